This is an optimization exercise on Yosys and OpenROAD, whose aim is small area, not a production implementation.
Where RTL was checked, it was by simulation tests only, not by an equivalence proof against the original.
Order is by start time. A run may have started before the one above it ended, and the first run may already hold edits.
Not every run is shown, and edits may drop behaviour that the tests do not exercise.
No functional check of the RTL was part of run 1.
Power is estimated from default activity; no workload was simulated.

==> flow/design.v <==
module ParityGenerator(
    input           clk,
    input           rst,
    input           p_ParityCalTrigger_i,    
    input           ParityMethod_i, 
    input [7:0]     Data_i, 
    output          ParityResult_o
    );
        reg         parity_result_r;
        wire        bit7_xor_bit6;       
        wire        bit5_xor_bit4;
        wire        bit3_xor_bit2;
        wire        bit1_xor_bit0;
        wire        bit76_xor_bit54;     
        wire        bit32_xor_bit10;
        wire        byte_xor;            
            parameter INTERVAL  = 5'b0_0001;
            parameter STARTBIT  = 5'b0_0010;
            parameter DATABITS  = 5'b0_0100;
            parameter PARITYBIT = 5'b0_1000;
            parameter STOPBIT   = 5'b1_0000;
            parameter BIT0      = 4'd0;
            parameter BIT1      = 4'd1;
            parameter BIT2      = 4'd2;
            parameter BIT3      = 4'd3;
            parameter BIT4      = 4'd4;
            parameter BIT5      = 4'd5;
            parameter BIT6      = 4'd6;
            parameter ENABLE    = 1'b1;
            parameter DISABLE   = 1'b0;
            parameter EVEN      = 1'b0;
            parameter ODD       = 1'b1;
            assign bit7_xor_bit6    = Data_i[7]         ^ Data_i[6];
            assign bit5_xor_bit4    = Data_i[5]         ^ Data_i[4] ;
            assign bit3_xor_bit2    = Data_i[3]         ^ Data_i[2] ;
            assign bit1_xor_bit0    = Data_i[1]         ^ Data_i[0] ;
            assign bit76_xor_bit54  = bit7_xor_bit6     ^ bit5_xor_bit4 ;
            assign bit32_xor_bit10  = bit3_xor_bit2     ^ bit1_xor_bit0 ;
            assign byte_xor         = bit76_xor_bit54   ^ bit32_xor_bit10 ;
            assign ParityResult_o   = parity_result_r;        
        always @(posedge clk or negedge rst) begin
            if (!rst) begin
                parity_result_r <= 1'b1;                
            end
            else if (p_ParityCalTrigger_i == 1'b1) begin
                if ( ParityMethod_i == EVEN) begin   
                    parity_result_r <= byte_xor;
                end
                else begin  
                    parity_result_r <= ~byte_xor ;
                end
            end
            else begin
                parity_result_r <= parity_result_r;
            end
        end 
endmodule
module  FIFO_ver2
#(
    parameter WIDTH = 16'd16,
    parameter DEPTH = 16'd4096
    )
(
    input           clk,
    input           rst,
    input [7:0]     data_i,
    input           n_we_i,
    input           n_re_i,
    input           n_clr_i,
    output [7:0]    data_o,
    output [15:0]   bytes_in_fifo_o,
    output          p_over_o,
    output          p_full_o,
    output          p_nearfull_o,        
    output          p_empty_o         
    );
        reg [7:0]   memory [DEPTH-1:0];      
            reg [15:0]  pointer_wr_r1 ;            
            reg [15:0]  pointer_rd_r1 ;            
            reg [15:0]  next_pointer_wr_r1 ;       
            reg [15:0]  pointer_wr_r2 ;            
            reg [15:0]  pointer_rd_r2 ;            
            reg [15:0]  next_pointer_wr_r2 ;       
            reg [15:0]  pointer_wr_r3 ;            
            reg [15:0]  pointer_rd_r3 ;            
            reg [15:0]  next_pointer_wr_r3 ;       
        reg [2:0]   p_empty_r ;
        reg [2:0]   p_full_r ;
        reg [2:0]   p_nearfull_r ;
        reg [2:0]   p_over_r ;
        reg [7:0]   output_data_r;
        reg [15:0]  bytes_in_fifo_r;         
        wire [15:0] pointer_wr_w;
        wire [15:0] pointer_rd_w;
        wire [15:0] next_pointer_wr_w;
        wire        p_full_w;
        wire        p_empty_w;
        wire        p_nearfull_w;
        wire        p_over_w;
        wire        p_full_condition_w;
        wire        p_empty_condition_w;
        wire        p_nearfull_condition_w;
        parameter   NEAR_FULL_LEVEL = (DEPTH>>2) * 3;
        assign pointer_wr_w             = (pointer_wr_r1 & pointer_wr_r2)|(pointer_wr_r2 & pointer_wr_r3)|(pointer_wr_r3 & pointer_wr_r1);
        assign pointer_rd_w             = (pointer_rd_r1 & pointer_rd_r2)|(pointer_rd_r2 & pointer_rd_r3)|(pointer_rd_r3 & pointer_rd_r1);
        assign next_pointer_wr_w        = (next_pointer_wr_r1 & next_pointer_wr_r2)|(next_pointer_wr_r2 & next_pointer_wr_r3)|(next_pointer_wr_r3 & next_pointer_wr_r1);        
        assign p_empty_condition_w      = (pointer_wr_w == pointer_rd_w);
        assign p_full_condition_w       = (next_pointer_wr_w == pointer_rd_w);
        assign p_nearfull_condition_w   = (bytes_in_fifo_r >= NEAR_FULL_LEVEL);
        assign p_empty_w                = (p_empty_r[0]&&p_empty_r[1])||(p_empty_r[1]&&p_empty_r[2])||(p_empty_r[2]&&p_empty_r[0]);
        assign p_full_w                 = (p_full_r[0] &&p_full_r[1]) ||(p_full_r[1]&& p_full_r[2]) ||(p_full_r[2]&& p_full_r[0]);
        assign p_nearfull_w             = (p_nearfull_r[0]&&p_nearfull_r[1])||(p_nearfull_r[1]&&p_nearfull_r[2])||(p_nearfull_r[2]&&p_nearfull_r[0]);
        assign p_over_w                 = (p_over_r[0]&&p_over_r[1])||(p_over_r[1]&&p_over_r[2])||(p_over_r[2]&&p_over_r[0]);
        assign p_empty_o                = p_empty_w;
        assign p_full_o                 = p_full_w;
        assign p_nearfull_o             = p_nearfull_w;
        assign p_over_o                 = p_over_w;
        assign data_o                   = output_data_r;
        assign bytes_in_fifo_o          = bytes_in_fifo_r;
        always @(posedge clk or negedge rst) begin
            if (!rst) begin
                pointer_wr_r1 <= 16'd0;
                pointer_wr_r2 <= 16'd0;
                pointer_wr_r3 <= 16'd0;              
            end
            else if (!n_clr_i) begin
                pointer_wr_r1 <= 16'd0;
                pointer_wr_r2 <= 16'd0;
                pointer_wr_r3 <= 16'd0;              
            end
            else if (n_we_i == 1'b0) begin
                pointer_wr_r1 <= next_pointer_wr_r1;
                pointer_wr_r2 <= next_pointer_wr_r2;
                pointer_wr_r3 <= next_pointer_wr_r3;
            end
            else begin
                pointer_wr_r1 <= pointer_wr_w;
                pointer_wr_r2 <= pointer_wr_w;
                pointer_wr_r3 <= pointer_wr_w;
            end
        end
        always @(posedge clk or negedge rst) begin
            if (!rst) begin
                next_pointer_wr_r1 <= 16'd1; 
                next_pointer_wr_r2 <= 16'd1;
                next_pointer_wr_r3 <= 16'd1;               
            end
            else if (!n_clr_i) begin
                next_pointer_wr_r1 <= 16'd1; 
                next_pointer_wr_r2 <= 16'd1;
                next_pointer_wr_r3 <= 16'd1;               
            end
            else if (n_we_i == 1'b0) begin
                if (next_pointer_wr_w >= DEPTH-1) begin
                    next_pointer_wr_r1 <= 16'd0;
                    next_pointer_wr_r2 <= 16'd0;
                    next_pointer_wr_r3 <= 16'd0;
                end
                else begin
                    next_pointer_wr_r1 <= next_pointer_wr_w + 1'b1;
                    next_pointer_wr_r2 <= next_pointer_wr_w + 1'b1;
                    next_pointer_wr_r3 <= next_pointer_wr_w + 1'b1;
                end
            end
            else begin
                next_pointer_wr_r1 <= next_pointer_wr_w;                
                next_pointer_wr_r2 <= next_pointer_wr_w;
                next_pointer_wr_r3 <= next_pointer_wr_w;                
            end
        end
        always @(posedge clk or negedge rst) begin
            if (!rst) begin
                pointer_rd_r1 <= 16'd0;
                pointer_rd_r2 <= 16'd0;
                pointer_rd_r3 <= 16'd0;                
            end
            else if (!n_clr_i) begin
                pointer_rd_r1 <= 16'd0;
                pointer_rd_r2 <= 16'd0;
                pointer_rd_r3 <= 16'd0;                
            end
            else if ((n_re_i == 1'b0) && (p_empty_w == 1'b0) || (n_we_i == 1'b0) && (p_full_w == 1'b1)) begin
                if (pointer_rd_w >= DEPTH-1) begin
                    pointer_rd_r1 <= 16'd0;
                    pointer_rd_r2 <= 16'd0;
                    pointer_rd_r3 <= 16'd0;
                end
                else begin
                    pointer_rd_r1 <= pointer_rd_w + 1'b1;
                    pointer_rd_r2 <= pointer_rd_w + 1'b1;
                    pointer_rd_r3 <= pointer_rd_w + 1'b1;
                end
            end
            else begin
                pointer_rd_r1 <= pointer_rd_w;
                pointer_rd_r2 <= pointer_rd_w;
                pointer_rd_r3 <= pointer_rd_w;
            end
        end
        always @(posedge clk or negedge rst) begin  
            if (!rst) begin
                p_empty_r   <= 3'b111;
                p_full_r    <= 3'b000;   
                p_nearfull_r<= 3'b000;  
            end
            else if (!n_clr_i) begin
                p_empty_r   <= 3'b111;
                p_full_r    <= 3'b000;   
                p_nearfull_r<= 3'b000;  
            end
            else begin
                p_empty_r   <= {p_empty_condition_w,p_empty_condition_w,p_empty_condition_w};
                p_full_r    <= {p_full_condition_w,p_full_condition_w,p_full_condition_w};
                p_nearfull_r<= {p_nearfull_condition_w,p_nearfull_condition_w,p_nearfull_condition_w};
            end
        end
        always @(posedge clk or negedge rst) begin
            if (!rst) begin
                p_over_r <= 3'b000;
            end
            else if (!n_clr_i) begin
                p_over_r <= 3'b000;
            end
            else if ((p_full_w == 1'b1)&&(n_we_i == 1'b0)&&(n_re_i == 1'b1)) begin
                p_over_r <= 3'b111;
            end
            else if (p_full_w == 1'b0) begin
                p_over_r <= 3'b000;
            end
            else begin
                p_over_r <= {p_over_w,p_over_w,p_over_w};
            end
        end
        always @(posedge clk or negedge rst) begin
            if (!rst) begin
                bytes_in_fifo_r <= 16'd0;              
            end
            else if (!n_clr_i) begin
                bytes_in_fifo_r <= 16'd0;              
            end
            else if (pointer_wr_w < pointer_rd_w) begin
                bytes_in_fifo_r <= pointer_wr_w - pointer_rd_w + DEPTH;           
            end
            else begin
                bytes_in_fifo_r <= pointer_wr_w - pointer_rd_w;
            end
        end
        always @(posedge clk) begin
            if (n_we_i == 1'b0) begin
                memory[pointer_wr_w] <= data_i;
            end
        end
        always @(posedge clk or negedge rst) begin
            if (!rst) begin
                output_data_r <= 8'd0;                
            end
            else if (!n_clr_i) begin
                output_data_r <= 8'd0;                
            end
            else if ((n_re_i == 1'b0) && (p_empty_w == 1'b0)) begin
                output_data_r <= memory[pointer_rd_w];
            end
            else begin
                output_data_r <= output_data_r;
            end
        end
endmodule
module FSM(
    input           clk,
    input           rst,
    input           p_Enable_i,
    input           p_BaudSig_i,
    input           p_FiFoEmpty_i,
    input           ParityEnable_i,
    output          p_ParityCalTrigger_o,
    output [4:0]    State_o,
    output [3:0]    BitCounter_o
    );
            reg [4:0]   state_A_r ;     
            reg [4:0]   state_B_r ;
            reg [4:0]   state_C_r ;
            reg [3:0]   bit_counter_A_r ;   
            reg [3:0]   bit_counter_B_r ;
            reg [3:0]   bit_counter_C_r ;
            wire [4:0]  state_w;    
            wire [3:0]  bit_counter_w;
            wire        p_ParityCalTrigger_w;
            parameter INTERVAL  = 5'b0_0001;
            parameter STARTBIT  = 5'b0_0010;
            parameter DATABITS  = 5'b0_0100;
            parameter PARITYBIT = 5'b0_1000;
            parameter STOPBIT   = 5'b1_0000;
            parameter EMPTY     = 1'b1;
            parameter NONEMPTY  = 1'b0;
            parameter ENABLE    = 1'b1;
            parameter DISABLE   = 1'b0;
            parameter BITNUMBER = 4'd7;
        assign state_w          = (state_A_r & state_B_r) 
                                | (state_B_r & state_C_r) 
                                | (state_C_r & state_A_r);
        assign bit_counter_w    = (bit_counter_A_r & bit_counter_B_r) 
                                | (bit_counter_B_r & bit_counter_C_r) 
                                | (bit_counter_C_r & bit_counter_A_r);
        assign BitCounter_o     = bit_counter_w;
        assign State_o          = state_w;
        assign p_ParityCalTrigger_o = p_ParityCalTrigger_w;
        assign p_ParityCalTrigger_w = (state_w == DATABITS) && (bit_counter_w == 4'd0) && (p_BaudSig_i == 1'b1);
        always @(posedge clk or negedge rst) begin
            if (!rst) begin
                bit_counter_A_r <= 4'd0;
                bit_counter_B_r <= 4'd0;
                bit_counter_C_r <= 4'd0;                
            end
            else if (state_w == DATABITS & p_BaudSig_i == 1'b1) begin
                bit_counter_A_r <= bit_counter_A_r + 1'b1;
                bit_counter_B_r <= bit_counter_B_r + 1'b1;
                bit_counter_C_r <= bit_counter_C_r + 1'b1;
            end
            else if (state_w == DATABITS & p_BaudSig_i == 1'b0) begin
                bit_counter_A_r <= bit_counter_A_r;
                bit_counter_B_r <= bit_counter_B_r;
                bit_counter_C_r <= bit_counter_C_r;
            end
            else begin
                bit_counter_A_r <= 4'd0;
                bit_counter_B_r <= 4'd0;
                bit_counter_C_r <= 4'd0;
            end
        end
        always @(posedge clk or negedge rst) begin
            if (!rst) begin
                state_A_r <= INTERVAL;
                state_B_r <= INTERVAL;
                state_C_r <= INTERVAL;                
            end
            else begin
                case(state_w)
                    INTERVAL:   begin
                        if (p_FiFoEmpty_i == NONEMPTY & p_BaudSig_i == 1'b1 & p_Enable_i == ENABLE) begin
                            state_A_r <= STARTBIT;
                            state_B_r <= STARTBIT;
                            state_C_r <= STARTBIT;
                        end
                        else begin
                            state_A_r <= INTERVAL;                            
                            state_B_r <= INTERVAL;
                            state_C_r <= INTERVAL;                            
                        end
                    end
                    STARTBIT:   begin
                        if (p_BaudSig_i == 1'b1) begin
                            state_A_r <= DATABITS;
                            state_B_r <= DATABITS;
                            state_C_r <= DATABITS;
                        end
                        else begin
                            state_A_r <= STARTBIT;                            
                            state_B_r <= STARTBIT;
                            state_C_r <= STARTBIT;                            
                        end
                    end
                    DATABITS:   begin
                        if ((bit_counter_w >= BITNUMBER) & (p_BaudSig_i == 1'b1) & (ParityEnable_i == ENABLE)) begin
                            state_A_r <= PARITYBIT;
                            state_B_r <= PARITYBIT;
                            state_C_r <= PARITYBIT;
                        end
                        else if ((bit_counter_w >= BITNUMBER) & (p_BaudSig_i == 1'b1) & (ParityEnable_i == DISABLE)) begin
                            state_A_r <= STOPBIT;
                            state_B_r <= STOPBIT;
                            state_C_r <= STOPBIT;
                        end
                        else begin
                            state_A_r <= DATABITS;                            
                            state_B_r <= DATABITS;
                            state_C_r <= DATABITS;   
                        end
                    end
                    PARITYBIT:  begin
                        if (p_BaudSig_i == 1'b1) begin
                            state_A_r <= STOPBIT;
                            state_B_r <= STOPBIT;
                            state_C_r <= STOPBIT;
                        end
                        else begin
                            state_A_r <= PARITYBIT;
                            state_B_r <= PARITYBIT;
                            state_C_r <= PARITYBIT;
                        end
                    end
                    STOPBIT:    begin
                        if (p_BaudSig_i == 1'b1) begin
                            state_A_r <= INTERVAL;
                            state_B_r <= INTERVAL;
                            state_C_r <= INTERVAL;
                        end
                        else begin
                            state_A_r <= STOPBIT;
                            state_B_r <= STOPBIT;
                            state_C_r <= STOPBIT;
                        end
                    end
                    default:    begin
                        state_A_r <= INTERVAL;                        
                        state_B_r <= INTERVAL;
                        state_C_r <= INTERVAL;                        
                    end
                endcase
            end
        end
endmodule
module ShiftRegister(
    input           clk,
    input           rst,
    input           p_BaudSig_i,
    input   [4:0]   State_i,
    input   [3:0]   BitCounter_i,
    output          n_FifoRe_o,
    input   [7:0]   FifoData_i,
    input           p_FiFoEmpty_i,
    input           p_BigEnd_i,
    input           ParityResult_i,
    output  [7:0]   ShiftData_o,
    output          SerialData_o
    );
            reg [1:0]   n_fifo_rd_r;
            reg [7:0]   shift_reg_r;
            reg         serial_data_r;
        wire    fifo_re_rising_w;  
            parameter INTERVAL  = 5'b0_0001;
            parameter STARTBIT  = 5'b0_0010;
            parameter DATABITS  = 5'b0_0100;
            parameter PARITYBIT = 5'b0_1000;
            parameter STOPBIT   = 5'b1_0000;
            parameter EMPTY     = 1'b1;
            parameter NONEMPTY  = 1'b0;
            parameter BIGEND    = 1'b1;
            parameter LITTLEEND = 1'b0;
            parameter BIT0      = 4'd0;
            parameter BIT1      = 4'd1;
            parameter BIT2      = 4'd2;
            parameter BIT3      = 4'd3;
            parameter BIT4      = 4'd4;
            parameter BIT5      = 4'd5;
            parameter BIT6      = 4'd6;
            parameter BIT7      = 4'd7;
            assign n_FifoRe_o   = n_fifo_rd_r[0];
            assign ShiftData_o  = shift_reg_r;
            assign SerialData_o = serial_data_r;
            assign fifo_re_rising_w     =   (State_i == INTERVAL)           
                                        &   (p_FiFoEmpty_i == NONEMPTY)
                                        &   (p_BaudSig_i == 1'b1);               
        always @(posedge clk or negedge rst) begin
            if (!rst) begin
                n_fifo_rd_r <= 2'b11;                
            end
            else if (fifo_re_rising_w == 1'b1) begin
                n_fifo_rd_r <= {n_fifo_rd_r[0],1'b0};
            end
            else begin
                n_fifo_rd_r <= {n_fifo_rd_r[0],1'b1};
            end
        end
        always @(posedge clk or negedge rst) begin
            if (!rst) begin
                shift_reg_r <= 7'd0;                
            end
            else if (n_fifo_rd_r[1] == 1'd0) begin
                shift_reg_r <= FifoData_i;
            end
            else begin
                shift_reg_r <= shift_reg_r;
            end
        end
        always @(posedge clk or negedge rst) begin
            if (!rst) begin
                serial_data_r <= 1'b1;                   
            end
            else if (State_i == STARTBIT) begin
                serial_data_r <= 1'b0;
            end
            else if (State_i == DATABITS) begin
                if (p_BigEnd_i == BIGEND) begin    
                    case(BitCounter_i)
                        BIT0:   serial_data_r <= shift_reg_r[7];
                        BIT1:   serial_data_r <= shift_reg_r[6];
                        BIT2:   serial_data_r <= shift_reg_r[5];
                        BIT3:   serial_data_r <= shift_reg_r[4];
                        BIT4:   serial_data_r <= shift_reg_r[3];
                        BIT5:   serial_data_r <= shift_reg_r[2];
                        BIT6:   serial_data_r <= shift_reg_r[1];
                        BIT7:   serial_data_r <= shift_reg_r[0];
                        default:serial_data_r <= 1'b0;
                    endcase
                end
                else begin                          
                    case(BitCounter_i)
                        BIT0:   serial_data_r <= shift_reg_r[0];
                        BIT1:   serial_data_r <= shift_reg_r[1];
                        BIT2:   serial_data_r <= shift_reg_r[2];
                        BIT3:   serial_data_r <= shift_reg_r[3];
                        BIT4:   serial_data_r <= shift_reg_r[4];
                        BIT5:   serial_data_r <= shift_reg_r[5];
                        BIT6:   serial_data_r <= shift_reg_r[6];
                        BIT7:   serial_data_r <= shift_reg_r[7];
                        default:serial_data_r <= 1'b0;
                    endcase
                end
            end
            else if (State_i == PARITYBIT) begin
                serial_data_r <= ParityResult_i;
            end
            else if (State_i == STOPBIT) begin
                serial_data_r <= 1'b1;
            end
            else begin
                serial_data_r <= 1'b1;
            end
        end
endmodule
module TxCore(
    input           clk,
    input           rst,
        input [7:0] Data_i,
        input       n_We_i,
        input       n_Clr_i,
        input       p_Enable_i,
        output      p_Full_o,
        output      p_Over_o,
        output      p_NearFull_o,
        output      p_Empty_o,
        output [15:0] bytes_in_fifo_o,
        input           p_BaudSig_i,
        input           p_ParityEnable_i,
        input           p_BigEnd_i,
        input           ParityMethod_i,
        output          Tx_o
    );
        wire    [4:0]   State_w;
        wire    [3:0]   BitCounter_w;
        wire            p_ParityCalTrigger_w;
        wire    [7:0]   ShiftData_w;
        wire    [7:0]   FifoData_w;
        wire            ParityResult_w;
        wire            p_FiFoEmpty_w;
        wire            n_FifoRe_w;
        wire            p_SendFinished_w;
        wire            n_enbaled_we_w;
            parameter INTERVAL  = 5'b0_0001;
            parameter STARTBIT  = 5'b0_0010;
            parameter DATABITS  = 5'b0_0100;
            parameter PARITYBIT = 5'b0_1000;
            parameter STOPBIT   = 5'b1_0000;
            parameter EMPTY     = 1'b1;
            parameter NONEMPTY  = 1'b0;
        assign p_SendFinished_w = (State_w == STOPBIT) && (p_FiFoEmpty_w == EMPTY) && (p_BaudSig_i == 1'b1);
        assign n_enbaled_we_w   = (~p_Enable_i) || (n_We_i);
            assign p_Empty_o    = p_FiFoEmpty_w;
    FSM StateMachine(
        .clk(clk),
        .rst(rst),
        .p_Enable_i(p_Enable_i),
        .p_BaudSig_i(p_BaudSig_i),
        .p_FiFoEmpty_i(p_FiFoEmpty_w),
        .ParityEnable_i(p_ParityEnable_i),
        .p_ParityCalTrigger_o(p_ParityCalTrigger_w),
        .State_o(State_w),
        .BitCounter_o(BitCounter_w)
        );
    ShiftRegister ShiftReg(
        .clk(clk),
        .rst(rst),
        .p_BaudSig_i(p_BaudSig_i),
        .State_i(State_w),
        .BitCounter_i(BitCounter_w),
        .n_FifoRe_o(n_FifoRe_w),
        .FifoData_i(FifoData_w),
        .p_FiFoEmpty_i(p_FiFoEmpty_w),
        .p_BigEnd_i(p_BigEnd_i),
        .ParityResult_i(ParityResult_w),
        .ShiftData_o(ShiftData_w),
        .SerialData_o(Tx_o)
        );
    ParityGenerator ParityGenerator(
        .clk(clk),
        .rst(rst),
        .p_ParityCalTrigger_i(p_ParityCalTrigger_w),
        .ParityMethod_i(ParityMethod_i),
        .Data_i(ShiftData_w),
        .ParityResult_o(ParityResult_w)
        );
    FIFO_ver2 #(
        .WIDTH(16'd128),
        .DEPTH(16'd128)        
        ) TxCoreFifo (
        .clk(clk),
        .rst(rst),
        .data_i(Data_i),
        .n_we_i(n_enbaled_we_w),
        .n_re_i(n_FifoRe_w),
        .n_clr_i(n_Clr_i),
        .data_o(FifoData_w),
        .bytes_in_fifo_o(bytes_in_fifo_o),
        .p_over_o(p_Over_o),
        .p_nearfull_o(p_NearFull_o),
        .p_empty_o(p_FiFoEmpty_w),
        .p_full_o(p_Full_o)
        );
endmodule
module FSM_Rx(
        input           clk,
        input           rst,
        input           p_Enable_i,
        input           Rx_Synch_i,          
        input           Bit_Synch_i,         
        input           AcqSig_i,
        input           p_ParityEnable_i,
        output [4:0]    State_o,             
        output [3:0]    BitCounter_o         
    );
            reg [4:0]   state_A_r ;     
            reg [4:0]   state_B_r ;
            reg [4:0]   state_C_r ;
            reg [3:0]   bit_counter_A_r ;   
            reg [3:0]   bit_counter_B_r ;
            reg [3:0]   bit_counter_C_r ;
        wire [4:0]      state_w;  
        wire [3:0]      bit_counter_w;
            parameter INTERVAL  = 5'b0_0001;
            parameter STARTBIT  = 5'b0_0010;
            parameter DATABITS  = 5'b0_0100;
            parameter PARITYBIT = 5'b0_1000;
            parameter STOPBIT   = 5'b1_0000;
            parameter ENABLE    = 1'b1;
            parameter DISABLE   = 1'b0;
        assign state_w          = (state_A_r & state_B_r)
                                & (state_B_r & state_C_r)
                                & (state_C_r & state_A_r);
        assign bit_counter_w    = (bit_counter_A_r & bit_counter_B_r)
                                & (bit_counter_B_r & bit_counter_C_r)
                                & (bit_counter_C_r & bit_counter_A_r);
        assign State_o          = state_w;
        assign BitCounter_o 	= bit_counter_w;
        always @(posedge clk or negedge rst) begin
            if (!rst) begin
                bit_counter_A_r <= 4'd0;
                bit_counter_B_r <= 4'd0;
                bit_counter_C_r <= 4'd0;                
            end
            else if ((state_w == DATABITS) && (Bit_Synch_i != 1'b1)) begin
                bit_counter_A_r <= bit_counter_w;
                bit_counter_B_r <= bit_counter_w;
                bit_counter_C_r <= bit_counter_w;
            end
            else if ((state_w == DATABITS) && (Bit_Synch_i == 1'b1)) begin
                bit_counter_A_r <= bit_counter_A_r + 1'b1;
                bit_counter_B_r <= bit_counter_B_r + 1'b1;
                bit_counter_C_r <= bit_counter_C_r + 1'b1;
            end
            else begin
                bit_counter_A_r <= 4'd0;
                bit_counter_B_r <= 4'd0;
                bit_counter_C_r <= 4'd0;
            end
         end 
        always @(posedge clk or negedge rst) begin
            if (!rst) begin
                state_A_r <= INTERVAL;                  
                state_B_r <= INTERVAL;
                state_C_r <= INTERVAL;              
            end
            else begin
                case(state_w)
                    INTERVAL: begin
                        if ((Rx_Synch_i == 1'b1)&&(p_Enable_i == ENABLE)) begin
                            state_A_r <= STARTBIT;                              
                            state_B_r <= STARTBIT;
                            state_C_r <= STARTBIT;
                        end
                        else begin
                            state_A_r <= INTERVAL;                              
                            state_B_r <= INTERVAL;
                            state_C_r <= INTERVAL;
                        end
                    end
                    STARTBIT: begin
                        if (Bit_Synch_i == 1'b1) begin
                            state_A_r <= DATABITS;
                            state_B_r <= DATABITS;
                            state_C_r <= DATABITS;
                        end
                        else begin
                            state_A_r <= STARTBIT;
                            state_B_r <= STARTBIT;
                            state_C_r <= STARTBIT;
                        end
                    end
                    DATABITS: begin
                        if ((Bit_Synch_i == 1'b1) && (bit_counter_w == 4'd7) && (p_ParityEnable_i == ENABLE)) begin
                            state_A_r <= PARITYBIT;
                            state_B_r <= PARITYBIT;
                            state_C_r <= PARITYBIT; 
                        end
                        else if ((Bit_Synch_i == 1'b1) && (bit_counter_w == 4'd7) && (p_ParityEnable_i == DISABLE)) begin
                            state_A_r <= STOPBIT;
                            state_B_r <= STOPBIT;
                            state_C_r <= STOPBIT; 
                        end
                        else begin
                            state_A_r <= DATABITS;
                            state_B_r <= DATABITS;
                            state_C_r <= DATABITS;
                        end
                    end
                    PARITYBIT: begin
                        if (Bit_Synch_i == 1'b1) begin
                            state_A_r <= STOPBIT;
                            state_B_r <= STOPBIT;
                            state_C_r <= STOPBIT;
                        end
                        else begin
                            state_A_r <= PARITYBIT;
                            state_B_r <= PARITYBIT;
                            state_C_r <= PARITYBIT;
                        end
                    end
                    STOPBIT: begin
                        if (Bit_Synch_i == 1'b1) begin
                            state_A_r <= INTERVAL;
                            state_B_r <= INTERVAL;
                            state_C_r <= INTERVAL;
                        end
                        else begin
                            state_A_r <= STOPBIT;
                            state_B_r <= STOPBIT;
                            state_C_r <= STOPBIT;
                        end
                    end
                endcase
            end
        end
endmodule
module ShiftRegister_Rx(
        input           clk,
        input           rst,
        input           AcqSig_i,
        input           Rx_i,
        input   [3:0]   AcqNumPerBit_i,
        input   [4:0]   State_i,
        output  [3:0]   BitWidthCnt_o,    
        output  [11:0]  Byte_o,          
        output          Bit_Synch_o,     
        output          Rx_Synch_o,      
        output          Byte_Synch_o     
    );
        reg [3:0]   shift_syn_rx_r;      
        reg [2:0]   shift_acq_r;         
        reg [2:0]   shift_reg_r;         
        reg [3:0]   bit_width_cnt_r;    
        reg [11:0]  byte_r;              
        reg         parity_error_r;      
        wire        filter_rx_w;         
        wire        falling_edge_rx_w;   
        wire        acqsig_dly_1clk_w;   
        wire        acqsig_dly_2clk_w;   
        wire        acqsig_dly_3clk_w;   
        wire [3:0]  acquisition_point_w; 
        wire        acquisite_time_w;    
            parameter   IDLE        = 5'b0_0001;   
            parameter   STARTBIT    = 5'b0_0010;
            parameter   DATABITS    = 5'b0_0100;
            parameter   PARITYBIT   = 5'b0_1000;
            parameter   STOPBIT     = 5'b1_0000;
            parameter   WRONG       = 1'b1;
            parameter   RIGHT       = 1'b0;  
        assign filter_rx_w          = (shift_syn_rx_r[3]&&shift_syn_rx_r[2])||(shift_syn_rx_r[2]&&shift_syn_rx_r[1])||(shift_syn_rx_r[1]&&shift_syn_rx_r[3]);
        assign falling_edge_rx_w    = shift_reg_r[2] & !shift_reg_r[1];  
        assign acqsig_dly_1clk_w    = shift_acq_r[0];
        assign acqsig_dly_2clk_w    = shift_acq_r[1];
        assign acqsig_dly_3clk_w    = shift_acq_r[2];
        assign acquisition_point_w  = {1'b0, AcqNumPerBit_i[3:1]};       
        assign acquisite_time_w     = bit_width_cnt_r == acquisition_point_w;
        assign Rx_Synch_o           = falling_edge_rx_w & (State_i == IDLE);
        assign Bit_Synch_o          = (bit_width_cnt_r >= AcqNumPerBit_i) & (State_i != IDLE) & (AcqSig_i == 1'b1);
        assign Byte_Synch_o         = (State_i == STOPBIT) & (acquisite_time_w == 1'b1) & (AcqSig_i == 1'b1);
        assign Byte_o               = byte_r;
        assign BitWidthCnt_o        = bit_width_cnt_r;
        always @(posedge clk or negedge rst) begin
            if (!rst) begin
                shift_syn_rx_r <= 4'b1111;               
            end
            else begin
                shift_syn_rx_r <= {shift_syn_rx_r[2:0], Rx_i};
            end
        end
        always @(posedge clk or negedge rst) begin
            if (!rst) begin
                shift_acq_r <= 3'b000;
            end
            else begin
                shift_acq_r <= {shift_acq_r[1:0],AcqSig_i};
            end
        end
        always @(posedge clk or negedge rst) begin
            if (!rst) begin
                shift_reg_r <= 3'b000;            
            end
            else if (AcqSig_i == 1'b1) begin
                shift_reg_r <= {shift_reg_r[1:0],filter_rx_w};
            end
            else begin
                shift_reg_r <= shift_reg_r;
            end
        end
        always @(posedge clk or negedge rst) begin   
            if (!rst) begin
                bit_width_cnt_r <= 4'd0;                
            end
            else if ((State_i == IDLE) && (falling_edge_rx_w == 1'd0) && (AcqSig_i == 1'b1)) begin
                bit_width_cnt_r <= 4'd0;
            end
            else if (Rx_Synch_o == 1'b1 && (AcqSig_i == 1'b1)) begin  
                bit_width_cnt_r <= 4'd1;
            end
            else if (Bit_Synch_o == 1'b1) begin
                bit_width_cnt_r <= 4'd0;    
            end
            else if ((State_i != IDLE) && (AcqSig_i == 1'b1) && (bit_width_cnt_r < AcqNumPerBit_i)) begin
                bit_width_cnt_r <= bit_width_cnt_r + 1'b1;
            end
            else begin
                bit_width_cnt_r <= bit_width_cnt_r;
            end
        end
        always @(posedge clk or negedge rst) begin
            if (!rst) begin
                byte_r <= 12'b0000_0000_0000;                
            end
            else if ((State_i == IDLE)) begin
                byte_r <= byte_r;
            end
            else if ((State_i == STARTBIT) && (acquisite_time_w == 1'b1) && (acqsig_dly_1clk_w == 1'b1)) begin    
                byte_r <= {shift_reg_r[2] , 11'd0};
            end
            else if ((State_i == DATABITS) && (acquisite_time_w == 1'b1) && (acqsig_dly_1clk_w == 1'b1)) begin    
                byte_r <= {byte_r[11] , byte_r[9:3] , shift_reg_r[2] , 1'b1 , byte_r[1:0]};
            end
            else if ((State_i == PARITYBIT) && (acquisite_time_w == 1'b1) && (acqsig_dly_1clk_w == 1'b1)) begin   
                byte_r <= {byte_r[11:3] , shift_reg_r[2] , byte_r[1:0]}; 
            end
            else if ((State_i == STOPBIT) && (acquisite_time_w == 1'b1) && (acqsig_dly_1clk_w == 1'b1)) begin     
                byte_r <= {byte_r[11:2],shift_reg_r[2],1'b1};
            end
            else begin
                byte_r <= byte_r;
            end
        end
endmodule
module ByteAnalyseV3(
    input   clk,
    input   rst,
        output          n_we_o,
        output  [7:0]   data_o,
        input           BaudSig_i,
        input   [11:0]  byte_i,
        input           Byte_Synch_i,
        input           p_ParityEnable_i,
        input           p_BigEnd_i,
        output  [7:0]   ParityCalData_o,
        output          p_ParityCalTrigger_o,
        input           ParityResult_i,
        output          p_ParityErr_o,     
        output          p_FrameErr_o,      
        output  [7:0]   ParityErrorNum_o
    );
            reg [4:0]       state_r;         
            reg [11:0]      byte_r;    
            reg             parity_trig_r;
            reg [2:0]       parity_result_r ;
            reg [2:0]       frame_error_r ;
            reg [7:0]       fifo_data_r;         
            reg             n_we_r;              
            reg [7:0]       parity_error_num_r;  
            wire [7:0]  big_end_data_w; 
            wire [7:0]  little_end_data_w;  
            wire        start_bit_w;
            wire        parity_bit_w;
            wire        stop_bit_w;
            wire        falling_edge_rd_fifo_w;
            wire        parity_result_w;
            wire        frame_error_w;
            wire [11:0] frame0_stamp_ms_w;
            wire [3:0]  frame0_stamp_us_w;
            wire [11:0] frame0_byte_num_w;
            wire [11:0] frame3_stamp_ms_w;
            wire [3:0]  frame3_stamp_us_w;
            wire [11:0] frame3_byte_num_w;
            parameter IDLE      = 5'b0_0001;     
            parameter BUFF      = 5'b0_0010;     
            parameter PARR      = 5'b0_0100;     
            parameter CHCK      = 5'b0_1000;     
            parameter FIFO      = 5'b1_0000;     
            parameter MAX_CNT_NUM           = 8'hff;
            parameter BYTE_CNT_NUM          = 8'd11;
            parameter FRAME_BYTE_INTERVAL   = BYTE_CNT_NUM + 8'd17;   
            parameter FRAME_INTERVAL        = BYTE_CNT_NUM + 8'd55;   
            parameter NEW_FRAME = 1'b1;
            parameter NOT_FINISH= 1'b0;
            parameter ENABLE    = 1'b1;
            parameter DISABLE   = 1'b0;
            parameter BIGEND    = 1'b1;
            parameter LITTLEEND = 1'b0;
            parameter PAR_TRUE  = 1'b1;
            parameter PAR_FALSE = 1'b0;
            parameter FRM_TRUE  = 1'b0;
            parameter FRM_FALSE = 1'b1; 
            assign ParityCalData_o      = byte_r[10:3];
            assign data_o               = fifo_data_r;
            assign p_ParityCalTrigger_o = parity_trig_r;
            assign n_we_o               = n_we_r;
            assign ParityErrorNum_o     = parity_error_num_r;
            assign p_ParityErr_o        = ~parity_result_w;
            assign p_FrameErr_o         = frame_error_w;
            assign start_bit_w              = byte_r[11];
            assign little_end_data_w        = {
                                                byte_r[3],byte_r[4],byte_r[5],byte_r[6],
                                                byte_r[7],byte_r[8],byte_r[9],byte_r[10]
                                                };
            assign big_end_data_w           = {
                                                byte_r[10],byte_r[9],byte_r[8],byte_r[7],
                                                byte_r[6],byte_r[5],byte_r[4],byte_r[3]
                                                };
            assign parity_bit_w             = byte_r[2];
            assign stop_bit_w               = byte_r[1];
            assign parity_result_w          = (
                                                    (parity_result_r[0]&parity_result_r[1])
                                                ||  (parity_result_r[1]&parity_result_r[2])
                                                ||  (parity_result_r[2]&parity_result_r[0])
                                            );
            assign frame_error_w            = (
                                                    (frame_error_r[0]&frame_error_r[1])
                                                ||  (frame_error_r[1]&frame_error_r[2])
                                                ||  (frame_error_r[2]&frame_error_r[0])
                                            ) ;
            always @(posedge clk or negedge rst) begin
                if (!rst) begin
                    state_r <= IDLE;                
                end
                else begin
                    case(state_r)
                        IDLE:   begin
                            if (Byte_Synch_i == 1'b1) begin
                                state_r <= BUFF;
                            end
                            else begin
                                state_r <= IDLE;
                            end
                        end
                        BUFF:   begin
                            state_r <= PARR;
                        end
                        PARR:   begin
                            state_r <= CHCK;
                        end
                        CHCK:   begin
                            state_r <= FIFO;
                        end
                        FIFO:   begin
                            state_r <= IDLE;
                        end
                        default: begin
                            state_r <= IDLE;
                        end
                    endcase
                end
            end
            always @(posedge clk or negedge rst) begin
                if (!rst) begin
                    byte_r <= 12'h000;
                end
                else if (Byte_Synch_i == 1'b1) begin
                    byte_r <= byte_i;
                end
                else begin
                    byte_r <= byte_r;
                end
            end
            always @(posedge clk or negedge rst) begin
                if (!rst) begin
                    parity_trig_r <= 1'b0;              
                end
                else if ((state_r == BUFF) && (p_ParityEnable_i == ENABLE)) begin
                    parity_trig_r <= 1'b1;
                end 
                else begin
                    parity_trig_r <= 1'b0;
                end
            end
            always @(posedge clk or negedge rst) begin
                if (!rst) begin
                    fifo_data_r <= 8'd0;                
                end
                else if (state_r == PARR) begin
                    if (p_BigEnd_i == BIGEND) begin
                        fifo_data_r <= big_end_data_w;
                    end
                    else begin
                        fifo_data_r <= little_end_data_w;
                    end
                end
                else begin
                    fifo_data_r <= fifo_data_r;
                end
            end
            always @(posedge clk or negedge rst) begin
                if (!rst) begin
                    parity_result_r <= {PAR_TRUE,PAR_TRUE,PAR_TRUE};                
                end
                else if ((state_r == CHCK) && (p_ParityEnable_i == ENABLE)) begin
                    parity_result_r <= {
                        ParityResult_i ^ ~parity_bit_w,
                        ParityResult_i ^ ~parity_bit_w,
                        ParityResult_i ^ ~parity_bit_w
                    };
                end
                else if (p_ParityEnable_i == DISABLE) begin
                    parity_result_r <= {PAR_TRUE,PAR_TRUE,PAR_TRUE};
                end
                else begin
                    parity_result_r <= parity_result_r;
                end
            end
            always @(posedge clk or negedge rst) begin
                if (!rst) begin
                    frame_error_r <= {FRM_TRUE, FRM_TRUE, FRM_TRUE};                  
                end
                else if (state_r == CHCK) begin
                    frame_error_r <= {~stop_bit_w,~stop_bit_w,~stop_bit_w};    
                end 
                else begin
                    frame_error_r <= {frame_error_w,frame_error_w,frame_error_w};
                end
            end
            always @(posedge clk or negedge rst) begin
                if (!rst) begin
                    n_we_r <= 1'b1;             
                end
                else if ((state_r == FIFO) && (parity_result_w == PAR_TRUE) && (frame_error_w == FRM_TRUE)) begin
                    n_we_r <= 1'b0;
                end
                else begin
                    n_we_r <= 1'b1;
                end
            end
endmodule
module AnsDelayTimeMeasure_ver2(
	input 	clk,
	input 	rst,
		input [15:0] 	TimeOutSet_i,
		input 			p_TimeCntHoldSig_i,
		input 			p_TimeCntStartSig_i,
		input 			p_TimeCntResetSig_i,
		output [15:0]	TimeCnt_o,
		output 			p_TimeOut_o,
		input 			AcqSig_i
	);
		reg [15:0]	RxTimeCounter_r;
		reg [2:0] 	WorkState_r ;
		reg [2:0]	TimeOut_r ;
		wire 		WorkState_w;
		wire 		p_over_limit_w;
		wire 		p_over_max_w;
			parameter COUNT = 1'b1;
			parameter HOLD 	= 1'b0;
			parameter MAX 	= 16'hFFFF;
		assign WorkState_w 		= (WorkState_r[0]&&WorkState_r[1])||(WorkState_r[1]&&WorkState_r[2])||(WorkState_r[2]&&WorkState_r[0]);
		assign p_over_limit_w 	= (RxTimeCounter_r >= TimeOutSet_i);
		assign p_over_max_w 	= (RxTimeCounter_r >= MAX);
		assign TimeCnt_o 		= RxTimeCounter_r;
		assign p_TimeOut_o   	= (TimeOut_r[0]&&TimeOut_r[1])||(TimeOut_r[1]&&TimeOut_r[2])||(TimeOut_r[2]&&TimeOut_r[0]);
		always @(posedge clk or negedge rst) begin
			if (!rst) begin
				WorkState_r <= {HOLD,HOLD,HOLD};				
			end
			else if (p_TimeCntStartSig_i == 1'b1) begin
				WorkState_r <= {COUNT,COUNT,COUNT};
			end
			else if ((p_over_limit_w == 1'b1) || (p_over_max_w == 1'b1) || (p_TimeCntHoldSig_i == 1'b1) ) begin
				WorkState_r <= {HOLD,HOLD,HOLD};
			end
			else begin
				WorkState_r <= {WorkState_w,WorkState_w,WorkState_w};
			end
		end
		always @(posedge clk or negedge rst) begin
			if (!rst) begin
				RxTimeCounter_r	<= 16'd0;			
			end
			else if ((WorkState_w == COUNT) && (AcqSig_i == 1'b1)) begin
				RxTimeCounter_r <= RxTimeCounter_r + 1'b1;
			end
			else if ((p_TimeCntStartSig_i == 1'b1) || (p_TimeCntResetSig_i == 1'b1)) begin
				RxTimeCounter_r	<= 16'd0;
			end
			else begin
				RxTimeCounter_r <= RxTimeCounter_r;   
			end
		end
	 	always @(posedge clk or negedge rst) begin
	 		if (!rst) begin
	 			TimeOut_r <= 3'b111;	 			
	 		end
	 		else begin
	 			TimeOut_r <= {p_over_limit_w,p_over_limit_w,p_over_limit_w};
	 		end
	 	end
endmodule
module RxCore(
    input   clk,
    input   rst,
        output [7:0]    Data_o,
        input           n_Rd_i,          
        input           n_Clr_i,	     
        input           p_Enable_i,      
        input           n_RxFrameInfo_Rd_i,  
        output          p_Empty_o,   
        output          p_NearFull_o,
        output          p_Full_o,
        output          p_Over_o,
        output [15:0]   RxFifoLevel_o,
        output          p_RxParityErr_o,
        output          p_RxFrameErr_o,
        input           p_ParityEnable_i,
        input           p_BigEnd_i,
        input           ParityMethod_i,
        input [15:0]    RxTimeOutSet_i,
        output          p_RxTimeOut_o,
        output[15:0]    RxDlyTime_o,
        input           p_TimeCntStartSig_i,
        input           p_TimeCntResetSig_i,
        input           AcqSig_i,    
        input 			BaudSig_i,
        input [3:0]     AcqNumPerBit_i,  
        output [7:0]    ParityErrorNum_o,
        input           Rx_i
    );
        wire        Rx_Synch_w;
        wire        Bit_Synch_w;
        wire 		Byte_Synch_w;
        wire        p_ParityCalTrigger_w;
        wire [4:0]  State_w;
        wire [3:0]  BitCounter_w;
        wire [3:0]  BitWidthCnt_w;
        wire        ParityResult_w;
        wire [11:0] Byte_w;
        wire [7:0]  Data_w;
        wire [7:0]	ParityData_w;
        wire        n_we_w;
        wire        p_full_w;
        wire 		p_DataReceived_w;
        	parameter INTERVAL  = 5'b0_0001;
            parameter STARTBIT  = 5'b0_0010;
            parameter DATABITS  = 5'b0_0100;
            parameter PARITYBIT = 5'b0_1000;
            parameter STOPBIT   = 5'b1_0000;
    	assign p_DataReceived_w = Byte_Synch_w;
    	assign p_DataReceived_o = p_DataReceived_w;
        assign RxFrameInfo = 28'h1234567;
    FSM_Rx StateMachine(
        .clk(clk),
        .rst(rst),
        .p_Enable_i(p_Enable_i),
        .Rx_Synch_i(Rx_Synch_w),
        .Bit_Synch_i(Bit_Synch_w),
        .AcqSig_i(AcqSig_i),
        .p_ParityEnable_i(p_ParityEnable_i),
        .State_o(State_w),
        .BitCounter_o(BitCounter_w)
        );
    ShiftRegister_Rx ShiftReg(
        .clk(clk),
        .rst(rst),
        .AcqSig_i(AcqSig_i),
        .AcqNumPerBit_i(AcqNumPerBit_i),
        .Rx_i(Rx_i),
        .State_i(State_w),
        .BitWidthCnt_o(BitWidthCnt_w),
        .Byte_o(Byte_w),
        .Bit_Synch_o(Bit_Synch_w),
        .Byte_Synch_o(Byte_Synch_w),
        .Rx_Synch_o(Rx_Synch_w)
        );
    ParityGenerator ParityGenerator(
        .clk(clk),
        .rst(rst),
        .p_ParityCalTrigger_i(p_ParityCalTrigger_w),
        .ParityMethod_i(ParityMethod_i),
        .Data_i(ParityData_w),           
        .ParityResult_o(ParityResult_w)
        );
    ByteAnalyseV3 ByteAnalyse(
      	.clk(clk),
		.rst(rst),
		.n_we_o(n_we_w),
		.data_o(Data_w),
		.BaudSig_i(BaudSig_i),
		.byte_i(Byte_w),
		.Byte_Synch_i(Byte_Synch_w),
		.p_ParityEnable_i(p_ParityEnable_i),
		.p_BigEnd_i(p_BigEnd_i),
		.ParityCalData_o(ParityData_w),
		.p_ParityCalTrigger_o(p_ParityCalTrigger_w),
		.ParityResult_i(ParityResult_w),
        .p_ParityErr_o(p_RxParityErr_o),
        .p_FrameErr_o(p_RxFrameErr_o),
		.ParityErrorNum_o(ParityErrorNum_o)
        );
    AnsDelayTimeMeasure_ver2 DlyTimeMea(
        .clk(clk),
        .rst(rst),
        .TimeOutSet_i(RxTimeOutSet_i),
        .p_TimeCntHoldSig_i(Byte_Synch_w),
        .p_TimeCntStartSig_i(p_TimeCntStartSig_i),
        .p_TimeCntResetSig_i(p_TimeCntResetSig_i),
        .TimeCnt_o(RxDlyTime_o),
        .p_TimeOut_o(p_RxTimeOut_o),
        .AcqSig_i(AcqSig_i)
        );
    FIFO_ver2 #(
        .DEPTH(16'd128),
        .WIDTH(16'd128)
        ) 
    RxCoreFifo (
        .clk(clk),
        .rst(rst),
        .data_i(Data_w),
        .n_we_i(n_we_w),
        .n_re_i(n_Rd_i),
        .n_clr_i(n_Clr_i),
        .data_o(Data_o),
        .bytes_in_fifo_o(RxFifoLevel_o),
        .p_over_o(p_Over_o),
        .p_full_o(p_Full_o),
        .p_empty_o(p_Empty_o),
        .p_nearfull_o(p_NearFull_o)
        );
endmodule
module BaudrateModule_ver2(
        input               clk,             
        input               rst,             
        input   [15:0]  AcqPeriod_i,         
        input   [7:0]   BitCompensation_i,   
        output          AcqSig_o,     
        output          BaudSig_o     
    );
            reg     [15:0]  acq_period_down_r;               
            reg     [15:0]  acq_period_up_r;                 
            reg     [3:0]   acq_up_time_limit_r;             
            reg     [3:0]   acq_down_time_limit_r;           
            reg     [15:0]  acq_period_limit_r;              
            reg     [15:0]  acq_period_counter_r;            
            reg     [3:0]   acq_down_time_cnt_r;             
            reg     [3:0]   acq_up_time_cnt_r;               
            reg             acqsig_r;                        
            reg             baudsig_r;                       
            wire        Time2Reload_w;                   
            wire        AcqUpNumberReachLimit_w;             
            wire        AcqDownNumberReachLimit_w;           
            wire        AcqUpNumberLeftMore_w;               
            wire        AcqUpNumberInitMore_w;               
            wire        AcqRising_w;                         
            wire        BaudRising_w;                        
            wire        AcqTimeUpSelected_w;                 
            wire        AcqNumberReload_w;                   
            wire [4:0]  Divivder_Cnt_w;
            parameter       DEFAULT_PERIOD      = 16'd20;
            parameter       DEFAULT_UP_TIME     = 4'd10;
            parameter       DEFAULT_DOWN_TIME   = 4'd5;
            parameter       BYTEWIDTH   = 4'd10;        
            parameter       POSITIVE    = 1'b1;         
            parameter       NEGATIVE    = 1'b0;         
            parameter       UP_PERIOD   = 1'b1;
            parameter       DOWN_PERIOD = 1'b0;
            parameter       INVALID     = 1'b0;
            parameter       ACTIVE      = 1'b1;
            assign Time2Reload_w    =   (acq_period_counter_r == 16'd0);
            assign AcqUpNumberReachLimit_w    = (acq_up_time_cnt_r == 4'd0);       
            assign AcqDownNumberReachLimit_w  = (acq_down_time_cnt_r == 4'd0);     
            assign AcqUpNumberLeftMore_w      = (acq_up_time_cnt_r > acq_down_time_cnt_r);
            assign AcqUpNumberInitMore_w      = (acq_up_time_limit_r > acq_down_time_limit_r);
            assign AcqRising_w          = (acq_period_counter_r == 16'd0);
            assign BaudRising_w         = AcqRising_w & (acq_up_time_cnt_r == 4'd0) & (acq_down_time_cnt_r == 4'd0);
            assign AcqTimeUpSelected_w  = (AcqUpNumberReachLimit_w & AcqDownNumberReachLimit_w & AcqUpNumberInitMore_w) 
                                        | (~AcqUpNumberReachLimit_w& AcqDownNumberReachLimit_w ) 
                                        | (~AcqUpNumberReachLimit_w&~AcqDownNumberReachLimit_w & AcqUpNumberLeftMore_w);
            assign AcqNumberReload_w    = AcqUpNumberReachLimit_w & AcqDownNumberReachLimit_w;
            assign AcqSig_o     = acqsig_r;
            assign BaudSig_o    = baudsig_r;
            assign Divivder_Cnt_w = acq_up_time_cnt_r + acq_down_time_cnt_r;
        always @(posedge clk or negedge rst) begin
            if (!rst) begin
                acq_period_down_r           <= DEFAULT_PERIOD;
                acq_period_up_r             <= DEFAULT_PERIOD + 1'b1;
                acq_up_time_limit_r         <= DEFAULT_UP_TIME;
                acq_down_time_limit_r       <= DEFAULT_DOWN_TIME;
            end
            else if (BaudRising_w == 1'b1) begin   
                acq_period_down_r           <= AcqPeriod_i;
                acq_period_up_r             <= AcqPeriod_i + 1'b1;
                acq_up_time_limit_r         <= BitCompensation_i[7:4];
                acq_down_time_limit_r       <= BitCompensation_i[3:0];
            end
            else begin
                acq_period_down_r           <= acq_period_down_r;                    
                acq_period_up_r             <= acq_period_up_r;      
                acq_up_time_limit_r         <= acq_up_time_limit_r;  
                acq_down_time_limit_r       <= acq_down_time_limit_r;                
            end
        end
        always @(posedge clk or negedge rst) begin
            if (!rst) begin
                acq_period_counter_r <= DEFAULT_PERIOD;
            end
            else if ((Time2Reload_w == 1'b1)) begin
                if (AcqTimeUpSelected_w == UP_PERIOD) begin
                    acq_period_counter_r <= acq_period_up_r;
                end
                else begin
                    acq_period_counter_r <= acq_period_down_r;
                end
            end
            else begin
                acq_period_counter_r <= acq_period_counter_r - 1'b1;
            end
        end 
        always @(posedge clk or negedge rst) begin
            if (!rst) begin
                acq_up_time_cnt_r   <= DEFAULT_UP_TIME;
                acq_down_time_cnt_r <= DEFAULT_DOWN_TIME;
            end
            else if (Time2Reload_w == 1'b1) begin
                if (AcqNumberReload_w == 1'b1) begin
                    acq_up_time_cnt_r   <= acq_up_time_limit_r;
                    acq_down_time_cnt_r <= acq_down_time_limit_r;
                end 
                else if (AcqTimeUpSelected_w == UP_PERIOD) begin
                    acq_up_time_cnt_r   <= acq_up_time_cnt_r - 1'b1;
                    acq_down_time_cnt_r <= acq_down_time_cnt_r;
                end
                else begin
                    acq_up_time_cnt_r   <= acq_up_time_cnt_r;
                    acq_down_time_cnt_r <= acq_down_time_cnt_r - 1'b1;
                end
            end
            else begin
                acq_up_time_cnt_r   <= acq_up_time_cnt_r;                   
                acq_down_time_cnt_r <= acq_down_time_cnt_r;                 
            end
        end
        always @(posedge clk or negedge rst) begin
            if (!rst) begin
                acqsig_r <= INVALID;              
            end
            else if (AcqRising_w == 1'b1) begin
                acqsig_r <= ACTIVE;
            end
            else begin
                acqsig_r <= INVALID;
            end
        end
        always @(posedge clk or negedge rst) begin
            if (!rst) begin
                baudsig_r <= INVALID;                
            end
            else if (BaudRising_w == 1'b1) begin
                baudsig_r <= ACTIVE;
            end
            else begin
                baudsig_r <= INVALID;
            end
        end
endmodule
module CtrlCore(
    input   clk,
    input   rst,
        input  [3:0]    AddrBus_i,                   
        input           n_ChipSelect_i,              
        input           n_rd_i,                      
        input           n_we_i,                      
        input  [7:0]    DataBus_i,                   
        output [7:0]    DataBus_o,                   
        output          p_IrqSig_o,                  
        output [15:0]   BaudRateGen_o,               
        output [3:0]    RoundUpNum_o,                
        output [3:0]    RoundDownNum_o,              
        output [3:0]    BaudDivider_o,               
        output          p_TxCoreEn_o,                
            output [7:0]    TxData_o,                
            input           p_TxFIFO_Over_i,         
            input           p_TxFIFO_Full_i,         
            input           p_TxFIFO_NearFull_i,     
            input           p_TxFIFO_Empty_i,        
            output          n_TxFIFO_We_o,           
            output          n_TxFIFO_Clr_o,          
            input [15:0]    TxFIFO_Level_i,          
        output          p_RxCoreEn_o,                
            input           p_RxParityErr_i,         
            input           p_RxFrameErr_i,          
            input [7:0]     RxData_i,                
            input           p_RxFIFO_Empty_i,        
            input           p_RxFIFO_Over_i,         
            input           p_RxFIFO_Full_i,         
            input           p_RxFIFO_NearFull_i,     
            output          n_RxFIFO_Rd_o,           
            output          n_RxFIFO_Clr_o,          
            output [15:0]   RxTimeOutSet_o,          
            input           p_RxTimeOut_i,           
            input [15:0]    RxFIFO_Level_i,          
            input [15:0]    AnsDelayTime_i,          
        output          p_ParityEnable_o,
        output          p_BigEnd_o,
        output          ParityMethod_o
    );
        reg [2:0]   shift_rd_r1                  ;   
        reg [7:0]   UartControl_r1               ;   
        reg         p_RxRst_r1                   ; 
        reg         p_TxRst_r1                   ; 
        reg [7:0]   UartMode_r1                  ;   
        reg [15:0]  BaudGenerator_r1             ;   
        reg [7:0]   BitCompensateMethod_r1       ;   
        reg [15:0]  InterruptMask_r1             ;   
        reg [15:0]  RxTrigLevel_r1               ;   
        reg [15:0]  TxTrigLevel_r1               ;   
        reg [15:0]  InterruptState_r1            ;   
        reg [15:0]  UartState_r1                 ;   
        reg [3:0]   BaudDivider_r1               ;   
        reg [2:0]   TxFIFO_We_r1                 ;   
        reg [7:0]   DataBus_r1                   ;   
        reg [15:0]  BytesNumberInRxFifo_r1       ;   
        reg [15:0]  BytesNumberInTxFifo_r1       ;   
        reg [15:0]  ReceiveTimeOutLvl_r1         ;   
        reg         p_IrqSig_r1                  ;   
        reg [2:0]   shift_TOVR_r1                ;   
        reg [2:0]   shift_TNFUL_r1               ;   
        reg [2:0]   shift_TTRIG_r1               ;   
        reg [2:0]   shift_TIMEOUT_r1             ;   
        reg [2:0]   shift_TFUL_r1                ;   
        reg [2:0]   shift_ParityErr_r1           ;   
        reg [2:0]   shift_FrameErr_r1            ;   
        reg [2:0]   shift_ROVR_r1                ;   
        reg [2:0]   shift_TEMPTY_r1              ;   
        reg [2:0]   shift_RFULL_r1               ;   
        reg [2:0]   shift_REMPTY_r1              ;   
        reg [2:0]   shift_RTRIG_r1               ;   
            wire        ConfigEn_w;
            wire        IrqConfigEn_w;
            wire        IrqLvlEn_w;
            wire        ClkSel_w;
            wire        RxEn_w;
            wire        TxEn_w;
            wire [3:0]  ModeSel_w;
            wire        EndSel_w;
            wire        ParEn_w;
            wire        ParSel_w;
            wire        p_Irq_TOVR_w;
            wire        p_Irq_TNFUL_w;
            wire        p_Irq_TTRIG_w;
            wire        p_Irq_TIMEOUT_w;
            wire        p_Irq_PARE_w;
            wire        p_Irq_FRAME_w;
            wire        p_Irq_ROVR_w;
            wire        p_Irq_TFUL_w;
            wire        p_Irq_TEMPTY_w;
            wire        p_Irq_RFULL_w;
            wire        p_Irq_REMPTY_w;
            wire        p_Irq_RTRIG_w;
            wire        FallingEdge_rd_w;        
            wire        ChipWriteAccess_w;       
            wire        ChipReadAccess_w;        
            wire        UartControl_Write_Access_w;
            wire        TxDataPort_Write_Access_w;
            wire        UartMode_Write_Access_w;
            wire        BaudGeneratorHigh_Write_Access_w;
            wire        BaudGeneratorLow_Write_Access_w;
            wire        BitCompensateMethod_Write_Access_w;
            wire        InterrputEnable1_Write_Access_w;
            wire        InterrputEnable2_Write_Access_w;
            wire        RxTrigLevelHigh_Write_Access_w;
            wire        RxTrigLevelLow_Write_Access_w;
            wire        TxTrigLevelHigh_Write_Access_w;
            wire        TxTrigLevelLow_Write_Access_w;
            wire        ReceiveTimeOutLvlHigh_Write_Access_w;
            wire        ReceiveTimeOutLvlLow_Write_Access_w;
            wire        InterruptStatus1_Write_Access_w;
            wire        InterruptStatus2_Write_Access_w;
            wire        UartControl_Read_Access_w;
            wire        UartStatus1_Read_Access_w;
            wire        UartStatus2_Read_Access_w;
            wire        RxDataPort_Read_Access_w;
            wire        UartMode_Read_Access_w;
            wire        BaudGeneratorHigh_Read_Access_w;
            wire        BaudGeneratorLow_Read_Access_w;
            wire        BitCompensateMethod_Read_Access_w;
            wire        InterruptMask1_Read_Access_w;
            wire        InterruptMask2_Read_Access_w;
            wire        RxTrigLevelHigh_Read_Access_w;
            wire        RxTrigLevelLow_Read_Access_w;
            wire        TxTrigLevelHigh_Read_Access_w;
            wire        TxTrigLevelLow_Read_Access_w;
            wire        ReceiveTimeOutLvlHigh_Read_Access_w;
            wire        ReceiveTimeOutLvlLow_Read_Access_w;
            wire        InterruptStatus1_Read_Access_w;
            wire        InterruptStatus2_Read_Access_w;
            wire        BytesNumberReceived1_Read_Access_w;
            wire        BytesNumberReceived2_Read_Access_w;
            wire        FrameFifoStatus_Read_Access_w;
            wire        FrameBytesNumberHigh_Read_Access_w;
            wire        FrameBytesNumberLow_Read_Access_w;
            wire        FrameTimeStampInfo1_Read_Access_w;
            wire        FrameTimeStampInfo2_Read_Access_w;
            wire        FrameAnsTimeInfo1_Read_Access_w;
            wire        FrameAnsTimeInfo2_Read_Access_w;
            wire        ReservedAddr3_Read_Access_w;
            wire        RisingEdge_TOVR_w;
            wire        RisingEdge_TNFUL_w;
            wire        RisingEdge_TTRIG_w;
            wire        RisingEdge_TIMEOUT_w;
            wire        RisingEdge_PARE_w;
            wire        RisingEdge_FRAME_w;
            wire        RisingEdge_ROVR_w;
            wire        RisingEdge_TFUL_w;
            wire        RisingEdge_TEMPTY_w;
            wire        RisingEdge_RFULL_w;
            wire        RisingEdge_REMPTY_w;
            wire        RisingEdge_RTRIG_w;
            parameter   ADDR_UartControl                = 4'b0000;
            parameter   ADDR_UartStatus1                = 4'b0001;
            parameter   ADDR_UartStatus2                = 4'b0010;
            parameter   ADDR_RxDataPort                 = 4'b0011;
            parameter   ADDR_TxDataPort                 = 4'b0011;
            parameter   ADDR_UartMode                   = 4'b0100;
            parameter   ADDR_BaudGeneratorHigh          = 4'b0101;
            parameter   ADDR_BaudGeneratorLow           = 4'b0110;
            parameter   ADDR_BitCompensateMethod        = 4'b0111;
            parameter   ADDR_InterrputEnable1           = 4'b1000;
            parameter   ADDR_InterrputEnable2           = 4'b1001;
            parameter   ADDR_InterruptMask1             = 4'b1000;
            parameter   ADDR_InterruptMask2             = 4'b1001;
            parameter   ADDR_RxTrigLevelHigh            = 4'b1010;
            parameter   ADDR_RxTrigLevelLow             = 4'b1011;
            parameter   ADDR_TxTrigLevelHigh            = 4'b1100;
            parameter   ADDR_TxTrigLevelLow             = 4'b1101;
            parameter   ADDR_ReceiveTimeOutHigh         = 4'b1110;
            parameter   ADDR_ReceiveTimeOutLow          = 4'b1111;
            parameter   ADDR_InterruptStatus1           = 4'b0100;
            parameter   ADDR_InterruptStatus2           = 4'b0101;
            parameter   ADDR_BytesNumberReceived1       = 4'b0110;
            parameter   ADDR_BytesNumberReceived2       = 4'b0111;
            parameter   ADDR_FrameFifoStatus            = 4'b1000;
            parameter   ADDR_FrameBytesNumberHigh       = 4'b1001;
            parameter   ADDR_FrameBytesNumberLow        = 4'b1010;
            parameter   ADDR_FrameTimeStampInfo1        = 4'b1011;
            parameter   ADDR_FrameTimeStampInfo2        = 4'b1100;
            parameter   ADDR_FrameAnsTimeInfo1          = 4'b1101;
            parameter   ADDR_FrameAnsTimeInfo2          = 4'b1110;
            parameter   ADDR_ReservedAddr3              = 4'b1111;
            parameter   ON      = 1'b1;
            parameter   OFF     = 1'b0;
            parameter   N_ON    = 1'b0;
            parameter   N_OFF   = 1'b1;
                    parameter   UartControl_ConfigEn_ON     = 1'b1;    
                    parameter   UartControl_ConfigEn_OFF    = 1'b0;    
                    parameter   UartControl_ClkSel_Time1    = 1'b0;
                    parameter   UartControl_ClkSel_Time8    = 1'b1;
                    parameter   UartControl_TxEn_ON         = 1'b1;
                    parameter   UartControl_TxEn_OFF        = 1'b0;
                    parameter   UartControl_RxEn_On         = 1'b1;
                    parameter   UartControl_RxEn_OFF        = 1'b0;
                    parameter   UartMode_NORMAL             = 4'b0001;     
                    parameter   UartMode_AUTO_ECHO          = 4'b0010;     
                    parameter   UartMode_LOCAL_LOOPBACK     = 4'b0100;     
                    parameter   UartMode_REMOTE_LOOPBACK    = 4'b1000;     
                    parameter   UartMode_BIGEND             = 1'b1;
                    parameter   UartMode_LITTLEEND          = 1'b0;    
                    parameter   UartMode_Parity_ENABLE      = 1'b1;
                    parameter   UartMode_Parity_DISABLE     = 1'b0;
                    parameter   UartMode_ParSel_EVEN        = 1'b0;
                    parameter   UartMode_ParSel_ODD         = 1'b1;
                    parameter   IRQ_TOVR_ON                 = 1'b1;
                    parameter   IRQ_TOVR_OFF                = 1'b0;
                    parameter   IRQ_TNFUL_ON                = 1'b1;
                    parameter   IRQ_TNFUL_OFF               = 1'b0;
                    parameter   IRQ_TTRIG_ON                = 1'b1;
                    parameter   IRQ_TTRIG_OFF               = 1'b0;
                    parameter   IRQ_TIMEOUT_ON              = 1'b1;
                    parameter   IRQ_TIMEOUT_OFF             = 1'b0;
                    parameter   IRQ_PARE_ON                 = 1'b1;
                    parameter   IRQ_PARE_OFF                = 1'b0;
                    parameter   IRQ_FRAME_ON                = 1'b1;
                    parameter   IRQ_FRAME_OFF               = 1'b0;
                    parameter   IRQ_ROVR_ON                 = 1'b1;
                    parameter   IRQ_ROVR_OFF                = 1'b0;
                    parameter   IRQ_TFUL_ON                 = 1'b1;
                    parameter   IRQ_TFUL_OFF                = 1'b0;
                    parameter   IRQ_TEMPTY_ON               = 1'b1;
                    parameter   IRQ_TEMPTY_OFF              = 1'b0;
                    parameter   IRQ_RFULL_ON                = 1'b1;
                    parameter   IRQ_RFULL_OFF               = 1'b0;
                    parameter   IRQ_REMPTY_ON               = 1'b1;
                    parameter   IRQ_REMPTY_OFF              = 1'b0;
                    parameter   IRQ_RTRIG_ON                = 1'b1;
                    parameter   IRQ_RTRIG_OFF               = 1'b0;
            parameter       DEFAULT_PERIOD      = 16'd68;     
            parameter       DEFAULT_UP_TIME     = 4'd2;
            parameter       DEFAULT_DOWN_TIME   = 4'd3;
            assign ConfigEn_w       = UartControl_r1[7];
            assign ClkSel_w         = UartControl_r1[4];
            assign RxEn_w           = UartControl_r1[3];
            assign TxEn_w           = UartControl_r1[2];
            assign ModeSel_w        = UartMode_r1[7:4];
            assign EndSel_w         = UartMode_r1[3];
            assign ParEn_w          = UartMode_r1[2];
            assign ParSel_w         = UartMode_r1[1];
            assign p_Irq_TOVR_w     = InterruptState_r1[12];
            assign p_Irq_TNFUL_w    = InterruptState_r1[11];
            assign p_Irq_TTRIG_w    = InterruptState_r1[10];
            assign p_Irq_TIMEOUT_w  = InterruptState_r1[8];
            assign p_Irq_PARE_w     = InterruptState_r1[7];
            assign p_Irq_FRAME_w    = InterruptState_r1[6];
            assign p_Irq_ROVR_w     = InterruptState_r1[5];
            assign p_Irq_TFUL_w     = InterruptState_r1[4];
            assign p_Irq_TEMPTY_w   = InterruptState_r1[3];
            assign p_Irq_RFULL_w    = InterruptState_r1[2];
            assign p_Irq_REMPTY_w   = InterruptState_r1[1];
            assign p_Irq_RTRIG_w    = InterruptState_r1[0];
            assign FallingEdge_rd_w                     = (n_ChipSelect_i == N_ON) && (shift_rd_r1[2] == N_OFF)&& (shift_rd_r1[1] == N_ON);      
            assign ChipWriteAccess_w                    = (n_ChipSelect_i == N_ON) && (n_we_i == N_ON);
            assign ChipReadAccess_w                     = (n_ChipSelect_i == N_ON) && (shift_rd_r1[2] == N_ON);  
            assign UartControl_Write_Access_w           = ChipWriteAccess_w && (AddrBus_i == ADDR_UartControl           );
            assign TxDataPort_Write_Access_w            = ChipWriteAccess_w && (AddrBus_i == ADDR_TxDataPort            );
            assign UartMode_Write_Access_w              = ChipWriteAccess_w && (AddrBus_i == ADDR_UartMode              ) && (ConfigEn_w == ON  );
            assign BaudGeneratorHigh_Write_Access_w     = ChipWriteAccess_w && (AddrBus_i == ADDR_BaudGeneratorHigh     ) && (ConfigEn_w == ON  );
            assign BaudGeneratorLow_Write_Access_w      = ChipWriteAccess_w && (AddrBus_i == ADDR_BaudGeneratorLow      ) && (ConfigEn_w == ON  );
            assign BitCompensateMethod_Write_Access_w   = ChipWriteAccess_w && (AddrBus_i == ADDR_BitCompensateMethod   ) && (ConfigEn_w == ON  );
            assign InterrputEnable1_Write_Access_w      = ChipWriteAccess_w && (AddrBus_i == ADDR_InterrputEnable1      ) && (ConfigEn_w == ON  );
            assign InterrputEnable2_Write_Access_w      = ChipWriteAccess_w && (AddrBus_i == ADDR_InterrputEnable2      ) && (ConfigEn_w == ON  );
            assign RxTrigLevelHigh_Write_Access_w       = ChipWriteAccess_w && (AddrBus_i == ADDR_RxTrigLevelHigh       ) && (ConfigEn_w == ON  );
            assign RxTrigLevelLow_Write_Access_w        = ChipWriteAccess_w && (AddrBus_i == ADDR_RxTrigLevelLow        ) && (ConfigEn_w == ON  );
            assign TxTrigLevelHigh_Write_Access_w       = ChipWriteAccess_w && (AddrBus_i == ADDR_TxTrigLevelHigh       ) && (ConfigEn_w == ON  );
            assign TxTrigLevelLow_Write_Access_w        = ChipWriteAccess_w && (AddrBus_i == ADDR_TxTrigLevelLow        ) && (ConfigEn_w == ON  );
            assign ReceiveTimeOutLvlHigh_Write_Access_w = ChipWriteAccess_w && (AddrBus_i == ADDR_ReceiveTimeOutHigh    ) && (ConfigEn_w == ON  );
            assign ReceiveTimeOutLvlLow_Write_Access_w  = ChipWriteAccess_w && (AddrBus_i == ADDR_ReceiveTimeOutLow     ) && (ConfigEn_w == ON  );
            assign InterruptStatus1_Write_Access_w      = ChipWriteAccess_w && (AddrBus_i == ADDR_InterruptStatus1      ) && (ConfigEn_w == OFF );
            assign InterruptStatus2_Write_Access_w      = ChipWriteAccess_w && (AddrBus_i == ADDR_InterruptStatus2      ) && (ConfigEn_w == OFF );           
            assign UartControl_Read_Access_w            = ChipReadAccess_w  && (AddrBus_i == ADDR_UartControl           );
            assign UartStatus1_Read_Access_w            = ChipReadAccess_w  && (AddrBus_i == ADDR_UartStatus1           );
            assign UartStatus2_Read_Access_w            = ChipReadAccess_w  && (AddrBus_i == ADDR_UartStatus2           );
            assign RxDataPort_Read_Access_w             = ChipReadAccess_w  && (AddrBus_i == ADDR_RxDataPort            );
            assign UartMode_Read_Access_w               = ChipReadAccess_w  && (AddrBus_i == ADDR_UartMode              ) && (ConfigEn_w == ON  );
            assign BaudGeneratorHigh_Read_Access_w      = ChipReadAccess_w  && (AddrBus_i == ADDR_BaudGeneratorHigh     ) && (ConfigEn_w == ON  );
            assign BaudGeneratorLow_Read_Access_w       = ChipReadAccess_w  && (AddrBus_i == ADDR_BaudGeneratorLow      ) && (ConfigEn_w == ON  );
            assign BitCompensateMethod_Read_Access_w    = ChipReadAccess_w  && (AddrBus_i == ADDR_BitCompensateMethod   ) && (ConfigEn_w == ON  );
            assign InterruptMask1_Read_Access_w         = ChipReadAccess_w  && (AddrBus_i == ADDR_InterruptMask1        ) && (ConfigEn_w == ON  );
            assign InterruptMask2_Read_Access_w         = ChipReadAccess_w  && (AddrBus_i == ADDR_InterruptMask2        ) && (ConfigEn_w == ON  );
            assign RxTrigLevelHigh_Read_Access_w        = ChipReadAccess_w  && (AddrBus_i == ADDR_RxTrigLevelHigh       ) && (ConfigEn_w == ON  );
            assign RxTrigLevelLow_Read_Access_w         = ChipReadAccess_w  && (AddrBus_i == ADDR_RxTrigLevelLow        ) && (ConfigEn_w == ON  );
            assign TxTrigLevelHigh_Read_Access_w        = ChipReadAccess_w  && (AddrBus_i == ADDR_TxTrigLevelHigh       ) && (ConfigEn_w == ON  );
            assign TxTrigLevelLow_Read_Access_w         = ChipReadAccess_w  && (AddrBus_i == ADDR_TxTrigLevelLow        ) && (ConfigEn_w == ON  );
            assign ReceiveTimeOutLvlHigh_Read_Access_w  = ChipReadAccess_w  && (AddrBus_i == ADDR_ReceiveTimeOutHigh    ) && (ConfigEn_w == ON  );
            assign ReceiveTimeOutLvlLow_Read_Access_w   = ChipReadAccess_w  && (AddrBus_i == ADDR_ReceiveTimeOutLow     ) && (ConfigEn_w == ON  );
            assign InterruptStatus1_Read_Access_w       = ChipReadAccess_w  && (AddrBus_i == ADDR_InterruptStatus1      ) && (ConfigEn_w == OFF );
            assign InterruptStatus2_Read_Access_w       = ChipReadAccess_w  && (AddrBus_i == ADDR_InterruptStatus2      ) && (ConfigEn_w == OFF );
            assign BytesNumberReceived1_Read_Access_w   = ChipReadAccess_w  && (AddrBus_i == ADDR_BytesNumberReceived1  ) && (ConfigEn_w == OFF );
            assign BytesNumberReceived2_Read_Access_w   = ChipReadAccess_w  && (AddrBus_i == ADDR_BytesNumberReceived2  ) && (ConfigEn_w == OFF );
            assign FrameFifoStatus_Read_Access_w        = ChipReadAccess_w  && (AddrBus_i == ADDR_FrameFifoStatus       ) && (ConfigEn_w == OFF );
            assign FrameBytesNumberHigh_Read_Access_w   = ChipReadAccess_w  && (AddrBus_i == ADDR_FrameBytesNumberHigh  ) && (ConfigEn_w == OFF );
            assign FrameBytesNumberLow_Read_Access_w    = ChipReadAccess_w  && (AddrBus_i == ADDR_FrameBytesNumberLow   ) && (ConfigEn_w == OFF );
            assign FrameTimeStampInfo1_Read_Access_w    = ChipReadAccess_w  && (AddrBus_i == ADDR_FrameTimeStampInfo1   ) && (ConfigEn_w == OFF );
            assign FrameTimeStampInfo2_Read_Access_w    = ChipReadAccess_w  && (AddrBus_i == ADDR_FrameTimeStampInfo2   ) && (ConfigEn_w == OFF );
            assign FrameAnsTimeInfo1_Read_Access_w      = ChipReadAccess_w  && (AddrBus_i == ADDR_FrameAnsTimeInfo1     ) && (ConfigEn_w == OFF );
            assign FrameAnsTimeInfo2_Read_Access_w      = ChipReadAccess_w  && (AddrBus_i == ADDR_FrameAnsTimeInfo2     ) && (ConfigEn_w == OFF );
            assign ReservedAddr3_Read_Access_w          = ChipReadAccess_w  && (AddrBus_i == ADDR_ReservedAddr3         ) && (ConfigEn_w == OFF );            
            assign DataBus_o            = DataBus_r1;
            assign p_TxCoreEn_o         = TxEn_w;
            assign TxData_o             = DataBus_i;
            assign n_TxFIFO_We_o        = ~((TxFIFO_We_r1[2] == N_OFF) && (TxFIFO_We_r1[1] == N_ON));      
            assign n_TxFIFO_Clr_o       = ~p_TxRst_r1; 
            assign p_RxCoreEn_o         = RxEn_w;
            assign n_RxFIFO_Rd_o        = ~(FallingEdge_rd_w && (AddrBus_i == ADDR_RxDataPort));     
            assign n_RxFIFO_Clr_o       = ~p_RxRst_r1;
            assign BaudRateGen_o        = BaudGenerator_r1;
            assign RoundUpNum_o         = BitCompensateMethod_r1[7:4];
            assign RoundDownNum_o       = BitCompensateMethod_r1[3:0];
            assign BaudDivider_o        = BaudDivider_r1;
            assign RxTimeOutSet_o       = ReceiveTimeOutLvl_r1;
            assign p_IrqSig_o           =       InterruptState_r1[12]        
                                            |   InterruptState_r1[11]        
                                            |   InterruptState_r1[10]        
                                            |   InterruptState_r1[08]        
                                            |   InterruptState_r1[07]        
                                            |   InterruptState_r1[06]        
                                            |   InterruptState_r1[05]        
                                            |   InterruptState_r1[04]        
                                            |   InterruptState_r1[03]        
                                            |   InterruptState_r1[02]        
                                            |   InterruptState_r1[01]        
                                            |   InterruptState_r1[00];       
            assign p_ParityEnable_o     = ParEn_w;
            assign p_BigEnd_o           = EndSel_w;
            assign ParityMethod_o       = ParSel_w;
            assign RisingEdge_TOVR_w    = (shift_TOVR_r1[2]     == OFF) && (shift_TOVR_r1[1]     == ON);
            assign RisingEdge_TNFUL_w   = (shift_TNFUL_r1[2]    == OFF) && (shift_TNFUL_r1[1]    == ON);
            assign RisingEdge_TTRIG_w   = (shift_TTRIG_r1[2]    == OFF) && (shift_TTRIG_r1[1]    == ON);
            assign RisingEdge_TIMEOUT_w = (shift_TIMEOUT_r1[2]  == OFF) && (shift_TIMEOUT_r1[1]  == ON);
            assign RisingEdge_TFUL_w    = (shift_TFUL_r1[2]     == OFF) && (shift_TFUL_r1[1]     == ON);
            assign RisingEdge_PARE_w    = (shift_ParityErr_r1[2]== OFF) && (shift_ParityErr_r1[1]== ON);
            assign RisingEdge_ROVR_w    = (shift_ROVR_r1[2]     == OFF) && (shift_ROVR_r1[1]     == ON);
            assign RisingEdge_FRAME_w   = (shift_FrameErr_r1[2] == OFF) && (shift_FrameErr_r1[1] == ON);
            assign RisingEdge_TEMPTY_w  = (shift_TEMPTY_r1[2]   == OFF) && (shift_TEMPTY_r1[1]   == ON);
            assign RisingEdge_RFULL_w   = (shift_RFULL_r1[2]    == OFF) && (shift_RFULL_r1[1]    == ON);
            assign RisingEdge_REMPTY_w  = (shift_REMPTY_r1[2]   == OFF) && (shift_REMPTY_r1[1]   == ON);
            assign RisingEdge_RTRIG_w   = (shift_RTRIG_r1[2]    == OFF) && (shift_RTRIG_r1[1]    == ON);
        always @(posedge clk or negedge rst) begin
            if (!rst) begin
                shift_rd_r1 <= 3'b111;
            end
            else begin
                shift_rd_r1 <= {shift_rd_r1[1:0],n_rd_i};
            end
        end
        always @(posedge clk or negedge rst) begin
            if (!rst) begin     
                UartControl_r1  <= {    UartControl_ConfigEn_ON,    OFF,                    OFF,    UartControl_ClkSel_Time1,
                                        UartControl_RxEn_OFF,       UartControl_TxEn_OFF,   OFF,    OFF
                                    };
                p_RxRst_r1      <= OFF;
                p_TxRst_r1      <= OFF;                              
            end
            else if (UartControl_Write_Access_w == ON ) begin
                UartControl_r1  <= {DataBus_i[7:2],2'b00};
                p_RxRst_r1      <= DataBus_i[1];
                p_TxRst_r1      <= DataBus_i[0];  
            end
            else begin
                UartControl_r1  <= UartControl_r1;
                p_RxRst_r1      <= OFF;
                p_TxRst_r1      <= OFF; 
            end
        end
        always @(posedge clk or negedge rst) begin
            if (!rst) begin    
                UartMode_r1     <= {UartMode_LOCAL_LOOPBACK,    UartMode_BIGEND,
                                    UartMode_Parity_DISABLE,    UartMode_ParSel_EVEN,
                                    1'b0};                
            end
            else if (UartMode_Write_Access_w == ON ) begin
                UartMode_r1     <= DataBus_i;
            end
            else begin
                UartMode_r1     <= UartMode_r1;
            end
        end
        always @(posedge clk or negedge rst) begin
            if (!rst) begin
                BaudGenerator_r1[15:8] <= DEFAULT_PERIOD[15:8];
            end
            else if (BaudGeneratorHigh_Write_Access_w == ON ) begin
                BaudGenerator_r1[15:8] <= DataBus_i;
            end
            else begin
                BaudGenerator_r1[15:8] <= BaudGenerator_r1[15:8];
            end
        end
        always @(posedge clk or negedge rst) begin
            if (!rst) begin
                BaudGenerator_r1[7:0]  <= DEFAULT_PERIOD[7:0];
            end
            else if (BaudGeneratorLow_Write_Access_w == ON ) begin
                BaudGenerator_r1[7:0]  <= DataBus_i;
            end
            else begin
                BaudGenerator_r1[7:0]  <= BaudGenerator_r1[7:0];
            end
        end
        always @(posedge clk or negedge rst) begin
            if (!rst) begin
                BitCompensateMethod_r1 <= {DEFAULT_UP_TIME, DEFAULT_DOWN_TIME};
                BaudDivider_r1         <= DEFAULT_UP_TIME + DEFAULT_DOWN_TIME;
            end
            else if (BitCompensateMethod_Write_Access_w == ON ) begin
                BitCompensateMethod_r1 <= DataBus_i;
                BaudDivider_r1         <= DataBus_i[7:4] + DataBus_i[3:0];
            end
            else begin
                BitCompensateMethod_r1 <= BitCompensateMethod_r1;
                BaudDivider_r1         <= BaudDivider_r1;
            end
        end
        always @(posedge clk or negedge rst) begin
            if (!rst) begin
                InterruptMask_r1[15:8] <= {
                    1'b0,           1'b0,           1'b0,   IRQ_TOVR_OFF,
                    IRQ_TNFUL_OFF,  IRQ_TTRIG_OFF,  1'b0,   IRQ_TIMEOUT_OFF
                };    
            end
            else if (InterrputEnable1_Write_Access_w == ON ) begin
                InterruptMask_r1[15:8] <= DataBus_i;
            end
            else begin
                InterruptMask_r1[15:8] <= InterruptMask_r1[15:8];
            end
        end
        always @(posedge clk or negedge rst) begin
            if (!rst) begin
                InterruptMask_r1[7:0] <= {
                    IRQ_PARE_OFF,   IRQ_FRAME_OFF,  IRQ_ROVR_OFF,   IRQ_TFUL_OFF,
                    IRQ_TEMPTY_OFF, IRQ_RFULL_OFF,  IRQ_REMPTY_OFF, IRQ_RTRIG_OFF
                };    
            end
            else if (InterrputEnable2_Write_Access_w == ON ) begin
                InterruptMask_r1[7:0] <= DataBus_i;
            end
            else begin
                InterruptMask_r1[7:0] <= InterruptMask_r1[7:0];
            end
        end
        always @(posedge clk or negedge rst) begin
            if (!rst) begin
                RxTrigLevel_r1[15:8] <= 8'h00;
            end
            else if (RxTrigLevelHigh_Write_Access_w == ON ) begin
                RxTrigLevel_r1[15:8] <= DataBus_i;
            end
            else begin
                RxTrigLevel_r1[15:8] <=  RxTrigLevel_r1[15:8];
            end
        end
        always @(posedge clk or negedge rst) begin
            if (!rst) begin
                RxTrigLevel_r1[7:0] <= 8'h00;
            end
            else if (RxTrigLevelLow_Write_Access_w == ON ) begin
                RxTrigLevel_r1[7:0] <= DataBus_i;
            end
            else begin
                RxTrigLevel_r1[7:0] <= RxTrigLevel_r1[7:0];
            end
        end
        always @(posedge clk or negedge rst) begin
            if (!rst) begin
                TxTrigLevel_r1[15:8] <= 8'h00;
            end
            else if (TxTrigLevelHigh_Write_Access_w == ON ) begin
                TxTrigLevel_r1[15:8] <= DataBus_i;
            end
            else begin
                TxTrigLevel_r1[15:8] <= TxTrigLevel_r1[15:8];
            end
        end
        always @(posedge clk or negedge rst) begin
            if (!rst) begin
                TxTrigLevel_r1[7:0] <= 8'h00;                
            end
            else if (TxTrigLevelLow_Write_Access_w == ON ) begin
                TxTrigLevel_r1[7:0] <= DataBus_i;
            end
            else begin
                TxTrigLevel_r1[7:0] <= TxTrigLevel_r1[7:0];
            end
        end
        always @(posedge clk or negedge rst) begin
            if (!rst) begin
                TxFIFO_We_r1   <= {N_OFF, N_OFF, N_OFF};
            end
            else if (TxDataPort_Write_Access_w == ON) begin
                TxFIFO_We_r1   <= {TxFIFO_We_r1[1:0], N_ON};
            end
            else begin
                TxFIFO_We_r1   <= {TxFIFO_We_r1[1:0], N_OFF};
            end
        end
        always @(posedge clk or negedge rst) begin
            if (!rst) begin
                BytesNumberInRxFifo_r1 <= 16'd0;              
            end
            else if (RxEn_w == ON ) begin
                BytesNumberInRxFifo_r1 <= RxFIFO_Level_i;
            end
            else begin
                BytesNumberInRxFifo_r1 <= 16'd0;
            end
        end
        always @(posedge clk or negedge rst) begin
            if (!rst) begin
                BytesNumberInTxFifo_r1 <= 16'd0; 
            end
            else if (TxEn_w == ON ) begin
                BytesNumberInTxFifo_r1 <= TxFIFO_Level_i;
            end
            else begin
                BytesNumberInTxFifo_r1 <= 16'd0;
            end
        end
        always @(posedge clk or negedge rst) begin
            if (!rst) begin
                ReceiveTimeOutLvl_r1[15:8] <= 8'd0;
            end
            else if (ReceiveTimeOutLvlHigh_Write_Access_w == ON ) begin
                ReceiveTimeOutLvl_r1[15:8] <= DataBus_i;
            end
            else begin
                ReceiveTimeOutLvl_r1[15:8] <= ReceiveTimeOutLvl_r1[15:8];
            end
        end
        always @(posedge clk or negedge rst) begin
            if (!rst) begin
                ReceiveTimeOutLvl_r1[7:0] <= 8'd0;
            end
            else if (ReceiveTimeOutLvlLow_Write_Access_w == ON ) begin
                ReceiveTimeOutLvl_r1[7:0] <= DataBus_i;
            end
            else begin
                ReceiveTimeOutLvl_r1[7:0] <= ReceiveTimeOutLvl_r1[7:0];
            end
        end
        always @(posedge clk or negedge rst) begin
            if (!rst) begin
                DataBus_r1 <= 8'hff;              
            end
            else if (UartControl_Read_Access_w == ON) begin
                DataBus_r1 <= UartControl_r1;
            end
            else if (UartStatus1_Read_Access_w == ON ) begin
                DataBus_r1 <= UartState_r1[15:8];
            end
            else if (UartStatus2_Read_Access_w == ON ) begin
                DataBus_r1 <= UartState_r1[7:0];
            end
            else if (RxDataPort_Read_Access_w == ON) begin
                DataBus_r1 <= RxData_i;
            end
            else if (UartMode_Read_Access_w == ON ) begin
                DataBus_r1 <= UartMode_r1;
            end
            else if (BaudGeneratorHigh_Read_Access_w == ON ) begin
                DataBus_r1 <= BaudGenerator_r1[15:8];
            end
            else if (BaudGeneratorLow_Read_Access_w == ON ) begin
                DataBus_r1 <= BaudGenerator_r1[7:0];
            end
            else if (BitCompensateMethod_Read_Access_w == ON ) begin
                DataBus_r1 <= BitCompensateMethod_r1;
            end
            else if (InterruptMask1_Read_Access_w == ON ) begin
                DataBus_r1 <= InterruptMask_r1[15:8];
            end
            else if (InterruptMask2_Read_Access_w == ON ) begin
                DataBus_r1 <= InterruptMask_r1[7:0];
            end
            else if (RxTrigLevelHigh_Read_Access_w == ON ) begin
                DataBus_r1 <= RxTrigLevel_r1[15:8];
            end
            else if (RxTrigLevelLow_Read_Access_w == ON ) begin
                DataBus_r1 <= RxTrigLevel_r1[7:0];
            end
            else if (TxTrigLevelHigh_Read_Access_w == ON ) begin
                DataBus_r1 <= TxTrigLevel_r1[15:8];
            end
            else if (TxTrigLevelLow_Read_Access_w == ON ) begin
                DataBus_r1 <= TxTrigLevel_r1[7:0];
            end
            else if (ReceiveTimeOutLvlHigh_Read_Access_w == ON ) begin
                DataBus_r1 <= ReceiveTimeOutLvl_r1[15:8];
            end
            else if (ReceiveTimeOutLvlLow_Read_Access_w == ON ) begin
                DataBus_r1 <= ReceiveTimeOutLvl_r1[7:0];
            end
            else if (InterruptStatus1_Read_Access_w == ON ) begin
                DataBus_r1 <= InterruptState_r1[15:8];
            end
            else if (InterruptStatus2_Read_Access_w == ON ) begin
                DataBus_r1 <= InterruptState_r1[7:0];
            end
            else if (BytesNumberReceived1_Read_Access_w == ON ) begin
                DataBus_r1 <= BytesNumberInRxFifo_r1[15:8];
            end
            else if (BytesNumberReceived2_Read_Access_w == ON ) begin
                DataBus_r1 <= BytesNumberInRxFifo_r1[7:0];
            end
            else if (FrameFifoStatus_Read_Access_w == ON ) begin
            end
            else if (FrameBytesNumberHigh_Read_Access_w == ON ) begin
            end
            else if (FrameBytesNumberLow_Read_Access_w == ON ) begin
            end
            else if (FrameTimeStampInfo1_Read_Access_w == ON ) begin
            end
            else if (FrameTimeStampInfo2_Read_Access_w == ON ) begin
            end
            else if (FrameAnsTimeInfo1_Read_Access_w == ON ) begin
                DataBus_r1 <= AnsDelayTime_i[15:8];
            end
            else if (FrameAnsTimeInfo2_Read_Access_w == ON ) begin
                DataBus_r1 <= AnsDelayTime_i[7:0];
            end
            else if (ReservedAddr3_Read_Access_w == ON ) begin
            end
         end 
            always @(posedge clk or negedge rst) begin
                if (!rst) begin
                    shift_TOVR_r1       <= 3'b0;
                    shift_TNFUL_r1      <= 3'b0;
                    shift_TTRIG_r1      <= 3'b0;
                    shift_TIMEOUT_r1    <= 3'b0;
                    shift_ParityErr_r1  <= 3'b0;
                    shift_FrameErr_r1   <= 3'b0;
                    shift_TFUL_r1       <= 3'b0;
                    shift_TEMPTY_r1     <= 3'b0;
                    shift_RFULL_r1      <= 3'b0;
                    shift_REMPTY_r1     <= 3'b0;
                    shift_ROVR_r1       <= 3'b0;
                    shift_RTRIG_r1      <= 3'b0;
                end
                else begin
                    shift_TOVR_r1       <= {shift_TOVR_r1[1:0],         p_TxFIFO_Over_i};
                    shift_TNFUL_r1      <= {shift_TNFUL_r1[1:0],        p_TxFIFO_NearFull_i};
                    shift_TTRIG_r1      <= {shift_TTRIG_r1[1:0],        ((BytesNumberInTxFifo_r1 >= TxTrigLevel_r1)&(TxTrigLevel_r1!=16'd0))};  
                    shift_TIMEOUT_r1    <= {shift_TIMEOUT_r1[1:0],      p_RxTimeOut_i};
                    shift_ParityErr_r1  <= {shift_ParityErr_r1[1:0],    p_RxParityErr_i};
                    shift_FrameErr_r1   <= {shift_FrameErr_r1[1:0],     p_RxFrameErr_i};
                    shift_TFUL_r1       <= {shift_TFUL_r1[1:0],         p_TxFIFO_Full_i};
                    shift_TEMPTY_r1     <= {shift_TEMPTY_r1[1:0],       p_TxFIFO_Empty_i};
                    shift_RFULL_r1      <= {shift_RFULL_r1[1:0],         p_RxFIFO_Full_i};
                    shift_REMPTY_r1     <= {shift_REMPTY_r1[1:0],       p_RxFIFO_Empty_i};
                    shift_ROVR_r1       <= {shift_ROVR_r1[1:0],         p_RxFIFO_Over_i};
                    shift_RTRIG_r1      <= {shift_RTRIG_r1[1:0],        ((BytesNumberInRxFifo_r1 >= RxTrigLevel_r1)&(RxTrigLevel_r1!=16'd0))};
                end
            end
            always @(posedge clk or negedge rst) begin
                if (!rst) begin
                    InterruptState_r1[12] <= IRQ_TOVR_OFF;    
                end
                else if (RisingEdge_TOVR_w == ON) begin  
                    InterruptState_r1[12] <= IRQ_TOVR_ON && InterruptMask_r1[12];    
                end
                else if (InterruptStatus1_Write_Access_w == ON) begin   
                    InterruptState_r1[12] <= DataBus_i[4]?IRQ_TOVR_OFF:InterruptState_r1[12];
                end
                else begin
                    InterruptState_r1[12] <= InterruptState_r1[12];
                end
            end
            always @(posedge clk or negedge rst) begin
                if (!rst) begin
                    InterruptState_r1[11] <= IRQ_TNFUL_OFF;  
                end
                else if (RisingEdge_TNFUL_w == ON) begin    
                    InterruptState_r1[11] <= IRQ_TNFUL_ON && InterruptMask_r1[11];
                end
                else if (InterruptStatus1_Write_Access_w == ON) begin  
                    InterruptState_r1[11] <= DataBus_i[3]?IRQ_TNFUL_OFF:InterruptState_r1[11];
                end
                else begin
                    InterruptState_r1[11] <= InterruptState_r1[11];
                end
            end
            always @(posedge clk or negedge rst) begin
                if (!rst) begin
                    InterruptState_r1[10] <= IRQ_TTRIG_OFF;
                end
                else if (RisingEdge_TTRIG_w == ON) begin  
                    InterruptState_r1[10] <= IRQ_TTRIG_ON && InterruptMask_r1[10];
                end
                else if (InterruptStatus1_Write_Access_w == ON ) begin   
                    InterruptState_r1[10] <= DataBus_i[2]?IRQ_TTRIG_OFF:InterruptState_r1[10];
                end
                else begin
                    InterruptState_r1[10] <= InterruptState_r1[10];
                end
            end
            always @(posedge clk or negedge rst) begin
                if (!rst) begin
                    InterruptState_r1[8] <= IRQ_TIMEOUT_OFF;                   
                end
                else if (RisingEdge_TIMEOUT_w ==  ON ) begin  
                    InterruptState_r1[8] <= IRQ_TIMEOUT_ON && InterruptMask_r1[8];
                end
                else if (InterruptStatus1_Write_Access_w == ON ) begin  
                    InterruptState_r1[8] <= DataBus_i[0]?IRQ_TIMEOUT_OFF:InterruptState_r1[8];
                end
                else begin
                    InterruptState_r1[8] <= InterruptState_r1[8];
                end
            end
            always @(posedge clk or negedge rst) begin
                if (!rst) begin
                    InterruptState_r1[7] <= IRQ_PARE_OFF;
                end
                else if (RisingEdge_PARE_w == ON ) begin   
                    InterruptState_r1[7] <= IRQ_PARE_ON && InterruptMask_r1[7];
                end
                else if (InterruptStatus2_Write_Access_w == ON ) begin  
                    InterruptState_r1[7] <= DataBus_i[7]?IRQ_PARE_OFF:InterruptState_r1[7];
                end
                else begin
                    InterruptState_r1[7] <= InterruptState_r1[7];
                end
            end
            always @(posedge clk or negedge rst) begin
                if (!rst) begin
                    InterruptState_r1[6] <= IRQ_FRAME_OFF;
                end
                else if (RisingEdge_FRAME_w == ON) begin  
                    InterruptState_r1[6] <= IRQ_FRAME_ON && InterruptMask_r1[6];
                end
                else if (InterruptStatus2_Write_Access_w == ON ) begin  
                    InterruptState_r1[6] <= DataBus_i[6]?IRQ_FRAME_OFF:InterruptState_r1[6];
                end
                else begin
                    InterruptState_r1[6] <= InterruptState_r1[6];
                end
            end
            always @(posedge clk or negedge rst) begin
                if (!rst) begin
                    InterruptState_r1[5] <= IRQ_ROVR_OFF;                  
                end
                else if (RisingEdge_ROVR_w == ON ) begin  
                    InterruptState_r1[5] <= IRQ_ROVR_ON && InterruptMask_r1[5];
                end
                else if (InterruptStatus2_Write_Access_w == ON ) begin  
                    InterruptState_r1[5] <= DataBus_i[5]?IRQ_ROVR_OFF:InterruptState_r1[5];
                end
                else begin
                    InterruptState_r1[5] <= InterruptState_r1[5];
                end
            end
            always @(posedge clk or negedge rst) begin
                if (!rst) begin
                    InterruptState_r1[4] <= IRQ_TFUL_OFF;
                end
                else if (RisingEdge_TFUL_w == ON ) begin  
                    InterruptState_r1[4] <= IRQ_TFUL_ON && InterruptMask_r1[4];
                end
                else if (InterruptStatus2_Write_Access_w == ON ) begin  
                    InterruptState_r1[4] <= DataBus_i[4]?IRQ_TFUL_OFF:InterruptState_r1[4];
                end
                else begin
                    InterruptState_r1[4] <= InterruptState_r1[4];
                end
            end
            always @(posedge clk or negedge rst) begin
                if (!rst) begin
                    InterruptState_r1[3] <= IRQ_TEMPTY_OFF;                    
                end
                else if (RisingEdge_TEMPTY_w == ON ) begin
                    InterruptState_r1[3] <= IRQ_TEMPTY_ON && InterruptMask_r1[3];
                end
                else if (InterruptStatus2_Write_Access_w == ON ) begin
                    InterruptState_r1[3] <= DataBus_i[3]?IRQ_TEMPTY_OFF:InterruptState_r1[3];
                end
                else begin
                    InterruptState_r1[3] <= InterruptState_r1[3];
                end
            end
            always @(posedge clk or negedge rst) begin
                if (!rst) begin
                    InterruptState_r1[2] <= IRQ_RFULL_OFF;
                end
                else if (RisingEdge_RFULL_w == ON ) begin
                    InterruptState_r1[2] <= IRQ_RFULL_ON && InterruptMask_r1[2];
                end
                else if (InterruptStatus2_Write_Access_w == ON ) begin
                    InterruptState_r1[2] <= DataBus_i[2]?IRQ_RFULL_OFF:InterruptState_r1[2];
                end
                else begin
                    InterruptState_r1[2] <= InterruptState_r1[2];
                end
            end
            always @(posedge clk or negedge rst) begin
                if (!rst) begin
                    InterruptState_r1[1] <= IRQ_REMPTY_OFF;
                end
                else if (RisingEdge_REMPTY_w == ON ) begin
                    InterruptState_r1[1] <= IRQ_REMPTY_ON && InterruptMask_r1[1];
                end
                else if (InterruptStatus2_Write_Access_w == ON ) begin
                    InterruptState_r1[1] <= DataBus_i[1]?IRQ_REMPTY_OFF:InterruptState_r1[1];
                end
                else begin
                    InterruptState_r1[1] <= InterruptState_r1[1];
                end
            end
            always @(posedge clk or negedge rst) begin
                if (!rst) begin
                    InterruptState_r1[0] <= IRQ_RTRIG_OFF;                    
                end
                else if (RisingEdge_RTRIG_w == ON ) begin
                    InterruptState_r1[0] <= IRQ_RTRIG_ON && InterruptMask_r1[0];
                end
                else if (InterruptStatus2_Write_Access_w == ON ) begin
                    InterruptState_r1[0] <= DataBus_i[0]?IRQ_RTRIG_OFF:InterruptState_r1[0];
                end
                else begin
                    InterruptState_r1[0] <= InterruptState_r1[0];
                end
            end
            always @(posedge clk or negedge rst) begin
                if (!rst) begin
                    UartState_r1 <= 16'd0;
                end
                else begin
                    UartState_r1 <= {
                        1'b0,   p_TxFIFO_NearFull_i,    ((BytesNumberInTxFifo_r1 >= TxTrigLevel_r1)&(TxTrigLevel_r1!=16'd0)),   1'b0,
                        ~p_TxFIFO_Empty_i,  ~p_RxFIFO_Empty_i,  2'b00,
                        3'b000, p_TxFIFO_Full_i,
                        p_TxFIFO_Empty_i,   p_RxFIFO_Full_i,    p_RxFIFO_Empty_i,   ((BytesNumberInRxFifo_r1 >= RxTrigLevel_r1)&(RxTrigLevel_r1!=16'd0))
                    };
                end
            end
            always @(posedge clk or negedge rst) begin
                if (!rst) begin
                    InterruptState_r1[15:13] <= 3'b000;
                    InterruptState_r1[9]     <= 1'b0;
                end
                else begin
                    InterruptState_r1[15:13] <= 3'b000;
                    InterruptState_r1[9]     <= 1'b0;
                end
            end
endmodule
module UartCore(
    input   clk,
    input   rst,
        input  [3:0]    AddrBus_i,     
        input           n_ChipSelect_i,
        input           n_rd_i,        
        input           n_we_i,        
        input  [7:0]    DataBus_i,     
        output [7:0]    DataBus_o,     
        output          p_IrqSig_o, 
        input           Rx_i,
        output          Tx_o
    );
    wire [15:0] AcqPeriod_w;
    wire [7:0]  BitCompensation_w;
    wire [3:0]  RoundUpNum_w;
    wire [3:0]  RoundDownNum_w;
    wire [3:0]  AcqNumPerBit_w;
    wire [15:0] RxFIFO_Level_w;
    wire [15:0] RxTimeOutSet_w;
    wire [15:0] RxTimeCnt_w;
    wire [7:0]  TxData_w;
    wire [7:0]  RxData_w;
    wire [15:0] TxFIFO_Level_w;
    wire [7:0]  ParityErrorNum_w;     
    wire        p_ParityEnable_w;
    wire        p_BigEnd_w;
    wire        ParityMethod_w; 
    wire        AcqSig_w;
    wire        BaudSig_w;
    wire        p_SendFinished_w;
    wire        p_DataReceived_w;
    wire        p_RxTimeOut_w;
        assign BitCompensation_w = {RoundUpNum_w, RoundDownNum_w};
    CtrlCore ControlCore(
        .clk(clk),
        .rst(rst),
            .AddrBus_i(AddrBus_i),
            .n_ChipSelect_i(n_ChipSelect_i),
            .n_rd_i(n_rd_i),
            .n_we_i(n_we_i),
            .DataBus_i(DataBus_i),
            .DataBus_o(DataBus_o),
            .p_IrqSig_o(p_IrqSig_o),
            .BaudRateGen_o(AcqPeriod_w),
            .RoundUpNum_o(RoundUpNum_w),
            .RoundDownNum_o(RoundDownNum_w),
            .BaudDivider_o(AcqNumPerBit_w), 
            .p_TxCoreEn_o(p_TxCoreEn_w),
            .TxData_o(TxData_w),
            .p_TxFIFO_Over_i(p_TxFIFO_Over_w),
            .p_TxFIFO_Full_i(p_TxFIFO_Full_w),
            .p_TxFIFO_NearFull_i(p_TxFIFO_NearFull_w),
            .p_TxFIFO_Empty_i(p_TxFIFO_Empty_w),
            .n_TxFIFO_We_o(n_TxFIFO_We_w),
            .n_TxFIFO_Clr_o(n_TxFIFO_Clr_w),
            .TxFIFO_Level_i(TxFIFO_Level_w),            
            .p_RxCoreEn_o(p_RxCoreEn_w),
            .p_RxParityErr_i(p_RxParityErr_w),
            .p_RxFrameErr_i(p_RxFrameErr_w),
            .RxData_i(RxData_w),
            .p_RxFIFO_Empty_i(p_RxFIFO_Empty_w),
            .p_RxFIFO_Over_i(p_RxFIFO_Over_w),
            .p_RxFIFO_Full_i(p_RxFIFO_Full_w),
            .p_RxFIFO_NearFull_i(p_RxFIFO_NearFull_w),
            .n_RxFIFO_Rd_o(n_RxFIFO_Rd_w),
            .n_RxFIFO_Clr_o(n_RxFIFO_Clr_w),
            .RxTimeOutSet_o(RxTimeOutSet_w),
            .p_RxTimeOut_i(p_RxTimeOut_w),
            .RxFIFO_Level_i(RxFIFO_Level_w),
            .AnsDelayTime_i(RxTimeCnt_w),
            .p_ParityEnable_o(p_ParityEnable_w),
            .p_BigEnd_o(p_BigEnd_w),
            .ParityMethod_o(ParityMethod_w)
    );
    BaudrateModule_ver2 BaudGen(
        .clk(clk),
        .rst(rst),
        .AcqPeriod_i(AcqPeriod_w),
        .BitCompensation_i(BitCompensation_w),
        .AcqSig_o(AcqSig_w),
        .BaudSig_o(BaudSig_w)
    );
    RxCore RxCore(
        .clk(clk),
        .rst(rst),
            .Data_o(RxData_w),
            .n_Rd_i(n_RxFIFO_Rd_w),
            .n_Clr_i(n_RxFIFO_Clr_w),
            .p_Enable_i(p_RxCoreEn_w),
            .n_RxFrameInfo_Rd_i(1'b1),
            .p_Empty_o(p_RxFIFO_Empty_w),
            .p_NearFull_o(p_RxFIFO_NearFull_w),
            .p_Full_o(p_RxFIFO_Full_w),
            .p_Over_o(p_RxFIFO_Over_w),
            .RxFifoLevel_o(RxFIFO_Level_w),
            .p_RxParityErr_o(p_RxParityErr_w),
            .p_RxFrameErr_o(p_RxFrameErr_w),
            .p_ParityEnable_i(p_ParityEnable_w),
            .p_BigEnd_i(p_BigEnd_w),
            .ParityMethod_i(ParityMethod_w),
            .RxTimeOutSet_i(RxTimeOutSet_w),
            .p_RxTimeOut_o(p_RxTimeOut_w),
            .RxDlyTime_o(RxTimeCnt_w),
            .p_TimeCntStartSig_i(p_TxFIFO_Empty_w),
            .p_TimeCntResetSig_i(1'b0),    
            .AcqSig_i(AcqSig_w),
            .BaudSig_i(BaudSig_w),
            .AcqNumPerBit_i(AcqNumPerBit_w),
            .ParityErrorNum_o(ParityErrorNum_w),
        .Rx_i(Rx_i)
    );
    TxCore TxCore(
        .clk(clk),
        .rst(rst),
            .Data_i(TxData_w),
            .n_We_i(n_TxFIFO_We_w),
            .n_Clr_i(n_TxFIFO_Clr_w),
            .p_Enable_i(p_TxCoreEn_w),
            .p_Full_o(p_TxFIFO_Full_w),
            .p_Over_o(p_TxFIFO_Over_w),
            .p_NearFull_o(p_TxFIFO_NearFull_w),
            .p_Empty_o(p_TxFIFO_Empty_w),
            .bytes_in_fifo_o(TxFIFO_Level_w),
            .p_BaudSig_i(BaudSig_w),
            .p_ParityEnable_i(p_ParityEnable_w),
            .p_BigEnd_i(p_BigEnd_w),
            .ParityMethod_i(ParityMethod_w),
        .Tx_o(Tx_o) 
    );
endmodule
==> flow/run.sh <==
#!/bin/bash
# synth_recipe.tcl (not shown) runs the flow's synth.tcl, then flattens the netlist and writes it again
# the make line also repeats each setting of config.mk as NAME=value (left out here)
make -C /OpenROAD-flow-scripts/flow DESIGN_CONFIG=/design/flow/config.mk WORK_HOME=/design/flow/orfs CLKGATE_MAP_FILE= SYNTH_SCRIPT=/design/flow/synth_recipe.tcl finish
==> flow/config.mk <==
export PLATFORM = sky130hd
export DESIGN_NAME = UartCore
export DESIGN_NICKNAME = UartCore
export VERILOG_FILES = /design/flow/design.v
export SDC_FILE = /design/flow/constraint.sdc
export NUM_CORES = 4
export LEC_CHECK = 0
export CAP_MARGIN = 20
export CORE_MARGIN = 2
export CORE_UTILIZATION = 40
export SLEW_MARGIN = 20
==> flow/constraint.sdc <==
create_clock -name core_clock -period 10.0 [get_ports {clk}]
set_input_delay 2.0000 -clock core_clock [delete_from_list [all_inputs] [get_ports {clk}]]
set_output_delay 2.0000 -clock core_clock [all_outputs]
set_load 0.01 [all_outputs]
==> notes.md, run 1 <==
Post-Syn Area=0.107 mm2; simple-gate share of the synthesized area=6.25%; Final HPWL DP=approximately 160000 um; max-slew violation count=0; Peak VDD IR=around 0.14 mV; Routed Antenna Nets=0; Adder-Cell Fraction of Synth Area=under 10%; Worst-Margin Slew=about 1100 ps; Avg Cell Area, Syn=around 16 um2; Initial Util=between 40% and 50%; Yosys top cell area share=57.7%; postcts setup bufs=0; drt via density=5.66; path type of the worst setup path=primary input to flip-flop; Worst Hold Path EP=ControlCore.shift_FrameErr_r1[1]$_DFF_PN0_; Synth Instances=6542; Num CTS Buffers=276; critical path fanouts, max=37; most frequent cells in the layout=edfxtp_1 (2048), nor2_1 (551), mux4_2 (466); most used flip-flop cell after synthesis=edfxtp_1; DR iter-0 viols=5692; utilization after layout=45.0%; layout cells sized above 1=16.8%; drt wl/cell=roughly 25 um; crit path DAT=5500 ps; CTS Buffer Depth=4; mux contribution to synthesized area=13.7%; GR Util All Layers=between 10% and 20%; largest net degree at the start of global routing=170; htree depth=5; hold buffer count at cts=0; R2R Path Start=RxCore.RxCoreFifo.pointer_rd_r3[1]$_DFFE_PN0P_; final worst setup slack=around 5300 ps; placed cell areas=0.111 mm2; first-pass GRT wire length=392000 um; YS warnings=28; status=no timing/DRC/antenna violations; CTS tree=yes; CTS resizes=0; Slowest-stage cell, CP=and2_1; period utilization=between 40% and 50%; type of origin of the critical path=primary input; flop2flop setup slack=between 5000 and 6000 ps; Final nets=6738; I/O pin total=28; Remaining Overflow, GRT=0; GP Congestion=0.891; drt pass-1 iters=19; P per Cell Area=207 mW/mm2; Die ar.=0.270 mm2; Clock transition at path regs=60 ps; post-synthesis compound-gate area fraction=5.44%; CTS root buf=clkbuf_16; RSZ-0062 raised after global routing=false; CP Cell Sequence=buf_2 -> buf_4 -> and2_1 -> nand4_1 -> nand2b_1 -> a221oi_1 -> and2_1 -> nor2_1 -> a21oi_1; Reg2Reg Depth=7; register area share after synthesis=70.4%; CP required=10770 ps; XOR/XNOR Fraction of Synth Area=about 1.0%; main combinational cell family by area after synthesis=multiplexers; fin area=0.119 mm2; Clk Latency, worst-skew pair=860 ps; Die Y=520 um; dominant cells by area after synthesis=edfxtp_1 (58%), dfrtp_1 (11%), mux4_2 (9.9%); Hold WS=348 ps; Worst setup EP type=flip-flop; CP peak stage delay=640 ps; synth-to-layout area growth=12.1%; Layout Skew=around 60 ps; Leakage=39.0 nW; Die Wd=520 um; async set-reset flop share out of synthesis=20.7%; max_cap viols=0; total negative slack=0 ps; initial antenna violation count=7; Post-Route WL=approximately 260000 um; number of I/O port buffers=27; hold path cells=0; CP most frequent cell=and2_1; # setup viols final=0; minimum clock period=4730 ps; fmax=211 MHz; flop and latch count out of synthesis=2583; dominant cell type by area after synthesis=edfxtp_1; Max-Slew Margin vs Limit=between 20% and 30%; dpl ws=4560 ps; Hold Crit Class=flip-flop to flip-flop; row cnt=189; Reg-to-Reg End=RxCore.RxCoreFifo.output_data_r[0]$_DFFE_PN0P_; vias=~59k; most common cell after layout, fill and taps aside=edfxtp_1; vias in the first global route=58.3k; # DRC=0; startpoint of the worst hold path=ControlCore.shift_FrameErr_r1[0]$_DFF_PN0_; number of synthesized flops with an enable pin=~2k; Yosys cell types=83; Num Clock Sinks=2583; core footprint=roughly 0.27 mm2; Hold Violations, Final=0
-- critical path: cells and delay by family --
kind                   cells  cell delay, ps
and+or+nand+nor            5            1770
buffers and inverters      2             930
AOI/OAI and AO/OA          2             750
-- flip-flops by register name (all words and copies together) (netlist names), 12 cells and up --
register	cells
BaudGen.acq_period_counter_r	16
BaudGen.acq_period_down_r	16
BaudGen.acq_period_up_r	16
ControlCore.BaudGenerator_r1	16
ControlCore.BytesNumberInRxFifo_r1	16
ControlCore.BytesNumberInTxFifo_r1	16
ControlCore.InterruptMask_r1	16
ControlCore.InterruptState_r1	12
ControlCore.ReceiveTimeOutLvl_r1	16
ControlCore.RxTrigLevel_r1	16
ControlCore.TxTrigLevel_r1	16
RxCore.DlyTimeMea.RxTimeCounter_r	16
RxCore.RxCoreFifo.bytes_in_fifo_r	16
RxCore.RxCoreFifo.memory	1024
RxCore.RxCoreFifo.next_pointer_wr_r3	16
RxCore.RxCoreFifo.pointer_rd_r3	16
RxCore.RxCoreFifo.pointer_wr_r1	16
TxCore.TxCoreFifo.bytes_in_fifo_r	16
TxCore.TxCoreFifo.memory	1024
TxCore.TxCoreFifo.next_pointer_wr_r1	16
TxCore.TxCoreFifo.pointer_rd_r3	16
TxCore.TxCoreFifo.pointer_wr_r1	16
-- Yosys cell counts, types with 15 or more instances --
cell	number
nor3_1	48
xor2_1	81
a211oi_1	15
a22o_1	21
nor2b_1	34
nand2b_1	35
and3_1	36
mux2i_1	317
nand4_1	62
and2_1	53
dfrtp_1	477
xnor2_1	46
o211ai_1	17
nor4_1	42
a21o_1	34
buf_1	42
edfxtp_1	2048
nor2_1	553
clkbuf_1	229
mux2_2	80
a31oi_1	28
nand2_1	438
o221ai_1	133
a21oi_1	209
ha_1	116
dfstp_2	58
o21ai_0	230
o31ai_1	17
o22ai_1	78
buf_2	49
mux4_2	466
inv_1	141
nand3_1	114
-- metrics by stage --
| stage | power (mW) | std cells |
|---|---|---|
| floorplan | 14.1 | 6542 |
| global placement | 15.0 | 9853 |
| detailed placement | 15.0 | 9855 |
| CTS | 24.9 | 10300 |
| global route | 25.5 | 10300 |
| finish | 24.7 | 10300 |
-- how the worst max path moves through the flow --
stage | from | endpoint | slack, ps | cells after the start
floorplan | n_ChipSelect_i | ControlCore.DataBus_r1[7]$_DFFE_PN1P_ | 6030 | 11
global placement | n_ChipSelect_i | ControlCore.DataBus_r1[2]$_DFFE_PN1P_ | 4570 | 9
detailed placement | n_ChipSelect_i | ControlCore.DataBus_r1[2]$_DFFE_PN1P_ | 4560 | 9
CTS | RxCore.RxCoreFifo.pointer_rd_r3[1]$_DFFE_PN0P_ | RxCore.RxCoreFifo.output_data_r[0]$_DFFE_PN0P_ | 5290 | 7
global route | RxCore.RxCoreFifo.pointer_rd_r3[1]$_DFFE_PN0P_ | RxCore.RxCoreFifo.output_data_r[0]$_DFFE_PN0P_ | 5210 | 7
finish | AddrBus_i[1] | RxCore.RxCoreFifo.pointer_rd_r3[5]$_DFFE_PN0P_ | 5270 | 9
-- routing by layer --
metal / GRT usage, % / routed length [um] / vias to the layer above
met5: 0 / 13 / -
met4: 4.83 / 6150 / 2
met3: 3.02 / 15700 / 383
met2: 31.0 / 126000 / 1741
met1: 27.3 / 115000 / 30700
li1: - / - / 25700
-- power breakdown --
part	switching (mW)	internal [mW]	total, mW	leakage (nW)
clock	4.17	5.73	9.89	4.27
combinational	1.46	1.11	2.57	11.7
sequential	0.376	11.8	12.2	23.1
-- kinds of logic after synthesis --
logic type,after synthesis
flops,2583
buf+inv,475
compound gates,893
simple gates,1478
xor+xnor,127
fa+ha+maj,123
mux,863
-- cell type report --
cell class                      instances  area (um2)
Multi-Input combinational cell       3484       29700
Tap cell                             3533        4420
Clock buffer                          346        7430
Fill cell                           22800      146000
Clock inverter                        141        1260
Antenna cell                            2        5.00
Sequential cell                      2583       75000
Timing Repair Buffer                  111        1020
Inverter                              145         547
==> inputs of run 2 (changes only) <==
==> flow/design.v (replaced) <==
module ParityGenerator(
    input           clk,
    input           rst,
    input           p_ParityCalTrigger_i,
    input           ParityMethod_i,
    input [7:0]     Data_i,
    output          ParityResult_o
    );
    reg parity_result_r;
    assign ParityResult_o = parity_result_r;
    always @(posedge clk or negedge rst) begin
        if (!rst)
            parity_result_r <= 1'b1;
        else if (p_ParityCalTrigger_i)
            parity_result_r <= (^Data_i) ^ ParityMethod_i;
    end
endmodule
module  FIFO_ver2
#(
    parameter WIDTH = 16'd16,
    parameter DEPTH = 16'd128
    )
(
    input           clk,
    input           rst,
    input [7:0]     data_i,
    input           n_we_i,
    input           n_re_i,
    input           n_clr_i,
    output [7:0]    data_o,
    output [15:0]   bytes_in_fifo_o,
    output          p_over_o,
    output          p_full_o,
    output          p_nearfull_o,
    output          p_empty_o
    );
    localparam SLOTS = DEPTH - 1;                
    localparam NEAR_FULL_LEVEL = (DEPTH>>2) * 3;
    reg [8*SLOTS-1:0]   slot_r;                  
    reg [6:0]           cnt_r;                   
    reg [6:0]           bytes_r;                 
    reg                 nearfull_r;
    reg                 over_r;
    reg [7:0]           output_data_r;
    wire write_w = ~n_we_i;
    wire empty_w = (bytes_r == 7'd0);
    wire full_w  = (bytes_r == SLOTS);
    wire read_w  = ~n_re_i & ~empty_w;
    wire drop_w  = read_w | (write_w & full_w);
    assign p_empty_o        = empty_w;
    assign p_full_o         = full_w;
    assign p_nearfull_o     = nearfull_r;
    assign p_over_o         = over_r;
    assign data_o           = output_data_r;
    assign bytes_in_fifo_o  = {9'd0, bytes_r};
    reg [7:0] rd_data_w;
    integer k;
    always @(*) begin
        rd_data_w = 8'd0;
        for (k = 1; k <= SLOTS; k = k + 1)
            rd_data_w = rd_data_w | ({8{cnt_r == k}} & slot_r[8*k-1 -: 8]);
    end
    always @(posedge clk) begin
        if (write_w)
            slot_r <= {slot_r[8*SLOTS-9:0], data_i};
    end
    always @(posedge clk or negedge rst) begin
        if (!rst) begin
            cnt_r           <= 7'd0;
            bytes_r         <= 7'd0;
            nearfull_r      <= 1'b0;
            over_r          <= 1'b0;
            output_data_r   <= 8'd0;
        end
        else if (!n_clr_i) begin
            cnt_r           <= 7'd0;
            bytes_r         <= 7'd0;
            nearfull_r      <= 1'b0;
            over_r          <= 1'b0;
            output_data_r   <= 8'd0;
        end
        else begin
            cnt_r           <= cnt_r + {6'd0, write_w} - {6'd0, drop_w};
            bytes_r         <= cnt_r;
            nearfull_r      <= (bytes_r >= NEAR_FULL_LEVEL);
            if (full_w & write_w & n_re_i)
                over_r      <= 1'b1;
            else if (!full_w)
                over_r      <= 1'b0;
            if (read_w)
                output_data_r <= rd_data_w;
        end
    end
endmodule
module FSM(
    input           clk,
    input           rst,
    input           p_Enable_i,
    input           p_BaudSig_i,
    input           p_FiFoEmpty_i,
    input           ParityEnable_i,
    output          p_ParityCalTrigger_o,
    output [4:0]    State_o,
    output [2:0]    BitCounter_o
    );
    reg [4:0]   state_r;         
    reg [2:0]   bit_counter_r;
    wire s_int_w  = state_r[0];
    wire s_start_w= state_r[1];
    wire s_data_w = state_r[2];
    wire s_par_w  = state_r[3];
    wire s_stop_w = state_r[4];
    assign State_o              = state_r;
    assign BitCounter_o         = bit_counter_r;
    assign p_ParityCalTrigger_o = s_data_w & (bit_counter_r == 3'd0) & p_BaudSig_i;
    wire last_bit_w = s_data_w & (bit_counter_r == 3'd7) & p_BaudSig_i;
    always @(posedge clk or negedge rst) begin
        if (!rst)
            bit_counter_r <= 3'd0;
        else if (s_data_w)
            bit_counter_r <= bit_counter_r + {2'd0, p_BaudSig_i};
        else
            bit_counter_r <= 3'd0;
    end
    always @(posedge clk or negedge rst) begin
        if (!rst)
            state_r <= 5'b00001;
        else if (p_BaudSig_i) begin
            state_r[0] <= (s_int_w & ~(~p_FiFoEmpty_i & p_Enable_i)) | s_stop_w;
            state_r[1] <= s_int_w & ~p_FiFoEmpty_i & p_Enable_i;
            state_r[2] <= s_start_w | (s_data_w & ~last_bit_w);
            state_r[3] <= last_bit_w & ParityEnable_i;
            state_r[4] <= (last_bit_w & ~ParityEnable_i) | s_par_w;
        end
    end
endmodule
module ShiftRegister(
    input           clk,
    input           rst,
    input           p_BaudSig_i,
    input   [4:0]   State_i,
    input   [2:0]   BitCounter_i,
    output          n_FifoRe_o,
    input   [7:0]   FifoData_i,
    input           p_FiFoEmpty_i,
    input           p_BigEnd_i,
    input           ParityResult_i,
    output  [7:0]   ShiftData_o,
    output          SerialData_o
    );
    reg [1:0]   n_fifo_rd_r;
    reg [7:0]   shift_reg_r;
    reg         serial_data_r;
    assign n_FifoRe_o   = n_fifo_rd_r[0];
    assign ShiftData_o  = shift_reg_r;
    assign SerialData_o = serial_data_r;
    wire fifo_re_rising_w = State_i[0] & ~p_FiFoEmpty_i & p_BaudSig_i;
    wire [2:0] bit_index_w = p_BigEnd_i ? ~BitCounter_i : BitCounter_i;
    always @(posedge clk or negedge rst) begin
        if (!rst)
            n_fifo_rd_r <= 2'b11;
        else
            n_fifo_rd_r <= {n_fifo_rd_r[0], ~fifo_re_rising_w};
    end
    always @(posedge clk or negedge rst) begin
        if (!rst)
            shift_reg_r <= 8'd0;
        else if (!n_fifo_rd_r[1])
            shift_reg_r <= FifoData_i;
    end
    always @(posedge clk or negedge rst) begin
        if (!rst)
            serial_data_r <= 1'b1;
        else if (State_i[1])
            serial_data_r <= 1'b0;
        else if (State_i[2])
            serial_data_r <= shift_reg_r[bit_index_w];
        else if (State_i[3])
            serial_data_r <= ParityResult_i;
        else
            serial_data_r <= 1'b1;
    end
endmodule
module TxCore(
    input           clk,
    input           rst,
        input [7:0]     Data_i,
        input           n_We_i,
        input           n_Clr_i,
        input           p_Enable_i,
        output          p_Full_o,
        output          p_Over_o,
        output          p_NearFull_o,
        output          p_Empty_o,
        output [6:0]    bytes_in_fifo_o,
        input           p_BaudSig_i,
        input           p_ParityEnable_i,
        input           p_BigEnd_i,
        input           ParityMethod_i,
    output          Tx_o
    );
    wire    [4:0]   State_w;
    wire    [2:0]   BitCounter_w;
    wire            p_ParityCalTrigger_w;
    wire    [7:0]   ShiftData_w;
    wire    [7:0]   FifoData_w;
    wire            ParityResult_w;
    wire            p_FiFoEmpty_w;
    wire            n_FifoRe_w;
    wire    [15:0]  bytes_w;
    assign p_Empty_o        = p_FiFoEmpty_w;
    assign bytes_in_fifo_o  = bytes_w[6:0];
    FSM StateMachine(
        .clk(clk),
        .rst(rst),
        .p_Enable_i(p_Enable_i),
        .p_BaudSig_i(p_BaudSig_i),
        .p_FiFoEmpty_i(p_FiFoEmpty_w),
        .ParityEnable_i(p_ParityEnable_i),
        .p_ParityCalTrigger_o(p_ParityCalTrigger_w),
        .State_o(State_w),
        .BitCounter_o(BitCounter_w)
    );
    ShiftRegister ShiftReg(
        .clk(clk),
        .rst(rst),
        .p_BaudSig_i(p_BaudSig_i),
        .State_i(State_w),
        .BitCounter_i(BitCounter_w),
        .n_FifoRe_o(n_FifoRe_w),
        .FifoData_i(FifoData_w),
        .p_FiFoEmpty_i(p_FiFoEmpty_w),
        .p_BigEnd_i(p_BigEnd_i),
        .ParityResult_i(ParityResult_w),
        .ShiftData_o(ShiftData_w),
        .SerialData_o(Tx_o)
    );
    ParityGenerator ParityGenerator(
        .clk(clk),
        .rst(rst),
        .p_ParityCalTrigger_i(p_ParityCalTrigger_w),
        .ParityMethod_i(ParityMethod_i),
        .Data_i(ShiftData_w),
        .ParityResult_o(ParityResult_w)
    );
    FIFO_ver2 #(
        .WIDTH(16'd128),
        .DEPTH(16'd128)
    ) TxCoreFifo (
        .clk(clk),
        .rst(rst),
        .data_i(Data_i),
        .n_we_i(~p_Enable_i | n_We_i),
        .n_re_i(n_FifoRe_w),
        .n_clr_i(n_Clr_i),
        .data_o(FifoData_w),
        .bytes_in_fifo_o(bytes_w),
        .p_over_o(p_Over_o),
        .p_nearfull_o(p_NearFull_o),
        .p_empty_o(p_FiFoEmpty_w),
        .p_full_o(p_Full_o)
    );
endmodule
module FSM_Rx(
    input           clk,
    input           rst,
    input           p_Enable_i,
    input           Rx_Synch_i,
    input           Bit_Synch_i,
    input           AcqSig_i,
    input           p_ParityEnable_i,
    output [4:0]    State_o,
    output [2:0]    BitCounter_o
    );
    reg [4:0]   state_r;         
    reg [2:0]   bit_counter_r;
    wire s_int_w  = state_r[0];
    wire s_start_w= state_r[1];
    wire s_data_w = state_r[2];
    wire s_par_w  = state_r[3];
    wire s_stop_w = state_r[4];
    assign State_o      = state_r;
    assign BitCounter_o = bit_counter_r;
    wire go_w       = s_int_w & Rx_Synch_i & p_Enable_i;
    wire last_bit_w = s_data_w & Bit_Synch_i & (bit_counter_r == 3'd7);
    always @(posedge clk or negedge rst) begin
        if (!rst)
            bit_counter_r <= 3'd0;
        else if (s_data_w)
            bit_counter_r <= bit_counter_r + {2'd0, Bit_Synch_i};
        else
            bit_counter_r <= 3'd0;
    end
    always @(posedge clk or negedge rst) begin
        if (!rst)
            state_r <= 5'b00001;
        else if (go_w | (Bit_Synch_i & ~s_int_w)) begin
            state_r[0] <= s_stop_w;
            state_r[1] <= s_int_w;
            state_r[2] <= s_start_w | (s_data_w & ~last_bit_w);
            state_r[3] <= last_bit_w & p_ParityEnable_i;
            state_r[4] <= (last_bit_w & ~p_ParityEnable_i) | s_par_w;
        end
    end
endmodule
module ShiftRegister_Rx(
    input           clk,
    input           rst,
    input           AcqSig_i,
    input           Rx_i,
    input   [3:0]   AcqNumPerBit_i,
    input   [4:0]   State_i,
    output  [3:0]   BitWidthCnt_o,
    output  [10:1]  Byte_o,
    output          Bit_Synch_o,
    output          Rx_Synch_o,
    output          Byte_Synch_o
    );
    reg [3:0]   shift_syn_rx_r;
    reg         acq_dly_r;
    reg [2:0]   shift_reg_r;
    reg [3:0]   bit_width_cnt_r;
    reg [10:1]  byte_r;
    wire idle_w             = State_i[0];
    wire filter_rx_w        = (shift_syn_rx_r[3] & shift_syn_rx_r[2]) | (shift_syn_rx_r[2] & shift_syn_rx_r[1]) | (shift_syn_rx_r[1] & shift_syn_rx_r[3]);
    wire falling_edge_rx_w  = shift_reg_r[2] & ~shift_reg_r[1];
    wire acquisite_time_w   = (bit_width_cnt_r == {1'b0, AcqNumPerBit_i[3:1]});
    wire sample_w           = acquisite_time_w & acq_dly_r;
    assign Rx_Synch_o   = falling_edge_rx_w & idle_w;
    assign Bit_Synch_o  = (bit_width_cnt_r >= AcqNumPerBit_i) & ~idle_w & AcqSig_i;
    assign Byte_Synch_o = State_i[4] & acquisite_time_w & AcqSig_i;
    assign Byte_o       = byte_r;
    assign BitWidthCnt_o= bit_width_cnt_r;
    always @(posedge clk or negedge rst) begin
        if (!rst)
            shift_syn_rx_r <= 4'b1111;
        else
            shift_syn_rx_r <= {shift_syn_rx_r[2:0], Rx_i};
    end
    always @(posedge clk or negedge rst) begin
        if (!rst)
            acq_dly_r <= 1'b0;
        else
            acq_dly_r <= AcqSig_i;
    end
    always @(posedge clk or negedge rst) begin
        if (!rst)
            shift_reg_r <= 3'b000;
        else if (AcqSig_i)
            shift_reg_r <= {shift_reg_r[1:0], filter_rx_w};
    end
    always @(posedge clk or negedge rst) begin
        if (!rst)
            bit_width_cnt_r <= 4'd0;
        else if (idle_w && !falling_edge_rx_w && AcqSig_i)
            bit_width_cnt_r <= 4'd0;
        else if (Rx_Synch_o && AcqSig_i)
            bit_width_cnt_r <= 4'd1;
        else if (Bit_Synch_o)
            bit_width_cnt_r <= 4'd0;
        else if (!idle_w && AcqSig_i && (bit_width_cnt_r < AcqNumPerBit_i))
            bit_width_cnt_r <= bit_width_cnt_r + 1'b1;
    end
    always @(posedge clk or negedge rst) begin
        if (!rst)
            byte_r <= 10'd0;
        else if (sample_w) begin
            if (State_i[1])
                byte_r <= 10'd0;
            else if (State_i[2])
                byte_r <= {byte_r[9:3], shift_reg_r[2], 1'b1, byte_r[1]};
            else if (State_i[3])
                byte_r[2] <= shift_reg_r[2];
            else if (State_i[4])
                byte_r[1] <= shift_reg_r[2];
        end
    end
endmodule
module ByteAnalyseV3(
    input   clk,
    input   rst,
    output          n_we_o,
    output  [7:0]   data_o,
    input           BaudSig_i,
    input   [10:1]  byte_i,
    input           Byte_Synch_i,
    input           p_ParityEnable_i,
    input           p_BigEnd_i,
    output  [7:0]   ParityCalData_o,
    output          p_ParityCalTrigger_o,
    input           ParityResult_i,
    output          p_ParityErr_o,
    output          p_FrameErr_o,
    output  [7:0]   ParityErrorNum_o
    );
    reg [3:0]       state_r;         
    reg [10:1]      byte_r;
    reg             parity_trig_r;
    reg             parity_result_r;
    reg             frame_error_r;
    reg [7:0]       fifo_data_r;
    reg             n_we_r;
    wire idle_w = ~|state_r;
    assign ParityCalData_o      = byte_r[10:3];
    assign data_o               = fifo_data_r;
    assign p_ParityCalTrigger_o = parity_trig_r;
    assign n_we_o               = n_we_r;
    assign ParityErrorNum_o     = 8'd0;
    assign p_ParityErr_o        = ~parity_result_r;
    assign p_FrameErr_o         = frame_error_r;
    always @(posedge clk or negedge rst) begin
        if (!rst)
            state_r <= 4'd0;
        else
            state_r <= {state_r[2:0], idle_w & Byte_Synch_i};
    end
    always @(posedge clk or negedge rst) begin
        if (!rst)
            byte_r <= 10'd0;
        else if (Byte_Synch_i)
            byte_r <= byte_i;
    end
    always @(posedge clk or negedge rst) begin
        if (!rst)
            parity_trig_r <= 1'b0;
        else
            parity_trig_r <= state_r[0] & p_ParityEnable_i;
    end
    always @(posedge clk or negedge rst) begin
        if (!rst)
            fifo_data_r <= 8'd0;
        else if (state_r[1])
            fifo_data_r <= p_BigEnd_i ? byte_r[10:3]
                         : {byte_r[3], byte_r[4], byte_r[5], byte_r[6],
                            byte_r[7], byte_r[8], byte_r[9], byte_r[10]};
    end
    always @(posedge clk or negedge rst) begin
        if (!rst)
            parity_result_r <= 1'b1;
        else if (state_r[2] && p_ParityEnable_i)
            parity_result_r <= ParityResult_i ^ ~byte_r[2];
        else if (!p_ParityEnable_i)
            parity_result_r <= 1'b1;
    end
    always @(posedge clk or negedge rst) begin
        if (!rst)
            frame_error_r <= 1'b0;
        else if (state_r[2])
            frame_error_r <= ~byte_r[1];
    end
    always @(posedge clk or negedge rst) begin
        if (!rst)
            n_we_r <= 1'b1;
        else
            n_we_r <= ~(state_r[3] & parity_result_r & ~frame_error_r);
    end
endmodule
module AnsDelayTimeMeasure_ver2(
    input   clk,
    input   rst,
        input [15:0]    TimeOutSet_i,
        input           p_TimeCntHoldSig_i,
        input           p_TimeCntStartSig_i,
        input           p_TimeCntResetSig_i,
        output [15:0]   TimeCnt_o,
        output          p_TimeOut_o,
        input           AcqSig_i
    );
    reg [15:0]  RxTimeCounter_r;
    reg         WorkState_r;
    reg         TimeOut_r;
    wire p_over_limit_w = (RxTimeCounter_r >= TimeOutSet_i);
    wire p_over_max_w   = &RxTimeCounter_r;
    assign TimeCnt_o    = RxTimeCounter_r;
    assign p_TimeOut_o  = TimeOut_r;
    always @(posedge clk or negedge rst) begin
        if (!rst)
            WorkState_r <= 1'b0;
        else if (p_TimeCntStartSig_i)
            WorkState_r <= 1'b1;
        else if (p_over_limit_w || p_over_max_w || p_TimeCntHoldSig_i)
            WorkState_r <= 1'b0;
    end
    always @(posedge clk or negedge rst) begin
        if (!rst)
            RxTimeCounter_r <= 16'd0;
        else if (WorkState_r && AcqSig_i)
            RxTimeCounter_r <= RxTimeCounter_r + 1'b1;
        else if (p_TimeCntStartSig_i || p_TimeCntResetSig_i)
            RxTimeCounter_r <= 16'd0;
    end
    always @(posedge clk or negedge rst) begin
        if (!rst)
            TimeOut_r <= 1'b1;
        else
            TimeOut_r <= p_over_limit_w;
    end
endmodule
module RxCore(
    input   clk,
    input   rst,
        output [7:0]    Data_o,
        input           n_Rd_i,
        input           n_Clr_i,
        input           p_Enable_i,
        output          p_Empty_o,
        output          p_NearFull_o,
        output          p_Full_o,
        output          p_Over_o,
        output [6:0]    RxFifoLevel_o,
        output          p_RxParityErr_o,
        output          p_RxFrameErr_o,
        input           p_ParityEnable_i,
        input           p_BigEnd_i,
        input           ParityMethod_i,
        input [15:0]    RxTimeOutSet_i,
        output          p_RxTimeOut_o,
        output [15:0]   RxDlyTime_o,
        input           p_TimeCntStartSig_i,
        input           p_TimeCntResetSig_i,
        input           AcqSig_i,
        input           BaudSig_i,
        input [3:0]     AcqNumPerBit_i,
    input           Rx_i
    );
    wire        Rx_Synch_w;
    wire        Bit_Synch_w;
    wire        Byte_Synch_w;
    wire        p_ParityCalTrigger_w;
    wire [4:0]  State_w;
    wire [2:0]  BitCounter_w;
    wire [3:0]  BitWidthCnt_w;
    wire        ParityResult_w;
    wire [10:1] Byte_w;
    wire [7:0]  Data_w;
    wire [7:0]  ParityData_w;
    wire        n_we_w;
    wire [7:0]  ParityErrorNum_w;
    wire [15:0] bytes_w;
    assign RxFifoLevel_o = bytes_w[6:0];
    FSM_Rx StateMachine(
        .clk(clk),
        .rst(rst),
        .p_Enable_i(p_Enable_i),
        .Rx_Synch_i(Rx_Synch_w),
        .Bit_Synch_i(Bit_Synch_w),
        .AcqSig_i(AcqSig_i),
        .p_ParityEnable_i(p_ParityEnable_i),
        .State_o(State_w),
        .BitCounter_o(BitCounter_w)
    );
    ShiftRegister_Rx ShiftReg(
        .clk(clk),
        .rst(rst),
        .AcqSig_i(AcqSig_i),
        .AcqNumPerBit_i(AcqNumPerBit_i),
        .Rx_i(Rx_i),
        .State_i(State_w),
        .BitWidthCnt_o(BitWidthCnt_w),
        .Byte_o(Byte_w),
        .Bit_Synch_o(Bit_Synch_w),
        .Byte_Synch_o(Byte_Synch_w),
        .Rx_Synch_o(Rx_Synch_w)
    );
    ParityGenerator ParityGenerator(
        .clk(clk),
        .rst(rst),
        .p_ParityCalTrigger_i(p_ParityCalTrigger_w),
        .ParityMethod_i(ParityMethod_i),
        .Data_i(ParityData_w),
        .ParityResult_o(ParityResult_w)
    );
    ByteAnalyseV3 ByteAnalyse(
        .clk(clk),
        .rst(rst),
        .n_we_o(n_we_w),
        .data_o(Data_w),
        .BaudSig_i(BaudSig_i),
        .byte_i(Byte_w),
        .Byte_Synch_i(Byte_Synch_w),
        .p_ParityEnable_i(p_ParityEnable_i),
        .p_BigEnd_i(p_BigEnd_i),
        .ParityCalData_o(ParityData_w),
        .p_ParityCalTrigger_o(p_ParityCalTrigger_w),
        .ParityResult_i(ParityResult_w),
        .p_ParityErr_o(p_RxParityErr_o),
        .p_FrameErr_o(p_RxFrameErr_o),
        .ParityErrorNum_o(ParityErrorNum_w)
    );
    AnsDelayTimeMeasure_ver2 DlyTimeMea(
        .clk(clk),
        .rst(rst),
        .TimeOutSet_i(RxTimeOutSet_i),
        .p_TimeCntHoldSig_i(Byte_Synch_w),
        .p_TimeCntStartSig_i(p_TimeCntStartSig_i),
        .p_TimeCntResetSig_i(p_TimeCntResetSig_i),
        .TimeCnt_o(RxDlyTime_o),
        .p_TimeOut_o(p_RxTimeOut_o),
        .AcqSig_i(AcqSig_i)
    );
    FIFO_ver2 #(
        .DEPTH(16'd128),
        .WIDTH(16'd128)
    ) RxCoreFifo (
        .clk(clk),
        .rst(rst),
        .data_i(Data_w),
        .n_we_i(n_we_w),
        .n_re_i(n_Rd_i),
        .n_clr_i(n_Clr_i),
        .data_o(Data_o),
        .bytes_in_fifo_o(bytes_w),
        .p_over_o(p_Over_o),
        .p_full_o(p_Full_o),
        .p_empty_o(p_Empty_o),
        .p_nearfull_o(p_NearFull_o)
    );
endmodule
module BaudrateModule_ver2(
    input           clk,
    input           rst,
    input   [15:0]  AcqPeriod_i,
    input   [7:0]   BitCompensation_i,
    output          AcqSig_o,
    output          BaudSig_o
    );
    reg     [15:0]  acq_period_down_r;
    reg     [3:0]   acq_up_time_limit_r;
    reg     [3:0]   acq_down_time_limit_r;
    reg     [15:0]  acq_period_counter_r;
    reg     [3:0]   acq_down_time_cnt_r;
    reg     [3:0]   acq_up_time_cnt_r;
    reg             acqsig_r;
    reg             baudsig_r;
    wire Time2Reload_w              = (acq_period_counter_r == 16'd0);
    wire AcqUpNumberReachLimit_w    = (acq_up_time_cnt_r == 4'd0);
    wire AcqDownNumberReachLimit_w  = (acq_down_time_cnt_r == 4'd0);
    wire AcqUpNumberLeftMore_w      = (acq_up_time_cnt_r > acq_down_time_cnt_r);
    wire AcqUpNumberInitMore_w      = (acq_up_time_limit_r > acq_down_time_limit_r);
    wire AcqNumberReload_w          = AcqUpNumberReachLimit_w & AcqDownNumberReachLimit_w;
    wire BaudRising_w               = Time2Reload_w & AcqNumberReload_w;
    wire AcqTimeUpSelected_w        = (AcqNumberReload_w & AcqUpNumberInitMore_w)
                                    | (~AcqUpNumberReachLimit_w & AcqDownNumberReachLimit_w)
                                    | (~AcqUpNumberReachLimit_w & ~AcqDownNumberReachLimit_w & AcqUpNumberLeftMore_w);
    assign AcqSig_o  = acqsig_r;
    assign BaudSig_o = baudsig_r;
    always @(posedge clk or negedge rst) begin
        if (!rst) begin
            acq_period_down_r       <= 16'd20;
            acq_up_time_limit_r     <= 4'd10;
            acq_down_time_limit_r   <= 4'd5;
        end
        else if (BaudRising_w) begin
            acq_period_down_r       <= AcqPeriod_i;
            acq_up_time_limit_r     <= BitCompensation_i[7:4];
            acq_down_time_limit_r   <= BitCompensation_i[3:0];
        end
    end
    always @(posedge clk or negedge rst) begin
        if (!rst)
            acq_period_counter_r <= 16'd20;
        else if (Time2Reload_w)
            acq_period_counter_r <= acq_period_down_r + {15'd0, AcqTimeUpSelected_w};
        else
            acq_period_counter_r <= acq_period_counter_r - 1'b1;
    end
    always @(posedge clk or negedge rst) begin
        if (!rst) begin
            acq_up_time_cnt_r   <= 4'd10;
            acq_down_time_cnt_r <= 4'd5;
        end
        else if (Time2Reload_w) begin
            if (AcqNumberReload_w) begin
                acq_up_time_cnt_r   <= acq_up_time_limit_r;
                acq_down_time_cnt_r <= acq_down_time_limit_r;
            end
            else if (AcqTimeUpSelected_w)
                acq_up_time_cnt_r   <= acq_up_time_cnt_r - 1'b1;
            else
                acq_down_time_cnt_r <= acq_down_time_cnt_r - 1'b1;
        end
    end
    always @(posedge clk or negedge rst) begin
        if (!rst) begin
            acqsig_r  <= 1'b0;
            baudsig_r <= 1'b0;
        end
        else begin
            acqsig_r  <= Time2Reload_w;
            baudsig_r <= BaudRising_w;
        end
    end
endmodule
module CtrlCore(
    input   clk,
    input   rst,
        input  [3:0]    AddrBus_i,
        input           n_ChipSelect_i,
        input           n_rd_i,
        input           n_we_i,
        input  [7:0]    DataBus_i,
        output [7:0]    DataBus_o,
        output          p_IrqSig_o,
        output [15:0]   BaudRateGen_o,
        output [3:0]    RoundUpNum_o,
        output [3:0]    RoundDownNum_o,
        output [3:0]    BaudDivider_o,
        output          p_TxCoreEn_o,
            output [7:0]    TxData_o,
            input           p_TxFIFO_Over_i,
            input           p_TxFIFO_Full_i,
            input           p_TxFIFO_NearFull_i,
            input           p_TxFIFO_Empty_i,
            output          n_TxFIFO_We_o,
            output          n_TxFIFO_Clr_o,
            input [6:0]     TxFIFO_Level_i,
        output          p_RxCoreEn_o,
            input           p_RxParityErr_i,
            input           p_RxFrameErr_i,
            input [7:0]     RxData_i,
            input           p_RxFIFO_Empty_i,
            input           p_RxFIFO_Over_i,
            input           p_RxFIFO_Full_i,
            input           p_RxFIFO_NearFull_i,
            output          n_RxFIFO_Rd_o,
            output          n_RxFIFO_Clr_o,
            output [15:0]   RxTimeOutSet_o,
            input           p_RxTimeOut_i,
            input [6:0]     RxFIFO_Level_i,
            input [15:0]    AnsDelayTime_i,
        output          p_ParityEnable_o,
        output          p_BigEnd_o,
        output          ParityMethod_o
    );
    reg [2:0]   shift_rd_r1;
    reg [7:2]   UartControl_r1;              
    reg         p_RxRst_r1;
    reg         p_TxRst_r1;
    reg [7:0]   UartMode_r1;
    reg [15:0]  BaudGenerator_r1;
    reg [7:0]   BitCompensateMethod_r1;
    reg [15:0]  InterruptMask_r1;
    reg [15:0]  RxTrigLevel_r1;
    reg [15:0]  TxTrigLevel_r1;
    reg [12:0]  InterruptState_r1;           
    reg [2:0]   TxFIFO_We_r1;
    reg [7:0]   DataBus_r1;
    reg [6:0]   BytesNumberInRxFifo_r1;
    reg [6:0]   BytesNumberInTxFifo_r1;
    reg [15:0]  ReceiveTimeOutLvl_r1;
    reg [2:0]   shift_TOVR_r1;
    reg [2:0]   shift_TNFUL_r1;
    reg [2:0]   shift_TTRIG_r1;
    reg [2:0]   shift_TIMEOUT_r1;
    reg [2:0]   shift_TFUL_r1;
    reg [2:0]   shift_ParityErr_r1;
    reg [2:0]   shift_FrameErr_r1;
    reg [2:0]   shift_ROVR_r1;
    reg [2:0]   shift_TEMPTY_r1;
    reg [2:0]   shift_RFULL_r1;
    reg [2:0]   shift_REMPTY_r1;
    reg [2:0]   shift_RTRIG_r1;
    reg [8:0]   UartState_r1;
    wire ConfigEn_w = UartControl_r1[7];
    wire RxEn_w     = UartControl_r1[3];
    wire TxEn_w     = UartControl_r1[2];
    wire ChipWriteAccess_w  = ~n_ChipSelect_i & ~n_we_i;
    wire ChipReadAccess_w   = ~n_ChipSelect_i & ~shift_rd_r1[2];
    wire FallingEdge_rd_w   = ~n_ChipSelect_i & shift_rd_r1[2] & ~shift_rd_r1[1];
    wire wr_ctrl_w  = ChipWriteAccess_w && (AddrBus_i == 4'd0);
    wire wr_tx_w    = ChipWriteAccess_w && (AddrBus_i == 4'd3);
    wire wr_cfg_w   = ChipWriteAccess_w &&  ConfigEn_w;
    wire wr_irq_w   = ChipWriteAccess_w && !ConfigEn_w;
    wire wr_mode_w  = wr_cfg_w && (AddrBus_i == 4'd4);
    wire wr_bgh_w   = wr_cfg_w && (AddrBus_i == 4'd5);
    wire wr_bgl_w   = wr_cfg_w && (AddrBus_i == 4'd6);
    wire wr_bcm_w   = wr_cfg_w && (AddrBus_i == 4'd7);
    wire wr_ie1_w   = wr_cfg_w && (AddrBus_i == 4'd8);
    wire wr_ie2_w   = wr_cfg_w && (AddrBus_i == 4'd9);
    wire wr_rth_w   = wr_cfg_w && (AddrBus_i == 4'd10);
    wire wr_rtl_w   = wr_cfg_w && (AddrBus_i == 4'd11);
    wire wr_tth_w   = wr_cfg_w && (AddrBus_i == 4'd12);
    wire wr_ttl_w   = wr_cfg_w && (AddrBus_i == 4'd13);
    wire wr_toh_w   = wr_cfg_w && (AddrBus_i == 4'd14);
    wire wr_tol_w   = wr_cfg_w && (AddrBus_i == 4'd15);
    wire wr_is1_w   = wr_irq_w && (AddrBus_i == 4'd4);
    wire wr_is2_w   = wr_irq_w && (AddrBus_i == 4'd5);
    wire TxTrig_w = (BytesNumberInTxFifo_r1 >= TxTrigLevel_r1) & (TxTrigLevel_r1 != 16'd0);
    wire RxTrig_w = (BytesNumberInRxFifo_r1 >= RxTrigLevel_r1) & (RxTrigLevel_r1 != 16'd0);
    assign DataBus_o        = DataBus_r1;
    assign p_TxCoreEn_o     = TxEn_w;
    assign TxData_o         = DataBus_i;
    assign n_TxFIFO_We_o    = ~(TxFIFO_We_r1[2] & ~TxFIFO_We_r1[1]);
    assign n_TxFIFO_Clr_o   = ~p_TxRst_r1;
    assign p_RxCoreEn_o     = RxEn_w;
    assign n_RxFIFO_Rd_o    = ~(FallingEdge_rd_w && (AddrBus_i == 4'd3));
    assign n_RxFIFO_Clr_o   = ~p_RxRst_r1;
    assign BaudRateGen_o    = BaudGenerator_r1;
    assign RoundUpNum_o     = BitCompensateMethod_r1[7:4];
    assign RoundDownNum_o   = BitCompensateMethod_r1[3:0];
    assign BaudDivider_o    = BitCompensateMethod_r1[7:4] + BitCompensateMethod_r1[3:0];
    assign RxTimeOutSet_o   = ReceiveTimeOutLvl_r1;
    assign p_IrqSig_o       = |{InterruptState_r1[12:10], InterruptState_r1[8:0]};
    assign p_ParityEnable_o = UartMode_r1[2];
    assign p_BigEnd_o       = UartMode_r1[3];
    assign ParityMethod_o   = UartMode_r1[1];
    always @(posedge clk or negedge rst) begin
        if (!rst)
            shift_rd_r1 <= 3'b111;
        else
            shift_rd_r1 <= {shift_rd_r1[1:0], n_rd_i};
    end
    always @(posedge clk or negedge rst) begin
        if (!rst) begin
            UartControl_r1  <= 6'b100000;
            p_RxRst_r1      <= 1'b0;
            p_TxRst_r1      <= 1'b0;
        end
        else if (wr_ctrl_w) begin
            UartControl_r1  <= DataBus_i[7:2];
            p_RxRst_r1      <= DataBus_i[1];
            p_TxRst_r1      <= DataBus_i[0];
        end
        else begin
            p_RxRst_r1      <= 1'b0;
            p_TxRst_r1      <= 1'b0;
        end
    end
    always @(posedge clk or negedge rst) begin
        if (!rst) begin
            UartMode_r1             <= 8'h48;
            BaudGenerator_r1        <= 16'd68;
            BitCompensateMethod_r1  <= 8'h23;
            InterruptMask_r1        <= 16'd0;
            RxTrigLevel_r1          <= 16'd0;
            TxTrigLevel_r1          <= 16'd0;
            ReceiveTimeOutLvl_r1    <= 16'd0;
        end
        else begin
            if (wr_mode_w) UartMode_r1                  <= DataBus_i;
            if (wr_bgh_w)  BaudGenerator_r1[15:8]       <= DataBus_i;
            if (wr_bgl_w)  BaudGenerator_r1[7:0]        <= DataBus_i;
            if (wr_bcm_w)  BitCompensateMethod_r1       <= DataBus_i;
            if (wr_ie1_w)  InterruptMask_r1[15:8]       <= DataBus_i;
            if (wr_ie2_w)  InterruptMask_r1[7:0]        <= DataBus_i;
            if (wr_rth_w)  RxTrigLevel_r1[15:8]         <= DataBus_i;
            if (wr_rtl_w)  RxTrigLevel_r1[7:0]          <= DataBus_i;
            if (wr_tth_w)  TxTrigLevel_r1[15:8]         <= DataBus_i;
            if (wr_ttl_w)  TxTrigLevel_r1[7:0]          <= DataBus_i;
            if (wr_toh_w)  ReceiveTimeOutLvl_r1[15:8]   <= DataBus_i;
            if (wr_tol_w)  ReceiveTimeOutLvl_r1[7:0]    <= DataBus_i;
        end
    end
    always @(posedge clk or negedge rst) begin
        if (!rst)
            TxFIFO_We_r1 <= 3'b111;
        else
            TxFIFO_We_r1 <= {TxFIFO_We_r1[1:0], ~wr_tx_w};
    end
    always @(posedge clk or negedge rst) begin
        if (!rst) begin
            BytesNumberInRxFifo_r1 <= 7'd0;
            BytesNumberInTxFifo_r1 <= 7'd0;
        end
        else begin
            BytesNumberInRxFifo_r1 <= RxEn_w ? RxFIFO_Level_i : 7'd0;
            BytesNumberInTxFifo_r1 <= TxEn_w ? TxFIFO_Level_i : 7'd0;
        end
    end
    always @(posedge clk or negedge rst) begin
        if (!rst)
            DataBus_r1 <= 8'hff;
        else if (ChipReadAccess_w) begin
            case ({ConfigEn_w, AddrBus_i})
                5'h00, 5'h10: DataBus_r1 <= {UartControl_r1, 2'b00};
                5'h01, 5'h11: DataBus_r1 <= {1'b0, UartState_r1[8:7], 1'b0, UartState_r1[6:5], 2'b00};
                5'h02, 5'h12: DataBus_r1 <= {3'b000, UartState_r1[4:0]};
                5'h03, 5'h13: DataBus_r1 <= RxData_i;
                5'h14: DataBus_r1 <= UartMode_r1;
                5'h15: DataBus_r1 <= BaudGenerator_r1[15:8];
                5'h16: DataBus_r1 <= BaudGenerator_r1[7:0];
                5'h17: DataBus_r1 <= BitCompensateMethod_r1;
                5'h18: DataBus_r1 <= InterruptMask_r1[15:8];
                5'h19: DataBus_r1 <= InterruptMask_r1[7:0];
                5'h1a: DataBus_r1 <= RxTrigLevel_r1[15:8];
                5'h1b: DataBus_r1 <= RxTrigLevel_r1[7:0];
                5'h1c: DataBus_r1 <= TxTrigLevel_r1[15:8];
                5'h1d: DataBus_r1 <= TxTrigLevel_r1[7:0];
                5'h1e: DataBus_r1 <= ReceiveTimeOutLvl_r1[15:8];
                5'h1f: DataBus_r1 <= ReceiveTimeOutLvl_r1[7:0];
                5'h04: DataBus_r1 <= {3'b000, InterruptState_r1[12:10], 1'b0, InterruptState_r1[8]};
                5'h05: DataBus_r1 <= InterruptState_r1[7:0];
                5'h06: DataBus_r1 <= 8'd0;
                5'h07: DataBus_r1 <= {1'b0, BytesNumberInRxFifo_r1};
                5'h0d: DataBus_r1 <= AnsDelayTime_i[15:8];
                5'h0e: DataBus_r1 <= AnsDelayTime_i[7:0];
                default: ;
            endcase
        end
    end
    always @(posedge clk or negedge rst) begin
        if (!rst) begin
            shift_TOVR_r1       <= 3'b0;
            shift_TNFUL_r1      <= 3'b0;
            shift_TTRIG_r1      <= 3'b0;
            shift_TIMEOUT_r1    <= 3'b0;
            shift_ParityErr_r1  <= 3'b0;
            shift_FrameErr_r1   <= 3'b0;
            shift_TFUL_r1       <= 3'b0;
            shift_TEMPTY_r1     <= 3'b0;
            shift_RFULL_r1      <= 3'b0;
            shift_REMPTY_r1     <= 3'b0;
            shift_ROVR_r1       <= 3'b0;
            shift_RTRIG_r1      <= 3'b0;
        end
        else begin
            shift_TOVR_r1       <= {shift_TOVR_r1[1:0],         p_TxFIFO_Over_i};
            shift_TNFUL_r1      <= {shift_TNFUL_r1[1:0],        p_TxFIFO_NearFull_i};
            shift_TTRIG_r1      <= {shift_TTRIG_r1[1:0],        TxTrig_w};
            shift_TIMEOUT_r1    <= {shift_TIMEOUT_r1[1:0],      p_RxTimeOut_i};
            shift_ParityErr_r1  <= {shift_ParityErr_r1[1:0],    p_RxParityErr_i};
            shift_FrameErr_r1   <= {shift_FrameErr_r1[1:0],     p_RxFrameErr_i};
            shift_TFUL_r1       <= {shift_TFUL_r1[1:0],         p_TxFIFO_Full_i};
            shift_TEMPTY_r1     <= {shift_TEMPTY_r1[1:0],       p_TxFIFO_Empty_i};
            shift_RFULL_r1      <= {shift_RFULL_r1[1:0],        p_RxFIFO_Full_i};
            shift_REMPTY_r1     <= {shift_REMPTY_r1[1:0],       p_RxFIFO_Empty_i};
            shift_ROVR_r1       <= {shift_ROVR_r1[1:0],         p_RxFIFO_Over_i};
            shift_RTRIG_r1      <= {shift_RTRIG_r1[1:0],        RxTrig_w};
        end
    end
    wire [12:0] rise_w = {
        ~shift_TOVR_r1[2]      & shift_TOVR_r1[1],
        ~shift_TNFUL_r1[2]     & shift_TNFUL_r1[1],
        ~shift_TTRIG_r1[2]     & shift_TTRIG_r1[1],
        1'b0,
        ~shift_TIMEOUT_r1[2]   & shift_TIMEOUT_r1[1],
        ~shift_ParityErr_r1[2] & shift_ParityErr_r1[1],
        ~shift_FrameErr_r1[2]  & shift_FrameErr_r1[1],
        ~shift_ROVR_r1[2]      & shift_ROVR_r1[1],
        ~shift_TFUL_r1[2]      & shift_TFUL_r1[1],
        ~shift_TEMPTY_r1[2]    & shift_TEMPTY_r1[1],
        ~shift_RFULL_r1[2]     & shift_RFULL_r1[1],
        ~shift_REMPTY_r1[2]    & shift_REMPTY_r1[1],
        ~shift_RTRIG_r1[2]     & shift_RTRIG_r1[1]
    };
    wire [12:0] clr_w = {{5{wr_is1_w}} & DataBus_i[4:0], {8{wr_is2_w}} & DataBus_i[7:0]};
    integer i;
    always @(posedge clk or negedge rst) begin
        if (!rst)
            InterruptState_r1 <= 13'd0;
        else begin
            for (i = 0; i <= 12; i = i + 1) begin
                if (i != 9) begin
                    if (rise_w[i])
                        InterruptState_r1[i] <= InterruptMask_r1[i];
                    else if (clr_w[i])
                        InterruptState_r1[i] <= 1'b0;
                end
                else
                    InterruptState_r1[i] <= 1'b0;
            end
        end
    end
    always @(posedge clk or negedge rst) begin
        if (!rst)
            UartState_r1 <= 9'd0;
        else
            UartState_r1 <= {
                p_TxFIFO_NearFull_i, TxTrig_w, ~p_TxFIFO_Empty_i, ~p_RxFIFO_Empty_i,
                p_TxFIFO_Full_i, p_TxFIFO_Empty_i, p_RxFIFO_Full_i, p_RxFIFO_Empty_i, RxTrig_w
            };
    end
endmodule
module UartCore(
    input   clk,
    input   rst,
        input  [3:0]    AddrBus_i,     
        input           n_ChipSelect_i,
        input           n_rd_i,        
        input           n_we_i,        
        input  [7:0]    DataBus_i,     
        output [7:0]    DataBus_o,     
        output          p_IrqSig_o, 
        input           Rx_i,
        output          Tx_o
    );
    wire [15:0] AcqPeriod_w;
    wire [7:0]  BitCompensation_w;
    wire [3:0]  RoundUpNum_w;
    wire [3:0]  RoundDownNum_w;
    wire [3:0]  AcqNumPerBit_w;
    wire [6:0]  RxFIFO_Level_w;
    wire [15:0] RxTimeOutSet_w;
    wire [15:0] RxTimeCnt_w;
    wire [7:0]  TxData_w;
    wire [7:0]  RxData_w;
    wire [6:0]  TxFIFO_Level_w;
    wire [7:0]  ParityErrorNum_w;     
    wire        p_ParityEnable_w;
    wire        p_BigEnd_w;
    wire        ParityMethod_w; 
    wire        AcqSig_w;
    wire        BaudSig_w;
    wire        p_SendFinished_w;
    wire        p_DataReceived_w;
    wire        p_RxTimeOut_w;
        assign BitCompensation_w = {RoundUpNum_w, RoundDownNum_w};
    CtrlCore ControlCore(
        .clk(clk),
        .rst(rst),
            .AddrBus_i(AddrBus_i),
            .n_ChipSelect_i(n_ChipSelect_i),
            .n_rd_i(n_rd_i),
            .n_we_i(n_we_i),
            .DataBus_i(DataBus_i),
            .DataBus_o(DataBus_o),
            .p_IrqSig_o(p_IrqSig_o),
            .BaudRateGen_o(AcqPeriod_w),
            .RoundUpNum_o(RoundUpNum_w),
            .RoundDownNum_o(RoundDownNum_w),
            .BaudDivider_o(AcqNumPerBit_w), 
            .p_TxCoreEn_o(p_TxCoreEn_w),
            .TxData_o(TxData_w),
            .p_TxFIFO_Over_i(p_TxFIFO_Over_w),
            .p_TxFIFO_Full_i(p_TxFIFO_Full_w),
            .p_TxFIFO_NearFull_i(p_TxFIFO_NearFull_w),
            .p_TxFIFO_Empty_i(p_TxFIFO_Empty_w),
            .n_TxFIFO_We_o(n_TxFIFO_We_w),
            .n_TxFIFO_Clr_o(n_TxFIFO_Clr_w),
            .TxFIFO_Level_i(TxFIFO_Level_w),            
            .p_RxCoreEn_o(p_RxCoreEn_w),
            .p_RxParityErr_i(p_RxParityErr_w),
            .p_RxFrameErr_i(p_RxFrameErr_w),
            .RxData_i(RxData_w),
            .p_RxFIFO_Empty_i(p_RxFIFO_Empty_w),
            .p_RxFIFO_Over_i(p_RxFIFO_Over_w),
            .p_RxFIFO_Full_i(p_RxFIFO_Full_w),
            .p_RxFIFO_NearFull_i(p_RxFIFO_NearFull_w),
            .n_RxFIFO_Rd_o(n_RxFIFO_Rd_w),
            .n_RxFIFO_Clr_o(n_RxFIFO_Clr_w),
            .RxTimeOutSet_o(RxTimeOutSet_w),
            .p_RxTimeOut_i(p_RxTimeOut_w),
            .RxFIFO_Level_i(RxFIFO_Level_w),
            .AnsDelayTime_i(RxTimeCnt_w),
            .p_ParityEnable_o(p_ParityEnable_w),
            .p_BigEnd_o(p_BigEnd_w),
            .ParityMethod_o(ParityMethod_w)
    );
    BaudrateModule_ver2 BaudGen(
        .clk(clk),
        .rst(rst),
        .AcqPeriod_i(AcqPeriod_w),
        .BitCompensation_i(BitCompensation_w),
        .AcqSig_o(AcqSig_w),
        .BaudSig_o(BaudSig_w)
    );
    RxCore RxCore(
        .clk(clk),
        .rst(rst),
            .Data_o(RxData_w),
            .n_Rd_i(n_RxFIFO_Rd_w),
            .n_Clr_i(n_RxFIFO_Clr_w),
            .p_Enable_i(p_RxCoreEn_w),
            .p_Empty_o(p_RxFIFO_Empty_w),
            .p_NearFull_o(p_RxFIFO_NearFull_w),
            .p_Full_o(p_RxFIFO_Full_w),
            .p_Over_o(p_RxFIFO_Over_w),
            .RxFifoLevel_o(RxFIFO_Level_w),
            .p_RxParityErr_o(p_RxParityErr_w),
            .p_RxFrameErr_o(p_RxFrameErr_w),
            .p_ParityEnable_i(p_ParityEnable_w),
            .p_BigEnd_i(p_BigEnd_w),
            .ParityMethod_i(ParityMethod_w),
            .RxTimeOutSet_i(RxTimeOutSet_w),
            .p_RxTimeOut_o(p_RxTimeOut_w),
            .RxDlyTime_o(RxTimeCnt_w),
            .p_TimeCntStartSig_i(p_TxFIFO_Empty_w),
            .p_TimeCntResetSig_i(1'b0),    
            .AcqSig_i(AcqSig_w),
            .BaudSig_i(BaudSig_w),
            .AcqNumPerBit_i(AcqNumPerBit_w),
        .Rx_i(Rx_i)
    );
    TxCore TxCore(
        .clk(clk),
        .rst(rst),
            .Data_i(TxData_w),
            .n_We_i(n_TxFIFO_We_w),
            .n_Clr_i(n_TxFIFO_Clr_w),
            .p_Enable_i(p_TxCoreEn_w),
            .p_Full_o(p_TxFIFO_Full_w),
            .p_Over_o(p_TxFIFO_Over_w),
            .p_NearFull_o(p_TxFIFO_NearFull_w),
            .p_Empty_o(p_TxFIFO_Empty_w),
            .bytes_in_fifo_o(TxFIFO_Level_w),
            .p_BaudSig_i(BaudSig_w),
            .p_ParityEnable_i(p_ParityEnable_w),
            .p_BigEnd_i(p_BigEnd_w),
            .ParityMethod_i(ParityMethod_w),
        .Tx_o(Tx_o) 
    );
endmodule
==> run 2 against run 1 <==
  * Still clean
  * Worst hold slack worse by 8.1 ps
  * Global-route usage up 13 points
  * Non-clock buffer count is 184 higher
  * Sequential share of layout area increased by 3.7 points
  * Sequential power decreased by 8%
  * Design area down 11%
  * Critical path type unchanged
==> notes.md, run 2 <==
status=no timing/DRC/antenna violations (unchanged); CTS tree=yes (unchanged); Peak VDD IR=0.189 mV (was 0.140 mV); drt via density=6.78 (was 5.66); htree depth=4 (was 5); Final HPWL DP=256000 um (was 162000 um); hold path cells=0 (unchanged); Die ar.=0.232 mm2 (was 0.270 mm2); vias=62.7k (was 58.5k); RSZ-0062 raised after global routing=false (unchanged); most common cell after layout, fill and taps aside=edfxtp_1 (unchanged); filler instances=19.4k (was 22.8k); drt wl/cell=40.7 um (was 25.4 um); # setup viols final=0 (unchanged); P per Cell Area=230 mW/mm2 (was 207 mW/mm2); register area share after synthesis=77.2% (was 70.4%); Clk Latency, worst-skew pair=920 ps (was 860 ps); Worst setup EP type=flip-flop (unchanged); async set-reset flop share out of synthesis=15.5% (was 20.7%); max_cap viols=0 (unchanged); type of origin of the critical path=primary input (unchanged); CP required=10750 ps (was 10770 ps); Die Y=481 um (was 520 um); fmax=188 MHz (was 211 MHz); Max-Slew Margin vs Limit=5.43% (was 23.2%); layout cells sized above 1=16.5% (was 16.8%); dominant cell type by area after synthesis=edfxtp_1 (unchanged); Reg2Reg Depth=10 (was 7); P_sw=6.78 mW (was 6.01 mW); Clock transition at path regs=60 ps (about the same); Avg Cell Area, Syn=16.4 um2 (was 16.3 um2); synth cell count leaders=edfxtp_1 (2032), a22oi_1 (784), nor2_1 (380), dfrtp_1 (326), nand2_1 (276) (was edfxtp_1 (2048), nor2_1 (553), dfrtp_1 (477), mux4_2 (466), nand2_1 (438)); Reg power frac=46.2% (was 49.4%); clock power share=39.9% (was 40.1%); Die Wd=481 um (was 520 um); most used flip-flop cell after synthesis=edfxtp_1 (unchanged); hold buffer count at cts=0 (unchanged); YS warnings=26 (was 28); flop and latch count out of synthesis=2406 (was 2583); Post-Route WL=377000 um (was 263000 um); total negative slack=0 ps (unchanged); CTS resizes=0 (unchanged); Largest regs=RxCore.RxCoreFifo.slot_r (1016), TxCore.TxCoreFifo.slot_r (1016) (was RxCore.RxCoreFifo.memory (1024), TxCore.TxCoreFifo.memory (1024)); largest net degree at the start of global routing=221 (was 170); minimum clock period=5310 ps (was 4730 ps); DR iter-0 viols=14.1k (was 5692); initial antenna violation count=42 (was 7); Yosys cell types=87 (was 83); row cnt=175 (was 189); period utilization=53.1% (was 47.3%); count leader, synth=edfxtp_1 (unchanged); max-slew violation count=0 (unchanged); core footprint=0.227 mm2 (was 0.265 mm2); synth-to-layout area growth=16.1% (was 12.1%); GR Util All Layers=31.7% (was 19.2%); critical path fanouts, max=16 (was 37); Num CTS Buffers=241 (was 276); P_int=17.5 mW (was 18.7 mW); Routed Antenna Nets=0 (unchanged); Switching Share=27.9% (was 24.4%); Remaining Overflow, GRT=0 (unchanged); first-pass GRT wire length=497000 um (was 392000 um); Final nets=6074 (was 6738); Yosys top cell area share=66.9% (was 57.7%); crit path DAT=6060 ps (was 5500 ps); Post-Syn Area=0.0912 mm2 (was 0.107 mm2); # DRC=0 (unchanged); Layout Skew=101 ps (was 61.8 ps); most frequent cells in the layout=edfxtp_1 (2032), a22oi_1 (784), dfrtp_1 (326) (was edfxtp_1 (2048), nor2_1 (551), mux4_2 (466)); combinational fraction of design power=13.9% (was 10.4%); Hold Violations, Final=0 (unchanged); Hold Crit Class=flip-flop to flip-flop (unchanged); vias in the first global route=57.4k (was 58.3k); dominant cells by area after synthesis=edfxtp_1 (67%), dfrtp_1 (8.9%), a22oi_1 (6.5%) (was edfxtp_1 (58%), dfrtp_1 (11%), mux4_2 (9.9%)); Initial Util=40.2% (about the same); CTS root buf=clkbuf_16 (unchanged); path type of the worst setup path=primary input to flip-flop (unchanged); Synth Instances=5568 (was 6542); placed cell areas=0.0972 mm2 (was 0.111 mm2); postcts setup bufs=0 (unchanged); CTS Buffer Depth=3 (was 4); Worst-Margin Slew=1420 ps (was 1150 ps); number of synthesized flops with an enable pin=2032 (was 2048); drt pass-1 iters=10 (was 19); Leakage=30.3 nW (was 39.0 nW); number of I/O port buffers=27 (unchanged); startpoint of the worst hold path=ControlCore.shift_FrameErr_r1[0]$_DFF_PN0_ (unchanged); I/O pin total=28 (unchanged); fin area=0.106 mm2 (was 0.119 mm2); GP Congestion=1.05 (was 0.891); Num Clock Sinks=2406 (was 2583); crit path from=AddrBus_i[1] (unchanged); R2R Path Start=RxCore.RxCoreFifo.cnt_r[5]$_DFF_PN0_ (was RxCore.RxCoreFifo.pointer_rd_r3[1]$_DFFE_PN0P_)
[run 2: cell count changes after synthesis, moves of 113 or more]
cell and change:
a22oi_1 +772, a21oi_1 -124, nand2_1 -162, clkbuf_1 -159
o221ai_1 -127, dfrtp_1 -151, mux2i_1 -298, nor2_1 -173
o21ai_0 -113, mux4_2 -461
[run 2: final timing paths]
path                                                              endpoint  slack (ps)
max                                   RxCore.RxCoreFifo.cnt_r[6]$_DFF_PN0_        4690
min                             ControlCore.shift_FrameErr_r1[1]$_DFF_PN0_         340
max reg2reg                 RxCore.RxCoreFifo.output_data_r[2]$_DFFE_PN0P_        5570
min reg2reg                     ControlCore.shift_FrameErr_r1[1]$_DFF_PN0_         340
max in group asynchronous  ControlCore.ReceiveTimeOutLvl_r1[1]$_DFFE_PN0P_        6790
min in group asynchronous   TxCore.TxCoreFifo.output_data_r[3]$_DFFE_PN0P_        1100
[run 2: cell type report]
class	count	area [um2]	area share (%)
Clock buffer	310	6480	6.12
Antenna cell	54	135	0.128
Clock inverter	147	1920	1.81
Inverter	105	398	0.376
Tap cell	3009	3760	3.56
Timing Repair Buffer	295	2470	2.33
Multi-Input combinational cell	2921	20300	19.1
Sequential cell	2406	70400	66.5
[run 2: kinds of logic after synthesis]
group	Yosys count	synth area share [%]
compound gates	1355	11.1
xor+xnor	62	0.612
fa+ha+maj	87	1.22
flops	2406	77.2
buf+inv	241	1.16
simple gates	1281	7.00
mux	136	1.72
[run 2: per-layer routing]
| metal | vias up | track usage (%) | part of all wire (%) |
|---|---|---|---|
| met2 | 6141 | 43.1 | 40 |
| met5 | - | 1.49 | 0.17 |
| li1 | 23500 | - | - |
| met1 | 31300 | 40.7 | 35 |
| met3 | 1625 | 15.2 | 16 |
| met4 | 40 | 18.9 | 7.9 |
[run 2: worst max-delay path, cell delays in order]
cell and delay [ps]:
clkdlybuf4s50_1 930, nand2_1 390, nor3_1 230, buf_4 180, nand3_1 100, nor2_1 100, buf_4 300, nand2_1 160
o21ai_0 120, ha_1 220, inv_1 70, fa_1 440, inv_1 90, a21oi_1 70, nor2_1 120, o21ai_0 120
a21oi_1 220, or3_1 130, a21oi_1 60
[run 2: power by group through the flow]
stage	registers (mW)	clock network [mW]	logic [mW]
4_1_cts	11.2	9.70	3.14
2_1_floorplan	11.3	0	1.73
6_report	11.2	9.69	3.38
5_1_grt	11.3	10.1	3.39
3_3_place_gp	11.4	0	3.11
3_5_place_dp	11.4	0	3.12
[run 2: per-stage QoR]
step	worst slack (ps)	cells	power, mW	hold WS (ps)	util [%]
final	4690	9247	24.3	340	46.6
after global routing	4510	9199	24.8	342	46.6
after CTS	4820	9190	24.1	320	46.5
after detailed placement	3890	8733	14.6	335	42.8
after global placement	3700	8730	14.6	331	42.8
after floorplan	-18010	5568	13.0	331	-
==> inputs of run 3 (changes only) <==
==> flow/design.v (replaced) <==
module UartCore(
    input   clk,
    input   rst,
        input  [3:0]    AddrBus_i,
        input           n_ChipSelect_i,
        input           n_rd_i,
        input           n_we_i,
        input  [7:0]    DataBus_i,
        output [7:0]    DataBus_o,
        output          p_IrqSig_o,
        input           Rx_i,
        output          Tx_o
    );
    reg [2:0]   shift_rd_r1;
    reg [7:2]   UartControl_r1;              
    reg         p_RxRst_r1;
    reg         p_TxRst_r1;
    reg [7:0]   UartMode_r1;
    reg [15:0]  BaudGenerator_r1;
    reg [7:0]   BitCompensateMethod_r1;
    reg [15:0]  InterruptMask_r1;
    reg [15:0]  RxTrigLevel_r1;
    reg [15:0]  TxTrigLevel_r1;
    reg [15:0]  ReceiveTimeOutLvl_r1;
    reg [12:0]  InterruptState_r1;           
    reg [2:0]   TxFIFO_We_r1;
    reg [7:0]   DataBus_r1;
    reg [6:0]   BytesNumberInRxFifo_r1;
    reg [6:0]   BytesNumberInTxFifo_r1;
    reg [2:0]   shift_TOVR_r1;
    reg [2:0]   shift_TNFUL_r1;
    reg [2:0]   shift_TTRIG_r1;
    reg [2:0]   shift_TIMEOUT_r1;
    reg [2:0]   shift_TFUL_r1;
    reg [2:0]   shift_ParityErr_r1;
    reg [2:0]   shift_FrameErr_r1;
    reg [2:0]   shift_ROVR_r1;
    reg [2:0]   shift_TEMPTY_r1;
    reg [2:0]   shift_RFULL_r1;
    reg [2:0]   shift_REMPTY_r1;
    reg [2:0]   shift_RTRIG_r1;
    wire [1:0]  fifo_empty_w;
    wire [1:0]  fifo_full_w;
    wire [1:0]  fifo_nearfull_w;
    wire [1:0]  fifo_over_w;
    wire [6:0]  fifo_bytes_w [0:1];
    wire [7:0]  fifo_data_w  [0:1];
    wire [1:0]  fifo_n_we_w;
    wire [1:0]  fifo_n_re_w;
    wire [1:0]  fifo_n_clr_w;
    wire [7:0]  fifo_din_w   [0:1];
    wire        rx_parity_err_w;
    wire        rx_frame_err_w;
    wire        rx_timeout_w;
    wire [15:0] rx_time_cnt_w;
    wire ConfigEn_w = UartControl_r1[7];
    wire RxEn_w     = UartControl_r1[3];
    wire TxEn_w     = UartControl_r1[2];
    wire BigEnd_w   = UartMode_r1[3];
    wire ParEn_w    = UartMode_r1[2];
    wire ParOdd_w   = UartMode_r1[1];
    wire [3:0] AcqNumPerBit_w = BitCompensateMethod_r1[7:4] + BitCompensateMethod_r1[3:0];
    wire ChipWriteAccess_w  = ~n_ChipSelect_i & ~n_we_i;
    wire ChipReadAccess_w   = ~n_ChipSelect_i & ~shift_rd_r1[2];
    wire FallingEdge_rd_w   = ~n_ChipSelect_i & shift_rd_r1[2] & ~shift_rd_r1[1];
    wire wr_ctrl_w  = ChipWriteAccess_w && (AddrBus_i == 4'd0);
    wire wr_tx_w    = ChipWriteAccess_w && (AddrBus_i == 4'd3);
    wire wr_cfg_w   = ChipWriteAccess_w &&  ConfigEn_w;
    wire wr_irq_w   = ChipWriteAccess_w && !ConfigEn_w;
    wire wr_is1_w   = wr_irq_w && (AddrBus_i == 4'd4);
    wire wr_is2_w   = wr_irq_w && (AddrBus_i == 4'd5);
    wire TxTrig_w = (BytesNumberInTxFifo_r1 >= TxTrigLevel_r1) & (TxTrigLevel_r1 != 16'd0);
    wire RxTrig_w = (BytesNumberInRxFifo_r1 >= RxTrigLevel_r1) & (RxTrigLevel_r1 != 16'd0);
    assign DataBus_o    = DataBus_r1;
    assign p_IrqSig_o   = |{InterruptState_r1[12:10], InterruptState_r1[8:0]};
    assign fifo_n_we_w[0]  = ~TxEn_w | ~(TxFIFO_We_r1[2] & ~TxFIFO_We_r1[1]);
    assign fifo_n_clr_w[0] = ~p_TxRst_r1;
    assign fifo_din_w[0]   = DataBus_i;
    assign fifo_n_re_w[1]  = ~(FallingEdge_rd_w && (AddrBus_i == 4'd3));
    assign fifo_n_clr_w[1] = ~p_RxRst_r1;
    always @(posedge clk or negedge rst) begin
        if (!rst)
            shift_rd_r1 <= 3'b111;
        else
            shift_rd_r1 <= {shift_rd_r1[1:0], n_rd_i};
    end
    always @(posedge clk or negedge rst) begin
        if (!rst) begin
            UartControl_r1  <= 6'b100000;
            p_RxRst_r1      <= 1'b0;
            p_TxRst_r1      <= 1'b0;
        end
        else if (wr_ctrl_w) begin
            UartControl_r1  <= DataBus_i[7:2];
            p_RxRst_r1      <= DataBus_i[1];
            p_TxRst_r1      <= DataBus_i[0];
        end
        else begin
            p_RxRst_r1      <= 1'b0;
            p_TxRst_r1      <= 1'b0;
        end
    end
    always @(posedge clk or negedge rst) begin
        if (!rst) begin
            UartMode_r1             <= 8'h48;
            BaudGenerator_r1        <= 16'd68;
            BitCompensateMethod_r1  <= 8'h23;
            InterruptMask_r1        <= 16'd0;
            RxTrigLevel_r1          <= 16'd0;
            TxTrigLevel_r1          <= 16'd0;
            ReceiveTimeOutLvl_r1    <= 16'd0;
        end
        else if (wr_cfg_w) begin
            case (AddrBus_i)
                4'd4:  UartMode_r1                  <= DataBus_i;
                4'd5:  BaudGenerator_r1[15:8]       <= DataBus_i;
                4'd6:  BaudGenerator_r1[7:0]        <= DataBus_i;
                4'd7:  BitCompensateMethod_r1       <= DataBus_i;
                4'd8:  InterruptMask_r1[15:8]       <= DataBus_i;
                4'd9:  InterruptMask_r1[7:0]        <= DataBus_i;
                4'd10: RxTrigLevel_r1[15:8]         <= DataBus_i;
                4'd11: RxTrigLevel_r1[7:0]          <= DataBus_i;
                4'd12: TxTrigLevel_r1[15:8]         <= DataBus_i;
                4'd13: TxTrigLevel_r1[7:0]          <= DataBus_i;
                4'd14: ReceiveTimeOutLvl_r1[15:8]   <= DataBus_i;
                4'd15: ReceiveTimeOutLvl_r1[7:0]    <= DataBus_i;
                default: ;
            endcase
        end
    end
    always @(posedge clk or negedge rst) begin
        if (!rst)
            TxFIFO_We_r1 <= 3'b111;
        else
            TxFIFO_We_r1 <= {TxFIFO_We_r1[1:0], ~wr_tx_w};
    end
    always @(posedge clk or negedge rst) begin
        if (!rst) begin
            BytesNumberInRxFifo_r1 <= 7'd0;
            BytesNumberInTxFifo_r1 <= 7'd0;
        end
        else begin
            BytesNumberInRxFifo_r1 <= RxEn_w ? fifo_bytes_w[1] : 7'd0;
            BytesNumberInTxFifo_r1 <= TxEn_w ? fifo_bytes_w[0] : 7'd0;
        end
    end
    wire [7:0] status1_w = {1'b0, shift_TNFUL_r1[0], shift_TTRIG_r1[0], 1'b0,
                            ~shift_TEMPTY_r1[0], ~shift_REMPTY_r1[0], 2'b00};
    wire [7:0] status2_w = {3'b000, shift_TFUL_r1[0], shift_TEMPTY_r1[0],
                            shift_RFULL_r1[0], shift_REMPTY_r1[0], shift_RTRIG_r1[0]};
    always @(posedge clk or negedge rst) begin
        if (!rst)
            DataBus_r1 <= 8'hff;
        else if (ChipReadAccess_w) begin
            case ({ConfigEn_w, AddrBus_i})
                5'h00, 5'h10: DataBus_r1 <= {UartControl_r1, 2'b00};
                5'h01, 5'h11: DataBus_r1 <= status1_w;
                5'h02, 5'h12: DataBus_r1 <= status2_w;
                5'h03, 5'h13: DataBus_r1 <= fifo_data_w[1];
                5'h14: DataBus_r1 <= UartMode_r1;
                5'h15: DataBus_r1 <= BaudGenerator_r1[15:8];
                5'h16: DataBus_r1 <= BaudGenerator_r1[7:0];
                5'h17: DataBus_r1 <= BitCompensateMethod_r1;
                5'h18: DataBus_r1 <= InterruptMask_r1[15:8];
                5'h19: DataBus_r1 <= InterruptMask_r1[7:0];
                5'h1a: DataBus_r1 <= RxTrigLevel_r1[15:8];
                5'h1b: DataBus_r1 <= RxTrigLevel_r1[7:0];
                5'h1c: DataBus_r1 <= TxTrigLevel_r1[15:8];
                5'h1d: DataBus_r1 <= TxTrigLevel_r1[7:0];
                5'h1e: DataBus_r1 <= ReceiveTimeOutLvl_r1[15:8];
                5'h1f: DataBus_r1 <= ReceiveTimeOutLvl_r1[7:0];
                5'h04: DataBus_r1 <= {3'b000, InterruptState_r1[12:10], 1'b0, InterruptState_r1[8]};
                5'h05: DataBus_r1 <= InterruptState_r1[7:0];
                5'h06: DataBus_r1 <= 8'd0;
                5'h07: DataBus_r1 <= {1'b0, BytesNumberInRxFifo_r1};
                5'h0d: DataBus_r1 <= rx_time_cnt_w[15:8];
                5'h0e: DataBus_r1 <= rx_time_cnt_w[7:0];
                default: ;       
            endcase
        end
    end
    always @(posedge clk or negedge rst) begin
        if (!rst) begin
            shift_TOVR_r1       <= 3'b0;
            shift_TNFUL_r1      <= 3'b0;
            shift_TTRIG_r1      <= 3'b0;
            shift_TIMEOUT_r1    <= 3'b0;
            shift_ParityErr_r1  <= 3'b0;
            shift_FrameErr_r1   <= 3'b0;
            shift_TFUL_r1       <= 3'b0;
            shift_TEMPTY_r1     <= 3'b0;
            shift_RFULL_r1      <= 3'b0;
            shift_REMPTY_r1     <= 3'b0;
            shift_ROVR_r1       <= 3'b0;
            shift_RTRIG_r1      <= 3'b0;
        end
        else begin
            shift_TOVR_r1       <= {shift_TOVR_r1[1:0],         fifo_over_w[0]};
            shift_TNFUL_r1      <= {shift_TNFUL_r1[1:0],        fifo_nearfull_w[0]};
            shift_TTRIG_r1      <= {shift_TTRIG_r1[1:0],        TxTrig_w};
            shift_TIMEOUT_r1    <= {shift_TIMEOUT_r1[1:0],      rx_timeout_w};
            shift_ParityErr_r1  <= {shift_ParityErr_r1[1:0],    rx_parity_err_w};
            shift_FrameErr_r1   <= {shift_FrameErr_r1[1:0],     rx_frame_err_w};
            shift_TFUL_r1       <= {shift_TFUL_r1[1:0],         fifo_full_w[0]};
            shift_TEMPTY_r1     <= {shift_TEMPTY_r1[1:0],       fifo_empty_w[0]};
            shift_RFULL_r1      <= {shift_RFULL_r1[1:0],        fifo_full_w[1]};
            shift_REMPTY_r1     <= {shift_REMPTY_r1[1:0],       fifo_empty_w[1]};
            shift_ROVR_r1       <= {shift_ROVR_r1[1:0],         fifo_over_w[1]};
            shift_RTRIG_r1      <= {shift_RTRIG_r1[1:0],        RxTrig_w};
        end
    end
    wire [12:0] rise_w = {
        ~shift_TOVR_r1[2]      & shift_TOVR_r1[1],
        ~shift_TNFUL_r1[2]     & shift_TNFUL_r1[1],
        ~shift_TTRIG_r1[2]     & shift_TTRIG_r1[1],
        1'b0,
        ~shift_TIMEOUT_r1[2]   & shift_TIMEOUT_r1[1],
        ~shift_ParityErr_r1[2] & shift_ParityErr_r1[1],
        ~shift_FrameErr_r1[2]  & shift_FrameErr_r1[1],
        ~shift_ROVR_r1[2]      & shift_ROVR_r1[1],
        ~shift_TFUL_r1[2]      & shift_TFUL_r1[1],
        ~shift_TEMPTY_r1[2]    & shift_TEMPTY_r1[1],
        ~shift_RFULL_r1[2]     & shift_RFULL_r1[1],
        ~shift_REMPTY_r1[2]    & shift_REMPTY_r1[1],
        ~shift_RTRIG_r1[2]     & shift_RTRIG_r1[1]
    };
    wire [12:0] clr_w = {{5{wr_is1_w}} & DataBus_i[4:0], {8{wr_is2_w}} & DataBus_i[7:0]};
    integer i;
    always @(posedge clk or negedge rst) begin
        if (!rst)
            InterruptState_r1 <= 13'd0;
        else begin
            for (i = 0; i <= 12; i = i + 1) begin
                if (i == 9)
                    InterruptState_r1[i] <= 1'b0;
                else if (rise_w[i])
                    InterruptState_r1[i] <= InterruptMask_r1[i];
                else if (clr_w[i])
                    InterruptState_r1[i] <= 1'b0;
            end
        end
    end
    reg     [15:0]  acq_period_down_r;
    reg     [3:0]   acq_up_time_limit_r;
    reg     [3:0]   acq_down_time_limit_r;
    reg     [15:0]  acq_period_counter_r;
    reg     [3:0]   acq_down_time_cnt_r;
    reg     [3:0]   acq_up_time_cnt_r;
    reg             acqsig_r;
    reg             baudsig_r;
    wire Time2Reload_w              = (acq_period_counter_r == 16'd0);
    wire AcqUpNumberReachLimit_w    = (acq_up_time_cnt_r == 4'd0);
    wire AcqDownNumberReachLimit_w  = (acq_down_time_cnt_r == 4'd0);
    wire AcqUpNumberLeftMore_w      = (acq_up_time_cnt_r > acq_down_time_cnt_r);
    wire AcqUpNumberInitMore_w      = (acq_up_time_limit_r > acq_down_time_limit_r);
    wire AcqNumberReload_w          = AcqUpNumberReachLimit_w & AcqDownNumberReachLimit_w;
    wire BaudRising_w               = Time2Reload_w & AcqNumberReload_w;
    wire AcqTimeUpSelected_w        = (AcqNumberReload_w & AcqUpNumberInitMore_w)
                                    | (~AcqUpNumberReachLimit_w & AcqDownNumberReachLimit_w)
                                    | (~AcqUpNumberReachLimit_w & ~AcqDownNumberReachLimit_w & AcqUpNumberLeftMore_w);
    wire AcqSig_w  = acqsig_r;
    wire BaudSig_w = baudsig_r;
    always @(posedge clk or negedge rst) begin
        if (!rst) begin
            acq_period_down_r       <= 16'd20;
            acq_up_time_limit_r     <= 4'd10;
            acq_down_time_limit_r   <= 4'd5;
        end
        else if (BaudRising_w) begin
            acq_period_down_r       <= BaudGenerator_r1;
            acq_up_time_limit_r     <= BitCompensateMethod_r1[7:4];
            acq_down_time_limit_r   <= BitCompensateMethod_r1[3:0];
        end
    end
    always @(posedge clk or negedge rst) begin
        if (!rst)
            acq_period_counter_r <= 16'd20;
        else if (Time2Reload_w)
            acq_period_counter_r <= acq_period_down_r + {15'd0, AcqTimeUpSelected_w};
        else
            acq_period_counter_r <= acq_period_counter_r - 1'b1;
    end
    always @(posedge clk or negedge rst) begin
        if (!rst) begin
            acq_up_time_cnt_r   <= 4'd10;
            acq_down_time_cnt_r <= 4'd5;
        end
        else if (Time2Reload_w) begin
            if (AcqNumberReload_w) begin
                acq_up_time_cnt_r   <= acq_up_time_limit_r;
                acq_down_time_cnt_r <= acq_down_time_limit_r;
            end
            else if (AcqTimeUpSelected_w)
                acq_up_time_cnt_r   <= acq_up_time_cnt_r - 1'b1;
            else
                acq_down_time_cnt_r <= acq_down_time_cnt_r - 1'b1;
        end
    end
    always @(posedge clk or negedge rst) begin
        if (!rst) begin
            acqsig_r  <= 1'b0;
            baudsig_r <= 1'b0;
        end
        else begin
            acqsig_r  <= Time2Reload_w;
            baudsig_r <= BaudRising_w;
        end
    end
    reg [4:0]   tx_state_r;
    reg [2:0]   tx_bit_cnt_r;
    reg [1:0]   tx_n_fifo_rd_r;
    reg [7:0]   tx_shift_reg_r;
    reg         tx_serial_r;
    reg         tx_parity_r;
    wire tx_int_w   = tx_state_r[0];
    wire tx_start_w = tx_state_r[1];
    wire tx_data_w  = tx_state_r[2];
    wire tx_par_w   = tx_state_r[3];
    wire tx_stop_w  = tx_state_r[4];
    wire tx_go_w    = tx_int_w & ~fifo_empty_w[0] & TxEn_w;
    wire tx_last_w  = tx_data_w & (tx_bit_cnt_r == 3'd7) & BaudSig_w;
    wire [2:0] tx_bit_index_w = BigEnd_w ? ~tx_bit_cnt_r : tx_bit_cnt_r;
    assign Tx_o             = tx_serial_r;
    assign fifo_n_re_w[0]   = tx_n_fifo_rd_r[0];
    always @(posedge clk or negedge rst) begin
        if (!rst)
            tx_bit_cnt_r <= 3'd0;
        else if (tx_data_w)
            tx_bit_cnt_r <= tx_bit_cnt_r + {2'd0, BaudSig_w};
        else
            tx_bit_cnt_r <= 3'd0;
    end
    always @(posedge clk or negedge rst) begin
        if (!rst)
            tx_state_r <= 5'b00001;
        else if (BaudSig_w) begin
            tx_state_r[0] <= (tx_int_w & ~tx_go_w) | tx_stop_w;
            tx_state_r[1] <= tx_go_w;
            tx_state_r[2] <= tx_start_w | (tx_data_w & ~tx_last_w);
            tx_state_r[3] <= tx_last_w & ParEn_w;
            tx_state_r[4] <= (tx_last_w & ~ParEn_w) | tx_par_w;
        end
    end
    always @(posedge clk or negedge rst) begin
        if (!rst)
            tx_n_fifo_rd_r <= 2'b11;
        else
            tx_n_fifo_rd_r <= {tx_n_fifo_rd_r[0], ~(tx_int_w & ~fifo_empty_w[0] & BaudSig_w)};
    end
    always @(posedge clk or negedge rst) begin
        if (!rst)
            tx_shift_reg_r <= 8'd0;
        else if (!tx_n_fifo_rd_r[1])
            tx_shift_reg_r <= fifo_data_w[0];
    end
    always @(posedge clk or negedge rst) begin
        if (!rst)
            tx_parity_r <= 1'b1;
        else if (tx_data_w & (tx_bit_cnt_r == 3'd0) & BaudSig_w)
            tx_parity_r <= (^tx_shift_reg_r) ^ ParOdd_w;
    end
    always @(posedge clk or negedge rst) begin
        if (!rst)
            tx_serial_r <= 1'b1;
        else if (tx_start_w)
            tx_serial_r <= 1'b0;
        else if (tx_data_w)
            tx_serial_r <= tx_shift_reg_r[tx_bit_index_w];
        else if (tx_par_w)
            tx_serial_r <= tx_parity_r;
        else
            tx_serial_r <= 1'b1;
    end
    reg [4:0]   rx_state_r;
    reg [2:0]   rx_bit_cnt_r;
    reg [3:0]   rx_syn_r;
    reg         rx_acq_dly_r;
    reg [2:0]   rx_shift_r;
    reg [3:0]   rx_width_cnt_r;
    reg [10:1]  rx_byte_r;
    wire rx_int_w   = rx_state_r[0];
    wire rx_start_w = rx_state_r[1];
    wire rx_data_w  = rx_state_r[2];
    wire rx_par_w   = rx_state_r[3];
    wire rx_stop_w  = rx_state_r[4];
    wire rx_filter_w    = (rx_syn_r[3] & rx_syn_r[2]) | (rx_syn_r[2] & rx_syn_r[1]) | (rx_syn_r[1] & rx_syn_r[3]);
    wire rx_fall_w      = rx_shift_r[2] & ~rx_shift_r[1];
    wire rx_acq_time_w  = (rx_width_cnt_r == {1'b0, AcqNumPerBit_w[3:1]});
    wire rx_sample_w    = rx_acq_time_w & rx_acq_dly_r;
    wire rx_synch_w     = rx_fall_w & rx_int_w;
    wire bit_synch_w    = (rx_width_cnt_r >= AcqNumPerBit_w) & ~rx_int_w & AcqSig_w;
    wire byte_synch_w   = rx_stop_w & rx_acq_time_w & AcqSig_w;
    wire rx_go_w        = rx_int_w & rx_synch_w & RxEn_w;
    wire rx_last_w      = rx_data_w & bit_synch_w & (rx_bit_cnt_r == 3'd7);
    always @(posedge clk or negedge rst) begin
        if (!rst)
            rx_bit_cnt_r <= 3'd0;
        else if (rx_data_w)
            rx_bit_cnt_r <= rx_bit_cnt_r + {2'd0, bit_synch_w};
        else
            rx_bit_cnt_r <= 3'd0;
    end
    always @(posedge clk or negedge rst) begin
        if (!rst)
            rx_state_r <= 5'b00001;
        else if (rx_go_w | (bit_synch_w & ~rx_int_w)) begin
            rx_state_r[0] <= rx_stop_w;
            rx_state_r[1] <= rx_int_w;
            rx_state_r[2] <= rx_start_w | (rx_data_w & ~rx_last_w);
            rx_state_r[3] <= rx_last_w & ParEn_w;
            rx_state_r[4] <= (rx_last_w & ~ParEn_w) | rx_par_w;
        end
    end
    always @(posedge clk or negedge rst) begin
        if (!rst) begin
            rx_syn_r     <= 4'b1111;
            rx_acq_dly_r <= 1'b0;
        end
        else begin
            rx_syn_r     <= {rx_syn_r[2:0], Rx_i};
            rx_acq_dly_r <= AcqSig_w;
        end
    end
    always @(posedge clk or negedge rst) begin
        if (!rst)
            rx_shift_r <= 3'b000;
        else if (AcqSig_w)
            rx_shift_r <= {rx_shift_r[1:0], rx_filter_w};
    end
    always @(posedge clk or negedge rst) begin
        if (!rst)
            rx_width_cnt_r <= 4'd0;
        else if (rx_int_w && !rx_fall_w && AcqSig_w)
            rx_width_cnt_r <= 4'd0;
        else if (rx_synch_w && AcqSig_w)
            rx_width_cnt_r <= 4'd1;
        else if (bit_synch_w)
            rx_width_cnt_r <= 4'd0;
        else if (!rx_int_w && AcqSig_w && (rx_width_cnt_r < AcqNumPerBit_w))
            rx_width_cnt_r <= rx_width_cnt_r + 1'b1;
    end
    always @(posedge clk or negedge rst) begin
        if (!rst)
            rx_byte_r <= 10'd0;
        else if (rx_sample_w) begin
            if (rx_start_w)
                rx_byte_r <= 10'd0;
            else if (rx_data_w)
                rx_byte_r <= {rx_byte_r[9:3], rx_shift_r[2], 1'b1, rx_byte_r[1]};
            else if (rx_par_w)
                rx_byte_r[2] <= rx_shift_r[2];
            else if (rx_stop_w)
                rx_byte_r[1] <= rx_shift_r[2];
        end
    end
    reg [3:0]   ba_state_r;
    reg [10:1]  ba_byte_r;
    reg         ba_parity_trig_r;
    reg         ba_parity_calc_r;
    reg         ba_parity_ok_r;
    reg         ba_frame_err_r;
    reg [7:0]   ba_fifo_data_r;
    reg         ba_n_we_r;
    assign rx_parity_err_w  = ~ba_parity_ok_r;
    assign rx_frame_err_w   = ba_frame_err_r;
    assign fifo_n_we_w[1]   = ba_n_we_r;
    assign fifo_din_w[1]    = ba_fifo_data_r;
    always @(posedge clk or negedge rst) begin
        if (!rst)
            ba_state_r <= 4'd0;
        else
            ba_state_r <= {ba_state_r[2:0], ~|ba_state_r & byte_synch_w};
    end
    always @(posedge clk or negedge rst) begin
        if (!rst)
            ba_byte_r <= 10'd0;
        else if (byte_synch_w)
            ba_byte_r <= rx_byte_r;
    end
    always @(posedge clk or negedge rst) begin
        if (!rst) begin
            ba_parity_trig_r <= 1'b0;
            ba_parity_calc_r <= 1'b1;
        end
        else begin
            ba_parity_trig_r <= ba_state_r[0] & ParEn_w;
            if (ba_parity_trig_r)
                ba_parity_calc_r <= (^ba_byte_r[10:3]) ^ ParOdd_w;
        end
    end
    always @(posedge clk or negedge rst) begin
        if (!rst)
            ba_fifo_data_r <= 8'd0;
        else if (ba_state_r[1])
            ba_fifo_data_r <= BigEnd_w ? ba_byte_r[10:3]
                            : {ba_byte_r[3], ba_byte_r[4], ba_byte_r[5], ba_byte_r[6],
                               ba_byte_r[7], ba_byte_r[8], ba_byte_r[9], ba_byte_r[10]};
    end
    always @(posedge clk or negedge rst) begin
        if (!rst) begin
            ba_parity_ok_r  <= 1'b1;
            ba_frame_err_r  <= 1'b0;
            ba_n_we_r       <= 1'b1;
        end
        else begin
            if (ba_state_r[2] && ParEn_w)
                ba_parity_ok_r <= ba_parity_calc_r ^ ~ba_byte_r[2];
            else if (!ParEn_w)
                ba_parity_ok_r <= 1'b1;
            if (ba_state_r[2])
                ba_frame_err_r <= ~ba_byte_r[1];
            ba_n_we_r <= ~(ba_state_r[3] & ba_parity_ok_r & ~ba_frame_err_r);
        end
    end
    reg [15:0]  to_cnt_r;
    reg         to_run_r;
    reg         to_flag_r;
    wire to_over_w = (to_cnt_r >= ReceiveTimeOutLvl_r1);
    assign rx_time_cnt_w = to_cnt_r;
    assign rx_timeout_w  = to_flag_r;
    always @(posedge clk or negedge rst) begin
        if (!rst) begin
            to_run_r  <= 1'b0;
            to_cnt_r  <= 16'd0;
            to_flag_r <= 1'b1;
        end
        else begin
            if (fifo_empty_w[0])
                to_run_r <= 1'b1;
            else if (to_over_w || (&to_cnt_r) || byte_synch_w)
                to_run_r <= 1'b0;
            if (to_run_r && AcqSig_w)
                to_cnt_r <= to_cnt_r + 1'b1;
            else if (fifo_empty_w[0])
                to_cnt_r <= 16'd0;
            to_flag_r <= to_over_w;
        end
    end
    genvar f, g, b;
    generate
        for (f = 0; f < 2; f = f + 1) begin : fifo
            reg [8*127-1:0] slot_r;          
            reg [6:0]       cnt_r;           
            reg [6:0]       bytes_r;         
            reg             nearfull_r;
            reg             over_r;
            reg [7:0]       out_r;
            wire write_w = ~fifo_n_we_w[f];
            wire empty_w = (bytes_r == 7'd0);
            wire full_w  = (bytes_r == 7'd127);
            wire read_w  = ~fifo_n_re_w[f] & ~empty_w;
            wire drop_w  = read_w | (write_w & full_w);
            assign fifo_empty_w[f]      = empty_w;
            assign fifo_full_w[f]       = full_w;
            assign fifo_nearfull_w[f]   = nearfull_r;
            assign fifo_over_w[f]       = over_r;
            assign fifo_bytes_w[f]      = bytes_r;
            assign fifo_data_w[f]       = out_r;
            wire [128:0]     sel_w;
            wire [8*129-1:0] vec_w = {8'd0, slot_r, 8'd0};
            for (g = 0; g < 129; g = g + 1) begin : dec
                if (g >= 1 && g <= 127)
                    assign sel_w[g] = (cnt_r == g);
                else
                    assign sel_w[g] = 1'b0;
            end
            wire [7:0] rd_data_w;
            for (b = 0; b < 8; b = b + 1) begin : bits
                wire [42:0] grp_n;
                for (g = 0; g < 43; g = g + 1) begin : grp
                    Aoi222 u (
                        .a1(sel_w[3*g]),   .a2(vec_w[8*(3*g)+b]),
                        .b1(sel_w[3*g+1]), .b2(vec_w[8*(3*g+1)+b]),
                        .c1(sel_w[3*g+2]), .c2(vec_w[8*(3*g+2)+b]),
                        .y(grp_n[g]));
                end
                assign rd_data_w[b] = ~&grp_n;
            end
            always @(posedge clk) begin
                if (write_w)
                    slot_r <= {slot_r[8*126-1:0], fifo_din_w[f]};
            end
            always @(posedge clk or negedge rst) begin
                if (!rst) begin
                    cnt_r       <= 7'd0;
                    bytes_r     <= 7'd0;
                    nearfull_r  <= 1'b0;
                    over_r      <= 1'b0;
                    out_r       <= 8'd0;
                end
                else if (!fifo_n_clr_w[f]) begin
                    cnt_r       <= 7'd0;
                    bytes_r     <= 7'd0;
                    nearfull_r  <= 1'b0;
                    over_r      <= 1'b0;
                    out_r       <= 8'd0;
                end
                else begin
                    cnt_r       <= cnt_r + {6'd0, write_w} - {6'd0, drop_w};
                    bytes_r     <= cnt_r;
                    nearfull_r  <= (bytes_r >= 7'd96);
                    if (full_w & write_w & fifo_n_re_w[f])
                        over_r  <= 1'b1;
                    else if (!full_w)
                        over_r  <= 1'b0;
                    if (read_w)
                        out_r   <= rd_data_w;
                end
            end
        end
    endgenerate
endmodule
module Aoi222(
    input   a1, input a2,
    input   b1, input b2,
    input   c1, input c2,
    output  y
    );
    assign y = ~((a1 & a2) | (b1 & b2) | (c1 & c2));
endmodule
--- a/flow/config.mk
+++ b/flow/config.mk
@@ -9,3 +9,6 @@
 export CORE_MARGIN = 2
 export CORE_UTILIZATION = 40
+export CTS_CLUSTER_DIAMETER = 80
+export CTS_CLUSTER_SIZE = 24
 export SLEW_MARGIN = 20
+export SYNTH_HIERARCHICAL = 1
==> run 3 against run 2 <==
  * Global-route usage shrank 13 points
  * Critical path type unchanged
  * Largest power group unchanged
  * Design area decreased by 8.6%
  * Worst hold slack improved by 9.5 ps
  * Wire length down 41%
  * First-iteration DRC count shrank 32%
==> notes.md, run 3 <==
Post-Syn Area=0.0887 mm2 (was 0.0912 mm2); CTS Buffer Depth=3 (unchanged); fmax=185 MHz (was 188 MHz); drt pass-1 iters=10 (unchanged); count leader, synth=edfxtp_1 (unchanged); Final HPWL DP=149000 um (was 256000 um); GR Util All Layers=19.1% (was 31.7%); fin area=0.0967 mm2 (was 0.106 mm2); flop and latch count out of synthesis=2404 (was 2406); CP Cell Sequence=clkdlybuf4s50_1 -> buf_4 -> and2_1 -> nand2_1 -> nor4_4 -> nand2_1 -> o21ai_0 -> ha_1 -> inv_1 -> fa_1 -> nand2b_1 -> a21oi_1 -> o21ai_0 -> a21oi_1 -> or3_1 -> a21oi_1 (was clkdlybuf4s50_1 -> nand2_1 -> nor3_1 -> buf_4 -> nand3_1 -> nor2_1 -> buf_4 -> nand2_1 -> o21ai_0 -> ha_1 -> inv_1 -> fa_1 -> inv_1 -> a21oi_1 -> nor2_1 -> o21ai_0 -> a21oi_1 -> or3_1 -> a21oi_1); most common cell after layout, fill and taps aside=edfxtp_1 (unchanged); max-slew violation count=0 (unchanged); filler instances=19.1k (was 19.4k); # DRC=0 (unchanged); minimum clock period=5410 ps (was 5310 ps); type of origin of the critical path=primary input (unchanged); Die ar.=0.226 mm2 (was 0.232 mm2); placed cell areas=0.0931 mm2 (was 0.0972 mm2); Worst-Margin Slew=1210 ps (was 1420 ps); drt wl/cell=26.9 um (was 40.7 um); Hold Violations, Final=0 (unchanged); YS warnings=7 (was 26); Leakage=26.1 nW (was 30.3 nW); htree depth=3 (was 4); Hold Crit Class=flip-flop to flip-flop (unchanged); max_cap viols=0 (unchanged); CTS tree=yes (unchanged); Remaining Overflow, GRT=0 (unchanged); # setup viols final=0 (unchanged); total chip power=19.2 mW (was 24.3 mW); Avg Cell Area, Syn=17.6 um2 (was 16.4 um2); CP peak stage delay=810 ps (was 930 ps); hold buffer count at cts=0 (unchanged); period utilization=54.1% (was 53.1%); Seq. cell area=0.0704 mm2 (about the same); core footprint=0.220 mm2 (was 0.227 mm2); Routed Antenna Nets=0 (unchanged); synth-to-layout area growth=9.03% (was 16.1%); Clk Latency, worst-skew pair=840 ps (was 920 ps); RSZ-0062 raised after global routing=false (unchanged); Peak VDD IR=0.173 mV (was 0.189 mV); synth cell count leaders=edfxtp_1 (2032), a222oi_1 (692), nor2_1 (364), dfrtp_1 (324), nand2_1 (246) (was edfxtp_1 (2032), a22oi_1 (784), nor2_1 (380), dfrtp_1 (326), nand2_1 (276)); register area share after synthesis=79.3% (was 77.2%); postcts setup bufs=0 (unchanged); DR iter-0 viols=9542 (was 14.1k); Synth Instances=5040 (was 5568); async set-reset flop share out of synthesis=15.5% (about the same); path type of the worst setup path=primary input to flip-flop (unchanged); vias in the first global route=47.9k (was 57.4k); Initial Util=40.3% (was 40.2%); status=no timing/DRC/antenna violations (unchanged); critical path fanouts, max=30 (was 16); Post-Route WL=222000 um (was 377000 um); CTS root buf=clkbuf_16 (unchanged); Biggest register=fifo.slot_r; number of synthesized flops with an enable pin=2032 (unchanged); Slowest-stage cell, CP=nor4_4 (was clkdlybuf4s50_1); row cnt=172 (was 175); most frequent cells in the layout=edfxtp_1 (2032), a222oi_1 (692), nor2_1 (364) (was edfxtp_1 (2032), a22oi_1 (784), dfrtp_1 (326)); largest net degree at the start of global routing=213 (was 221); Num Clock Sinks=2404 (was 2406); total negative slack=0 ps (unchanged); vias=50.3k (was 62.7k); CP most frequent cell=a21oi_1 (unchanged); layout cells sized above 1=6.87% (was 16.5%); Layout Skew=92.5 ps (was 101 ps); Max-Slew Margin vs Limit=18.4% (was 5.43%); number of I/O port buffers=27 (unchanged); Yosys cell types=80 (was 87); CP required=10620 ps (was 10750 ps); Final nets=5315 (was 6074); dominant cell type by area after synthesis=edfxtp_1 (unchanged); initial antenna violation count=2 (was 42); Worst setup EP type=flip-flop (unchanged); first-pass GRT wire length=324000 um (was 497000 um); Die Y=475 um (was 481 um); CTS resizes=0 (unchanged); Yosys top cell area share=68.8% (was 66.9%); GP Congestion=0.893 (was 1.05); Multi-input gate area=0.0178 mm2 (was 0.0203 mm2); max reg flops=just over 2k; Num CTS Buffers=117 (was 241); crit path DAT=6020 ps (was 6060 ps); P per Cell Area=199 mW/mm2 (was 230 mW/mm2); I/O pin total=28 (unchanged); drt via density=6.11 (was 6.78); Clock transition at path regs=100 ps (was 60 ps); most used flip-flop cell after synthesis=edfxtp_1 (unchanged); dominant cells by area after synthesis=edfxtp_1 (69%), dfrtp_1 (9.1%), a222oi_1 (7.8%) (was edfxtp_1 (67%), dfrtp_1 (8.9%), a22oi_1 (6.5%)); Die Wd=475 um (was 481 um)
[run 3: cell types whose count changed after synthesis, moves of 32 or more]
cell	previous run	this run
a22oi_1	784	30
a222oi_1	19	692
a22o_1	86	18
a32oi_1	70	3
a221oi_1	60	5
nand3_1	119	74
nand4_1	150	187
mux2_2	112	80
[run 3: metal layers]
layer  part of all wire, %  up-vias  track usage, %
li1                      -    21700               -
met1                    44    26100            28.3
met2                    46     2317            29.6
met3                   7.2      281            2.53
met4                   2.7        2            5.16
met5                0.0059        -               0
[run 3: where the power goes]
| part | switching, mW | internal [mW] | total (mW) |
|---|---|---|---|
| clock network | 3.14 | 2.33 | 5.47 |
| registers | 0.252 | 10.9 | 11.2 |
| logic | 1.75 | 0.809 | 2.56 |
[run 3: area by class of cell]
class | instances | share of cell area, %
clock inverters | 25 | 0.400
diodes | 2 | 0.00517
flip-flops and latches | 2404 | 72.8
repair buffers | 88 | 0.876
clock buffers | 165 | 3.29
inverters | 101 | 0.396
well taps | 2958 | 3.83
multi-input cells | 2498 | 18.4
[run 3: cell families (layout without fill, tap and decap cells)]
| logic type | Yosys count | count (layout) | synth area share, % |
|---|---|---|---|
| flops | 2404 | 2404 | 79.3 |
| compound gates | 1042 | 1042 | 10.3 |
| buf+inv | 201 | 379 | 0.917 |
| other cells | 1 | 66 | 0.00423 |
| xor+xnor | 62 | 62 | 0.628 |
| simple gates | 1135 | 1135 | 6.28 |
| mux | 107 | 107 | 1.32 |
| fa+ha+maj | 88 | 88 | 1.26 |
[run 3: worst max-delay path: cells and delay by family]
| family | cells | cell delay (ps) |
|---|---|---|
| AND/OR/NAND/NOR | 6 | 1860 |
| buffers and inverters | 3 | 890 |
| AO/OA/AOI/OAI | 5 | 670 |
| adder cells (fa/ha/maj) | 2 | 580 |
[run 3: worst paths after layout]
| kind | endpoint | cells after the start | slack (ps) | startpoint |
|---|---|---|---|---|
| min in group asynchronous | fifo[0].cnt_r[6]$_DFF_PN0_ | 1 | 1190 | rst |
| hold / removal | shift_TFUL_r1[2]$_DFF_PN0_ | 0 | 350 | shift_TFUL_r1[1]$_DFF_PN0_ |
| hold reg to reg | shift_TFUL_r1[2]$_DFF_PN0_ | 0 | 350 | shift_TFUL_r1[1]$_DFF_PN0_ |
| setup reg to reg | fifo[0].out_r[2]$_DFFE_PN0P_ | 8 | 5370 | fifo[0].cnt_r[0]$_DFF_PN0_ |
| setup / recovery | fifo[1].cnt_r[6]$_DFF_PN0_ | 16 | 4590 | AddrBus_i[0] |
| max in group asynchronous | InterruptMask_r1[14]$_DFFE_PN0P_ | 2 | 7290 | rst |
[run 3: Yosys stat by module (local to each module, per instance)]
| module | cell area, um2 | flops+latches |
|---|---|---|
| UartCore | 81800 | 2404 |
| Aoi222 | 10.0 | 0 |
[run 3: metrics by stage]
step / setup WS, ps / hold WS (ps) / util [%] / cells
after floorplan: -18840 / 331 / - / 5103
after global placement: 3780 / 337 / 42.3 / 8049
after detailed placement: 3810 / 335 / 42.3 / 8049
after CTS: 4650 / 345 / 43.9 / 8239
after global routing: 4350 / 356 / 43.9 / 8240
final: 4590 / 350 / 43.9 / 8241
==> inputs of run 4 (changes only) <==
--- a/flow/config.mk
+++ b/flow/config.mk
@@ -8,5 +8,5 @@
 export CAP_MARGIN = 20
 export CORE_MARGIN = 2
-export CORE_UTILIZATION = 40
+export CORE_UTILIZATION = 65
 export CTS_CLUSTER_DIAMETER = 80
 export CTS_CLUSTER_SIZE = 24
==> run 4 against run 3 <==
  * Still clean
  * Final cell count fell by 14%
  * Fmax decreased by 0.40%
  * Core utilization is 26 points higher
  * Global-route usage rose by 12 points
  * Wire length fell by 1.7%
  * Power shrank 1.2%
  * Combinational power is essentially flat
  * Die area decreased by 38%
  * Non-clock buffer count fell by 4
  * Via count grew 1.6%
  * Sequential power about the same
  * Sequential cell count unchanged
  * Critical path type unchanged
  * Largest power group unchanged
==> notes.md, run 4 <==
status=no timing/DRC/antenna violations (unchanged); Worst setup EP type=flip-flop (unchanged); number of I/O port buffers=27 (unchanged); postcts setup bufs=0 (unchanged); post-synthesis compound-gate area fraction=10.3% (unchanged); Final nets=5308 (was 5315); max reg flops=2032 (unchanged); max_cap viols=0 (unchanged); DR iter-0 viols=11.8k (was 9542); Final HPWL DP=149000 um (about the same); P per Cell Area=200 mW/mm2 (was 199 mW/mm2); Remaining Overflow, GRT=0 (unchanged); Num Clock Sinks=2404 (unchanged); drt via density=7.25 (was 6.11); CTS Buffer Depth=3 (unchanged); Clk Latency, worst-skew pair=760 ps (was 840 ps); most frequent cells in the layout=edfxtp_1 (2032), a222oi_1 (692), nor2_1 (364) (unchanged); CP required=10620 ps (about the same); core footprint=0.135 mm2 (was 0.220 mm2); main combinational cell family by area after synthesis=compound AO/OA/AOI/OAI gates (unchanged); layout cells sized above 1=6.64% (was 6.87%); drt wl/cell=30.9 um (was 26.9 um); fmax=184 MHz (was 185 MHz); Hold Crit Class=flip-flop to flip-flop (unchanged); placed cell areas=0.0916 mm2 (was 0.0931 mm2); Die ar.=0.139 mm2 (was 0.226 mm2); dominant cell type by area after synthesis=edfxtp_1 (unchanged); Die Wd=373 um (was 475 um); most common cell after layout, fill and taps aside=edfxtp_1 (unchanged); I/O pin total=28 (unchanged); Hold Violations, Final=0 (unchanged); simple-gate share of the synthesized area=6.28% (unchanged); CTS root buf=clkbuf_16 (unchanged); Synth Instances=5040 (unchanged); CTS tree=yes (unchanged); Routed Antenna Nets=0 (unchanged); Clock transition at path regs=90 ps (was 100 ps); XOR/XNOR Fraction of Synth Area=0.628% (unchanged); type of origin of the critical path=primary input (unchanged); Biggest register=fifo.slot_r (unchanged); # setup viols final=0 (unchanged); fin area=0.0950 mm2 (was 0.0967 mm2); max-slew violation count=0 (unchanged); vias=51.1k (was 50.3k); Avg Cell Area, Syn=17.6 um2 (unchanged); # DRC=0 (unchanged); flop and latch count out of synthesis=2404 (unchanged); drt pass-1 iters=13 (was 10); Die Y=373 um (was 475 um); total negative slack=0 ps (unchanged); GP Congestion=0.944 (was 0.893); Max-Slew Margin vs Limit=21.0% (was 18.4%); initial antenna violation count=3 (was 2); Post-Route WL=218000 um (was 222000 um); Adder-Cell Fraction of Synth Area=1.26% (unchanged); number of synthesized flops with an enable pin=2032 (unchanged); htree depth=3 (unchanged); critical path fanouts, max=30 (unchanged); Initial Util=65.5% (was 40.3%); Yosys top cell area share=68.8% (unchanged); Post-Syn Area=0.0887 mm2 (unchanged); utilization after layout=70.1% (was 43.9%); YS warnings=7 (unchanged); async set-reset flop share out of synthesis=15.5% (unchanged); most used flip-flop cell after synthesis=edfxtp_1 (unchanged); synth cell count leaders=edfxtp_1 (2032), a222oi_1 (692), nor2_1 (364), dfrtp_1 (324), nand2_1 (246) (unchanged); RSZ-0062 raised after global routing=false (unchanged); largest net degree at the start of global routing=216 (was 213); path type of the worst setup path=primary input to flip-flop (unchanged); Worst-Margin Slew=1190 ps (was 1210 ps); mux contribution to synthesized area=1.32% (unchanged); Yosys cell types=80 (unchanged); hold buffer count at cts=0 (unchanged); ant diodes=0 (was 2); dominant cells by area after synthesis=edfxtp_1 (69%), dfrtp_1 (9.1%), a222oi_1 (7.8%) (unchanged); Leakage=26.0 nW (was 26.1 nW); Num CTS Buffers=114 (was 117); flop2flop setup slack=5360 ps (was 5370 ps); row cnt=135 (was 172); count leader, synth=edfxtp_1 (unchanged); period utilization=54.3% (was 54.1%); crit path DAT=6040 ps (was 6020 ps); synth-to-layout area growth=7.11% (was 9.03%); minimum clock period=5430 ps (was 5410 ps); CTS resizes=0 (unchanged); vias in the first global route=47.7k (was 47.9k); Peak VDD IR=0.193 mV (was 0.173 mV); GR Util All Layers=30.8% (was 19.1%); register area share after synthesis=79.3% (unchanged); Layout Skew=50.2 ps (was 92.5 ps); first-pass GRT wire length=319000 um (was 324000 um)
[run 4: cell type report]
cell class	count	area (um2)
Fill cell	8736	40400
Tap cell	1781	2230
Clock inverter	18	229
Multi-Input combinational cell	2498	17800
Sequential cell	2404	70400
Timing Repair Buffer	84	835
Inverter	101	383
Clock buffer	166	3140
[run 4: critical path, stage by stage]
cell             delay, ps
clkdlybuf4s50_1        450
buf_4                  390
and2_1                 390
nand2_1                210
nor4_4                 770
nand2_1                220
o21ai_0                130
ha_1                   190
inv_1                   50
fa_1                   390
nand2b_1               160
a21oi_1                180
o21ai_0                120
a21oi_1                190
or3_1                  130
a21oi_1                 60
[run 4: layer usage]
metal | up-vias | part of all wire [%] | track usage, %
li1 | 21600 | - | -
met1 | 26100 | 42 | 48.9
met2 | 3109 | 45 | 45.2
met3 | 305 | 11 | 5.66
met4 | 2 | 2.5 | 7.12
met5 | - | 0.021 | 0.240
[run 4: cell families (layout without fill, tap and decap cells)]
family                   Yosys count  after routing
flip-flops                      2404           2404
XOR/XNOR                          62             62
other                              1             64
buffers and inverters            201            369
adder cells (fa/ha/maj)           88             88
AO/OA/AOI/OAI                   1042           1042
AND/OR/NAND/NOR                 1135           1135
multiplexers                     107            107
[run 4: path summary, 6_finish.rpt]
path / depth (start not counted) / end / from
hold reg to reg: 0 / shift_ParityErr_r1[1]$_DFF_PN0_ / shift_ParityErr_r1[0]$_DFF_PN0_
setup reg to reg: 6 / fifo[0].slot_r[361]$_DFFE_PN_ / UartControl_r1[2]$_DFFE_PN0P_
hold / removal: 0 / shift_ParityErr_r1[1]$_DFF_PN0_ / shift_ParityErr_r1[0]$_DFF_PN0_
min in group asynchronous: 1 / acq_down_time_cnt_r[1]$_DFFE_PN0P_ / rst
max in group asynchronous: 3 / ba_state_r[1]$_DFF_PN0_ / rst
setup / recovery: 16 / fifo[1].cnt_r[6]$_DFF_PN0_ / AddrBus_i[0]
[run 4: power breakdown]
part           switching [mW]  internal, mW
registers               0.253          10.9
logic                    1.74         0.806
clock network            3.01          2.24
total                    5.01          14.0
[run 4: per-stage QoR]
step / hold slack, ps / total power [mW] / std cells / worst slack, ps
2_1_floorplan: 331 / 12.7 / 5103 / -18840
3_3_place_gp: 335 / 13.8 / 6866 / 3840
3_5_place_dp: 339 / 13.9 / 6866 / 3810
4_1_cts: 360 / 19.0 / 7050 / 4630
5_1_grt: 364 / 19.6 / 7052 / 4210
6_report: 358 / 19.0 / 7052 / 4570
[run 4: Yosys stat by module, one instance, submodules excluded]
module	flops+latches	copies in the design	area, um2
Aoi222	0	688	10.0
UartCore	2404	1	81800
==> inputs of run 5 (changes only) <==
--- a/flow/design.v
+++ b/flow/design.v
@@ -557,22 +557,19 @@
             assign fifo_bytes_w[f]      = bytes_r;
             assign fifo_data_w[f]       = out_r;
-            wire [128:0]     sel_w;
-            wire [8*129-1:0] vec_w = {8'd0, slot_r, 8'd0};
-            for (g = 0; g < 129; g = g + 1) begin : dec
-                if (g >= 1 && g <= 127)
-                    assign sel_w[g] = (cnt_r == g);
-                else
-                    assign sel_w[g] = 1'b0;
+            wire [127:1] sel_w;
+            for (g = 1; g <= 127; g = g + 1) begin : dec
+                assign sel_w[g] = (cnt_r == g);
             end
             wire [7:0] rd_data_w;
             for (b = 0; b < 8; b = b + 1) begin : bits
                 wire [42:0] grp_n;
-                for (g = 0; g < 43; g = g + 1) begin : grp
+                for (g = 0; g < 42; g = g + 1) begin : grp
                     Aoi222 u (
-                        .a1(sel_w[3*g]),   .a2(vec_w[8*(3*g)+b]),
-                        .b1(sel_w[3*g+1]), .b2(vec_w[8*(3*g+1)+b]),
-                        .c1(sel_w[3*g+2]), .c2(vec_w[8*(3*g+2)+b]),
+                        .a1(sel_w[3*g+1]), .a2(slot_r[8*(3*g)+b]),
+                        .b1(sel_w[3*g+2]), .b2(slot_r[8*(3*g+1)+b]),
+                        .c1(sel_w[3*g+3]), .c2(slot_r[8*(3*g+2)+b]),
                         .y(grp_n[g]));
                 end
+                assign grp_n[42] = ~(sel_w[127] & slot_r[8*126+b]);
                 assign rd_data_w[b] = ~&grp_n;
             end
--- a/flow/config.mk
+++ b/flow/config.mk
@@ -8,5 +8,5 @@
 export CAP_MARGIN = 20
 export CORE_MARGIN = 2
-export CORE_UTILIZATION = 65
+export CORE_UTILIZATION = 70
 export CTS_CLUSTER_DIAMETER = 80
 export CTS_CLUSTER_SIZE = 24
==> run 5 against run 4 <==
  * Design area shrank 0.82%
  * Global-route usage grew 1.3 points
  * Worst hold slack lost 1.8 ps
  * Clock power shrank 3%
  * Sequential power is essentially flat
  * Largest cell class unchanged
  * Non-clock buffer count is the same
  * Synthesized cell count shrank 1.6%
  * Wire length shrank 3.3%
==> notes.md, run 5 <==
status=no timing/DRC/antenna violations (unchanged); max-slew violation count=0 (unchanged); postcts setup bufs=0 (unchanged); drt pass-1 iters=15 (was 13); path type of the worst setup path=primary input to flip-flop (unchanged); most common cell after layout, fill and taps aside=edfxtp_1 (unchanged); crit path DAT=5930 ps (was 6040 ps); first-pass GRT wire length=310000 um (was 319000 um); minimum clock period=5300 ps (was 5430 ps); period utilization=53.0% (was 54.3%); Layout Skew=33.0 ps (was 50.2 ps); vias=50.7k (was 51.1k); Num Clock Sinks=2404 (unchanged); ant diodes=0 (unchanged); CTS Buffer Depth=3 (unchanged); CP peak stage delay=620 ps (was 770 ps); max reg flops=2032 (unchanged); Reg power frac=58.8% (was 58.9%); row cnt=130 (was 135); filler instances=7237 (was 8736); CTS resizes=0 (unchanged); I/O pin total=28 (unchanged); total chip power=19.0 mW (about the same); Synth Instances=4961 (was 5040); Num CTS Buffers=111 (was 114); Initial Util=70.4% (was 65.5%); async set-reset flop share out of synthesis=15.5% (unchanged); Final HPWL DP=143000 um (was 149000 um); CP Cell Sequence=clkdlybuf4s50_1 -> buf_4 -> nor2_1 -> nand4_1 -> nor2_2 -> nand2_1 -> o21ai_0 -> ha_1 -> inv_1 -> fa_1 -> nand2b_1 -> a21oi_1 -> o21ai_0 -> a21oi_1 -> or3_1 -> a21oi_1 (was clkdlybuf4s50_1 -> buf_4 -> and2_1 -> nand2_1 -> nor4_4 -> nand2_1 -> o21ai_0 -> ha_1 -> inv_1 -> fa_1 -> nand2b_1 -> a21oi_1 -> o21ai_0 -> a21oi_1 -> or3_1 -> a21oi_1); Hold Violations, Final=0 (unchanged); Peak VDD IR=0.155 mV (was 0.193 mV); GR Util All Layers=32.1% (was 30.8%); Avg Cell Area, Syn=17.8 um2 (was 17.6 um2); fin area=0.0942 mm2 (was 0.0950 mm2); combinational fraction of design power=14.5% (was 13.4%); Final nets=5175 (was 5308); Hold WS=356 ps (was 358 ps); total negative slack=0 ps (unchanged); CTS tree=yes (unchanged); hold buffer count at cts=0 (unchanged); Slowest-stage cell, CP=nor2_2 (was nor4_4); dominant cell type by area after synthesis=edfxtp_1 (unchanged); clock power share=26.7% (was 27.7%); Max-Slew Margin vs Limit=23.2% (was 21.0%); # setup viols final=0 (unchanged); most frequent cells in the layout=edfxtp_1 (2032), a222oi_1 (675), nor2_1 (363) (was edfxtp_1 (2032), a222oi_1 (692), nor2_1 (364)); RSZ-0062 raised after global routing=false (unchanged); CP required=10630 ps (was 10620 ps); Worst setup EP type=flip-flop (unchanged); # DRC=0 (unchanged); Die ar.=0.129 mm2 (was 0.139 mm2); GP Congestion=0.931 (was 0.944); CTS root buf=clkbuf_16 (unchanged); Post-Syn Area=0.0884 mm2 (was 0.0887 mm2); number of synthesized flops with an enable pin=2032 (unchanged); Worst-Margin Slew=1140 ps (was 1190 ps); layout cells sized above 1=7.22% (was 6.64%); Post-Route WL=211000 um (was 218000 um); P_int=13.9 mW (was 14.0 mW); max_cap viols=0 (unchanged); Clock transition at path regs=100 ps (was 90 ps); Hold Crit Class=flip-flop to flip-flop (unchanged); Switching Share=26.9% (was 26.4%); synth cell count leaders=edfxtp_1 (2032), a222oi_1 (675), nor2_1 (364), dfrtp_1 (324), nand2_1 (204) (was edfxtp_1 (2032), a222oi_1 (692), nor2_1 (364), dfrtp_1 (324), nand2_1 (246)); Worst Path Buf+Inv=3 (unchanged); Die Wd=359 um (was 373 um); Biggest register=fifo.slot_r (unchanged); Routed Antenna Nets=0 (unchanged); placed cell areas=0.0910 mm2 (was 0.0916 mm2); Clk Latency, worst-skew pair=780 ps (was 760 ps); drt via density=7.49 (was 7.25); type of origin of the critical path=primary input (unchanged); DR iter-0 viols=12.3k (was 11.8k); vias in the first global route=47.4k (was 47.7k); Die Y=359 um (was 373 um); register area share after synthesis=79.6% (was 79.3%); most used flip-flop cell after synthesis=edfxtp_1 (unchanged); synth-to-layout area growth=6.56% (was 7.11%); Leakage=25.5 nW (was 26.0 nW); P_sw=5.11 mW (was 5.01 mW); critical path fanouts, max=25 (was 30); CP most frequent cell=a21oi_1 (unchanged); Remaining Overflow, GRT=0 (unchanged); flop and latch count out of synthesis=2404 (unchanged); drt wl/cell=31.1 um (was 30.9 um); core footprint=0.126 mm2 (was 0.135 mm2); htree depth=3 (unchanged); dominant cells by area after synthesis=edfxtp_1 (69%), dfrtp_1 (9.2%), a222oi_1 (7.6%) (was edfxtp_1 (69%), dfrtp_1 (9.1%), a222oi_1 (7.8%)); Yosys top cell area share=69.0% (was 68.8%); Yosys cell types=72 (was 80); CP top delay family=simple AND/OR/NAND/NOR gates (unchanged); number of I/O port buffers=27 (unchanged); YS warnings=7 (unchanged); fmax=189 MHz (was 184 MHz); P per Cell Area=202 mW/mm2 (was 200 mW/mm2); count leader, synth=edfxtp_1 (unchanged); initial antenna violation count=3 (unchanged); largest net degree at the start of global routing=201 (was 216)
## run 5: cell types whose count changed in the layout (fill, tap and decap cells not counted), sizes merged, moves of 9 or more
cell / before / now
clkbuf: 166 / 152
and3: 26 / 12
nor3: 50 / 32
nor2b: 15 / 24
xnor2: 39 / 28
nand2: 247 / 204
conb: 64 / 0
mux2: 80 / 108
a2111oi: 3 / 18
a222oi: 692 / 675
## run 5: cells by family after synthesis
logic type | after synthesis | share of synthesized area, %
compound gates | 1036 | 10.2
xor+xnor | 57 | 0.580
fa+ha+maj | 88 | 1.27
buf+inv | 193 | 0.852
flops | 2404 | 79.6
mux | 134 | 1.74
simple gates | 1049 | 5.78
## run 5: path summary, 6_finish.rpt
check	slack, ps	from	cells past startpoint	end
min in group asynchronous	1260	rst	1	acq_period_counter_r[7]$_DFF_PN0_
worst min register to register	360	shift_ParityErr_r1[0]$_DFF_PN0_	0	shift_ParityErr_r1[1]$_DFF_PN0_
worst min-delay path	360	shift_ParityErr_r1[0]$_DFF_PN0_	0	shift_ParityErr_r1[1]$_DFF_PN0_
max in group asynchronous	7230	rst	3	tx_state_r[0]$_DFFE_PN1P_
worst max register to register	5330	fifo[0].cnt_r[2]$_DFF_PN0_	10	fifo[0].out_r[4]$_DFFE_PN0P_
worst max-delay path	4700	AddrBus_i[2]	16	fifo[1].cnt_r[6]$_DFF_PN0_
## run 5: area by class of cell
| cell class | instances | area [um2] | area share (%) |
|---|---|---|---|
| multi-input combinational | 2364 | 17400 | 18.5 |
| tap | 1650 | 2060 | 2.19 |
| sequential | 2404 | 70400 | 74.7 |
| clock inverter | 14 | 165 | 0.175 |
| inverter | 105 | 398 | 0.422 |
| clock buffer | 152 | 2960 | 3.14 |
| timing repair buffer | 84 | 878 | 0.932 |
## run 5: metal layers
layer  vias to the layer above  global-route usage [%]  part of all wire [%]
met2                      3525                    47.8                    45
met5                         -                       0                 0.038
li1                      21300                       -                     -
met1                     25600                    50.2                    40
met3                       358                    5.57                    12
met4                         6                    9.10                   2.8
## run 5: stage by stage
step	utilization (%)	setup WS (ps)	instances
2_1_floorplan	-	-18830	4961
3_3_place_gp	72.4	3750	6602
3_5_place_dp	72.4	3550	6603
4_1_cts	74.9	4360	6769
5_1_grt	75.1	4270	6773
6_report	75.1	4700	6773
## run 5: Yosys stat by module, one instance, submodules excluded
module / flops+latches / copies in the design / area (um2)
UartCore: 2404 / 1 / 81700
Aoi222: 0 / 672 / 10.0
## run 5: power by group through the flow
stage | combinational [mW] | clock [mW] | sequential, mW
final | 2.76 | 5.07 | 11.2
after floorplan | 1.45 | 0 | 11.3
after detailed placement | 2.68 | 0 | 11.4
after global placement | 2.65 | 0 | 11.4
after global routing | 2.91 | 5.45 | 11.2
after CTS | 2.70 | 5.13 | 11.2
==> inputs of run 6 (changes only) <==
==> flow/flow/run.sh (new file) <==
#!/bin/bash
# Layout flow: the standard flow (standard.sh) unchanged except for clock
# tree synthesis, which clusters the register clock pins in groups of at most
# 24 within 80 um (as config.mk also says) and inserts no dummy loads.
# The make output of the whole flow goes to standard_flow.log here; each
# ORFS step keeps its own log under orfs/logs/.
set -euo pipefail
cd "$(dirname "$0")/.."
export CTS_ARGS="-sink_clustering_enable -repair_clock_nets -sink_clustering_size 24 -sink_clustering_max_diameter 80 -dont_use_dummy_load"
bash standard.sh > standard_flow.log 2>&1
==> flow/standard.sh (new file) <==
#!/bin/bash
# synth_recipe.tcl (not shown) runs the flow's synth.tcl, then flattens the netlist and writes it again
# the make line also repeats each setting of config.mk as NAME=value (left out here)
make -C /OpenROAD-flow-scripts/flow DESIGN_CONFIG=/design/flow/config.mk WORK_HOME=/design/flow/orfs CLKGATE_MAP_FILE= SYNTH_SCRIPT=/design/flow/synth_recipe.tcl "${@:-finish}"
--- a/flow/config.mk
+++ b/flow/config.mk
@@ -8,5 +8,5 @@
 export CAP_MARGIN = 20
 export CORE_MARGIN = 2
-export CORE_UTILIZATION = 70
+export CORE_UTILIZATION = 50
 export CTS_CLUSTER_DIAMETER = 80
 export CTS_CLUSTER_SIZE = 24
removed: flow/run.sh
==> run 6 against run 5 <==
  * Sequential cell count unchanged
  * First-iteration DRC count down 27%
  * Global-route usage down 8.2 points
  * Design area up 0.83%
  * Critical path depth unchanged
  * Power down 0.50%
  * Register-to-register slack worse by 200 ps
  * Combinational power down 3%
  * Synthesized area unchanged
  * Sequential power about the same
  * Die area up 40%
  * Worst hold slack worse by 18 ps
==> notes.md, run 6 <==
Remaining Overflow, GRT=0 (unchanged); I/O pin total=28 (unchanged); dominant cell type by area after synthesis=edfxtp_1 (unchanged); vias in the first global route=47.4k (about the same); status=no timing/DRC/antenna violations (unchanged); Final nets=5196 (was 5175); Hold Violations, Final=0 (unchanged); Hold Crit Class=flip-flop to flip-flop (unchanged); crit path DAT=6100 ps (was 5930 ps); dpl cells=7306 (was 6603); # setup viols final=0 (unchanged); total chip power=18.9 mW (was 19.0 mW); Routed Antenna Nets=0 (unchanged); Worst-Margin Slew=1210 ps (was 1140 ps); Num CTS Buffers=119 (was 111); async set-reset flop share out of synthesis=15.5% (unchanged); Yosys cell types=72 (unchanged); Biggest register=fifo.slot_r (unchanged); Yosys top cell area share=69.0% (unchanged); RSZ-0062 raised after global routing=false (unchanged); CP required=10580 ps (was 10630 ps); type of origin of the critical path=primary input (unchanged); CTS resizes=0 (unchanged); P per Cell Area=199 mW/mm2 (was 202 mW/mm2); GR Util All Layers=23.9% (was 32.1%); hold buffer count at cts=0 (unchanged); period utilization=55.2% (was 53.0%); core footprint=0.176 mm2 (was 0.126 mm2); total negative slack=0 ps (unchanged); synth cell count leaders=edfxtp_1 (2032), a222oi_1 (675), nor2_1 (364), dfrtp_1 (324), nand2_1 (204) (unchanged); row cnt=154 (was 130); Final HPWL DP=148000 um (was 143000 um); placed cell areas=0.0919 mm2 (was 0.0910 mm2); first-pass GRT wire length=322000 um (was 310000 um); max_cap viols=0 (unchanged); CTS root buf=clkbuf_16 (unchanged); met2 Usage GRT=37.5% (was 47.8%); drt wl/cell=29.5 um (was 31.1 um); flop and latch count out of synthesis=2404 (unchanged); htree depth=3 (unchanged); most frequent cells in the layout=edfxtp_1 (2032), a222oi_1 (675), nor2_1 (364) (was edfxtp_1 (2032), a222oi_1 (675), nor2_1 (363)); CTS tree=yes (unchanged); most used flip-flop cell after synthesis=edfxtp_1 (unchanged); Initial Util=50.3% (was 70.4%); max-slew violation count=0 (unchanged); Die ar.=0.180 mm2 (was 0.129 mm2); Die Y=425 um (was 359 um); utilization after layout=54.0% (was 75.1%); DR iter-0 viols=9018 (was 12.3k); postcts setup bufs=0 (unchanged); most common cell after layout, fill and taps aside=edfxtp_1 (unchanged); number of synthesized flops with an enable pin=2032 (unchanged); minimum clock period=5520 ps (was 5300 ps); drt via density=6.64 (was 7.49); critical path fanouts, max=25 (unchanged); Post-Syn Area=0.0884 mm2 (unchanged); max reg flops=2032 (unchanged); Die Wd=425 um (was 359 um); final worst setup slack=4480 ps (was 4700 ps); Peak VDD IR=0.146 mV (was 0.155 mV); GP Congestion=0.933 (was 0.931); CTS Buffer Depth=3 (unchanged); Clk Latency, worst-skew pair=810 ps (was 780 ps); Clock transition at path regs=90 ps (was 100 ps); Leakage=25.5 nW (about the same); Most Crowded Layer GR=met2 (was met1); YS warnings=7 (unchanged); dominant cells by area after synthesis=edfxtp_1 (69%), dfrtp_1 (9.2%), a222oi_1 (7.6%) (unchanged); Avg Cell Area, Syn=17.8 um2 (unchanged); Layout Skew=120 ps (was 33.0 ps); Synth Instances=4961 (unchanged); dpl ws=3770 ps (was 3550 ps); largest net degree at the start of global routing=212 (was 201); drt pass-1 iters=9 (was 15); layout cells sized above 1=7.49% (was 7.22%); synth-to-layout area growth=7.45% (was 6.56%); number of I/O port buffers=27 (unchanged); Non-Filler Instances=7432 (was 6773); Max-Slew Margin vs Limit=18.8% (was 23.2%); met1 usage=35.4% (was 50.2%); # DRC=0 (unchanged); path type of the worst setup path=primary input to flip-flop (unchanged); fmax=181 MHz (was 189 MHz); Post-Route WL=220000 um (was 211000 um); Worst setup EP type=flip-flop (unchanged); fin area=0.0950 mm2 (was 0.0942 mm2); grt met3 use=3.33% (was 5.57%); initial antenna violation count=4 (was 3); vias=49.3k (was 50.7k); Hold WS=338 ps (was 356 ps); count leader, synth=edfxtp_1 (unchanged); Num Clock Sinks=2404 (unchanged); register area share after synthesis=79.6% (unchanged)
[run 6: cell count changes in the layout (fill, tap and decap cells not counted), sizes merged]
cell           change
bufinv             -1
clkinv             -7
inv                -6
clkdlybuf4s50      -1
buf               +13
clkbuf            -32
diode              +3
[run 6: worst paths after layout]
check / startpoint / end / slack (ps) / cells after the start
worst max-delay path: AddrBus_i[2] / fifo[1].cnt_r[6]$_DFF_PN0_ / 4480 / 16
worst min-delay path: fifo[0].nearfull_r$_DFF_PN0_ / shift_TNFUL_r1[0]$_DFF_PN0_ / 340 / 0
worst max register to register: UartControl_r1[2]$_DFFE_PN0P_ / fifo[0].slot_r[375]$_DFFE_PN_ / 5130 / 6
worst min register to register: fifo[0].nearfull_r$_DFF_PN0_ / shift_TNFUL_r1[0]$_DFF_PN0_ / 340 / 0
max in group asynchronous: rst / to_cnt_r[1]$_DFFE_PN0P_ / 6550 / 3
min in group asynchronous: rst / acq_period_counter_r[0]$_DFF_PN0_ / 1210 / 1
[run 6: worst max-delay path, cell delays in order]
cell and delay (ps):
clkdlybuf4s50_1 400, buf_4 220, nor2_1 530, nand4_1 270
nor2_1 800, nand2_1 230, o21ai_0 140, ha_1 200
inv_1 60, fa_1 390, nand2b_1 160, a21oi_1 180
o21ai_0 130, a21oi_1 190, or3_1 120, a21oi_1 60
[run 6: per-layer routing]
layer | wire length, um | part of all wire (%)
met2 | 104000 | 47
met3 | 15800 | 7.2
met5 | 22 | 0.010
met4 | 6470 | 2.9
met1 | 93700 | 43
[run 6: modules after synthesis, one instance, submodules excluded]
module	copies in the design	area (um2)
Aoi222	672	10.0
UartCore	1	81700
[run 6: logic make-up (layout without fill, tap and decap cells)]
kind of cell	after synthesis	count (layout)	share of synthesized area [%]
compound gates	1036	1036	10.2
xor+xnor	57	57	0.580
fa+ha+maj	88	88	1.27
buf+inv	193	321	0.852
flops	2404	2404	79.6
mux	134	134	1.74
other cells	0	3	0
simple gates	1049	1049	5.78
[run 6: cell type report]
class | count | area (um2)
antenna | 3 | 7.51
multi-input combinational | 2364 | 17400
fill | 13800 | 80900
sequential | 2404 | 70400
inverter | 105 | 398
tap | 2340 | 2930
timing repair buffer | 97 | 927
clock buffer | 119 | 2980
[run 6: report_power, final]
group,internal [mW],switching (mW)
logic,0.875,1.80
registers,10.9,0.257
clock network,2.11,2.95
total,13.9,5.01

==> what the ideal ports hide <==
The results above use ideal ports. As a check the final layouts listed here were re-extracted and re-timed, cells and wires unchanged.
Step 1: set_driving_cell puts a clkbuf_16 on clk and a buf_2 on each other input, an assumption about the parent block.
Step 2 also shifts input and output timing later by t, the mid clock arrival at the registers, as if the neighbouring blocks saw the same clock.
Three values: no drivers, after step 1, after step 2; two values: the first two.
run	t, ns	slack for setup (ns)	latest minus earliest clock arrival (ns)
run 1	0.916	5.272 / 5.329 / 4.412	0.071 / 0.071
run 2	0.966	4.691 / 4.703 / 3.737	0.121 / 0.121
run 3	0.869	4.594 / 4.652 / 3.783	0.104 / 0.104
run 4	0.820	4.572 / 4.627 / 3.807	0.061 / 0.061
run 5	0.843	4.703 / 4.765 / 3.922	0.034 / 0.034
run 6	0.838	4.480 / 4.540 / 3.703	0.121 / 0.121
After both steps every run listed still meets setup and hold. For run 2, which loses most, drivers alone change the setup slack by +0.012 ns; drivers and shift together by -0.954 ns.
